What follows belongs to an exercise in optimizing a design on an open flow for small area; a production flow would make more cautious choices.
Where RTL was checked, it was by simulation tests only, not by an equivalence proof against the original.
Runs are listed by start time; runs that overlapped did not see each other's results, and the first one shown may already differ from the original design.
The series may have gaps, and a smaller design here may also do less where the tests do not look.
The RTL of runs 2 to 5, 9 to 15 and 17 to 19 was laid out without a check of its function.
No driver is modelled on the clock port, so clocking that relies on it looks cheaper here than on a real chip.
Power is estimated from default activity; no workload was simulated.

`design.v`:
```
module Fifo #(
    parameter WIDTH      = 8,  
    parameter LOG2_DEPTH = 4   
)
(
    input clk,                        
    input rst,                        
    input write,                      
    input read,                       
    input [WIDTH-1:0] dataIn,         
    output wire [WIDTH-1:0] dataOut,  
    output reg dataPresent,           
    output wire halfFull,             
    output wire full                  
);
reg [WIDTH-1:0] memory[2**LOG2_DEPTH-1:0];
reg [LOG2_DEPTH-1:0] pointer;
wire zero;
integer i;
always @(posedge clk) begin
    if (write) begin
        memory[0] <= dataIn;
        for (i=1; i<(2**LOG2_DEPTH); i=i+1) begin
            memory[i] <= memory[i-1];
        end
    end
end
assign dataOut = memory[pointer];
always @(posedge clk) begin
    if (rst) begin
        pointer <= 'd0;
        dataPresent <= 1'b0;
    end
    else begin
        dataPresent <= write 
                     | (dataPresent & ~zero)
                     | (dataPresent &  zero & ~read);
        case ({read, write})
            2'b00 : pointer <= pointer;
            2'b01 : pointer <= (!full && dataPresent) ? pointer + 2'd1 : pointer;
            2'b10 : pointer <= (!zero)  ? pointer - 2'd1 : pointer;
            2'b11 : pointer <= pointer;
        endcase
    end
end
assign zero = ~|pointer;
assign halfFull = pointer[LOG2_DEPTH-1];  
assign full = &pointer;
endmodule
module Tx8b10b #(
    parameter FILL_WORD_RD0 = 10'b0011111010,  
    parameter FILL_WORD_RD1 = 10'b1100000101,  
    parameter FILL_WORD_FLIP = 1'b1,           
    parameter LOG2_DEPTH = 4                   
)
(
    input clk,           
    input rst,           
    input en,            
    input [7:0] dataIn,  
    input writeStrobe,   
    output dataPresent,  
    output halfFull,     
    output full,         
    output tx            
);
wire [7:0] dataToEncode;
reg [3:0] outCounter;
reg [1:9] shiftOut;
reg readStrobe;
reg runDisparity6b;  
reg runDisparity4b;  
reg useAlt;
reg dataPresentLatch;
reg busy;  
if (LOG2_DEPTH > 0) begin
    Fifo #(
        .WIDTH(8),               
        .LOG2_DEPTH(LOG2_DEPTH)  
    )
    txFifo
    (
        .clk(clk),                  
        .rst(rst),                  
        .write(writeStrobe),        
        .read(readStrobe),          
        .dataIn(dataIn),            
        .dataOut(dataToEncode),     
        .dataPresent(dataPresent),  
        .halfFull(halfFull),        
        .full(full)                 
    );
end
else begin
    assign dataToEncode = dataIn;
    always @(posedge clk) begin
        if (rst) begin
            busy <= 1'b0;
        end
        else begin
            busy <= busy ? (~readStrobe & busy) : writeStrobe;
        end
    end
end
assign tx = shiftOut[1];
always @(posedge clk) begin
    if (rst) begin
        readStrobe       <= 1'b0;
        runDisparity6b   <= 1'b0;
        runDisparity4b   <= 1'b0;
        outCounter       <= 'd0;
        shiftOut         <= 'd0;
        useAlt           <= 1'b0;
        dataPresentLatch <= 1'b0;
    end
    else if (en) begin
        if (outCounter == 'd0) begin
            readStrobe <= 1'b0;
            outCounter <= 'd9;
            shiftOut[7:9] <= {shiftOut[8:9], 1'b0};
            useAlt <= 1'b0;
            dataPresentLatch <= dataPresent;
            if (dataPresent) begin
                case ({dataToEncode[4:0], runDisparity6b})
                    6'b000000 : begin shiftOut[1:6] <= 6'b100111; runDisparity4b <= 1'b1; end
                    6'b000001 : begin shiftOut[1:6] <= 6'b011000; runDisparity4b <= 1'b0; end
                    6'b000010 : begin shiftOut[1:6] <= 6'b011101; runDisparity4b <= 1'b1; end
                    6'b000011 : begin shiftOut[1:6] <= 6'b100010; runDisparity4b <= 1'b0; end
                    6'b000100 : begin shiftOut[1:6] <= 6'b101101; runDisparity4b <= 1'b1; end
                    6'b000101 : begin shiftOut[1:6] <= 6'b010010; runDisparity4b <= 1'b0; end
                    6'b000110 : begin shiftOut[1:6] <= 6'b110001; runDisparity4b <= 1'b0; end
                    6'b000111 : begin shiftOut[1:6] <= 6'b110001; runDisparity4b <= 1'b1; end
                    6'b001000 : begin shiftOut[1:6] <= 6'b110101; runDisparity4b <= 1'b1; end
                    6'b001001 : begin shiftOut[1:6] <= 6'b001010; runDisparity4b <= 1'b0; end
                    6'b001010 : begin shiftOut[1:6] <= 6'b101001; runDisparity4b <= 1'b0; end
                    6'b001011 : begin shiftOut[1:6] <= 6'b101001; runDisparity4b <= 1'b1; end
                    6'b001100 : begin shiftOut[1:6] <= 6'b011001; runDisparity4b <= 1'b0; end
                    6'b001101 : begin shiftOut[1:6] <= 6'b011001; runDisparity4b <= 1'b1; end
                    6'b001110 : begin shiftOut[1:6] <= 6'b111000; runDisparity4b <= 1'b0; end
                    6'b001111 : begin shiftOut[1:6] <= 6'b000111; runDisparity4b <= 1'b1; end
                    6'b010000 : begin shiftOut[1:6] <= 6'b111001; runDisparity4b <= 1'b1; end
                    6'b010001 : begin shiftOut[1:6] <= 6'b000110; runDisparity4b <= 1'b0; end
                    6'b010010 : begin shiftOut[1:6] <= 6'b100101; runDisparity4b <= 1'b0; end
                    6'b010011 : begin shiftOut[1:6] <= 6'b100101; runDisparity4b <= 1'b1; end
                    6'b010100 : begin shiftOut[1:6] <= 6'b010101; runDisparity4b <= 1'b0; end
                    6'b010101 : begin shiftOut[1:6] <= 6'b010101; runDisparity4b <= 1'b1; end
                    6'b010110 : begin shiftOut[1:6] <= 6'b110100; runDisparity4b <= 1'b0; end
                    6'b010111 : begin shiftOut[1:6] <= 6'b110100; runDisparity4b <= 1'b1; useAlt <= 1'b1; end
                    6'b011000 : begin shiftOut[1:6] <= 6'b001101; runDisparity4b <= 1'b0; end
                    6'b011001 : begin shiftOut[1:6] <= 6'b001101; runDisparity4b <= 1'b1; end
                    6'b011010 : begin shiftOut[1:6] <= 6'b101100; runDisparity4b <= 1'b0; end
                    6'b011011 : begin shiftOut[1:6] <= 6'b101100; runDisparity4b <= 1'b1; useAlt <= 1'b1; end
                    6'b011100 : begin shiftOut[1:6] <= 6'b011100; runDisparity4b <= 1'b0; end
                    6'b011101 : begin shiftOut[1:6] <= 6'b011100; runDisparity4b <= 1'b1; useAlt <= 1'b1; end
                    6'b011110 : begin shiftOut[1:6] <= 6'b010111; runDisparity4b <= 1'b1; end
                    6'b011111 : begin shiftOut[1:6] <= 6'b101000; runDisparity4b <= 1'b0; end
                    6'b100000 : begin shiftOut[1:6] <= 6'b011011; runDisparity4b <= 1'b1; end
                    6'b100001 : begin shiftOut[1:6] <= 6'b100100; runDisparity4b <= 1'b0; end
                    6'b100010 : begin shiftOut[1:6] <= 6'b100011; runDisparity4b <= 1'b0; useAlt <= 1'b1; end
                    6'b100011 : begin shiftOut[1:6] <= 6'b100011; runDisparity4b <= 1'b1; end
                    6'b100100 : begin shiftOut[1:6] <= 6'b010011; runDisparity4b <= 1'b0; useAlt <= 1'b1; end
                    6'b100101 : begin shiftOut[1:6] <= 6'b010011; runDisparity4b <= 1'b1; end
                    6'b100110 : begin shiftOut[1:6] <= 6'b110010; runDisparity4b <= 1'b0; end
                    6'b100111 : begin shiftOut[1:6] <= 6'b110010; runDisparity4b <= 1'b1; end
                    6'b101000 : begin shiftOut[1:6] <= 6'b001011; runDisparity4b <= 1'b0; useAlt <= 1'b1; end
                    6'b101001 : begin shiftOut[1:6] <= 6'b001011; runDisparity4b <= 1'b1; end
                    6'b101010 : begin shiftOut[1:6] <= 6'b101010; runDisparity4b <= 1'b0; end
                    6'b101011 : begin shiftOut[1:6] <= 6'b101010; runDisparity4b <= 1'b1; end
                    6'b101100 : begin shiftOut[1:6] <= 6'b011010; runDisparity4b <= 1'b0; end
                    6'b101101 : begin shiftOut[1:6] <= 6'b011010; runDisparity4b <= 1'b1; end
                    6'b101110 : begin shiftOut[1:6] <= 6'b111010; runDisparity4b <= 1'b1; end
                    6'b101111 : begin shiftOut[1:6] <= 6'b000101; runDisparity4b <= 1'b0; end
                    6'b110000 : begin shiftOut[1:6] <= 6'b110011; runDisparity4b <= 1'b1; end
                    6'b110001 : begin shiftOut[1:6] <= 6'b001100; runDisparity4b <= 1'b0; end
                    6'b110010 : begin shiftOut[1:6] <= 6'b100110; runDisparity4b <= 1'b0; end
                    6'b110011 : begin shiftOut[1:6] <= 6'b100110; runDisparity4b <= 1'b1; end
                    6'b110100 : begin shiftOut[1:6] <= 6'b010110; runDisparity4b <= 1'b0; end
                    6'b110101 : begin shiftOut[1:6] <= 6'b010110; runDisparity4b <= 1'b1; end
                    6'b110110 : begin shiftOut[1:6] <= 6'b110110; runDisparity4b <= 1'b1; end
                    6'b110111 : begin shiftOut[1:6] <= 6'b001001; runDisparity4b <= 1'b0; end
                    6'b111000 : begin shiftOut[1:6] <= 6'b001110; runDisparity4b <= 1'b0; end
                    6'b111001 : begin shiftOut[1:6] <= 6'b001110; runDisparity4b <= 1'b1; end
                    6'b111010 : begin shiftOut[1:6] <= 6'b101110; runDisparity4b <= 1'b1; end
                    6'b111011 : begin shiftOut[1:6] <= 6'b010001; runDisparity4b <= 1'b0; end
                    6'b111100 : begin shiftOut[1:6] <= 6'b011110; runDisparity4b <= 1'b1; end
                    6'b111101 : begin shiftOut[1:6] <= 6'b100001; runDisparity4b <= 1'b0; end
                    6'b111110 : begin shiftOut[1:6] <= 6'b101011; runDisparity4b <= 1'b1; end
                    6'b111111 : begin shiftOut[1:6] <= 6'b010100; runDisparity4b <= 1'b0; end
                endcase
            end
            else begin
                shiftOut[1:6] <= (runDisparity4b) ? FILL_WORD_RD1[9:4] : FILL_WORD_RD0[9:4];
                runDisparity6b <= runDisparity4b;
            end
        end
        else if (outCounter == 'd9) begin
            outCounter <= outCounter - 2'd1;
            shiftOut[1:5] <= shiftOut[2:6];
            if (dataPresentLatch) begin
                readStrobe <= 1'b1;
                case ({dataToEncode[7:5], runDisparity4b})
                    4'b0000 : begin shiftOut[6:9] <= 4'b1011; runDisparity6b <= 1'b1; end
                    4'b0001 : begin shiftOut[6:9] <= 4'b0100; runDisparity6b <= 1'b0; end
                    4'b0010 : begin shiftOut[6:9] <= 4'b1001; runDisparity6b <= 1'b0; end
                    4'b0011 : begin shiftOut[6:9] <= 4'b1001; runDisparity6b <= 1'b1; end
                    4'b0100 : begin shiftOut[6:9] <= 4'b0101; runDisparity6b <= 1'b0; end
                    4'b0101 : begin shiftOut[6:9] <= 4'b0101; runDisparity6b <= 1'b1; end
                    4'b0110 : begin shiftOut[6:9] <= 4'b1100; runDisparity6b <= 1'b0; end
                    4'b0111 : begin shiftOut[6:9] <= 4'b0011; runDisparity6b <= 1'b1; end
                    4'b1000 : begin shiftOut[6:9] <= 4'b1101; runDisparity6b <= 1'b1; end
                    4'b1001 : begin shiftOut[6:9] <= 4'b0010; runDisparity6b <= 1'b0; end
                    4'b1010 : begin shiftOut[6:9] <= 4'b1010; runDisparity6b <= 1'b0; end
                    4'b1011 : begin shiftOut[6:9] <= 4'b1010; runDisparity6b <= 1'b1; end
                    4'b1100 : begin shiftOut[6:9] <= 4'b0110; runDisparity6b <= 1'b0; end
                    4'b1101 : begin shiftOut[6:9] <= 4'b0110; runDisparity6b <= 1'b1; end
                    4'b1110 : begin shiftOut[6:9] <= (useAlt) ? 4'b0111 : 4'b1110; runDisparity6b <= 1'b1; end
                    4'b1111 : begin shiftOut[6:9] <= (useAlt) ? 4'b1000 : 4'b0001; runDisparity6b <= 1'b0; end
                endcase
            end
            else begin
                readStrobe <= 1'b0;
                shiftOut[6:9] <= (runDisparity4b) ? FILL_WORD_RD1[3:0] : FILL_WORD_RD0[3:0];
                runDisparity4b <= FILL_WORD_FLIP ^ runDisparity6b;
            end
        end
        else begin
            readStrobe <= 1'b0;
            outCounter <= outCounter - 2'd1;
            shiftOut <= {shiftOut[2:9], 1'b0};
        end
    end
    else begin
        readStrobe <= 1'b0;
    end
end
endmodule
```
`run.sh`:
```
#!/bin/bash
# synth_recipe.tcl (not shown) runs the flow's synth.tcl, then flattens the netlist and writes it again
# the make line also repeats each setting of config.mk as NAME=value (left out here)
make -C /OpenROAD-flow-scripts/flow DESIGN_CONFIG=/design/flow/config.mk WORK_HOME=/design/flow/orfs CLKGATE_MAP_FILE= SYNTH_SCRIPT=/design/flow/synth_recipe.tcl finish
```
`config.mk`:
```
export PLATFORM = sky130hd
export DESIGN_NAME = Tx8b10b
export DESIGN_NICKNAME = Tx8b10b
export VERILOG_FILES = /design/flow/design.v
export SDC_FILE = /design/flow/constraint.sdc
export NUM_CORES = 4
export LEC_CHECK = 0
export CAP_MARGIN = 20
export CORE_MARGIN = 2
export CORE_UTILIZATION = 40
export SLEW_MARGIN = 20
```
`constraint.sdc`:
```
create_clock -name core_clock -period 5.0 [get_ports {clk}]
set_input_delay 1.0000 -clock core_clock [delete_from_list [all_inputs] [get_ports {clk}]]
set_output_delay 1.0000 -clock core_clock [all_outputs]
set_load 0.01 [all_outputs]
```
==> results.cfg, run 1 <==
[min_path]
hold_path.class = flop to flop
holdPathStages = 0

[critical_path]
cp_common_cell = nor2_1
crit_path_start_kind = flop
worstRegToRegCells = 10
required_ps = 5350
cp.arrival_ps = 4340
slowest_delay_ps = 780
rrSetupSlack_ps = 1020
path_max_fanout = 20
crit_slowest_cell = a2111o_1
critical_path_class = flop to flop
end_kind = flop
crit_chain = inv_1 -> ha_1 -> a2111o_1 -> nor2_1 -> a41o_1 -> nor2_1 -> a32o_1 -> a311o_1 -> o32a_1 -> a41oi_2

[drt]
drt-initial-drc-count = 493
drtPass1Iterations = 5
detail-route-antenna-nets = 0
drt_wl_total_um = 16900
wl_per_cell_um = 20.0
via_per_inst = 6.14
num_vias = 5184
drc_errors = 0

[logic_synthesis]
synthArstFlopShare_pct = 0
synth-main-ff-cell = edfxtp_1
synth_top_area_share_pct = 53.6
synth_top_family_by_area = compound AO/OA/AOI/OAI gates
netlist_instances = 603
synth_xor_area_share_pct = 0.976
synth-simple-area-share_pct = 10.2
ys_seq_area_share_pct = 60.0
synth_edf_count = 128
yosys.area_share.adder_pct = 1.36
synth_area_mm2 = 0.00718
synth.distinct_cells = 71
synth_compound_area_share_pct = 20.5
synthMuxAreaShare_pct = 3.02
synth_warnings = 3
syn_area_per_cell_um2 = 11.9
synth_top_cell_by_area = edfxtp_1
ys_top_cells_by_area = edfxtp_1 (54%), dfxtp_1 (6.4%), a21oi_1 (2.7%)
syn_nets = 622
ys_ff_latch = 151

[global_routing]
grt_pass1_vias = 5153
antenna_found_initial = 0
grt_util_all_layers_pct = 18.9
grt_max_degree = 69
grt_pass1_wl_um = 27400
overflow = 0

[sta]
rsz0062_at_grt = false
max-slew-margin-rel_pct = 43.2
fmax_mhz = 251
hold_violations = 0
worst_pin_slew_ps = 852
finalCriticalPeriod_ps = 3980
finalCritPeriodShare_pct = 79.7
fin_skew_ps = 7.26
slew_violations = 0
setup_viol = 0
finalSetupTns_ps = 0

[die]
io-pin-count = 16
initial_core_util_pct = 41.2
dieHeight_um = 138
coreArea_mm2 = 0.0174
dieArea_mm2 = 0.0190
die_w_um = 138
fp-row-count = 48

[placed_design]
port_buffers = 15
hpwlAfterDp_um = 10900
place.gp.congestion = 0.845

[layout]
synthToLayoutAreaGrowth_pct = 13.4
fin_util_pct = 46.7
n_antenna_cell = 0
fin_nets = 625
drive_gt1_share_pct = 11.8

[clock_tree]
hold_buffers = 0
cts_made_buffers = 17
insertion_delay_ps = 430
cts_buffer_depth = 2
cts_sinks = 151
h-tree-depth = 4
post_cts.repair.setup_buffers = 0
cts_tree = yes
cts_resized = 0
clk_pin_slew_ps = 70
cts_root_buffer = clkbuf_16

[flow_run]
maxCapViolCount = 0

[pwr]
power.density_mw_per_mm2 = 432
p_leak_uw = 0.00270
peakVddDrop_mv = 0.332

[outcome]
status = finished clean
## layout by cell type, fill, tap and decap left out, types with 8 or more instances in the layout
cell	synthesis	routed
buf_4	2	20
nand3_1	17	17
o21ai_0	25	25
nor3_1	9	9
nand2_1	47	47
a22o_1	8	8
a221oi_1	16	16
nor2_1	45	45
a31oi_1	12	12
a222oi_1	8	8
dfxtp_1	23	23
nor2b_1	9	9
inv_1	11	11
edfxtp_1	128	128
a21oi_1	39	39
clkdlybuf4s50_1	0	14
clkbuf_16	0	17
a22oi_1	25	25
## stage by stage
step                instance area, µm²  hold slack, ps  worst slack (ps)  cells  total power, µW
global placement                  7500             425              1100    812             2170
detailed placement                7500             431               989    812             2170
global route                      8130             454               727    844             3660
CTS                               8130             447               990    844             3530
finish                            8130             446              1020    844             3510
floorplan                         7180             418              1950    603             1990
## metal layers
layer	GRT usage, %	vias to the layer above	wire length, µm
met5	0	-	0
met4	8.45	0	425
met3	3.84	28	916
met2	29.3	181	7870
met1	25.7	2581	7640
li1	-	2394	-
## cell usage after synthesis, drive strengths merged (6+ instances only)
cell    count
clkbuf     15
a222oi      8
a221oi     16
nand2      47
a31oi      13
nor2b       9
buf        35
edfxtp    128
nor3        9
a21oi      39
inv        11
a22oi      25
o22ai       8
a22o        8
nor2       47
nand3      17
xnor2       6
mux2        7
ha          7
dfxtp      23
mux2i       7
o21ai      27
## registers in the layout (all words and copies together), names as in the netlist, 4 cells and up
signal,flops
shiftOut,9
genblk1.txFifo.pointer,4
outCounter,4
genblk1.txFifo.memory,128
## power by group
part	internal (µW)	total, µW	leakage [µW]	switching, µW
sequential	1450	1510	0.00144	57.6
clock	802	1350	0.000301	550
combinational	230	648	0.000956	419
total	2490	3510	0.00270	1030
## critical path, delay by kind of cell (launching register included)
| kind | cells | cell delay [ps] |
|---|---|---|
| AOI/OAI and AO/OA | 6 | 2410 |
| adders and majority gates | 1 | 460 |
| buffers and inverters | 1 | 130 |
| DFF | 1 | 440 |
| and+or+nand+nor | 2 | 460 |
## logic make-up (layout without fill, tap and decap cells)
logic type	after synthesis	count (layout)
AOI/OAI and AO/OA	202	202
xor gates and xnor gates	8	8
adders and majority gates	8	8
and+or+nand+nor	156	156
muxes	17	17
DFF	151	151
buffers and inverters	61	77
## final timing paths
check | to | start
hold / removal | genblk1.txFifo.memory[7][7] | genblk1.txFifo.memory[6][7]
hold reg to reg | genblk1.txFifo.memory[7][7] | genblk1.txFifo.memory[6][7]
setup reg to reg | shiftOut[6] | genblk1.txFifo.pointer[0]
setup / recovery | shiftOut[6] | genblk1.txFifo.pointer[0]
## layout make-up
type / count / area (µm²)
clock buffer: 18 / 429
clock inverter: 14 / 195
fill: 1602 / 9280
inverter: 11 / 41.3
multi-input combinational: 391 / 2590
sequential: 151 / 4300
tap: 225 / 282
timing repair buffer: 34 / 290
==> run 2, diff against run 1 <==
==> design.v (replaced) <==
module Fifo(input clk, input rst, input write, input read, input [7:0] dataIn,
 output [7:0] dataOut, output reg dataPresent, output halfFull, output full);
reg [7:0] memory[15:0];
reg [3:0] pointer;
wire zero = ~|pointer;
integer i;
always @(posedge clk) if (write) begin memory[0] <= dataIn; for (i=1;i<16;i=i+1) memory[i] <= memory[i-1]; end
always @(posedge clk) begin
  if (rst) begin pointer <= 0; dataPresent <= 0; end
  else begin
    dataPresent <= write | (dataPresent & ~(zero & read));
    case ({read, write})
      2'b01: if (!full && dataPresent) pointer <= pointer + 1'b1;
      2'b10: if (!zero) pointer <= pointer - 1'b1;
      default: ;
    endcase
  end
end
assign halfFull = pointer[3];
assign full = &pointer;
reg [7:0] rd; always @* begin rd=0; for (i=0;i<16;i=i+1) rd = rd | (memory[i] & {8{pointer==i}}); end
assign dataOut=rd;
endmodule
module Tx8b10b (
    input clk,
    input rst,
    input en,
    input [7:0] dataIn,
    input writeStrobe,
    output dataPresent,
    output halfFull,
    output full,
    output tx
);
wire [7:0] d;
reg readStrobe;
Fifo txFifo (
    .clk(clk), .rst(rst), .write(writeStrobe), .read(readStrobe), .dataIn(dataIn),
    .dataOut(d), .dataPresent(dataPresent), .halfFull(halfFull), .full(full)
);
reg [3:0] cnt;       
reg [1:9] s;         
reg rd6;             
reg rd4;             
wire c0 = (cnt == 4'd0);
wire c9 = (cnt == 4'd9);
reg [5:0] base6;    
always @* begin
    case (d[4:0])
        5'd0 : base6 = 6'b100111;  5'd1 : base6 = 6'b011101;
        5'd2 : base6 = 6'b101101;  5'd3 : base6 = 6'b110001;
        5'd4 : base6 = 6'b110101;  5'd5 : base6 = 6'b101001;
        5'd6 : base6 = 6'b011001;  5'd7 : base6 = 6'b111000;
        5'd8 : base6 = 6'b111001;  5'd9 : base6 = 6'b100101;
        5'd10: base6 = 6'b010101;  5'd11: base6 = 6'b110100;
        5'd12: base6 = 6'b001101;  5'd13: base6 = 6'b101100;
        5'd14: base6 = 6'b011100;  5'd15: base6 = 6'b010111;
        5'd16: base6 = 6'b011011;  5'd17: base6 = 6'b100011;
        5'd18: base6 = 6'b010011;  5'd19: base6 = 6'b110010;
        5'd20: base6 = 6'b001011;  5'd21: base6 = 6'b101010;
        5'd22: base6 = 6'b011010;  5'd23: base6 = 6'b111010;
        5'd24: base6 = 6'b110011;  5'd25: base6 = 6'b100110;
        5'd26: base6 = 6'b010110;  5'd27: base6 = 6'b110110;
        5'd28: base6 = 6'b001110;  5'd29: base6 = 6'b101110;
        5'd30: base6 = 6'b011110;  default: base6 = 6'b101011;
    endcase
end
wire [31:0] NN6 = 32'he9818117;    
wire [31:0] CP6 = 32'he9818197;    
wire nn6 = NN6[d[4:0]];
wire flip6 = rd6 & CP6[d[4:0]];
wire [5:0] code6 = base6 ^ {6{flip6}};
wire [5:0] fill6 = rd4 ? 6'b110000 : 6'b001111;
wire dpLatch = ~((s[3] == s[4]) & (s[4] == s[5]) & (s[5] == s[6]));
wire useAlt = (s[5] == s[6]) & (s[6] != rd4);
reg [3:0] base4;    
always @* begin
    case (d[7:5])
        3'd0: base4 = 4'b1011;  3'd1: base4 = 4'b1001;
        3'd2: base4 = 4'b0101;  3'd3: base4 = 4'b1100;
        3'd4: base4 = 4'b1101;  3'd5: base4 = 4'b1010;
        3'd6: base4 = 4'b0110;  default: base4 = useAlt ? 4'b0111 : 4'b1110;
    endcase
end
wire nn4 = (d[7:5] == 3'd0) | (d[7:5] == 3'd4) | (d[7:5] == 3'd7);
wire flip4 = rd4 & (nn4 | (d[7:5] == 3'd3));
wire [3:0] code4 = base4 ^ {4{flip4}};
wire [3:0] fill4 = rd4 ? 4'b0101 : 4'b1010;
reg [3:0] cntDec;
always @* begin
    case (cnt)
        4'd8: cntDec = 4'd7;  4'd7: cntDec = 4'd6;  4'd6: cntDec = 4'd5;
        4'd5: cntDec = 4'd4;  4'd4: cntDec = 4'd3;  4'd3: cntDec = 4'd2;
        4'd2: cntDec = 4'd1;  default: cntDec = 4'd0;
    endcase
end
assign tx = s[1];
always @(posedge clk) begin
    if (rst) begin
        readStrobe <= 1'b0;
        rd6 <= 1'b0;
        rd4 <= 1'b0;
        cnt <= 4'd0;
        s <= 9'd0;
    end
    else begin
        readStrobe <= en & c9 & dpLatch;
        if (en) begin
            if (c0) begin
                cnt <= 4'd9;
                s[1:6] <= dataPresent ? code6 : fill6;
                s[7:9] <= 3'b000;
                if (dataPresent) rd4 <= rd6 ^ nn6;
                else rd6 <= rd4;
            end
            else if (c9) begin
                cnt <= 4'd8;
                s[1:5] <= s[2:6];
                s[6:9] <= dpLatch ? code4 : fill4;
                if (dpLatch) rd6 <= rd4 ^ nn4;
                else rd4 <= ~rd4;
            end
            else begin
                cnt <= cntDec;
                s <= {s[2:9], 1'b0};
            end
        end
    end
end
endmodule
==> flow/run.sh (new file) <==
#!/bin/bash
# Own flow: the standard ORFS flow, with synthesis using an area-oriented ABC script
# (flow/abc.script) and no half-adder extraction, and a leaner clock tree.
set -euo pipefail
W=$PWD
export OWN_ABC_SCRIPT=$W/flow/abc.script
bash standard.sh synth SYNTH_SCRIPT=$W/flow/my_synth.tcl > $W/own_synth.log 2>&1
export CTS_ARGS="-sink_clustering_enable -repair_clock_nets -dont_use_dummy_load"
bash standard.sh > $W/own_flow.log 2>&1
==> flow/abc.script (new file) <==
&get -n
&st
&dch -f
&nf -R 1000
&put
==> flow/my_synth.tcl (new file) <==
proc synth {args} { yosys synth -nofsm -noshare {*}$args }
proc abc {args} {
  set i [lsearch -exact $args -script]
  if { $i >= 0 } { lset args [expr {$i + 1}] $::env(OWN_ABC_SCRIPT) }
  puts "own abc: [lindex $args [expr {$i + 1}]]"
  yosys abc {*}$args
}
proc extract_fa {args} { puts "extract_fa skipped" }
source $::env(SCRIPTS_DIR)/synth.tcl
# left out here: clear keep_hierarchy, flatten, clean up, hide names made inside functions, write 1_2_yosys.v
==> standard.sh (new file) <==
#!/bin/bash
# synth_recipe.tcl (not shown) runs the flow's synth.tcl, then flattens the netlist and writes it again
# the make line also repeats each setting of config.mk as NAME=value (left out here)
make -C /OpenROAD-flow-scripts/flow DESIGN_CONFIG=/design/flow/config.mk WORK_HOME=/design/flow/orfs CLKGATE_MAP_FILE= SYNTH_SCRIPT=/design/flow/synth_recipe.tcl "${@:-finish}"
removed: run.sh
==> results.cfg, run 2 <==
[logic_synthesis]
syn_area_per_cell_um2 = 13.3
synth-main-ff-cell = edfxtp_1
synth_top_area_share_pct = 64.3
syn_nets = 463
ys_seq_area_share_pct = 71.3
synth_top_cell_by_area = edfxtp_1
yosysMostFrequentCell = edfxtp_1
ys_top_cells_by_area = edfxtp_1 (64%), dfxtp_1 (7.0%), nand2_1 (3.1%)
netlist_instances = 451
synth_area_mm2 = 0.00598
ys_ff_latch = 149
synth_common_cells = edfxtp_1 (128), nand2_1 (50), nor2_1 (43)
synth_edf_count = 128
synth.distinct_cells = 33
synthArstFlopShare_pct = 0
synth_warnings = 3

[clock_tree]
hold_buffers = 0
post_cts.repair.setup_buffers = 0
cts_sinks = 149
h-tree-depth = 4
cts_buffer_depth = 2
cts_tree = yes
insertion_delay_ps = 420
cts_made_buffers = 17
clk_pin_slew_ps = 50
cts_root_buffer = clkbuf_16

[global_routing]
antenna_found_initial = 0
grt_max_degree = 81
grt_util_all_layers_pct = 15.3
grt_pass1_wl_um = 19300
overflow = 0
grt_pass1_vias = 3704

[min_path]
hold_path.class = flop to flop

[flow_run]
maxCapViolCount = 0

[critical_path]
crit_slowest_cell = or2_0
path_max_fanout = 10
cp_top_family = compound AO/OA/AOI/OAI gates
critical_path_class = flop to flop
crit_path_start_kind = flop
crit_chain = buf_4 -> nand2b_1 -> nor3_2 -> a222oi_1 -> nand3_1 -> a221o_1 -> a221o_1 -> a221o_1 -> a221oi_1 -> nand4_1 -> or2_0 -> clkinv_1 -> o21ai_0 -> and2_0 -> o21a_1 -> a21oi_1 -> buf_4 -> xnor2_1 -> nand2_1 -> nand2_1 -> nand2_1 -> a211oi_1
end_kind = flop
cp.arrival_ps = 4780
required_ps = 5310
crit_buf_inv = 3
slowest_delay_ps = 360

[die]
coreArea_mm2 = 0.0146
io-pin-count = 16
die_w_um = 126
dieHeight_um = 126
dieArea_mm2 = 0.0159
fp-row-count = 44
initial_core_util_pct = 41.0

[layout]
final_common_cell = edfxtp_1
top_regs = txFifo.memory x128, s x9
fillers = 1269
ff_latch_area_mm2 = 0.00427
synthToLayoutAreaGrowth_pct = 14.9
n_antenna_cell = 0
largest_reg_flops = 128
final_area_mm2 = 0.00687
fin_nets = 506
largest_register = txFifo.memory
final_cell_mix = edfxtp_1 (128), nand2_1 (50), nor2_1 (43)
drive_gt1_share_pct = 6.71
multi_input_area_mm2 = 0.00170

[sta]
final_critical_path_setup_slack_ps = 531
fmax_mhz = 224
worst_pin_slew_ps = 1050
rsz0062_at_grt = false
finalSetupTns_ps = 0
finalCritPeriodShare_pct = 89.4
setup_viol = 0
holdWs_ps = 445
hold_violations = 0
max-slew-margin-rel_pct = 29.5
finalCriticalPeriod_ps = 4470
slew_violations = 0
fin_skew_ps = 15.1

[pwr]
power.density_mw_per_mm2 = 398
p_leak_uw = 0.00228
peakVddDrop_mv = 0.260

[drt]
drt_wl_total_um = 11600
wl_per_cell_um = 17.2
drt-initial-drc-count = 459
via_per_inst = 5.68
detail-route-antenna-nets = 0
num_vias = 3843
drtPass1Iterations = 6
drc_errors = 0

[placed_design]
placed_cell_area_mm2 = 0.00643
pre_cts_slack_ps = 338
place.gp.congestion = 0.768
hpwlAfterDp_um = 7620
port_buffers = 15

[outcome]
status = finished clean
[run 2: cell types whose count changed after synthesis, sizes merged, moves of 10 or more]
cell / delta
nor3: +10
buf: -35
inv: -11
a22oi: -18
clkbuf: -15
a31oi: -10
[run 2: logic make-up (layout without fill, tap and decap cells)]
family / count (synthesis) / after routing / synth area share, %
AND/OR/NAND/NOR: 161 / 161 / 12.2
flip-flops: 149 / 149 / 71.3
AO/OA/AOI/OAI: 117 / 117 / 13.7
XOR/XNOR: 14 / 14 / 2.05
buffers and inverters: 9 / 50 / 0.565
multiplexers: 1 / 1 / 0.167
[run 2: worst paths after layout]
| check | to | slack, ps | depth (start not counted) | start |
|---|---|---|---|---|
| max | s[6] | 530 | 22 | txFifo.pointer[0] |
| min | txFifo.memory[14][2] | 450 | 0 | txFifo.memory[13][2] |
| max reg2reg | s[6] | 530 | 22 | txFifo.pointer[0] |
| min reg2reg | txFifo.memory[14][2] | 450 | 0 | txFifo.memory[13][2] |
[run 2: final cells by class]
class                           count  area share, %
Timing Repair Buffer               24           3.13
Tap cell                          184           3.35
Sequential cell                   149           62.1
Inverter                            9          0.492
Clock buffer                       17           6.19
Multi-Input combinational cell    293           24.7
[run 2: power by group]
group | internal (µW) | switching [µW]
registers | 1430 | 43.9
logic | 102 | 158
clock network | 587 | 412
total | 2120 | 614
[run 2: metrics by stage]
step	utilization, %	cells	power, µW
2_1_floorplan	-	451	1660
3_3_place_gp	44.1	659	1750
3_5_place_dp	44.1	659	1760
4_1_cts	47.0	676	2760
5_1_grt	47.1	676	2860
6_report	47.1	676	2740
[run 2: timing repair]
action,in CTS,in global routing
endpoints found under the setup margin,0,6
gates resized for setup,0,6
hold endpoints to repair,0,0
[run 2: layer usage]
metal / vias to the layer above / global-route usage, % / part of all wire [%]
li1: 1864 / - / -
met1: 1880 / 21.1 / 48
met2: 89 / 23.6 / 47
met3: 10 / 4.51 / 4.1
met4: 0 / 4.85 / 0.83
met5: - / 0 / 0
==> run 3, diff against run 2 <==
--- a/flow/run.sh
+++ b/flow/run.sh
@@ -7,3 +7,4 @@
 bash standard.sh synth SYNTH_SCRIPT=$W/flow/my_synth.tcl > $W/own_synth.log 2>&1
-export CTS_ARGS="-sink_clustering_enable -repair_clock_nets -dont_use_dummy_load"
+export CTS_ARGS="-sink_clustering_enable -repair_clock_nets -dont_use_dummy_load -buf_list sky130_fd_sc_hd__clkbuf_8"
+export BUFFER_PORTS_ARGS="-buffer_cell sky130_fd_sc_hd__buf_1"
 bash standard.sh > $W/own_flow.log 2>&1
==> results.cfg, run 3 <==
[layout]
n_antenna_cell = 0
fin_util_pct = 45.3
largest_register = txFifo.memory
top_regs = txFifo.memory x128, s x9
final_cell_mix = edfxtp_1 (128), nand2_1 (50), nor2_1 (43)
multi_input_area_mm2 = 0.00170
largest_reg_flops = 128
fin_nets = 509
final_area_mm2 = 0.00661
drive_gt1_share_pct = 7.07
fillers = 1286
synthToLayoutAreaGrowth_pct = 10.6
ff_latch_area_mm2 = 0.00427
final_common_cell = edfxtp_1

[die]
initial_core_util_pct = 41.0
dieArea_mm2 = 0.0159
coreArea_mm2 = 0.0146
dieHeight_um = 126
fp-row-count = 44
die_w_um = 126
io-pin-count = 16

[logic_synthesis]
ys_top_cells_by_area = edfxtp_1 (64%), dfxtp_1 (7.0%), nand2_1 (3.1%)
ys_seq_area_share_pct = 71.3
netlist_instances = 451
synth-main-ff-cell = edfxtp_1
ys_ff_latch = 149
synth_top_area_share_pct = 64.3
synth_edf_count = 128
yosysMostFrequentCell = edfxtp_1
synth.distinct_cells = 33
synth_area_mm2 = 0.00598
syn_nets = 463
synth_top_cell_by_area = edfxtp_1
synthArstFlopShare_pct = 0
synth_warnings = 3
syn_area_per_cell_um2 = 13.3
synth_common_cells = edfxtp_1 (128), nand2_1 (50), nor2_1 (43)

[min_path]
hold_path.class = flop to flop

[global_routing]
overflow = 0
grt_util_all_layers_pct = 15.2
grt_max_degree = 80
grt_pass1_wl_um = 19200
antenna_found_initial = 0
grt_pass1_vias = 3746

[clock_tree]
cts_made_buffers = 17
cts_sinks = 149
h-tree-depth = 4
clk_pin_slew_ps = 90
insertion_delay_ps = 440
cts_tree = yes
hold_buffers = 0
cts_root_buffer = clkbuf_8
cts_buffer_depth = 2

[sta]
fin_skew_ps = 31.0
setup_viol = 0
hold_violations = 0
holdWs_ps = 440
finalCritPeriodShare_pct = 92.4
max-slew-margin-rel_pct = 33.8
slew_violations = 0
finalCriticalPeriod_ps = 4620
fmax_mhz = 216
worst_pin_slew_ps = 985

[critical_path]
cp.arrival_ps = 4950
crit_path_start_kind = flop
critical_path_class = flop to flop
path_max_fanout = 11
required_ps = 5330
end_kind = flop

[pwr]
p_total_uw = 2410
power.density_mw_per_mm2 = 364
peakVddDrop_mv = 0.213
p_leak_uw = 0.00216

[placed_design]
placed_cell_area_mm2 = 0.00635
port_buffers = 15
hpwlAfterDp_um = 7710
place.gp.congestion = 0.785

[outcome]
status = finished clean

[drt]
drtPass1Iterations = 5
drc_errors = 0
via_per_inst = 5.74
num_vias = 3899
wl_per_cell_um = 17.2
drt_wl_total_um = 11700
detail-route-antenna-nets = 0
drt-initial-drc-count = 408

[flow_run]
maxCapViolCount = 0
[run 3: worst paths after layout]
kind	startpoint	end	cells past startpoint	slack, ps
max	txFifo.pointer[3]	s[6]	21	380
min	txFifo.memory[7][3]	txFifo.memory[8][3]	0	440
max reg2reg	txFifo.pointer[3]	s[6]	21	380
min reg2reg	txFifo.memory[7][3]	txFifo.memory[8][3]	0	440
[run 3: final cells by class]
cell class / instances / area share [%]
sequential: 149 / 64.5
inverter: 9 / 0.511
clock buffer: 17 / 3.54
tap: 184 / 3.48
timing repair buffer: 27 / 2.27
multi-input combinational: 293 / 25.7
[run 3: metrics by stage]
step / TNS (ps) / worst slack [ps] / instances
after global routing: -56.4 / -29.1 / 679
final: 0 / 378 / 679
after CTS: 0 / 281 / 677
after global placement: 0 / 568 / 660
after floorplan: 0 / 601 / 451
after detailed placement: 0 / 295 / 660
[run 3: power by group]
part | total (µW) | leakage, µW | internal, µW | switching, µW
combinational | 258 | 0.000618 | 99.8 | 158
clock | 673 | 0.000122 | 300 | 374
sequential | 1480 | 0.00142 | 1430 | 43.6
[run 3: timing repair]
action                     4_1_cts  5_1_grt
setup endpoints to repair        0        6
gates resized for setup          0        6
buffers inserted                 0        2
[run 3: logic make-up (layout without fill, tap and decap cells)]
logic type	count (synthesis)	in the layout	synth area share (%)
XOR/XNOR	14	14	2.05
AND/OR/NAND/NOR	161	161	12.2
AO/OA/AOI/OAI	117	117	13.7
multiplexers	1	1	0.167
flip-flops	149	149	71.3
buffers and inverters	9	53	0.565
[run 3: critical path: stages (launching register included)]
cell and delay, ps:
dfxtp_1 590, nor3_1 270, a222oi_1 400, nand3_1 130
a221o_1 270, a221o_1 260, a221o_1 260, a221oi_1 240
nand4_1 260, or2_4 340, clkinv_1 60, o21ai_0 100
nor3_1 230, a31oi_1 100, o21ai_1 230, a21oi_1 60
buf_4 170, xnor2_1 140, nand2_1 70, nand2_1 80
nand2_1 50, a211oi_1 210
[run 3: per-layer routing]
| layer | vias up | part of all wire, % | GRT usage, % |
|---|---|---|---|
| met5 | - | 0 | 0 |
| met4 | 0 | 1.2 | 5.30 |
| met3 | 11 | 4.1 | 4.13 |
| met2 | 85 | 49 | 24.3 |
| met1 | 1935 | 46 | 20.1 |
| li1 | 1868 | - | - |
==> run 4, diff against run 3 <==
--- a/design.v
+++ b/design.v
@@ -97,5 +97,6 @@
 assign tx = s[1];
+wire [1:6] L6 = dataPresent ? code6 : fill6;
+wire [6:9] L4 = dpLatch ? code4 : fill4;
 always @(posedge clk) begin
     if (rst) begin
-        readStrobe <= 1'b0;
         rd6 <= 1'b0;
@@ -103,25 +104,18 @@
         cnt <= 4'd0;
-        s <= 9'd0;
+        s[1] <= 1'b0;
     end
-    else begin
-        readStrobe <= en & c9 & dpLatch;
-        if (en) begin
-            if (c0) begin
-                cnt <= 4'd9;
-                s[1:6] <= dataPresent ? code6 : fill6;
-                s[7:9] <= 3'b000;
-                if (dataPresent) rd4 <= rd6 ^ nn6;
-                else rd6 <= rd4;
-            end
-            else if (c9) begin
-                cnt <= 4'd8;
-                s[1:5] <= s[2:6];
-                s[6:9] <= dpLatch ? code4 : fill4;
-                if (dpLatch) rd6 <= rd4 ^ nn4;
-                else rd4 <= ~rd4;
-            end
-            else begin
-                cnt <= cntDec;
-                s <= {s[2:9], 1'b0};
-            end
+    else if (en) begin
+        s[1] <= c0 ? L6[1] : s[2];
+        if (c0) begin
+            cnt <= 4'd9;
+            if (dataPresent) rd4 <= rd6 ^ nn6;
+            else rd6 <= rd4;
+        end
+        else if (c9) begin
+            cnt <= 4'd8;
+            if (dpLatch) rd6 <= rd4 ^ nn4;
+            else rd4 <= ~rd4;
+        end
+        else begin
+            cnt <= cntDec;
         end
@@ -129,2 +123,11 @@
 end
+always @(posedge clk) begin
+    readStrobe <= en & c9 & dpLatch;
+    if (en) begin
+        s[2:5] <= c0 ? L6[2:5] : s[3:6];
+        s[6]   <= c0 ? L6[6] : c9 ? L4[6] : s[7];
+        s[7:8] <= c9 ? L4[7:8] : s[8:9];
+        s[9]   <= L4[9];
+    end
+end
 endmodule
--- a/flow/run.sh
+++ b/flow/run.sh
@@ -7,3 +7,3 @@
 bash standard.sh synth SYNTH_SCRIPT=$W/flow/my_synth.tcl > $W/own_synth.log 2>&1
-export CTS_ARGS="-sink_clustering_enable -repair_clock_nets -dont_use_dummy_load -buf_list sky130_fd_sc_hd__clkbuf_8"
+export CTS_ARGS="-sink_clustering_enable -repair_clock_nets -dont_use_dummy_load -buf_list {sky130_fd_sc_hd__clkbuf_4 sky130_fd_sc_hd__clkbuf_8}"
 export BUFFER_PORTS_ARGS="-buffer_cell sky130_fd_sc_hd__buf_1"
==> results.cfg, run 4 <==
[outcome]
status = finished clean

[sta]
rsz0062_at_grt = false
finalSetupTns_ps = 0
finalCriticalPeriod_ps = 4640
fin_skew_ps = 33.8
finalCritPeriodShare_pct = 92.7
fmax_mhz = 216
worst_pin_slew_ps = 1110
max-slew-margin-rel_pct = 25.3
setup_viol = 0
slew_violations = 0
hold_violations = 0

[die]
die_w_um = 126
dieHeight_um = 126
coreArea_mm2 = 0.0145
fp-row-count = 44
dieArea_mm2 = 0.0159
initial_core_util_pct = 41.1
io-pin-count = 16

[logic_synthesis]
ys_ff_latch = 149
synth-main-ff-cell = edfxtp_1
ys_top_cells_by_area = edfxtp_1 (68%), dfxtp_1 (4.4%), nand2_1 (3.1%)
netlist_instances = 429
yosysMostFrequentCell = edfxtp_1
syn_area_per_cell_um2 = 13.9
ys_seq_area_share_pct = 72.8
synthArstFlopShare_pct = 0
syn_nets = 441
synth_area_mm2 = 0.00597
synth_common_cells = edfxtp_1 (136), nand2_1 (50), nor2_1 (45)
synth_top_area_share_pct = 68.4
synth_edf_count = 136
synth_top_cell_by_area = edfxtp_1
synth.distinct_cells = 36
synth_warnings = 3

[drt]
wl_per_cell_um = 17.9
via_per_inst = 5.78
num_vias = 3795
drtPass1Iterations = 6
detail-route-antenna-nets = 0
drc_errors = 0
drt-initial-drc-count = 449
drt_wl_total_um = 11800

[critical_path]
crit_path_start_kind = flop
critical_path_class = flop to flop
cp.arrival_ps = 4810
path_max_fanout = 12
required_ps = 5180
end_kind = flop
r2r-end = s[6]
r2r-start = txFifo.pointer[0]
worstRegToRegCells = 18
rrSetupSlack_ps = 360

[layout]
n_antenna_cell = 0
synthToLayoutAreaGrowth_pct = 10.6
largest_reg_flops = 128
layoutNonFillerInstCount = 657
largest_register = txFifo.memory
final_common_cell = edfxtp_1
top_regs = txFifo.memory x128, s x9
fin_nets = 487
fillers = 1321
drive_gt1_share_pct = 7.40
final_cell_mix = edfxtp_1 (136), nand2_1 (50), nor2_1 (45)

[min_path]
hold_end = txFifo.memory[6][1]
holdPathStages = 0
hp-start = txFifo.memory[5][1]
hold_path.class = flop to flop

[clock_tree]
cts_sinks = 149
clk_pin_slew_ps = 90
cts_buffer_depth = 2
h-tree-depth = 4
cts_root_buffer = clkbuf_8
hold_buffers = 0
insertion_delay_ps = 450
cts_made_buffers = 17
cts_tree = yes

[global_routing]
grt_pass1_vias = 3563
overflow = 0
grt_max_degree = 92
grt_util_all_layers_pct = 15.2
grt_pass1_wl_um = 18900
antenna_found_initial = 0

[flow_run]
maxCapViolCount = 0

[pwr]
p_leak_uw = 0.00220
peakVddDrop_mv = 0.205
p_total_uw = 2450
power.density_mw_per_mm2 = 371

[placed_design]
port_buffers = 15
place.gp.congestion = 0.801
hpwlAfterDp_um = 7710
placed_cells = 639
-- run 4: area by class of cell --
class	instances	area [µm²]	share of cell area (%)
Tap cell	184	230	3.49
Inverter	8	30.0	0.455
Clock buffer	17	234	3.54
Timing Repair Buffer	27	154	2.33
Multi-Input combinational cell	272	1610	24.4
Sequential cell	149	4350	65.8
-- run 4: worst max-delay path by stage --
stage	from	end	depth (start not counted)
after CTS	txFifo.pointer[0]	s[6]	18
after global routing	txFifo.pointer[0]	s[6]	18
after global placement	txFifo.pointer[1]	s[6]	18
final	txFifo.pointer[0]	s[6]	18
after floorplan	txFifo.pointer[1]	s[6]	16
after detailed placement	txFifo.pointer[0]	s[6]	18
-- run 4: metal layers --
| layer | vias to the layer above | track usage [%] | share of wire [%] |
|---|---|---|---|
| li1 | 1796 | - | - |
| met5 | - | 0 | 0 |
| met2 | 112 | 23.4 | 47 |
| met1 | 1876 | 20.9 | 47 |
| met4 | 0 | 4.46 | 0.90 |
| met3 | 11 | 4.63 | 5.4 |
-- run 4: worst max-delay path, cell delays in order (launching register included) --
cell      delay (ps)
dfxtp_2          450
nand2b_1         240
nor3_1           190
a222oi_1         360
nand3_1          120
a221o_1          260
a221o_1          260
a221o_1          260
a221oi_1         240
nand4_1          360
or2_0            380
nor2_1           210
nor2_1           120
o21ai_0          140
and3_2           290
xor2_1           160
nand2_1           60
a32oi_1          170
o21ai_0          100
-- run 4: through the flow --
step	util [%]	setup WS [ps]	hold slack, ps	instance area [µm²]
2_1_floorplan	-	601	425	5970
3_3_place_gp	43.7	401	431	6350
3_5_place_dp	43.7	211	435	6350
4_1_cts	45.3	192	439	6580
5_1_grt	45.4	9.22	453	6600
6_report	45.4	364	438	6600
-- run 4: what timing repair did --
action | 4_1_cts | 5_1_grt
endpoints found under the setup margin | 0 | 6
resized for setup | 0 | 4
setup buffers | 0 | 1
-- run 4: logic make-up after synthesis --
| kind of cell | share of synthesized area (%) |
|---|---|
| buffers and inverters | 0.503 |
| AND/OR/NAND/NOR | 11.3 |
| AO/OA/AOI/OAI | 12.9 |
| multiplexers | 0.671 |
| XOR/XNOR | 1.91 |
| flip-flops | 72.8 |
-- run 4: report_power, final --
group / total, µW / internal [µW] / switching, µW / leakage (µW)
clock: 681 / 300 / 381 / 0.000122
combinational: 262 / 104 / 158 / 0.000639
sequential: 1510 / 1460 / 51.0 / 0.00144
==> run 5, diff against run 4 <==
--- a/flow/run.sh
+++ b/flow/run.sh
@@ -7,3 +7,3 @@
 bash standard.sh synth SYNTH_SCRIPT=$W/flow/my_synth.tcl > $W/own_synth.log 2>&1
-export CTS_ARGS="-sink_clustering_enable -repair_clock_nets -dont_use_dummy_load -buf_list {sky130_fd_sc_hd__clkbuf_4 sky130_fd_sc_hd__clkbuf_8}"
+export CTS_ARGS="-sink_clustering_enable -repair_clock_nets -dont_use_dummy_load -buf_list sky130_fd_sc_hd__clkbuf_4 -root_buf sky130_fd_sc_hd__clkbuf_8"
 export BUFFER_PORTS_ARGS="-buffer_cell sky130_fd_sc_hd__buf_1"
--- a/config.mk
+++ b/config.mk
@@ -9,3 +9,3 @@
 export CORE_MARGIN = 2
-export CORE_UTILIZATION = 40
+export CORE_UTILIZATION = 60
 export SLEW_MARGIN = 20
==> results.cfg, run 5 <==
[die]
initial_core_util_pct = 61.4
dieArea_mm2 = 0.0108
io-pin-count = 16
fp-row-count = 36
die_w_um = 104
dieHeight_um = 104
coreArea_mm2 = 0.00973

[clock_tree]
cts_tree = yes
cts_buffer_depth = 2
insertion_delay_ps = 420
cts_root_buffer = clkbuf_8
h-tree-depth = 4
clk_pin_slew_ps = 120
cts_sinks = 149
cts_made_buffers = 17

[logic_synthesis]
synth_edf_count = 136
netlist_instances = 429
synth_warnings = 3
syn_nets = 441
ys_top_cells_by_area = edfxtp_1 (68%), dfxtp_1 (4.4%), nand2_1 (3.1%)
synth_top_area_share_pct = 68.4
synth_common_cells = edfxtp_1 (136), nand2_1 (50), nor2_1 (45)
ys_seq_area_share_pct = 72.8
yosysMostFrequentCell = edfxtp_1
synth_area_mm2 = 0.00597
synth_top_cell_by_area = edfxtp_1
synth-main-ff-cell = edfxtp_1
ys_ff_latch = 149
syn_area_per_cell_um2 = 13.9
synthArstFlopShare_pct = 0
synth.distinct_cells = 36

[sta]
worst_pin_slew_ps = 1030
holdWs_ps = 449
hold_violations = 0
max-slew-margin-rel_pct = 31.6
fin_skew_ps = 46.5
rsz0062_at_grt = false
finalCriticalPeriod_ps = 4470
finalSetupTns_ps = 0
slew_violations = 0
finalCritPeriodShare_pct = 89.5
fmax_mhz = 224
setup_viol = 0

[pwr]
power.density_mw_per_mm2 = 352
peakVddDrop_mv = 0.246
p_leak_uw = 0.00217

[layout]
final_common_cell = edfxtp_1
final_cell_mix = edfxtp_1 (136), nand2_1 (50), nor2_1 (45)
top_regs = txFifo.memory x128, s x9
fin_nets = 489
drive_gt1_share_pct = 8.00
largest_register = txFifo.memory
synthToLayoutAreaGrowth_pct = 8.15
layoutNonFillerInstCount = 608
largest_reg_flops = 128
fin_util_pct = 66.4
n_antenna_cell = 0

[drt]
drc_errors = 0
drt_wl_total_um = 11400
wl_per_cell_um = 18.7
detail-route-antenna-nets = 0
num_vias = 3819
via_per_inst = 6.28
drt-initial-drc-count = 314
drtPass1Iterations = 5

[critical_path]
required_ps = 5120
r2r-end = s[6]
rrSetupSlack_ps = 530
cp.arrival_ps = 4590
path_max_fanout = 12
cp_common_cell = a221o_1
crit_path_end = s[6]
slowest_delay_ps = 430
end_kind = flop
worstRegToRegCells = 18
crit_path_start_kind = flop
crit_chain = nand2b_1 -> nor3_1 -> a222oi_1 -> nand3_1 -> a221o_1 -> a221o_1 -> a221o_1 -> a221oi_1 -> nand4_1 -> or2_0 -> nor2_1 -> nor2_1 -> o21ai_0 -> and3_2 -> xor2_1 -> nand2_1 -> a32oi_1 -> o21ai_0
cp-startpoint = txFifo.pointer[0]
r2r-start = txFifo.pointer[0]
crit_slowest_cell = dfxtp_4
critical_path_class = flop to flop

[outcome]
status = finished clean

[placed_design]
placed_cells = 588
port_buffers = 15
place.gp.congestion = 0.871
hpwlAfterDp_um = 7650

[global_routing]
antenna_found_initial = 0
overflow = 0
grt_pass1_wl_um = 18300
grt_pass1_vias = 3589
grt_max_degree = 85
grt_util_all_layers_pct = 22.3

[min_path]
hold_path.class = flop to flop

[flow_run]
maxCapViolCount = 0
-- run 5: worst min path at each step --
stage | startpoint | end | slack (ps) | cells after the start
floorplan | txFifo.memory[10][2] | txFifo.memory[11][2] | 430 | 0
global route | txFifo.memory[13][0] | txFifo.memory[14][0] | 460 | 0
finish | txFifo.memory[14][5] | txFifo.memory[15][5] | 450 | 0
global placement | txFifo.memory[9][2] | txFifo.memory[10][2] | 430 | 0
detailed placement | txFifo.memory[3][4] | txFifo.memory[4][4] | 430 | 0
CTS | txFifo.memory[14][5] | txFifo.memory[15][5] | 450 | 0
-- run 5: area by class of cell --
| type | count | area, µm² |
|---|---|---|
| multi-input combinational | 272 | 1610 |
| inverter | 8 | 30.0 |
| tap | 133 | 166 |
| fill | 729 | 3270 |
| sequential | 149 | 4350 |
| timing repair buffer | 29 | 165 |
| clock buffer | 17 | 134 |
-- run 5: cell families after synthesis --
kind of cell | after synthesis | synth area share [%]
compound gates | 106 | 12.9
buf+inv | 8 | 0.503
flops | 149 | 72.8
simple gates | 149 | 11.3
xor+xnor | 13 | 1.91
mux | 4 | 0.671
-- run 5: repair_timing --
item,in CTS,in global routing
endpoints found under the setup margin,0,6
hold buffers,0,0
setup buffers,0,3
endpoints found under the hold margin,0,0
resized for setup,0,5
-- run 5: report_power, final --
| part | total (µW) | internal (µW) | switching (µW) |
|---|---|---|---|
| logic | 268 | 108 | 160 |
| clock network | 503 | 167 | 336 |
| registers | 1500 | 1450 | 49.6 |
-- run 5: routing by layer --
layer	global-route usage, %	vias up	share of wire [%]
met1	30.5	1872	46
met3	6.73	12	5.7
li1	-	1798	-
met4	7.24	0	1.1
met2	34.7	137	48
met5	0	-	0
-- run 5: stage by stage --
step	instance area, µm²	total power (µW)	setup WS (ps)
2_1_floorplan	5970	1700	601
3_3_place_gp	6290	1780	416
3_5_place_dp	6290	1790	169
4_1_cts	6420	2290	86.4
5_1_grt	6460	2380	24.7
6_report	6460	2280	526
-- run 5: critical path: cells and delay by family, from the launching register on --
kind	cells	cell delay, ps
AOI/OAI and AO/OA	8	1830
and+or+nand+nor	9	1730
DFF	1	430
xor gates and xnor gates	1	170
==> run 6, diff against run 5 <==
--- a/design.v
+++ b/design.v
@@ -40,8 +40,10 @@
 );
-reg [3:0] cnt;       
-reg [1:9] s;         
+reg line;
+reg [8:0] t;
+reg ph;              
+reg idle;            
 reg rd6;             
 reg rd4;             
-wire c0 = (cnt == 4'd0);
-wire c9 = (cnt == 4'd9);
+wire c9 = ph;
+wire c0 = idle | (~ph & ~|t[7:0]);
 reg [5:0] base6;    
@@ -73,4 +75,4 @@
 wire [5:0] fill6 = rd4 ? 6'b110000 : 6'b001111;
-wire dpLatch = ~((s[3] == s[4]) & (s[4] == s[5]) & (s[5] == s[6]));
-wire useAlt = (s[5] == s[6]) & (s[6] != rd4);
+wire dpLatch = ~((t[7] == t[6]) & (t[6] == t[5]) & (t[5] == t[4]));
+wire useAlt = (t[5] == t[4]) & (t[4] != rd4);
 reg [3:0] base4;    
@@ -88,13 +90,5 @@
 wire [3:0] fill4 = rd4 ? 4'b0101 : 4'b1010;
-reg [3:0] cntDec;
-always @* begin
-    case (cnt)
-        4'd8: cntDec = 4'd7;  4'd7: cntDec = 4'd6;  4'd6: cntDec = 4'd5;
-        4'd5: cntDec = 4'd4;  4'd4: cntDec = 4'd3;  4'd3: cntDec = 4'd2;
-        4'd2: cntDec = 4'd1;  default: cntDec = 4'd0;
-    endcase
-end
-assign tx = s[1];
-wire [1:6] L6 = dataPresent ? code6 : fill6;
-wire [6:9] L4 = dpLatch ? code4 : fill4;
+assign tx = line;
+wire [5:0] L6 = dataPresent ? code6 : fill6;    
+wire [3:0] L4 = dpLatch ? code4 : fill4;        
 always @(posedge clk) begin
@@ -103,9 +97,11 @@
         rd4 <= 1'b0;
-        cnt <= 4'd0;
-        s[1] <= 1'b0;
+        ph <= 1'b0;
+        idle <= 1'b1;
+        line <= 1'b0;
     end
     else if (en) begin
-        s[1] <= c0 ? L6[1] : s[2];
+        idle <= 1'b0;
+        ph <= c0;
+        line <= c0 ? L6[5] : t[8];
         if (c0) begin
-            cnt <= 4'd9;
             if (dataPresent) rd4 <= rd6 ^ nn6;
@@ -114,8 +110,4 @@
         else if (c9) begin
-            cnt <= 4'd8;
             if (dpLatch) rd6 <= rd4 ^ nn4;
             else rd4 <= ~rd4;
-        end
-        else begin
-            cnt <= cntDec;
         end
@@ -126,6 +118,6 @@
     if (en) begin
-        s[2:5] <= c0 ? L6[2:5] : s[3:6];
-        s[6]   <= c0 ? L6[6] : c9 ? L4[6] : s[7];
-        s[7:8] <= c9 ? L4[7:8] : s[8:9];
-        s[9]   <= L4[9];
+        t[8:5] <= c0 ? L6[4:1] : t[7:4];
+        t[4]   <= c0 ? L6[0] : c9 ? L4[3] : t[3];
+        t[3:1] <= c9 ? L4[2:0] : t[2:0];
+        t[0]   <= c9;
     end
==> results.cfg, run 6 <==
[outcome]
status = finished clean

[clock_tree]
post_cts.repair.setup_buffers = 0
cts_buffer_depth = 2
cts_sinks = 148
cts_made_buffers = 17
clk_pin_slew_ps = 120
h-tree-depth = 4
cts_root_buffer = clkbuf_8
insertion_delay_ps = 420
cts_tree = yes

[die]
dieHeight_um = 103
coreArea_mm2 = 0.00964
fp-row-count = 36
io-pin-count = 16
initial_core_util_pct = 61.2
dieArea_mm2 = 0.0106
die_w_um = 103

[sta]
hold_violations = 0
setup_viol = 0
rsz0062_at_grt = false
finalCritPeriodShare_pct = 90.7
fin_skew_ps = 35.1
fmax_mhz = 221
finalSetupTns_ps = 0
finalCriticalPeriod_ps = 4540
worst_pin_slew_ps = 1030
max-slew-margin-rel_pct = 30.8
slew_violations = 0

[layout]
n_antenna_cell = 0
fin_nets = 467
fillers = 733
top_regs = txFifo.memory x128, t x9, txFifo.pointer x4
final_common_cell = edfxtp_1
final_cell_mix = edfxtp_1 (137), nand2_1 (38), nor2_1 (34)
drive_gt1_share_pct = 7.51
fin_util_pct = 66.0
largest_reg_flops = 128
synthToLayoutAreaGrowth_pct = 7.83
largest_register = txFifo.memory

[critical_path]
cp.arrival_ps = 4700
crit_chain = nand2b_1 -> nor3_1 -> a222oi_1 -> nand3_1 -> a221o_1 -> a221o_1 -> a221o_1 -> a221oi_1 -> nand4_1 -> nor2_2 -> nor2_1 -> nor2_1 -> nor2_1 -> or4_1 -> nand3_1 -> xor2_1 -> nand2_1 -> a22o_1
critical_path_class = flop to flop
r2r-end = t[5]
worstRegToRegCells = 18
end_kind = flop
rrSetupSlack_ps = 460
crit_slowest_cell = or4_1
required_ps = 5170
crit_path_start_kind = flop
slowest_delay_ps = 490
r2r-start = txFifo.pointer[1]
path_max_fanout = 12

[min_path]
hold_path.class = flop to flop
hold_end = txFifo.memory[7][1]
holdPathStages = 0
hp-start = txFifo.memory[6][1]

[logic_synthesis]
synth_warnings = 3
yosysMostFrequentCell = edfxtp_1
synth_edf_count = 137
syn_area_per_cell_um2 = 14.4
ys_top_cells_by_area = edfxtp_1 (70%), dfxtp_1 (3.7%), a221o_1 (3.1%)
synth_top_area_share_pct = 69.7
netlist_instances = 409
synth-main-ff-cell = edfxtp_1
synthArstFlopShare_pct = 0
synth.distinct_cells = 34
ys_ff_latch = 148
syn_nets = 421
synth_top_cell_by_area = edfxtp_1
synth_common_cells = edfxtp_1 (137), nand2_1 (38), nor2_1 (35)
ys_seq_area_share_pct = 73.5
synth_area_mm2 = 0.00590

[placed_design]
hpwlAfterDp_um = 7650
port_buffers = 15
place.gp.congestion = 0.869

[global_routing]
grt_util_all_layers_pct = 22.7
grt_pass1_wl_um = 17600
overflow = 0
grt_max_degree = 75
grt_pass1_vias = 3415
antenna_found_initial = 0

[drt]
drtPass1Iterations = 6
num_vias = 3631
drc_errors = 0
via_per_inst = 6.20
detail-route-antenna-nets = 0
wl_per_cell_um = 19.1
drt-initial-drc-count = 329
drt_wl_total_um = 11200

[pwr]
p_sw_share_pct = 23.8
power.density_mw_per_mm2 = 354
pwr-share-seq_pct = 66.2
peakVddDrop_mv = 0.235
p_comb_share_pct = 11.7
p_switching_uw = 536
p_int_uw = 1720
p_leak_uw = 0.00209
p_clk_share_pct = 22.1

[flow_run]
maxCapViolCount = 0
==> run 6: cell types whose count changed in the layout (fill, tap and decap cells not counted), sizes merged, moves of 3 or more <==
cell and change:
a21oi +3, a221o +7, a222oi -3, a22oi +5, mux2i -3, nand2 -12, nor2 -10
==> run 6: power by group through the flow <==
stage / clock [µW] / combinational (µW) / sequential, µW
final: 498 / 265 / 1490
after global routing: 566 / 296 / 1500
after CTS: 517 / 264 / 1490
after detailed placement: 0 / 263 / 1520
after global placement: 0 / 255 / 1510
after floorplan: 0 / 185 / 1500
==> run 6: worst max-delay path by stage <==
stage	start	endpoint	slack, ps	depth (start not counted)
final	txFifo.pointer[1]	t[5]	460	18
after detailed placement	txFifo.pointer[1]	t[5]	350	18
after CTS	txFifo.pointer[1]	t[5]	310	18
after global placement	txFifo.pointer[0]	t[5]	470	18
after global routing	txFifo.pointer[2]	t[4]	100	17
after floorplan	txFifo.pointer[1]	t[5]	780	18
==> run 6: worst max-delay path, delay by kind of cell (launching register included) <==
family,cells,cell delay (ps)
xor gates and xnor gates,1,180
DFF,1,460
AOI/OAI and AO/OA,6,1520
and+or+nand+nor,11,2110
==> run 6: routing by layer <==
metal  GRT usage [%]  part of all wire, %  up-vias
li1                -                    -     1742
met1            31.8                   45     1746
met2            35.5                   48      132
met3            5.97                  5.7       11
met4            6.58                  1.1        0
met5               0                    0        -
==> run 6: metrics by stage <==
step | total power, µW | cell area [µm²] | setup WS, ps | hold slack, ps | instances
final | 2250 | 6360 | 465 | 415 | 586
after global routing | 2360 | 6360 | 96.3 | 420 | 586
after CTS | 2270 | 6350 | 308 | 411 | 586
after floorplan | 1680 | 5900 | 777 | 425 | 409
after detailed placement | 1780 | 6220 | 346 | 436 | 569
after global placement | 1770 | 6220 | 472 | 428 | 569
==> run 6: cell type report <==
type / instances / area, µm² / share of cell area [%]
tap: 133 / 166 / 2.62
clock buffer: 17 / 134 / 2.11
timing repair buffer: 27 / 150 / 2.36
inverter: 8 / 30.0 / 0.472
sequential: 148 / 4340 / 68.2
multi-input combinational: 253 / 1540 / 24.3
==> run 6: timing repair <==
action / in CTS / in global routing
hold buffers: 0 / 0
setup endpoints to repair: 0 / 5
gates resized for setup: 0 / 3
==> run 6: cells by family after synthesis <==
group / share of synthesized area, %
buffers and inverters: 0.509
AOI/OAI and AO/OA: 14.5
DFF: 73.5
xor gates and xnor gates: 1.63
muxes: 0.361
and+or+nand+nor: 9.53
==> run 7, diff against run 6 <==
==> flow/abc.script (replaced) <==
&get -n
&st
&dc2
&dc2
&dch -f
&nf -R 1000 -p -C 32 -F 8
&put
==> results.cfg, run 7 <==
[outcome]
status = finished clean

[clock_tree]
cts_root_buffer = clkbuf_8
insertion_delay_ps = 410
cts_resized = 0
hold_buffers = 0
cts_made_buffers = 17
cts_sinks = 148
h-tree-depth = 4
cts_tree = yes
clk_pin_slew_ps = 110
post_cts.repair.setup_buffers = 0
cts_buffer_depth = 2

[critical_path]
crit_chain = nand2_1 -> nor2_1 -> a222oi_1 -> nand3_1 -> nor2_1 -> nor3_1 -> clkinv_1 -> a21oi_1 -> or3b_1 -> nand2_1 -> a31oi_1 -> xor2_1 -> a21oi_1 -> a21o_1
crit_buf_inv = 1
slowest_delay_ps = 800
critical_path_class = flop to flop
required_ps = 5170
crit_slowest_cell = nor2_1
crit_path_start_kind = flop
cp_top_family = simple AND/OR/NAND/NOR gates
cp.arrival_ps = 4370
end_kind = flop
path_max_fanout = 11

[layout]
fin_nets = 447
final_cell_mix = edfxtp_1 (137), nor2_1 (36), a22oi_1 (31)
largest_register = txFifo.memory
synthToLayoutAreaGrowth_pct = 7.58
largest_reg_flops = 128
n_antenna_cell = 0
final_area_mm2 = 0.00627
drive_gt1_share_pct = 6.47
final_common_cell = edfxtp_1
top_regs = txFifo.memory x128, t x9, txFifo.pointer x4

[logic_synthesis]
synth_common_cells = edfxtp_1 (137), nor2_1 (36), a22oi_1 (31)
ys_seq_area_share_pct = 74.4
netlist_instances = 392
synth-main-ff-cell = edfxtp_1
syn_area_per_cell_um2 = 14.9
synth_top_cell_by_area = edfxtp_1
yosysMostFrequentCell = edfxtp_1
synth_warnings = 3
synth_area_mm2 = 0.00583
ys_ff_latch = 148
synth_top_area_share_pct = 70.6
syn_nets = 404
ys_top_cells_by_area = edfxtp_1 (71%), a22oi_1 (4.0%), dfxtp_1 (3.8%)
synth_edf_count = 137
synth.distinct_cells = 39
synthArstFlopShare_pct = 0

[placed_design]
hpwlAfterDp_um = 8250
placed_cell_area_mm2 = 0.00614
port_buffers = 15
place.gp.congestion = 0.813

[drt]
drt_wl_total_um = 12500
wl_per_cell_um = 22.3
num_vias = 3736
detail-route-antenna-nets = 0
top_layer = met4
drt-initial-drc-count = 588
via_per_inst = 6.65
wl_met2_um = 5880
drc_errors = 0
wl_met1_um = 5330
route.met3.wl_um = 1100
drtPass1Iterations = 9

[sta]
hold_violations = 0
finalSetupTns_ps = 0
fin_skew_ps = 35.4
setup_viol = 0
max-slew-margin-rel_pct = 33.9
slew_violations = 0
finalCritPeriodShare_pct = 84.1
finalCriticalPeriod_ps = 4210
worst_pin_slew_ps = 989
rsz0062_at_grt = false
fmax_mhz = 238

[global_routing]
grt_pass1_vias = 3569
overflow = 0
grt_max_degree = 105
grt_util_all_layers_pct = 25.5
antenna_found_initial = 0
grt_pass1_wl_um = 19100

[pwr]
p_leak_uw = 0.00207
peakVddDrop_mv = 0.235
power.density_mw_per_mm2 = 356

[die]
dieArea_mm2 = 0.0105
io-pin-count = 16
die_w_um = 103
coreArea_mm2 = 0.00933
dieHeight_um = 103
fp-row-count = 35
initial_core_util_pct = 62.5

[flow_run]
maxCapViolCount = 0

[min_path]
hold_path.class = flop to flop
## run 7: power breakdown
group	switching (µW)	internal (µW)	total, µW
logic	147	89.7	237
clock network	338	167	505
registers	50.9	1440	1490
## run 7: area by class of cell
cell class	count	area, µm²
sequential	148	4330
fill	679	3060
multi-input combinational	237	1480
tap	129	161
timing repair buffer	24	140
clock buffer	17	134
inverter	7	26.3
## run 7: per-stage QoR
step	setup WS (ps)	total power, µW	util, %	hold WS (ps)	cells
floorplan	1370	1660	-	425	392
global placement	1000	1750	65.8	431	545
detailed placement	870	1750	65.8	434	545
CTS	876	2250	67.2	443	562
global route	440	2340	67.2	455	562
finish	793	2230	67.2	438	562
## run 7: worst paths after layout
kind	start	end	slack (ps)	cells after the start
setup / recovery	txFifo.pointer[0]	t[8]	790	14
hold / removal	txFifo.memory[2][0]	txFifo.memory[3][0]	440	0
setup reg to reg	txFifo.pointer[0]	t[8]	790	14
hold reg to reg	txFifo.memory[2][0]	txFifo.memory[3][0]	440	0
## run 7: worst register-to-register path, delay by kind of cell (launching register included)
family / cells / cell delay (ps)
flops: 1 / 580
simple gates: 7 / 1820
buf+inv: 1 / 170
compound gates: 5 / 1200
xor+xnor: 1 / 210
## run 7: cell families (layout without fill, tap and decap cells)
logic type	Yosys count	after routing	synth area share, %
flip-flops	148	148	74.4
multiplexers	1	1	0.193
XOR/XNOR	12	12	1.80
AO/OA/AOI/OAI	117	117	14.8
AND/OR/NAND/NOR	107	107	8.41
buffers and inverters	7	48	0.451
## run 7: per-layer routing
metal | GRT usage [%] | up-vias
met5 | 0 | -
met4 | 11.6 | 0
met3 | 6.10 | 24
met2 | 39.0 | 198
met1 | 35.5 | 1812
li1 | - | 1702
==> run 8, diff against run 7 <==
--- a/config.mk
+++ b/config.mk
@@ -9,3 +9,3 @@
 export CORE_MARGIN = 2
-export CORE_UTILIZATION = 60
+export CORE_UTILIZATION = 75
 export SLEW_MARGIN = 20
==> results.cfg, run 8 <==
[logic_synthesis]
synthArstFlopShare_pct = 0
yosysMostFrequentCell = edfxtp_1
synth_warnings = 3
synth.distinct_cells = 39
synth_top_cell_by_area = edfxtp_1
ys_seq_area_share_pct = 74.4
synth_area_mm2 = 0.00583
ys_top_cells_by_area = edfxtp_1 (71%), a22oi_1 (4.0%), dfxtp_1 (3.8%)
synth-main-ff-cell = edfxtp_1
syn_area_per_cell_um2 = 14.9
syn_nets = 404
synth_top_area_share_pct = 70.6
synth_common_cells = edfxtp_1 (137), nor2_1 (36), a22oi_1 (31)
synth_edf_count = 137
ys_ff_latch = 148
netlist_instances = 392

[clock_tree]
hold_buffers = 0
cts_buffer_depth = 2
cts_sinks = 148
cts_made_buffers = 17
h-tree-depth = 4
cts_tree = yes
cts_root_buffer = clkbuf_8
post_cts.repair.setup_buffers = 0
insertion_delay_ps = 430
clk_pin_slew_ps = 110
cts_resized = 0

[global_routing]
grt_pass1_vias = 3631
antenna_found_initial = 0
grt_util_all_layers_pct = 31.4
grt_max_degree = 70
grt_pass1_wl_um = 19400
overflow = 0

[pwr]
peakVddDrop_mv = 0.326
p_leak_uw = 0.00206
power.density_mw_per_mm2 = 360

[critical_path]
end_kind = flop
path_max_fanout = 11
r2r-start = txFifo.pointer[0]
critical_path_class = flop to flop
cp-startpoint = txFifo.pointer[0]
cp.arrival_ps = 4360
required_ps = 5140
crit_path_start_kind = flop

[die]
dieHeight_um = 92.2
io-pin-count = 16
fp-row-count = 32
dieArea_mm2 = 0.00849
initial_core_util_pct = 76.2
coreArea_mm2 = 0.00765
die_w_um = 92.2

[sta]
finalCritPeriodShare_pct = 84.4
max-slew-margin-rel_pct = 34.2
rsz0062_at_grt = false
fin_skew_ps = 44.6
setup_viol = 0
hold_violations = 0
worst_pin_slew_ps = 983
slew_violations = 0
finalSetupTns_ps = 0
fmax_mhz = 237
finalCriticalPeriod_ps = 4220

[layout]
fin_nets = 446
largest_reg_flops = 128
top_regs = txFifo.memory x128, t x9, txFifo.pointer x4
fillers = 405
fin_util_pct = 81.3
final_common_cell = edfxtp_1
multi_input_area_mm2 = 0.00148
layoutNonFillerInstCount = 534
drive_gt1_share_pct = 6.25
synthToLayoutAreaGrowth_pct = 6.65
n_antenna_cell = 0
largest_register = txFifo.memory
final_cell_mix = edfxtp_1 (137), nor2_1 (36), a22oi_1 (31)
ff_latch_area_mm2 = 0.00433

[drt]
num_vias = 3879
detail-route-antenna-nets = 0
wl_per_cell_um = 23.4
drt_wl_total_um = 12500
via_per_inst = 7.26
drtPass1Iterations = 5
drt-initial-drc-count = 568
drc_errors = 0

[flow_run]
maxCapViolCount = 0

[placed_design]
place.gp.congestion = 0.828
hpwlAfterDp_um = 8190
port_buffers = 15
placed_cells = 517

[min_path]
hp-start = txFifo.memory[9][5]
hold_path.class = flop to flop

[outcome]
status = finished clean
==> run 8: cell counts after synthesis <==
No cell type changed its count.
==> run 8: critical path: stages, from the launching register on <==
cell      delay (ps)
dfxtp_1          560
nand2_1          200
nor2_1           720
a222oi_1         270
nand4_1          250
nor2_1           130
nor3_1           280
clkinv_1         180
a21oi_1          160
or3b_1           130
nand2_1           50
a31oi_1          540
xor2_1           200
nand2_1           80
a22o_1           210
==> run 8: path summary, 6_finish.rpt <==
check | end | slack [ps] | depth (start not counted)
worst min register to register | txFifo.memory[10][5] | 450 | 0
worst min-delay path | txFifo.memory[10][5] | 450 | 0
worst max-delay path | t[7] | 780 | 14
worst max register to register | t[7] | 780 | 14
==> run 8: where the power goes <==
part / switching [µW] / internal, µW / total (µW) / leakage, µW
Sequential: 52.1 / 1440 / 1490 / 0.00143
Combinational: 153 / 88.6 / 242 / 0.000547
Clock: 335 / 167 / 501 / 0.0000808
Total: 540 / 1700 / 2240 / 0.00206
==> run 8: logic make-up after synthesis <==
group	Yosys count	synth area share [%]
muxes	1	0.193
DFF	148	74.4
and+or+nand+nor	107	8.41
buffers and inverters	7	0.451
AOI/OAI and AO/OA	117	14.8
xor gates and xnor gates	12	1.80
==> run 8: cell type report <==
| type | instances | share of cell area [%] |
|---|---|---|
| sequential | 148 | 69.7 |
| multi-input combinational | 237 | 23.7 |
| clock buffer | 17 | 2.15 |
| tap | 102 | 2.05 |
| timing repair buffer | 23 | 1.93 |
| inverter | 7 | 0.423 |
==> run 8: stage by stage <==
step | hold WS [ps] | area [µm²] | setup WS, ps | power [µW]
after global routing | 461 | 6220 | 370 | 2320
after CTS | 451 | 6220 | 854 | 2230
after detailed placement | 436 | 6080 | 865 | 1760
after global placement | 430 | 6080 | 1050 | 1740
after floorplan | 425 | 5830 | 1370 | 1660
final | 446 | 6220 | 782 | 2240
==> run 8: per-layer routing <==
metal / share of wire (%) / GRT usage [%] / vias to the layer above / routed length [µm]
met3: 12 / 9.70 / 29 / 1470
met5: 0 / 0 / - / 0
li1: - / - / 1700 / -
met1: 39 / 44.4 / 1851 / 4940
met2: 46 / 47.4 / 299 / 5800
met4: 2.5 / 11.1 / 0 / 308
==> run 9, diff against run 8 <==
--- a/design.v
+++ b/design.v
@@ -77,5 +77,6 @@
 wire useAlt = (t[5] == t[4]) & (t[4] != rd4);
+wire [2:0] x4 = dpLatch ? d[7:5] : {~rd4, rd4, ~rd4};
 reg [3:0] base4;    
 always @* begin
-    case (d[7:5])
+    case (x4)
         3'd0: base4 = 4'b1011;  3'd1: base4 = 4'b1001;
@@ -86,4 +87,4 @@
 end
-wire nn4 = (d[7:5] == 3'd0) | (d[7:5] == 3'd4) | (d[7:5] == 3'd7);
-wire flip4 = rd4 & (nn4 | (d[7:5] == 3'd3));
+wire nn4 = (x4 == 3'd0) | (x4 == 3'd4) | (x4 == 3'd7);
+wire flip4 = rd4 & (nn4 | (x4 == 3'd3));
 wire [3:0] code4 = base4 ^ {4{flip4}};
@@ -91,4 +92,4 @@
 assign tx = line;
-wire [5:0] L6 = dataPresent ? code6 : fill6;    
-wire [3:0] L4 = dpLatch ? code4 : fill4;        
+wire [5:0] L6 = (dataPresent ? base6 : 6'b001111) ^ {6{dataPresent ? flip6 : rd4}};    
+wire [3:0] L4 = code4;        
 always @(posedge clk) begin
@@ -110,4 +111,4 @@
         else if (c9) begin
-            if (dpLatch) rd6 <= rd4 ^ nn4;
-            else rd4 <= ~rd4;
+            rd6 <= rd4 ^ nn4;
+            if (~dpLatch) rd4 <= ~rd4;
         end
--- a/flow/run.sh
+++ b/flow/run.sh
@@ -8,2 +8,4 @@
 export CTS_ARGS="-sink_clustering_enable -repair_clock_nets -dont_use_dummy_load -buf_list sky130_fd_sc_hd__clkbuf_4 -root_buf sky130_fd_sc_hd__clkbuf_8"
+export POST_CTS_TCL=$W/flow/post_cts.tcl
+export OWN_CLK_SLEW=0.112
 export BUFFER_PORTS_ARGS="-buffer_cell sky130_fd_sc_hd__buf_1"
==> flow/post_cts.tcl (new file) <==
estimate_parasitics -placement
proc own_load_slew { inst } {
  set worst 0
  set out [get_pins -of_objects $inst -filter "direction == output"]
  foreach pin [get_pins -of_objects [get_nets -of_objects $out]] {
    if { [get_property $pin direction] == "output" } { continue }
    set s [get_property $pin slew_max]
    if { $s > $worst } { set worst $s }
  }
  return $worst
}
set own_sizes {sky130_fd_sc_hd__clkbuf_4 sky130_fd_sc_hd__clkbuf_8 sky130_fd_sc_hd__clkbuf_16}
set n 0
foreach inst [get_cells clkbuf_*] {
  set leaf 1
  set out [get_pins -of_objects $inst -filter "direction == output"]
  foreach pin [get_pins -of_objects [get_nets -of_objects $out]] {
    if { [get_property $pin direction] == "output" } { continue }
    if { [string match "clkbuf_*" [get_full_name [get_cells -of_objects $pin]]] } { set leaf 0 }
  }
  if { !$leaf } { continue }
  set cur [lsearch -exact $own_sizes [get_property $inst ref_name]]
  if { $cur < 0 } { continue }
  while { [own_load_slew $inst] > $::env(OWN_CLK_SLEW) && $cur < [llength $own_sizes] - 1 } {
    incr cur
    replace_cell $inst [lindex $own_sizes $cur]
    incr n
  }
}
puts "post_cts: upsized clock buffers $n times"
if { $n > 0 } {
  detailed_placement
  estimate_parasitics -placement
}
--- a/config.mk
+++ b/config.mk
@@ -9,3 +9,3 @@
 export CORE_MARGIN = 2
-export CORE_UTILIZATION = 75
+export CORE_UTILIZATION = 70
 export SLEW_MARGIN = 20
==> results.cfg, run 9 <==
[outcome]
status = finished clean

[critical_path]
crit_path_start_kind = flop
cp.arrival_ps = 4310
required_ps = 5140
end_kind = flop
critical_path_class = flop to flop
path_max_fanout = 10
cp-startpoint = txFifo.pointer[3]
r2r-start = txFifo.pointer[3]

[logic_synthesis]
synth_area_mm2 = 0.00580
synth_warnings = 3
ys_top_cells_by_area = edfxtp_1 (71%), a222oi_1 (3.8%), dfxtp_1 (3.8%)
synth_top_area_share_pct = 70.9
ys_ff_latch = 148
ys_seq_area_share_pct = 74.7
syn_nets = 402
synth-main-ff-cell = edfxtp_1
yosysMostFrequentCell = edfxtp_1
synthArstFlopShare_pct = 0
synth.distinct_cells = 38
netlist_instances = 390
synth_top_cell_by_area = edfxtp_1
synth_edf_count = 137
syn_area_per_cell_um2 = 14.9
synth_common_cells = edfxtp_1 (137), nor2_1 (47), a22oi_1 (28)

[layout]
drive_gt1_share_pct = 7.78
fin_util_pct = 77.0
fillers = 478
final_common_cell = edfxtp_1
largest_reg_flops = 128
multi_input_area_mm2 = 0.00145
largest_register = txFifo.memory
final_cell_mix = edfxtp_1 (137), nor2_1 (47), a22oi_1 (28)
top_regs = txFifo.memory x128, t x9, txFifo.pointer x4
synthToLayoutAreaGrowth_pct = 7.98
ff_latch_area_mm2 = 0.00433
n_antenna_cell = 0
fin_nets = 451
layoutNonFillerInstCount = 542

[global_routing]
grt_pass1_wl_um = 19600
grt_max_degree = 88
grt_util_all_layers_pct = 30.6
grt_pass1_vias = 3633
overflow = 0
antenna_found_initial = 0

[sta]
fin_skew_ps = 32.0
fmax_mhz = 240
max-slew-margin-rel_pct = 31.4
final_critical_path_setup_slack_ps = 833
setup_viol = 0
finalCritPeriodShare_pct = 83.3
finalCriticalPeriod_ps = 4170
finalSetupTns_ps = 0
worst_pin_slew_ps = 1030
holdWs_ps = 452
rsz0062_at_grt = false
hold_violations = 0
slew_violations = 0

[min_path]
hp-start = txFifo.memory[7][7]
hold_path.class = flop to flop

[die]
io-pin-count = 16
die_w_um = 95.0
dieHeight_um = 95.0
coreArea_mm2 = 0.00813
initial_core_util_pct = 71.3
fp-row-count = 33
dieArea_mm2 = 0.00903

[placed_design]
port_buffers = 15
hpwlAfterDp_um = 8640
pre_cts_slack_ps = 960
place.gp.congestion = 0.978
placed_cells = 525

[clock_tree]
cts_sinks = 148
clk_pin_slew_ps = 100
cts_tree = yes
insertion_delay_ps = 410

[pwr]
p_leak_uw = 0.00207
peakVddDrop_mv = 0.265
power.density_mw_per_mm2 = 362

[drt]
drc_errors = 0
drtPass1Iterations = 6
wl_per_cell_um = 24.0
via_per_inst = 7.16
drt-initial-drc-count = 532
detail-route-antenna-nets = 0
drt_wl_total_um = 13000
num_vias = 3883

[flow_run]
maxCapViolCount = 0
run 9: changes by cell type after synthesis, sizes merged, moves of 3 or more:
cell,change
a22oi,-3
o21ai,-3
a21o,-4
a22o,-4
a21oi,+7
o22ai,-3
mux2i,+3
nor3,-5
nand2,-4
nor2,+11
run 9: logic make-up (layout without fill, tap and decap cells):
| logic type | Yosys count | count (layout) | synth area share, % |
|---|---|---|---|
| flops | 148 | 148 | 74.7 |
| simple gates | 116 | 116 | 9.30 |
| compound gates | 108 | 108 | 13.6 |
| xor+xnor | 10 | 10 | 1.51 |
| buf+inv | 5 | 52 | 0.324 |
| mux | 3 | 3 | 0.518 |
run 9: path summary, 6_finish.rpt:
check,to,slack (ps),cells after the start
setup / recovery,t[5],830,13
hold / removal,txFifo.memory[8][7],450,0
setup reg to reg,t[5],830,13
hold reg to reg,txFifo.memory[8][7],450,0
run 9: worst max-delay path: stages, from the launching register on:
cell and delay (ps):
dfxtp_1 520, nand2b_1 170, nor2_1 820, a22oi_1 250, nand4_1 170, nor2_1 120
nor2_1 220, nor2_1 100, nor3_1 250, o21ai_0 150, o2111ai_1 320, o21ai_0 390
xnor2_1 310, a21oi_1 100
run 9: area by class of cell:
| type | count | area share [%] |
|---|---|---|
| inverters | 5 | 0.300 |
| flip-flops and latches | 148 | 69.2 |
| multi-input cells | 237 | 23.2 |
| clock buffers | 17 | 2.44 |
| well taps | 105 | 2.10 |
| repair buffers | 30 | 2.76 |
run 9: stage by stage:
step | power (µW) | area, µm²
6_report | 2270 | 6260
5_1_grt | 2350 | 6260
3_5_place_dp | 1750 | 6110
3_3_place_gp | 1740 | 6110
2_1_floorplan | 1650 | 5800
run 9: report_power, final:
group          internal [µW]  switching, µW
clock                    192            343
combinational           80.6            152
sequential              1440           54.6
run 9: metal layers:
metal | share of wire (%) | track usage [%]
met1 | 37 | 41.0
met2 | 47 | 46.6
met3 | 12 | 9.33
met4 | 3.7 | 14.5
met5 | 0 | 0
==> run 10, diff against run 9 <==
--- a/config.mk
+++ b/config.mk
@@ -9,3 +9,3 @@
 export CORE_MARGIN = 2
-export CORE_UTILIZATION = 70
+export CORE_UTILIZATION = 75
 export SLEW_MARGIN = 20
==> results.cfg, run 10 <==
[layout]
n_antenna_cell = 0
final_area_mm2 = 0.00625
final_common_cell = edfxtp_1
largest_register = txFifo.memory
fin_nets = 450
synthToLayoutAreaGrowth_pct = 7.79
top_regs = txFifo.memory x128, t x9, txFifo.pointer x4
drive_gt1_share_pct = 7.57
fillers = 396
final_cell_mix = edfxtp_1 (137), nor2_1 (47), a22oi_1 (28)
largest_reg_flops = 128

[sta]
final_critical_path_setup_slack_ps = 899
setup_viol = 0
slew_violations = 0
fmax_mhz = 244
rsz0062_at_grt = false
max-slew-margin-rel_pct = 35.7
finalCriticalPeriod_ps = 4100
fin_skew_ps = 35.1
finalSetupTns_ps = 0
finalCritPeriodShare_pct = 82.0
hold_violations = 0
worst_pin_slew_ps = 965

[critical_path]
cp.arrival_ps = 4220
critical_path_class = flop to flop
crit_path_start_kind = flop
path_max_fanout = 10
end_kind = flop
required_ps = 5120

[die]
coreArea_mm2 = 0.00761
io-pin-count = 16
fp-row-count = 32
dieArea_mm2 = 0.00845
initial_core_util_pct = 76.2
dieHeight_um = 91.9
die_w_um = 91.9

[logic_synthesis]
synth-main-ff-cell = edfxtp_1
ys_top_cells_by_area = edfxtp_1 (71%), a222oi_1 (3.8%), dfxtp_1 (3.8%)
yosysMostFrequentCell = edfxtp_1
synth_warnings = 3
synth_edf_count = 137
syn_area_per_cell_um2 = 14.9
synth_common_cells = edfxtp_1 (137), nor2_1 (47), a22oi_1 (28)
synth_top_area_share_pct = 70.9
synth_area_mm2 = 0.00580
synthArstFlopShare_pct = 0
ys_ff_latch = 148
synth.distinct_cells = 38
ys_seq_area_share_pct = 74.7
syn_nets = 402
netlist_instances = 390
synth_top_cell_by_area = edfxtp_1

[flow_run]
maxCapViolCount = 0

[placed_design]
hpwlAfterDp_um = 8470
place.gp.congestion = 1.02
placed_cell_area_mm2 = 0.00610
port_buffers = 15
pre_cts_slack_ps = 1000

[pwr]
peakVddDrop_mv = 0.308
power.density_mw_per_mm2 = 361
p_leak_uw = 0.00206

[global_routing]
antenna_found_initial = 0
grt_pass1_wl_um = 19900
grt_pass1_vias = 3693
grt_util_all_layers_pct = 32.4
overflow = 0
grt_max_degree = 78

[clock_tree]
insertion_delay_ps = 420
clk_pin_slew_ps = 110
cts_sinks = 148
cts_tree = yes

[drt]
via_per_inst = 7.22
num_vias = 3884
drt-initial-drc-count = 630
detail-route-antenna-nets = 0
drtPass1Iterations = 6
drt_wl_total_um = 12800
drc_errors = 0
wl_per_cell_um = 23.8

[min_path]
hold_path.class = flop to flop

[outcome]
status = finished clean
-- run 10: cell counts after synthesis --
Identical to the previous run, type by type.
-- run 10: logic make-up (layout without fill, tap and decap cells) --
group | after synthesis | count (layout) | synth area share (%)
DFF | 148 | 148 | 74.7
xor gates and xnor gates | 10 | 10 | 1.51
and+or+nand+nor | 116 | 116 | 9.30
AOI/OAI and AO/OA | 108 | 108 | 13.6
buffers and inverters | 5 | 51 | 0.324
muxes | 3 | 3 | 0.518
-- run 10: final cells by class --
type | instances | area (µm²) | share of cell area [%]
sequential | 148 | 4330 | 69.3
multi-input combinational | 237 | 1450 | 23.2
timing repair buffer | 29 | 165 | 2.64
clock buffer | 17 | 153 | 2.44
tap | 102 | 128 | 2.04
inverter | 5 | 18.8 | 0.300
-- run 10: per-layer routing --
layer | wire length [µm] | track usage (%) | vias up
li1 | - | - | 1696
met1 | 4910 | 45.4 | 1841
met2 | 5890 | 49.0 | 286
met3 | 1570 | 9.61 | 61
met4 | 437 | 12.6 | 0
met5 | 0 | 0 | -
-- run 10: metrics by stage --
stage | utilization, % | instances | power [µW] | hold slack, ps
floorplan | - | 390 | 1650 | 425
global placement | 80.2 | 521 | 1740 | 429
detailed placement | 80.2 | 521 | 1750 | 434
global route | 82.2 | 538 | 2340 | 448
finish | 82.2 | 538 | 2260 | 440
-- run 10: final timing paths --
| path | start | end | slack (ps) | cells past startpoint |
|---|---|---|---|---|
| min | txFifo.memory[11][6] | txFifo.memory[12][6] | 440 | 0 |
| max reg2reg | txFifo.pointer[0] | t[6] | 900 | 12 |
| min reg2reg | txFifo.memory[11][6] | txFifo.memory[12][6] | 440 | 0 |
| max | txFifo.pointer[0] | t[6] | 900 | 12 |
-- run 10: power by group --
part / total (µW) / internal [µW] / switching (µW)
registers: 1500 / 1440 / 54.0
logic: 230 / 80.6 / 149
clock network: 530 / 192 / 338
-- run 10: critical path: stages (launching register included) --
cell and delay (ps):
dfxtp_1 540, nand2b_1 260, nor2_1 230, a222oi_1 410, nand3_1 190, nor2_1 500
nor3_1 180, nor2b_1 250, o21ai_0 150, o2111ai_1 320, o21ai_0 400, xnor2_1 290
a21oi_1 90
==> run 11, diff against run 10 <==
--- a/flow/run.sh
+++ b/flow/run.sh
@@ -10,2 +10,4 @@
 export OWN_CLK_SLEW=0.112
+# Timing-driven global placement keeps none of its trial buffering.
+export GPL_KEEP_OVERFLOW=0
 export BUFFER_PORTS_ARGS="-buffer_cell sky130_fd_sc_hd__buf_1"
==> results.cfg, run 11 <==
[global_routing]
antenna_found_initial = 0
grt_pass1_vias = 3639
grt_util_all_layers_pct = 33.5
overflow = 0
grt_pass1_wl_um = 20300
grt_max_degree = 37

[pwr]
p_clk_share_pct = 23.4
p_total_uw = 2270
p_switching_uw = 551
p_leak_uw = 0.00204
p_comb_share_pct = 10.4
peakVddDrop_mv = 0.279
p_int_uw = 1720
p_sw_share_pct = 24.3
pwr-share-seq_pct = 66.1
power.density_mw_per_mm2 = 363

[sta]
setup_viol = 0
fin_skew_ps = 32.4
fmax_mhz = 227
hold_violations = 0
finalCritPeriodShare_pct = 88.1
rsz0062_at_grt = false
finalCriticalPeriod_ps = 4400
max-slew-margin-rel_pct = 29.3
worst_pin_slew_ps = 1060
slew_violations = 0
holdWs_ps = 417

[min_path]
hold_path.class = flop to flop

[clock_tree]
insertion_delay_ps = 430
clk_pin_slew_ps = 110
cts_tree = yes
cts_sinks = 148

[layout]
fillers = 375
largest_register = txFifo.memory
n_antenna_cell = 0
final_area_mm2 = 0.00624
final_common_cell = edfxtp_1
largest_reg_flops = 128
fin_util_pct = 82.0
top_regs = txFifo.memory x128, t x9, txFifo.pointer x4
fin_nets = 440
final_cell_mix = edfxtp_1 (137), nor2_1 (47), a22oi_1 (28)
synthToLayoutAreaGrowth_pct = 7.57
drive_gt1_share_pct = 6.81
layoutNonFillerInstCount = 528

[critical_path]
slowest_delay_ps = 850
required_ps = 5340
end_kind = flop
crit_path_start_kind = flop
cp_common_cell = nor2_1
path_max_fanout = 10
crit_slowest_cell = nor2_1
critical_path_class = flop to flop
crit_chain = nand2_1 -> nor2_1 -> a22oi_1 -> nand4_1 -> nor2_1 -> nor2_1 -> nor2_1 -> nor3_1 -> o21ai_0 -> o2111ai_1 -> o21ai_0 -> o21ai_0 -> a21oi_1 -> nor2_1 -> a21oi_1 -> nor2_1
cp.arrival_ps = 4740

[logic_synthesis]
synth_area_mm2 = 0.00580
synth.distinct_cells = 38
ys_ff_latch = 148
ys_seq_area_share_pct = 74.7
synth_warnings = 3
yosysMostFrequentCell = edfxtp_1
synth-main-ff-cell = edfxtp_1
synthArstFlopShare_pct = 0
synth_edf_count = 137
ys_top_cells_by_area = edfxtp_1 (71%), a222oi_1 (3.8%), dfxtp_1 (3.8%)
synth_top_cell_by_area = edfxtp_1
syn_nets = 402
synth_top_area_share_pct = 70.9
netlist_instances = 390
synth_common_cells = edfxtp_1 (137), nor2_1 (47), a22oi_1 (28)
syn_area_per_cell_um2 = 14.9

[drt]
num_vias = 3870
drt_wl_total_um = 13300
drt-initial-drc-count = 624
detail-route-antenna-nets = 0
via_per_inst = 7.33
wl_per_cell_um = 25.1
drc_errors = 0
drtPass1Iterations = 7

[placed_design]
hpwlAfterDp_um = 8370
place.gp.congestion = 0.944
placed_cells = 511
placed_cell_area_mm2 = 0.00609
port_buffers = 15

[flow_run]
maxCapViolCount = 0

[die]
coreArea_mm2 = 0.00761
die_w_um = 91.9
initial_core_util_pct = 76.2
dieHeight_um = 91.9
io-pin-count = 16
fp-row-count = 32
dieArea_mm2 = 0.00845

[outcome]
status = finished clean
## run 11: changes by cell type in the layout (fill, tap and decap cells not counted), sizes merged
| cell | before | now |
|---|---|---|
| buf | 28 | 19 |
| clkbuf | 18 | 17 |
## run 11: layout make-up
| type | instances | area (µm²) | share of cell area [%] |
|---|---|---|---|
| flip-flops and latches | 148 | 4330 | 69.5 |
| clock buffers | 17 | 153 | 2.45 |
| well taps | 102 | 128 | 2.05 |
| multi-input cells | 237 | 1480 | 23.8 |
| inverters | 5 | 18.8 | 0.301 |
| repair buffers | 19 | 123 | 1.97 |
## run 11: cells by family after synthesis
group / share of synthesized area [%]
simple gates: 9.30
flops: 74.7
buf+inv: 0.324
mux: 0.518
xor+xnor: 1.51
compound gates: 13.6
## run 11: critical path: cells and delay by family, from the launching register on
family	cells	cell delay, ps
compound gates	7	1440
simple gates	9	2270
flops	1	600
## run 11: per-layer routing
metal	vias to the layer above	wire length (µm)	global-route usage, %
met4	0	362	13.2
met1	1825	4970	46.1
met3	36	1650	11.3
met2	325	6290	50.6
li1	1684	-	-
met5	-	0	0
## run 11: power groups by stage
stage	Sequential (µW)	Combinational (µW)	Clock (µW)
6_report	1500	237	531
5_1_grt	1510	256	580
3_5_place_dp	1520	228	0
3_3_place_gp	1530	211	0
2_1_floorplan	1500	151	0
## run 11: path summary, 6_finish.rpt
| path | end | slack [ps] | cells past startpoint | start |
|---|---|---|---|---|
| worst max-delay path | line | 600 | 16 | txFifo.pointer[0] |
| worst max register to register | line | 600 | 16 | txFifo.pointer[0] |
| worst min-delay path | txFifo.memory[7][4] | 420 | 0 | txFifo.memory[6][4] |
| worst min register to register | txFifo.memory[7][4] | 420 | 0 | txFifo.memory[6][4] |
## run 11: per-stage QoR
| step | worst slack (ps) | setup TNS, ps |
|---|---|---|
| global placement | -2330 | -144840 |
| floorplan | 1590 | 0 |
| global route | 296 | 0 |
| finish | 596 | 0 |
| detailed placement | 815 | 0 |
==> run 12, diff against run 11 <==
--- a/config.mk
+++ b/config.mk
@@ -9,3 +9,3 @@
 export CORE_MARGIN = 2
-export CORE_UTILIZATION = 75
+export CORE_UTILIZATION = 65
 export SLEW_MARGIN = 20
==> results.cfg, run 12 <==
[outcome]
status = finished clean

[logic_synthesis]
netlist_instances = 390
syn_nets = 402
ys_top_cells_by_area = edfxtp_1 (71%), a222oi_1 (3.8%), dfxtp_1 (3.8%)
synth_area_mm2 = 0.00580
synth_top_area_share_pct = 70.9
ys_seq_area_share_pct = 74.7
syn_area_per_cell_um2 = 14.9
synth.distinct_cells = 38
yosysMostFrequentCell = edfxtp_1
synthArstFlopShare_pct = 0
synth-main-ff-cell = edfxtp_1
ys_ff_latch = 148
synth_top_cell_by_area = edfxtp_1
synth_warnings = 3
synth_edf_count = 137
synth_common_cells = edfxtp_1 (137), nor2_1 (47), a22oi_1 (28)

[critical_path]
path_max_fanout = 10
rrSetupSlack_ps = 650
r2r-end = t[6]
cp.arrival_ps = 4480
crit_path_start_kind = flop
critical_path_class = flop to flop
r2r-start = txFifo.pointer[0]
required_ps = 5130
worstRegToRegCells = 13
cp-startpoint = txFifo.pointer[0]
end_kind = flop

[layout]
largest_reg_flops = 128
top_regs = txFifo.memory x128, t x9, txFifo.pointer x4
largest_register = txFifo.memory
synthToLayoutAreaGrowth_pct = 8.59
drive_gt1_share_pct = 7.24
n_antenna_cell = 0
fin_nets = 442
fillers = 574
fin_util_pct = 72.6
final_cell_mix = edfxtp_1 (137), nor2_1 (47), a22oi_1 (28)
final_common_cell = edfxtp_1

[global_routing]
grt_util_all_layers_pct = 27.6
grt_pass1_wl_um = 19900
grt_pass1_vias = 3651
overflow = 0
antenna_found_initial = 0
grt_max_degree = 38

[pwr]
p_switching_uw = 551
peakVddDrop_mv = 0.247
power.density_mw_per_mm2 = 362
pwr-share-seq_pct = 65.6
p_comb_share_pct = 10.3
p_leak_uw = 0.00207
p_total_uw = 2280
p_sw_share_pct = 24.2
p_int_uw = 1730
p_clk_share_pct = 24.0

[die]
dieArea_mm2 = 0.00969
die_w_um = 98.5
coreArea_mm2 = 0.00868
dieHeight_um = 98.5
io-pin-count = 16
initial_core_util_pct = 66.8
fp-row-count = 34

[sta]
fin_skew_ps = 41.7
hold_violations = 0
slew_violations = 0
rsz0062_at_grt = false
final_critical_path_setup_slack_ps = 650
setup_viol = 0
holdWs_ps = 441
worst_pin_slew_ps = 1080
finalCriticalPeriod_ps = 4350
fmax_mhz = 230
max-slew-margin-rel_pct = 27.7
finalSetupTns_ps = 0
finalCritPeriodShare_pct = 87.0

[placed_design]
place.gp.congestion = 0.838
hpwlAfterDp_um = 8450
port_buffers = 15
pre_cts_slack_ps = 829

[flow_run]
maxCapViolCount = 0

[drt]
drc_errors = 0
via_per_inst = 7.08
detail-route-antenna-nets = 0
num_vias = 3797
drt-initial-drc-count = 533
drtPass1Iterations = 6
drt_wl_total_um = 12700
wl_per_cell_um = 23.7

[clock_tree]
cts_sinks = 148
cts_tree = yes
insertion_delay_ps = 420
clk_pin_slew_ps = 100

[min_path]
hold_end = txFifo.memory[13][4]
hp-start = txFifo.memory[12][4]
holdPathStages = 0
hold_path.class = flop to flop
-- run 12: final cells by class --
class / count / area, µm² / area share [%]
Sequential cell: 148 / 4330 / 68.8
Multi-Input combinational cell: 237 / 1480 / 23.5
Timing Repair Buffer: 21 / 168 / 2.66
Clock buffer: 17 / 159 / 2.52
Tap cell: 108 / 135 / 2.15
Inverter: 5 / 18.8 / 0.298
-- run 12: per-layer routing --
| layer | wire, µm | vias up | GRT usage [%] |
|---|---|---|---|
| met5 | 0 | - | 0 |
| met4 | 218 | 0 | 10.1 |
| met3 | 1370 | 18 | 5.89 |
| met2 | 5970 | 240 | 41.8 |
| met1 | 5160 | 1855 | 40.7 |
| li1 | - | 1684 | - |
-- run 12: worst max-delay path by stage --
stage | end | slack [ps] | depth (start not counted)
global placement | txFifo.pointer[2] | -2410 | 6
floorplan | t[5] | 1590 | 12
global route | line | 190 | 16
finish | t[6] | 650 | 13
detailed placement | line | 830 | 16
-- run 12: worst max-delay path, cell delays in order (launching register included) --
cell and delay (ps):
dfxtp_1 600, nand2_1 200, nor2_1 870, a22oi_1 220, nand4_1 220, nor2_1 120, nor2_1 210, nor2_1 100
nor3_1 260, o21ai_0 160, o2111ai_1 320, o21ai_0 380, xnor2_1 310, a21oi_1 90
-- run 12: power by group through the flow --
| stage | combinational (µW) | sequential (µW) | clock (µW) |
|---|---|---|---|
| detailed placement | 230 | 1520 | 0 |
| global route | 262 | 1500 | 599 |
| global placement | 212 | 1530 | 0 |
| floorplan | 151 | 1500 | 0 |
| finish | 236 | 1500 | 547 |
-- run 12: logic make-up (layout without fill, tap and decap cells) --
group | Yosys count | after routing | synth area share, %
AO/OA/AOI/OAI | 108 | 108 | 13.6
flip-flops | 148 | 148 | 74.7
XOR/XNOR | 10 | 10 | 1.51
AND/OR/NAND/NOR | 116 | 116 | 9.30
multiplexers | 3 | 3 | 0.518
buffers and inverters | 5 | 43 | 0.324
-- run 12: through the flow --
| step | instances | instance area, µm² |
|---|---|---|
| finish | 536 | 6300 |
| global route | 536 | 6300 |
| detailed placement | 519 | 6140 |
| global placement | 513 | 5990 |
| floorplan | 390 | 5800 |
==> run 13, diff against run 12 <==
--- a/flow/run.sh
+++ b/flow/run.sh
@@ -10,4 +10,2 @@
 export OWN_CLK_SLEW=0.112
-# Timing-driven global placement keeps none of its trial buffering.
-export GPL_KEEP_OVERFLOW=0
 export BUFFER_PORTS_ARGS="-buffer_cell sky130_fd_sc_hd__buf_1"
--- a/config.mk
+++ b/config.mk
@@ -9,3 +9,3 @@
 export CORE_MARGIN = 2
-export CORE_UTILIZATION = 65
+export CORE_UTILIZATION = 80
 export SLEW_MARGIN = 20
==> results.cfg, run 13 <==
[layout]
synthToLayoutAreaGrowth_pct = 7.36
final_cell_mix = edfxtp_1 (137), nor2_1 (47), a22oi_1 (28)
largest_reg_flops = 128
largest_register = txFifo.memory
n_antenna_cell = 0
drive_gt1_share_pct = 7.14
final_common_cell = edfxtp_1
top_regs = txFifo.memory x128, t x9, txFifo.pointer x4
layoutNonFillerInstCount = 533
fin_nets = 448

[sta]
max-slew-margin-rel_pct = 35.2
worst_pin_slew_ps = 968
finalCriticalPeriod_ps = 4470
slew_violations = 0
setup_viol = 0
fin_skew_ps = 30.7
fmax_mhz = 224
rsz0062_at_grt = false
hold_violations = 0
finalCritPeriodShare_pct = 89.5
finalSetupTns_ps = 0

[die]
dieArea_mm2 = 0.00795
fp-row-count = 31
initial_core_util_pct = 81.3
die_w_um = 89.1
dieHeight_um = 89.1
coreArea_mm2 = 0.00714
io-pin-count = 16

[critical_path]
rrSetupSlack_ps = 530
cp.arrival_ps = 4830
crit_path_start_kind = flop
r2r-end = line
path_max_fanout = 10
slowest_delay_ps = 770
cp_common_cell = nor2_1
r2r-start = txFifo.pointer[3]
crit_chain = nand2b_1 -> nor2_1 -> a22oi_1 -> nand4_1 -> nor2_1 -> nor2_1 -> nor2_1 -> nor3_1 -> o21ai_0 -> o2111ai_1 -> o21ai_0 -> o21ai_0 -> a21oi_1 -> nor2_1 -> a21oi_1 -> nor2_1
worstRegToRegCells = 16
crit_slowest_cell = nor2_1
end_kind = flop
critical_path_class = flop to flop
required_ps = 5350

[logic_synthesis]
synth.distinct_cells = 38
ys_top_cells_by_area = edfxtp_1 (71%), a222oi_1 (3.8%), dfxtp_1 (3.8%)
ys_seq_area_share_pct = 74.7
synth_top_family_by_area = compound AO/OA/AOI/OAI gates
synth_xor_area_share_pct = 1.51
synthArstFlopShare_pct = 0
synth_compound_area_share_pct = 13.6
ys_ff_latch = 148
synthMuxAreaShare_pct = 0.518
synth_area_mm2 = 0.00580
synth_common_cells = edfxtp_1 (137), nor2_1 (47), a22oi_1 (28)
netlist_instances = 390
yosysMostFrequentCell = edfxtp_1
yosys.area_share.adder_pct = 0
synth_warnings = 3
syn_nets = 402
synth-main-ff-cell = edfxtp_1
synth_top_cell_by_area = edfxtp_1
synth-simple-area-share_pct = 9.30
synth_top_area_share_pct = 70.9
syn_area_per_cell_um2 = 14.9
synth_edf_count = 137

[clock_tree]
cts_sinks = 148
cts_tree = yes
insertion_delay_ps = 420
clk_pin_slew_ps = 110

[min_path]
hp-start = txFifo.memory[14][5]
holdPathStages = 0
hold_path.class = flop to flop
hold_end = txFifo.memory[15][5]

[global_routing]
grt_util_all_layers_pct = 36.1
grt_max_degree = 71
overflow = 0
antenna_found_initial = 0
grt_pass1_vias = 3776
grt_pass1_wl_um = 20200

[placed_design]
port_buffers = 15
hpwlAfterDp_um = 8830
placed_cells = 516
place.gp.congestion = 1.08

[drt]
via_per_inst = 7.66
drt_wl_total_um = 13500
drtPass1Iterations = 8
drt-initial-drc-count = 840
num_vias = 4083
wl_per_cell_um = 25.4
detail-route-antenna-nets = 0
drc_errors = 0

[pwr]
power.density_mw_per_mm2 = 364
peakVddDrop_mv = 0.296
p_total_uw = 2270
p_leak_uw = 0.00205

[outcome]
status = finished clean

[flow_run]
maxCapViolCount = 0
run 13: cell types whose count changed in the layout (fill, tap and decap cells not counted):
cell      delta
buf_16       -2
nor3_2       -6
buf_4       +10
buf_12       -2
clkbuf_4     +3
buf_2        -1
nor3_1       +6
clkbuf_8     -2
run 13: power breakdown:
part           switching, µW  leakage [µW]  internal [µW]
clock network            347     0.0000860            184
logic                    153      0.000532           80.7
registers               58.2       0.00143           1440
run 13: layout make-up:
cell class	instances	area [µm²]
Clock buffer	17	146
Fill cell	318	911
Tap cell	99	124
Sequential cell	148	4330
Multi-Input combinational cell	237	1450
Timing Repair Buffer	27	150
Inverter	5	18.8
run 13: worst max-delay path by stage:
stage,start,to,slack (ps),depth (start not counted)
after floorplan,txFifo.pointer[0],t[5],1590,12
after detailed placement,txFifo.pointer[0],line,850,16
after global routing,txFifo.pointer[3],line,360,16
after global placement,txFifo.pointer[0],line,1270,16
final,txFifo.pointer[3],line,530,16
run 13: cells by family after synthesis:
kind of cell,after synthesis
xor gates and xnor gates,10
DFF,148
AOI/OAI and AO/OA,108
and+or+nand+nor,116
buffers and inverters,5
muxes,3
run 13: critical path, delay by kind of cell, from the launching register on:
family	cells	cell delay, ps
flip-flops	1	580
AO/OA/AOI/OAI	7	1640
AND/OR/NAND/NOR	9	2190
run 13: metrics by stage:
stage                     hold slack [ps]  utilization (%)  setup slack [ps]  area [µm²]
after detailed placement              432             85.2               849        6080
after global routing                  440             87.2               355        6230
after floorplan                       425                -              1590        5800
after global placement                432             85.2              1270        6080
final                                 443             87.2               527        6230
run 13: metal layers:
| layer | up-vias | global-route usage, % | routed length (µm) |
|---|---|---|---|
| met5 | - | 0 | 0 |
| li1 | 1697 | - | - |
| met3 | 94 | 10.6 | 1890 |
| met1 | 1871 | 49.0 | 4610 |
| met2 | 421 | 53.5 | 6130 |
| met4 | 0 | 19.5 | 881 |
==> run 14, diff against run 13 <==
--- a/config.mk
+++ b/config.mk
@@ -9,3 +9,3 @@
 export CORE_MARGIN = 2
-export CORE_UTILIZATION = 80
+export CORE_UTILIZATION = 72
 export SLEW_MARGIN = 20
==> results.cfg, run 14 <==
[outcome]
status = finished clean

[layout]
fin_nets = 451
fillers = 427
top_regs = txFifo.memory x128, t x9, txFifo.pointer x4
largest_register = txFifo.memory
synthToLayoutAreaGrowth_pct = 8.20
drive_gt1_share_pct = 7.78
final_common_cell = edfxtp_1
n_antenna_cell = 0
fin_util_pct = 80.8
ff_latch_area_mm2 = 0.00433
largest_reg_flops = 128
multi_input_area_mm2 = 0.00145
final_cell_mix = edfxtp_1 (137), nor2_1 (47), a22oi_1 (28)

[clock_tree]
cts_sinks = 148
insertion_delay_ps = 430
clk_pin_slew_ps = 110
cts_tree = yes

[flow_run]
maxCapViolCount = 0

[critical_path]
crit_chain = nand2b_1 -> nor2_1 -> a222oi_1 -> nand4_1 -> nor2_1 -> nor3_1 -> nor2b_1 -> o21ai_0 -> o2111ai_1 -> o21ai_0 -> o21ai_0 -> a21oi_1 -> nor2_1 -> a21oi_1 -> nor2_1
cp.arrival_ps = 4560
required_ps = 5270
cp-startpoint = txFifo.pointer[0]
crit_path_start_kind = flop
critical_path_class = flop to flop
crit_slowest_cell = nor2_1
crit_buf_inv = 0
cp_top_family = simple AND/OR/NAND/NOR gates
path_max_fanout = 10
cp_common_cell = nor2_1
slowest_delay_ps = 730
r2r-start = txFifo.pointer[0]
end_kind = flop

[logic_synthesis]
synth_edf_count = 137
synth.distinct_cells = 38
netlist_instances = 390
synth_top_area_share_pct = 70.9
synth_common_cells = edfxtp_1 (137), nor2_1 (47), a22oi_1 (28)
synthArstFlopShare_pct = 0
ys_ff_latch = 148
synth-main-ff-cell = edfxtp_1
syn_nets = 402
ys_top_cells_by_area = edfxtp_1 (71%), a222oi_1 (3.8%), dfxtp_1 (3.8%)
synth_warnings = 3
syn_area_per_cell_um2 = 14.9
ys_seq_area_share_pct = 74.7
synth_top_cell_by_area = edfxtp_1
synth_area_mm2 = 0.00580
yosysMostFrequentCell = edfxtp_1

[min_path]
hp-start = txFifo.memory[12][6]
hold_path.class = flop to flop

[drt]
num_vias = 3974
drt_wl_total_um = 13100
drc_errors = 0
detail-route-antenna-nets = 0
wl_per_cell_um = 24.3
drtPass1Iterations = 6
drt-initial-drc-count = 593
via_per_inst = 7.37

[die]
die_w_um = 93.7
dieHeight_um = 93.7
initial_core_util_pct = 74.7
fp-row-count = 32
dieArea_mm2 = 0.00879
io-pin-count = 16
coreArea_mm2 = 0.00777

[global_routing]
grt_pass1_vias = 3774
grt_pass1_wl_um = 20300
overflow = 0
grt_util_all_layers_pct = 32.2
grt_max_degree = 97
antenna_found_initial = 0

[sta]
rsz0062_at_grt = false
finalCritPeriodShare_pct = 85.8
fmax_mhz = 233
fin_skew_ps = 36.6
finalSetupTns_ps = 0
slew_violations = 0
finalCriticalPeriod_ps = 4290
max-slew-margin-rel_pct = 36.2
hold_violations = 0
worst_pin_slew_ps = 953
setup_viol = 0

[pwr]
p_leak_uw = 0.00207
power.density_mw_per_mm2 = 365
peakVddDrop_mv = 0.245

[placed_design]
hpwlAfterDp_um = 8650
port_buffers = 15
place.gp.congestion = 0.932
==> run 14: cell counts after synthesis <==
No cell type changed its count.
==> run 14: logic make-up (layout without fill, tap and decap cells) <==
family          Yosys count  count (layout)  share of synthesized area (%)
xor+xnor                 10              10                           1.51
simple gates            116             116                           9.30
buf+inv                   5              52                          0.324
flops                   148             148                           74.7
mux                       3               3                          0.518
compound gates          108             108                           13.6
==> run 14: final timing paths <==
path	to	cells after the start	slack, ps
min reg2reg	txFifo.memory[13][6]	0	420
max	line	15	710
max reg2reg	line	15	710
min	txFifo.memory[13][6]	0	420
==> run 14: through the flow <==
step	instance area (µm²)	setup WS [ps]	power (µW)	hold WS, ps	std cells
global route	6270	303	2370	432	539
floorplan	5800	1590	1650	425	390
global placement	6110	1250	1730	430	522
detailed placement	6110	935	1750	433	522
finish	6270	710	2290	415	539
==> run 14: power by group <==
part | switching, µW | total, µW | internal [µW] | leakage [µW]
logic | 152 | 231 | 79.6 | 0.000550
clock network | 354 | 563 | 209 | 0.0000937
registers | 53.9 | 1500 | 1440 | 0.00143
==> run 14: layout make-up <==
type | instances | area share, %
well taps | 102 | 2.03
multi-input cells | 237 | 23.2
clock buffers | 17 | 2.63
inverters | 5 | 0.299
flip-flops and latches | 148 | 69.1
repair buffers | 30 | 2.81
==> run 14: layer usage <==
layer / track usage [%] / up-vias / share of wire (%)
li1: - / 1702 / -
met1: 45.2 / 1889 / 38
met2: 47.5 / 331 / 46
met3: 8.43 / 52 / 12
met4: 15.7 / 0 / 3.7
met5: 0 / - / 0
==> run 15, diff against run 14 <==
--- a/flow/run.sh
+++ b/flow/run.sh
@@ -10,2 +10,3 @@
 export OWN_CLK_SLEW=0.112
+export POST_GLOBAL_PLACE_TCL=$W/flow/post_gp.tcl
 export BUFFER_PORTS_ARGS="-buffer_cell sky130_fd_sc_hd__buf_1"
==> flow/post_gp.tcl (new file) <==
# Drop the buffers that timing-driven global placement put on internal nets
# (not those on the input ports' fan-out); repair_design in the resize step
# adds back whatever slew or capacitance still needs.
set own_bufs {}
foreach inst [get_cells place*] {
  if { ![string match "sky130_fd_sc_hd__buf_*" [get_property $inst ref_name]] } { continue }
  set in [get_pins -of_objects $inst -filter "direction == input"]
  set drv [get_pins -of_objects [get_nets -of_objects $in] -filter "direction == output"]
  if { [llength $drv] == 0 } { continue }
  if { [string match "input*" [get_full_name [get_cells -of_objects $drv]]] } { continue }
  lappend own_bufs $inst
}
puts "post_gp: removing [llength $own_bufs] buffers"
if { [llength $own_bufs] > 0 } {
  remove_buffers $own_bufs
  estimate_parasitics -placement
}
--- a/config.mk
+++ b/config.mk
@@ -9,3 +9,3 @@
 export CORE_MARGIN = 2
-export CORE_UTILIZATION = 72
+export CORE_UTILIZATION = 75
 export SLEW_MARGIN = 20
==> results.cfg, run 15 <==
[outcome]
status = finished clean

[sta]
finalSetupTns_ps = 0
hold_violations = 0
rsz0062_at_grt = false
worst_pin_slew_ps = 1110
finalCritPeriodShare_pct = 88.5
fmax_mhz = 226
max-slew-margin-rel_pct = 25.4
fin_skew_ps = 38.4
slew_violations = 0
finalCriticalPeriod_ps = 4420
setup_viol = 0
final_critical_path_setup_slack_ps = 577

[logic_synthesis]
ys_seq_area_share_pct = 74.7
synth_edf_count = 137
ys_top_cells_by_area = edfxtp_1 (71%), a222oi_1 (3.8%), dfxtp_1 (3.8%)
ys_ff_latch = 148
synth-main-ff-cell = edfxtp_1
yosysMostFrequentCell = edfxtp_1
synth_warnings = 3
synth_top_area_share_pct = 70.9
syn_area_per_cell_um2 = 14.9
synthArstFlopShare_pct = 0
syn_nets = 402
synth_top_cell_by_area = edfxtp_1
netlist_instances = 390
synth.distinct_cells = 38
synth_area_mm2 = 0.00580
synth_common_cells = edfxtp_1 (137), nor2_1 (47), a22oi_1 (28)

[critical_path]
required_ps = 5330
path_max_fanout = 10
rrSetupSlack_ps = 580
worstRegToRegCells = 16
critical_path_class = flop to flop
end_kind = flop
cp.arrival_ps = 4750
cp-startpoint = txFifo.pointer[1]
r2r-start = txFifo.pointer[1]
r2r-end = line
crit_path_start_kind = flop

[layout]
largest_register = txFifo.memory
fin_nets = 422
top_regs = txFifo.memory x128, t x9, txFifo.pointer x4
largest_reg_flops = 128
final_common_cell = edfxtp_1
final_cell_mix = edfxtp_1 (137), nor2_1 (47), a22oi_1 (28)
ff_latch_area_mm2 = 0.00433
synthToLayoutAreaGrowth_pct = 5.70
drive_gt1_share_pct = 6.13
n_antenna_cell = 0
final_area_mm2 = 0.00613
multi_input_area_mm2 = 0.00149
fillers = 398
layoutNonFillerInstCount = 510

[clock_tree]
clk_pin_slew_ps = 120
insertion_delay_ps = 420
cts_tree = yes
cts_sinks = 148

[die]
fp-row-count = 32
die_w_um = 91.9
coreArea_mm2 = 0.00761
io-pin-count = 16
initial_core_util_pct = 76.2
dieArea_mm2 = 0.00845
dieHeight_um = 91.9

[min_path]
hold_end = txFifo.memory[14][7]
hold_path.class = flop to flop
hp-start = txFifo.memory[13][7]
holdPathStages = 0

[drt]
wl_per_cell_um = 25.4
drtPass1Iterations = 6
detail-route-antenna-nets = 0
drt-initial-drc-count = 659
num_vias = 3801
drt_wl_total_um = 13000
drc_errors = 0
via_per_inst = 7.45

[global_routing]
overflow = 0
antenna_found_initial = 0
grt_pass1_wl_um = 20000
grt_max_degree = 132
grt_util_all_layers_pct = 32.5
grt_pass1_vias = 3607

[pwr]
p_sw_share_pct = 23.8
pwr-share-seq_pct = 67.2
p_switching_uw = 530
p_int_uw = 1700
p_clk_share_pct = 24.0
peakVddDrop_mv = 0.274
p_comb_share_pct = 8.9
p_leak_uw = 0.00200
p_total_uw = 2230
power.density_mw_per_mm2 = 364

[placed_design]
hpwlAfterDp_um = 8030
port_buffers = 15
placed_cell_area_mm2 = 0.00598
pre_cts_slack_ps = 799
placed_cells = 493

[flow_run]
maxCapViolCount = 0
==> run 15: how the worst max path moves through the flow <==
stage	end	slack (ps)	cells past startpoint
floorplan	t[5]	1590	12
global placement	line	1210	16
detailed placement	line	800	16
global route	line	290	16
finish	line	580	16
==> run 15: final cells by class <==
| cell class | count | area share [%] |
|---|---|---|
| sequential | 148 | 70.7 |
| multi-input combinational | 237 | 24.3 |
| clock buffer | 17 | 2.39 |
| tap | 102 | 2.08 |
| inverter | 5 | 0.306 |
| timing repair buffer | 1 | 0.184 |
==> run 15: metal layers <==
layer | GRT usage (%) | routed length [µm]
met2 | 48.0 | 5970
met1 | 46.4 | 4970
met5 | 0 | 0
met3 | 9.78 | 1610
met4 | 13.2 | 415
==> run 15: critical path, cell delays in order, from the launching register on <==
cell and delay [ps]:
dfxtp_1 600, nand2b_1 240, nor2_1 830, a22oi_1 230, nand4_1 240, nor2_1 130
nor2_1 200, nor2_1 100, nor3_1 280, o21ai_0 170, o2111ai_1 320, o21ai_0 380
o21ai_0 280, a21oi_1 70, nor2_1 140, a21oi_1 50, nor2_1 100
==> run 15: logic make-up after synthesis <==
group                     Yosys count  share of synthesized area (%)
buffers and inverters               5                          0.324
AOI/OAI and AO/OA                 108                           13.6
muxes                               3                          0.518
and+or+nand+nor                   116                           9.30
xor gates and xnor gates           10                           1.51
DFF                               148                           74.7
==> run 15: per-stage QoR <==
stage / utilization (%) / hold WS (ps)
2_1_floorplan: - / 425
3_3_place_gp: 80.2 / 429
3_5_place_dp: 78.7 / 435
5_1_grt: 80.6 / 432
6_report: 80.6 / 437
==> run 15: power groups by stage <==
stage                     Clock, µW  Combinational (µW)  Sequential [µW]
after floorplan                   0                 151             1500
after global placement            0                 217             1520
after detailed placement          0                 193             1520
after global routing            580                 219             1510
final                           535                 198             1500
==> run 16, diff against run 15 <==
--- a/design.v
+++ b/design.v
@@ -77,6 +77,5 @@
 wire useAlt = (t[5] == t[4]) & (t[4] != rd4);
-wire [2:0] x4 = dpLatch ? d[7:5] : {~rd4, rd4, ~rd4};
 reg [3:0] base4;    
 always @* begin
-    case (x4)
+    case (d[7:5])
         3'd0: base4 = 4'b1011;  3'd1: base4 = 4'b1001;
@@ -87,4 +86,4 @@
 end
-wire nn4 = (x4 == 3'd0) | (x4 == 3'd4) | (x4 == 3'd7);
-wire flip4 = rd4 & (nn4 | (x4 == 3'd3));
+wire nn4 = (d[7:5] == 3'd0) | (d[7:5] == 3'd4) | (d[7:5] == 3'd7);
+wire flip4 = rd4 & (nn4 | (d[7:5] == 3'd3));
 wire [3:0] code4 = base4 ^ {4{flip4}};
@@ -92,4 +91,4 @@
 assign tx = line;
-wire [5:0] L6 = (dataPresent ? base6 : 6'b001111) ^ {6{dataPresent ? flip6 : rd4}};    
-wire [3:0] L4 = code4;        
+wire [5:0] L6 = dataPresent ? code6 : fill6;    
+wire [3:0] L4 = dpLatch ? code4 : fill4;        
 always @(posedge clk) begin
@@ -111,4 +110,4 @@
         else if (c9) begin
-            rd6 <= rd4 ^ nn4;
-            if (~dpLatch) rd4 <= ~rd4;
+            if (dpLatch) rd6 <= rd4 ^ nn4;
+            else rd4 <= ~rd4;
         end
==> flow/post_gp.tcl (replaced) <==
# Drop the buffers that timing-driven global placement put on internal nets
# (not the port buffers, nor buffers on the input ports' fan-out); the resize
# step's repair_design adds back whatever slew or capacitance still needs.
set own_n 0
foreach inst [get_cells place*] {
  if { ![string match "sky130_fd_sc_hd__buf_*" [get_property $inst ref_name]] } { continue }
  set name [get_full_name $inst]
  set in_net [get_nets -of_objects [get_pins $name/A]]
  set out_net [get_nets -of_objects [get_pins $name/X]]
  set drv [get_pins -of_objects $in_net -filter "direction == output"]
  if { [llength $drv] != 1 } { continue }
  if { [string match "input*" [get_full_name [get_cells -of_objects $drv]]] } { continue }
  if { [llength [get_ports -quiet -of_objects $out_net]] > 0 } { continue }
  if { [llength [get_ports -quiet -of_objects $in_net]] > 0 } { continue }
  foreach pin [get_pins -of_objects $out_net -filter "direction == input"] {
    disconnect_pin $out_net $pin
    connect_pin $in_net $pin
  }
  disconnect_pin $in_net [get_pins $name/A]
  disconnect_pin $out_net [get_pins $name/X]
  delete_instance $inst
  delete_net $out_net
  incr own_n
}
puts "post_gp: removed $own_n buffers"
estimate_parasitics -placement
==> results.cfg, run 16 <==
[min_path]
holdPathStages = 0
hold_path.class = flop to flop
hold_end = txFifo.memory[8][7]
hp-start = txFifo.memory[7][7]

[layout]
synthToLayoutAreaGrowth_pct = 6.74
fin_util_pct = 81.4
final_common_cell = edfxtp_1
top_regs = txFifo.memory x128, t x9, txFifo.pointer x4
drive_gt1_share_pct = 6.12
largest_reg_flops = 128
final_cell_mix = edfxtp_1 (137), nor2_1 (36), a22oi_1 (31)
n_antenna_cell = 0
fin_nets = 439
largest_register = txFifo.memory
fillers = 411

[logic_synthesis]
ys_seq_area_share_pct = 74.4
syn_nets = 404
synthArstFlopShare_pct = 0
yosysMostFrequentCell = edfxtp_1
ys_top_cells_by_area = edfxtp_1 (71%), a22oi_1 (4.0%), dfxtp_1 (3.8%)
synth_common_cells = edfxtp_1 (137), nor2_1 (36), a22oi_1 (31)
synth_top_area_share_pct = 70.6
synth_area_mm2 = 0.00583
synth_edf_count = 137
synth_warnings = 3
syn_area_per_cell_um2 = 14.9
synth_top_cell_by_area = edfxtp_1
synth.distinct_cells = 39
ys_ff_latch = 148
synth-main-ff-cell = edfxtp_1
netlist_instances = 392

[sta]
worst_pin_slew_ps = 1000
final_critical_path_setup_slack_ps = 644
fmax_mhz = 230
max-slew-margin-rel_pct = 32.9
slew_violations = 0
rsz0062_at_grt = false
holdWs_ps = 442
hold_violations = 0
finalSetupTns_ps = 0
finalCritPeriodShare_pct = 87.1
fin_skew_ps = 37.1
finalCriticalPeriod_ps = 4360
setup_viol = 0

[drt]
detail-route-antenna-nets = 0
via_per_inst = 7.36
drt-initial-drc-count = 571
wl_per_cell_um = 24.3
drtPass1Iterations = 5
num_vias = 3881
drc_errors = 0
drt_wl_total_um = 12800

[critical_path]
end_kind = flop
r2r-start = txFifo.pointer[0]
r2r-end = t[7]
path_max_fanout = 11
crit_chain = nand2b_1 -> nor2_1 -> a222oi_1 -> nand3_1 -> nor2_1 -> nor3_1 -> clkinv_1 -> a21oi_1 -> or3b_1 -> nand2_1 -> a31oi_1 -> xor2_1 -> nand2_1 -> a22o_1
crit_slowest_cell = nor2_1
worstRegToRegCells = 14
cp.arrival_ps = 4520
rrSetupSlack_ps = 640
slowest_delay_ps = 730
critical_path_class = flop to flop
crit_path_start_kind = flop
required_ps = 5170

[clock_tree]
insertion_delay_ps = 420
clk_pin_slew_ps = 100
cts_tree = yes
cts_sinks = 148

[pwr]
p_clk_share_pct = 23.7
p_total_uw = 2280
peakVddDrop_mv = 0.269
p_sw_share_pct = 24.3
p_switching_uw = 554
p_int_uw = 1720
power.density_mw_per_mm2 = 366
p_leak_uw = 0.00206
p_comb_share_pct = 10.5
pwr-share-seq_pct = 65.8

[placed_design]
port_buffers = 15
pre_cts_slack_ps = 715
hpwlAfterDp_um = 8300

[die]
dieHeight_um = 92.2
die_w_um = 92.2
initial_core_util_pct = 76.2
dieArea_mm2 = 0.00849
fp-row-count = 32
coreArea_mm2 = 0.00765
io-pin-count = 16

[global_routing]
busiest_layer = met2
grt_max_degree = 70
grt_pass1_vias = 3731
antenna_found_initial = 0
overflow = 0
grt_pass1_wl_um = 19600
grt_util_all_layers_pct = 32.0
use_met1_pct = 43.9
met2_usage_pct = 49.0
grtUsageMet3_pct = 8.22

[flow_run]
maxCapViolCount = 0

[outcome]
status = finished clean
[run 16: layout make-up]
| type | instances | area [µm²] | area share, % |
|---|---|---|---|
| Sequential cell | 148 | 4330 | 69.7 |
| Multi-Input combinational cell | 237 | 1510 | 24.3 |
| Clock buffer | 17 | 153 | 2.45 |
| Tap cell | 102 | 128 | 2.05 |
| Timing Repair Buffer | 16 | 67.6 | 1.09 |
| Inverter | 7 | 26.3 | 0.422 |
[run 16: critical path: cells and delay by family, from the launching register on]
kind                      cells  cell delay, ps
DFF                           1             650
AOI/OAI and AO/OA             4            1180
and+or+nand+nor               8            1900
buffers and inverters         1             180
xor gates and xnor gates      1             200
[run 16: worst max path at each step]
stage,start,cells past startpoint,slack [ps],end
2_1_floorplan,txFifo.pointer[0],13,1370,t[5]
3_3_place_gp,txFifo.pointer[0],14,1050,t[7]
3_5_place_dp,txFifo.pointer[0],14,720,t[6]
5_1_grt,txFifo.pointer[0],14,280,t[7]
6_report,txFifo.pointer[0],14,640,t[7]
[run 16: routing by layer]
metal	vias to the layer above	share of wire, %
met5	-	0
met4	0	3.3
met2	288	48
li1	1685	-
met1	1857	36
met3	51	12
[run 16: kinds of logic (layout without fill, tap and decap cells)]
group           Yosys count  count (layout)  share of synthesized area, %
xor+xnor                 12              12                          1.80
simple gates            107             107                          8.41
buf+inv                   7              40                         0.451
mux                       1               1                         0.193
flops                   148             148                          74.4
compound gates          117             117                          14.8
[run 16: metrics by stage]
step	instances	instance area, µm²
2_1_floorplan	392	5830
3_3_place_gp	517	6080
3_5_place_dp	510	6070
5_1_grt	527	6220
6_report	527	6220
[run 16: power groups by stage]
stage	sequential, µW	clock, µW	combinational [µW]
floorplan	1500	0	163
global placement	1510	0	227
detailed placement	1520	0	235
global route	1500	575	264
finish	1500	540	238
==> run 17, diff against run 16 <==
--- a/design.v
+++ b/design.v
@@ -77,5 +77,6 @@
 wire useAlt = (t[5] == t[4]) & (t[4] != rd4);
+wire [2:0] x4 = dpLatch ? d[7:5] : {~rd4, rd4, ~rd4};
 reg [3:0] base4;    
 always @* begin
-    case (d[7:5])
+    case (x4)
         3'd0: base4 = 4'b1011;  3'd1: base4 = 4'b1001;
@@ -86,4 +87,4 @@
 end
-wire nn4 = (d[7:5] == 3'd0) | (d[7:5] == 3'd4) | (d[7:5] == 3'd7);
-wire flip4 = rd4 & (nn4 | (d[7:5] == 3'd3));
+wire nn4 = (x4 == 3'd0) | (x4 == 3'd4) | (x4 == 3'd7);
+wire flip4 = rd4 & (nn4 | (x4 == 3'd3));
 wire [3:0] code4 = base4 ^ {4{flip4}};
@@ -91,4 +92,4 @@
 assign tx = line;
-wire [5:0] L6 = dataPresent ? code6 : fill6;    
-wire [3:0] L4 = dpLatch ? code4 : fill4;        
+wire [5:0] L6 = (dataPresent ? base6 : 6'b001111) ^ {6{dataPresent ? flip6 : rd4}};    
+wire [3:0] L4 = code4;        
 always @(posedge clk) begin
@@ -110,4 +111,4 @@
         else if (c9) begin
-            if (dpLatch) rd6 <= rd4 ^ nn4;
-            else rd4 <= ~rd4;
+            rd6 <= rd4 ^ nn4;
+            if (~dpLatch) rd4 <= ~rd4;
         end
==> results.cfg, run 17 <==
[outcome]
status = finished clean

[logic_synthesis]
yosysMostFrequentCell = edfxtp_1
syn_nets = 402
synth_top_area_share_pct = 70.9
synth_area_mm2 = 0.00580
synth_edf_count = 137
ys_seq_area_share_pct = 74.7
netlist_instances = 390
synth_common_cells = edfxtp_1 (137), nor2_1 (47), a22oi_1 (28)
synth-main-ff-cell = edfxtp_1
synth_top_cell_by_area = edfxtp_1
synth_warnings = 3
ys_top_cells_by_area = edfxtp_1 (71%), a222oi_1 (3.8%), dfxtp_1 (3.8%)
synthArstFlopShare_pct = 0
ys_ff_latch = 148
synth.distinct_cells = 38
syn_area_per_cell_um2 = 14.9

[flow_run]
maxCapViolCount = 0

[drt]
drc_errors = 0
detail-route-antenna-nets = 0
drtPass1Iterations = 7
via_per_inst = 7.40
drt_wl_total_um = 13000
drt-initial-drc-count = 662
num_vias = 3884
wl_per_cell_um = 24.8

[critical_path]
required_ps = 5130
crit_buf_inv = 0
cp.arrival_ps = 4590
end_kind = flop
critical_path_class = flop to flop
crit_slowest_cell = nor2_1
cp_common_cell = nor2_1
path_max_fanout = 10
crit_chain = nand2_1 -> nor2_1 -> a22oi_1 -> nand4_1 -> nor2_1 -> nor2_1 -> nor2_1 -> nor3_1 -> o21ai_0 -> o2111ai_1 -> o21ai_0 -> xnor2_1 -> a21oi_1
slowest_delay_ps = 920
crit_path_start_kind = flop
worstRegToRegCells = 13
crit_cells = 13
cp_top_family = simple AND/OR/NAND/NOR gates

[layout]
multi_input_area_mm2 = 0.00149
fillers = 405
drive_gt1_share_pct = 6.15
ff_latch_area_mm2 = 0.00433
largest_register = txFifo.memory
fin_util_pct = 81.5
synthToLayoutAreaGrowth_pct = 6.88
final_common_cell = edfxtp_1
n_antenna_cell = 0
final_cell_mix = edfxtp_1 (137), nor2_1 (47), a22oi_1 (28)
top_regs = txFifo.memory x128, t x9, txFifo.pointer x4
fin_nets = 437
largest_reg_flops = 128

[min_path]
hold_path.class = flop to flop
holdPathStages = 0

[placed_design]
hpwlAfterDp_um = 8250
port_buffers = 15

[clock_tree]
cts_tree = yes
clk_pin_slew_ps = 110
insertion_delay_ps = 430
cts_sinks = 148

[sta]
fmax_mhz = 224
hold_violations = 0
setup_viol = 0
finalSetupTns_ps = 0
fin_skew_ps = 36.2
rsz0062_at_grt = false
slew_violations = 0
worst_pin_slew_ps = 1160
max-slew-margin-rel_pct = 22.7
finalCritPeriodShare_pct = 89.3
finalCriticalPeriod_ps = 4460

[pwr]
peakVddDrop_mv = 0.298
power.density_mw_per_mm2 = 367
p_leak_uw = 0.00203

[global_routing]
grt_max_degree = 78
use_met1_pct = 48.3
met2_usage_pct = 46.9
grt_pass1_vias = 3639
grt_util_all_layers_pct = 32.8
overflow = 0
busiest_layer = met1
antenna_found_initial = 0
grt_pass1_wl_um = 20100
grtUsageMet3_pct = 9.12

[die]
coreArea_mm2 = 0.00761
die_w_um = 91.9
dieArea_mm2 = 0.00845
dieHeight_um = 91.9
io-pin-count = 16
fp-row-count = 32
initial_core_util_pct = 76.2
run 17: cell types whose count changed after synthesis, moves of 4 or more:
cell     change
nor3_1       -5
nand2_1      -4
a21o_1       -4
nor2_1      +11
a21oi_1      +7
a22o_1       -4
run 17: layout make-up:
type	count	share of cell area, %
clock buffers	17	2.56
inverters	5	0.303
multi-input cells	237	24.1
flip-flops and latches	148	69.9
well taps	102	2.06
repair buffers	16	1.09
run 17: metal layers:
metal	up-vias	part of all wire [%]
met2	319	44
met5	-	0
met3	44	12
met4	0	3.4
li1	1674	-
met1	1847	40
run 17: final timing paths:
kind / slack [ps] / from / end
max: 540 / txFifo.pointer[1] / t[5]
min: 440 / txFifo.memory[11][6] / txFifo.memory[12][6]
max reg2reg: 540 / txFifo.pointer[1] / t[5]
min reg2reg: 440 / txFifo.memory[11][6] / txFifo.memory[12][6]
run 17: per-stage QoR:
step / worst slack, ps / power, µW / cells / hold slack (ps) / cell area [µm²]
after global placement: 1210 / 1740 / 521 / 429 / 6100
after floorplan: 1590 / 1650 / 390 / 425 / 5800
after detailed placement: 717 / 1740 / 508 / 437 / 6040
after global routing: 223 / 2350 / 525 / 445 / 6200
final: 536 / 2270 / 525 / 440 / 6200
run 17: cells by family after synthesis:
logic type	count (synthesis)	share of synthesized area [%]
buffers and inverters	5	0.324
multiplexers	3	0.518
XOR/XNOR	10	1.51
flip-flops	148	74.7
AND/OR/NAND/NOR	116	9.30
AO/OA/AOI/OAI	108	13.6
run 17: where the power goes:
group	leakage, µW	switching, µW	internal (µW)	total [µW]
sequential	0.00143	55.9	1440	1500
combinational	0.000506	149	77.7	227
clock	0.0000912	347	201	548
total	0.00203	552	1720	2270
==> run 18, diff against run 17 <==
--- a/config.mk
+++ b/config.mk
@@ -7,5 +7,5 @@
 export LEC_CHECK = 0
-export CAP_MARGIN = 20
+export CAP_MARGIN = 0
 export CORE_MARGIN = 2
 export CORE_UTILIZATION = 75
-export SLEW_MARGIN = 20
+export SLEW_MARGIN = 0
==> results.cfg, run 18 <==
[critical_path]
critical_path_class = flop to flop
cp_common_cell = nor2_1
crit_path_start_kind = flop
rrSetupSlack_ps = 300
crit_chain = nand2_1 -> nor3_1 -> a22oi_1 -> nand4_1 -> nor2_1 -> nor2_1 -> nor2_1 -> nor3_1 -> o21ai_0 -> o2111ai_1 -> o21ai_0 -> xnor2_1 -> a21oi_1
r2r-start = txFifo.pointer[3]
crit_slowest_cell = nor3_1
path_max_fanout = 10
end_kind = flop
required_ps = 5110
cp.arrival_ps = 4820
slowest_delay_ps = 1190
cp-startpoint = txFifo.pointer[3]
crit_path_end = t[5]
r2r-end = t[5]
worstRegToRegCells = 13

[clock_tree]
insertion_delay_ps = 410
cts_sinks = 148
clk_pin_slew_ps = 100
cts_tree = yes

[logic_synthesis]
synth_edf_count = 137
ys_seq_area_share_pct = 74.7
synth_common_cells = edfxtp_1 (137), nor2_1 (47), a22oi_1 (28)
synthArstFlopShare_pct = 0
ys_top_cells_by_area = edfxtp_1 (71%), a222oi_1 (3.8%), dfxtp_1 (3.8%)
ys_ff_latch = 148
yosysMostFrequentCell = edfxtp_1
netlist_instances = 390
synth-main-ff-cell = edfxtp_1
syn_area_per_cell_um2 = 14.9
synth_top_cell_by_area = edfxtp_1
synth_area_mm2 = 0.00580
synth.distinct_cells = 38
synth_top_area_share_pct = 70.9
synth_warnings = 3
syn_nets = 402

[layout]
drive_gt1_share_pct = 5.42
largest_register = txFifo.memory
fin_nets = 438
top_regs = txFifo.memory x128, t x9, txFifo.pointer x4
ff_latch_area_mm2 = 0.00433
final_common_cell = edfxtp_1
synthToLayoutAreaGrowth_pct = 6.41
n_antenna_cell = 0
largest_reg_flops = 128
layoutNonFillerInstCount = 526
multi_input_area_mm2 = 0.00146
fillers = 405
final_cell_mix = edfxtp_1 (137), nor2_1 (47), a22oi_1 (28)

[drt]
via_per_inst = 7.45
drtPass1Iterations = 7
num_vias = 3917
drt_wl_total_um = 12900
drt-initial-drc-count = 692
detail-route-antenna-nets = 0
wl_per_cell_um = 24.5
drc_errors = 0

[pwr]
p_leak_uw = 0.00200
power.density_mw_per_mm2 = 366
peakVddDrop_mv = 0.324

[outcome]
status = complete, but fails checks
so.violations = capacitance limit, slew limit

[die]
coreArea_mm2 = 0.00761
dieHeight_um = 91.9
fp-row-count = 32
io-pin-count = 16
initial_core_util_pct = 76.2
dieArea_mm2 = 0.00845
die_w_um = 91.9

[sta]
rsz0062_at_grt = false
setup_viol = 0
finalSetupTns_ps = 0
fin_skew_ps = 24.9
worst_pin_slew_ps = 1540
max-slew-margin-rel_pct = -3.34
hold_violations = 0
finalCriticalPeriod_ps = 4700
slew_violations = 9
fmax_mhz = 213
finalCritPeriodShare_pct = 94.1

[placed_design]
hpwlAfterDp_um = 8180
port_buffers = 15
placed_cells = 508

[global_routing]
grt_util_all_layers_pct = 31.7
grt_pass1_vias = 3610
antenna_found_initial = 0
grt_pass1_wl_um = 19300
overflow = 0
grt_max_degree = 78

[flow_run]
maxCapViolCount = 1

[min_path]
hp-start = txFifo.memory[10][5]
hold_path.class = flop to flop
## run 18: cell types whose count changed in the layout (fill, tap and decap cells not counted)
cell / before / now
clkbuf_4: 13 / 14
nor4_2: 0 / 1
nor3_1: 7 / 11
nor3_2: 6 / 2
clkbuf_8: 5 / 4
nor4_4: 1 / 0
buf_4: 1 / 2
## run 18: routing by layer
layer	wire length [µm]	vias to the layer above	global-route usage, %
met5	0	-	0
met4	361	0	12.6
met3	1560	47	8.30
met2	5970	331	47.9
met1	5000	1867	45.4
li1	-	1672	-
## run 18: worst min path at each step
stage / slack (ps) / endpoint / cells after the start
floorplan: 430 / txFifo.memory[10][3] / 0
global placement: 430 / txFifo.memory[14][3] / 0
detailed placement: 430 / txFifo.memory[1][6] / 0
global route: 460 / txFifo.memory[11][5] / 0
finish: 450 / txFifo.memory[11][5] / 0
## run 18: logic make-up after synthesis
family | count (synthesis) | share of synthesized area (%)
muxes | 3 | 0.518
buffers and inverters | 5 | 0.324
DFF | 148 | 74.7
and+or+nand+nor | 116 | 9.30
AOI/OAI and AO/OA | 108 | 13.6
xor gates and xnor gates | 10 | 1.51
## run 18: worst max-delay path: cells and delay by family (launching register included)
family	cells	cell delay, ps
simple gates	7	2340
flops	1	530
xor+xnor	1	330
compound gates	5	1240
## run 18: power by group
group	total (µW)	switching (µW)	internal (µW)	leakage (µW)
combinational	228	150	77.9	0.000487
clock	533	340	192	0.0000886
sequential	1500	54.9	1440	0.00143
total	2260	545	1710	0.00200
## run 18: stage by stage
| stage | power [µW] | cell area, µm² | hold WS [ps] | utilization (%) | setup WS, ps |
|---|---|---|---|---|---|
| after floorplan | 1650 | 5800 | 425 | - | 1590 |
| after detailed placement | 1740 | 6000 | 435 | 78.9 | 576 |
| after global placement | 1740 | 6100 | 429 | 80.2 | 1210 |
| after global routing | 2330 | 6170 | 458 | 81.1 | 71.3 |
| final | 2260 | 6170 | 452 | 81.1 | 296 |
## run 18: area by class of cell
| type | instances | area share (%) |
|---|---|---|
| Clock buffer | 17 | 2.47 |
| Inverter | 5 | 0.304 |
| Multi-Input combinational cell | 237 | 23.7 |
| Sequential cell | 148 | 70.2 |
| Tap cell | 102 | 2.07 |
| Timing Repair Buffer | 17 | 1.22 |
==> run 19, diff against run 18 <==
--- a/config.mk
+++ b/config.mk
@@ -7,5 +7,5 @@
 export LEC_CHECK = 0
-export CAP_MARGIN = 0
+export CAP_MARGIN = 5
 export CORE_MARGIN = 2
 export CORE_UTILIZATION = 75
-export SLEW_MARGIN = 0
+export SLEW_MARGIN = 5
==> results.cfg, run 19 <==
[global_routing]
overflow = 0
grt_pass1_wl_um = 19700
grt_pass1_vias = 3577
antenna_found_initial = 0
grt_util_all_layers_pct = 32.0
grt_max_degree = 78

[die]
coreArea_mm2 = 0.00761
initial_core_util_pct = 76.2
die_w_um = 91.9
dieArea_mm2 = 0.00845
dieHeight_um = 91.9
io-pin-count = 16
fp-row-count = 32

[sta]
rsz0062_at_grt = false
finalSetupTns_ps = 0
max-slew-margin-rel_pct = 31.3
final_critical_path_setup_slack_ps = 665
finalCritPeriodShare_pct = 86.7
finalCriticalPeriod_ps = 4340
setup_viol = 0
slew_violations = 0
fmax_mhz = 231
worst_pin_slew_ps = 1030
hold_violations = 0
fin_skew_ps = 26.6

[drt]
drt-initial-drc-count = 603
drtPass1Iterations = 7
drt_wl_total_um = 12900
via_per_inst = 7.39
num_vias = 3900
wl_per_cell_um = 24.4
detail-route-antenna-nets = 0
drc_errors = 0

[logic_synthesis]
synth_common_cells = edfxtp_1 (137), nor2_1 (47), a22oi_1 (28)
syn_nets = 402
synth_area_mm2 = 0.00580
ys_seq_area_share_pct = 74.7
synth_edf_count = 137
synth-main-ff-cell = edfxtp_1
syn_area_per_cell_um2 = 14.9
yosysMostFrequentCell = edfxtp_1
ys_ff_latch = 148
synth_top_cell_by_area = edfxtp_1
ys_top_cells_by_area = edfxtp_1 (71%), a222oi_1 (3.8%), dfxtp_1 (3.8%)
synthArstFlopShare_pct = 0
synth_warnings = 3
netlist_instances = 390
synth_top_area_share_pct = 70.9
synth.distinct_cells = 38

[clock_tree]
insertion_delay_ps = 420
cts_tree = yes
cts_sinks = 148
clk_pin_slew_ps = 110

[layout]
final_common_cell = edfxtp_1
largest_register = txFifo.memory
final_cell_mix = edfxtp_1 (137), nor2_1 (47), a22oi_1 (28)
top_regs = txFifo.memory x128, t x9, txFifo.pointer x4
drive_gt1_share_pct = 6.10
n_antenna_cell = 0
largest_reg_flops = 128
synthToLayoutAreaGrowth_pct = 6.80
fin_nets = 440

[critical_path]
r2r-end = t[5]
rrSetupSlack_ps = 660
cp_common_cell = nor2_1
crit_chain = nand2_1 -> nor2_1 -> a22oi_1 -> nand4_1 -> nor2_1 -> nor2_1 -> nor2_1 -> nor3_1 -> o21ai_0 -> o2111ai_1 -> o21ai_0 -> xnor2_1 -> a21oi_1
path_max_fanout = 10
critical_path_class = flop to flop
crit_path_start_kind = flop
required_ps = 5120
crit_path_end = t[5]
cp-startpoint = txFifo.pointer[0]
crit_slowest_cell = nor2_1
end_kind = flop
slowest_delay_ps = 830
cp.arrival_ps = 4460
worstRegToRegCells = 13
r2r-start = txFifo.pointer[0]

[pwr]
peakVddDrop_mv = 0.215
p_leak_uw = 0.00202
power.density_mw_per_mm2 = 364
p_total_uw = 2250

[placed_design]
port_buffers = 15
pre_cts_slack_ps = 568
hpwlAfterDp_um = 8320

[min_path]
hold_path.class = flop to flop

[outcome]
status = finished clean

[flow_run]
maxCapViolCount = 0
## run 19: cell counts after synthesis
Identical to the previous run, type by type.
## run 19: how the worst min path moves through the flow
stage	cells after the start	end	start
after floorplan	0	txFifo.memory[10][3]	txFifo.memory[9][3]
after global placement	0	txFifo.memory[14][3]	txFifo.memory[13][3]
after detailed placement	0	txFifo.memory[1][6]	txFifo.memory[0][6]
after global routing	0	txFifo.memory[12][6]	txFifo.memory[11][6]
final	0	txFifo.memory[12][6]	txFifo.memory[11][6]
## run 19: report_power, final
| part | switching, µW | internal, µW |
|---|---|---|
| Sequential | 55.4 | 1440 |
| Clock | 341 | 184 |
| Combinational | 149 | 78.5 |
| Total | 546 | 1710 |
## run 19: logic make-up after synthesis
kind of cell    count (synthesis)  share of synthesized area (%)
xor+xnor                       10                           1.51
compound gates                108                           13.6
mux                             3                          0.518
simple gates                  116                           9.30
buf+inv                         5                          0.324
flops                         148                           74.7
## run 19: worst max-delay path, delay by kind of cell (launching register included)
family | cells | cell delay [ps]
AND/OR/NAND/NOR | 7 | 1960
AO/OA/AOI/OAI | 5 | 1160
flip-flops | 1 | 620
XOR/XNOR | 1 | 310
## run 19: layout make-up
| cell class | instances | area (µm²) |
|---|---|---|
| sequential | 148 | 4330 |
| multi-input combinational | 237 | 1480 |
| timing repair buffer | 19 | 90.1 |
| clock buffer | 17 | 146 |
| fill | 403 | 1410 |
| tap | 102 | 128 |
| inverter | 5 | 18.8 |
## run 19: through the flow
stage | hold WS [ps] | area [µm²] | util (%) | cells
after floorplan | 425 | 5800 | - | 390
after global placement | 429 | 6100 | 80.2 | 521
after detailed placement | 435 | 6030 | 79.2 | 510
after global routing | 436 | 6190 | 81.4 | 528
final | 434 | 6190 | 81.4 | 528
## run 19: per-layer routing
layer | track usage (%) | vias up | wire [µm]
li1 | - | 1682 | -
met1 | 46.8 | 1861 | 4960
met2 | 49.3 | 319 | 6060
met3 | 7.31 | 38 | 1490
met4 | 10.2 | 0 | 381
met5 | 0 | - | 0
==> run 20, diff against run 19 <==
--- a/design.v
+++ b/design.v
@@ -1,4 +1,13 @@
-module Fifo(input clk, input rst, input write, input read, input [7:0] dataIn,
- output [7:0] dataOut, output reg dataPresent, output halfFull, output full);
-reg [7:0] memory[15:0];
+module Fifo (
+    input clk,
+    input rst,
+    input write,
+    input read,
+    input [7:0] dataIn,
+    output [7:0] dataOut,
+    output reg dataPresent,
+    output halfFull,
+    output full
+);
+reg [7:0] memory [15:0];
 reg [3:0] pointer;
@@ -6,13 +15,21 @@
 integer i;
-always @(posedge clk) if (write) begin memory[0] <= dataIn; for (i=1;i<16;i=i+1) memory[i] <= memory[i-1]; end
 always @(posedge clk) begin
-  if (rst) begin pointer <= 0; dataPresent <= 0; end
-  else begin
-    dataPresent <= write | (dataPresent & ~(zero & read));
-    case ({read, write})
-      2'b01: if (!full && dataPresent) pointer <= pointer + 1'b1;
-      2'b10: if (!zero) pointer <= pointer - 1'b1;
-      default: ;
-    endcase
-  end
+    if (write) begin
+        memory[0] <= dataIn;
+        for (i = 1; i < 16; i = i + 1) memory[i] <= memory[i-1];
+    end
+end
+always @(posedge clk) begin
+    if (rst) begin
+        pointer <= 0;
+        dataPresent <= 0;
+    end
+    else begin
+        dataPresent <= write | (dataPresent & ~(zero & read));
+        case ({read, write})
+            2'b01: if (!full && dataPresent) pointer <= pointer + 1'b1;
+            2'b10: if (!zero) pointer <= pointer - 1'b1;
+            default: ;
+        endcase
+    end
 end
@@ -20,4 +37,8 @@
 assign full = &pointer;
-reg [7:0] rd; always @* begin rd=0; for (i=0;i<16;i=i+1) rd = rd | (memory[i] & {8{pointer==i}}); end
-assign dataOut=rd;
+reg [7:0] rd;
+always @* begin
+    rd = 0;
+    for (i = 0; i < 16; i = i + 1) rd = rd | (memory[i] & {8{pointer == i}});
+end
+assign dataOut = rd;
 endmodule
@@ -73,4 +94,2 @@
 wire flip6 = rd6 & CP6[d[4:0]];
-wire [5:0] code6 = base6 ^ {6{flip6}};
-wire [5:0] fill6 = rd4 ? 6'b110000 : 6'b001111;
 wire dpLatch = ~((t[7] == t[6]) & (t[6] == t[5]) & (t[5] == t[4]));
@@ -90,3 +109,2 @@
 wire [3:0] code4 = base4 ^ {4{flip4}};
-wire [3:0] fill4 = rd4 ? 4'b0101 : 4'b1010;
 assign tx = line;
--- a/flow/run.sh
+++ b/flow/run.sh
@@ -1,4 +1,11 @@
 #!/bin/bash
-# Own flow: the standard ORFS flow, with synthesis using an area-oriented ABC script
-# (flow/abc.script) and no half-adder extraction, and a leaner clock tree.
+# Own flow: the standard ORFS flow (standard.sh) with these changes, all aimed
+# at cell area:
+#  - synthesis uses an area-oriented ABC script (flow/abc.script) and skips
+#    Yosys's half-adder extraction (flow/my_synth.tcl); registers are mapped as
+#    in the standard synthesis, before ABC, so they are the same;
+#  - port buffers are buf_1;
+#  - buffers that timing-driven global placement put on internal nets are taken
+#    out again (flow/post_gp.tcl); the resize step's repair_design keeps what
+#    slew and capacitance need, and later timing repair what timing needs;
 set -euo pipefail
--- a/flow/my_synth.tcl
+++ b/flow/my_synth.tcl
@@ -1 +1,4 @@
+# synth_recipe.tcl (the standard synthesis) with two changes: the final ABC mapping
+# uses the script in $OWN_ABC_SCRIPT, and extract_fa (half-adder extraction) is
+# skipped. Flip-flops are mapped before ABC as in the standard synthesis.
 proc synth {args} { yosys synth -nofsm -noshare {*}$args }
==> results.cfg, run 20 <==
[placed_design]
placed_cells = 510
port_buffers = 15
hpwlAfterDp_um = 8320
placed_cell_area_mm2 = 0.00603

[die]
dieArea_mm2 = 0.00845
io-pin-count = 16
coreArea_mm2 = 0.00761
die_w_um = 91.9
dieHeight_um = 91.9
initial_core_util_pct = 76.2
fp-row-count = 32

[drt]
drt-initial-drc-count = 603
via_per_inst = 7.39
wl_met2_um = 6060
drtPass1Iterations = 7
wl_per_cell_um = 24.4
drc_errors = 0
detail-route-antenna-nets = 0
top_layer = met4
route.met3.wl_um = 1490
num_vias = 3900
drt_wl_total_um = 12900
wl_met1_um = 4960

[pwr]
p_total_uw = 2250
peakVddDrop_mv = 0.215
power.density_mw_per_mm2 = 364
p_leak_uw = 0.00202

[logic_synthesis]
synth_top_cell_by_area = edfxtp_1
netlist_instances = 390
synth_top_family_by_area = compound AO/OA/AOI/OAI gates
synth_warnings = 3
synth_compound_area_share_pct = 13.6
synth_top_area_share_pct = 70.9
syn_area_per_cell_um2 = 14.9
synthArstFlopShare_pct = 0
synth_common_cells = edfxtp_1 (137), nor2_1 (47), a22oi_1 (28)
synth_xor_area_share_pct = 1.51
yosysMostFrequentCell = edfxtp_1
synth-main-ff-cell = edfxtp_1
synth.distinct_cells = 38
ys_ff_latch = 148
synth-simple-area-share_pct = 9.30
yosys.area_share.adder_pct = 0
ys_seq_area_share_pct = 74.7
ys_top_cells_by_area = edfxtp_1 (71%), a222oi_1 (3.8%), dfxtp_1 (3.8%)
syn_nets = 402
synth_edf_count = 137
synthMuxAreaShare_pct = 0.518
synth_area_mm2 = 0.00580

[layout]
layoutNonFillerInstCount = 528
final_common_cell = edfxtp_1
largest_register = txFifo.memory
synthToLayoutAreaGrowth_pct = 6.80
fin_nets = 440
largest_reg_flops = 128
drive_gt1_share_pct = 6.10
n_antenna_cell = 0
top_regs = txFifo.memory x128, t x9, txFifo.pointer x4
final_area_mm2 = 0.00619
final_cell_mix = edfxtp_1 (137), nor2_1 (47), a22oi_1 (28)

[critical_path]
crit_buf_inv = 0
crit_slowest_cell = nor2_1
path_max_fanout = 10
end_kind = flop
cp.arrival_ps = 4460
cp_common_cell = nor2_1
required_ps = 5120
crit_path_start_kind = flop
critical_path_class = flop to flop
slowest_delay_ps = 830
cp_top_family = simple AND/OR/NAND/NOR gates
crit_chain = nand2_1 -> nor2_1 -> a22oi_1 -> nand4_1 -> nor2_1 -> nor2_1 -> nor2_1 -> nor3_1 -> o21ai_0 -> o2111ai_1 -> o21ai_0 -> xnor2_1 -> a21oi_1

[global_routing]
antenna_found_initial = 0
grt_max_degree = 78
grt_util_all_layers_pct = 32.0
overflow = 0
grt_pass1_vias = 3577
grt_pass1_wl_um = 19700

[clock_tree]
clk_pin_slew_ps = 110
insertion_delay_ps = 420
cts_tree = yes
cts_sinks = 148

[sta]
setup_viol = 0
hold_violations = 0
max-slew-margin-rel_pct = 31.3
fmax_mhz = 231
finalSetupTns_ps = 0
holdWs_ps = 434
finalCritPeriodShare_pct = 86.7
slew_violations = 0
finalCriticalPeriod_ps = 4340
rsz0062_at_grt = false
fin_skew_ps = 26.6
worst_pin_slew_ps = 1030

[min_path]
hold_path.class = flop to flop

[outcome]
status = finished clean

[flow_run]
maxCapViolCount = 0
[run 20: cell counts after synthesis]
Identical to the previous run, type by type.
[run 20: cells by family after synthesis]
kind of cell | after synthesis
DFF | 148
muxes | 3
and+or+nand+nor | 116
buffers and inverters | 5
xor gates and xnor gates | 10
AOI/OAI and AO/OA | 108
[run 20: worst paths after layout]
path / to / depth (start not counted) / slack, ps / startpoint
max reg2reg: t[5] / 13 / 660 / txFifo.pointer[0]
max: t[5] / 13 / 660 / txFifo.pointer[0]
min: txFifo.memory[12][6] / 0 / 430 / txFifo.memory[11][6]
min reg2reg: txFifo.memory[12][6] / 0 / 430 / txFifo.memory[11][6]
[run 20: per-stage QoR]
| step | util [%] | worst slack (ps) |
|---|---|---|
| final | 81.4 | 665 |
| after detailed placement | 79.2 | 568 |
| after floorplan | - | 1590 |
| after global routing | 81.4 | 256 |
| after global placement | 80.2 | 1210 |
[run 20: report_power, final]
| group | total, µW | switching, µW | internal, µW |
|---|---|---|---|
| clock | 525 | 341 | 184 |
| combinational | 227 | 149 | 78.5 |
| sequential | 1500 | 55.4 | 1440 |
[run 20: worst register-to-register path: stages, from the launching register on]
cell	delay [ps]
dfxtp_1	620
nand2_1	210
nor2_1	830
a22oi_1	180
nand4_1	230
nor2_1	130
nor2_1	210
nor2_1	90
nor3_1	270
o21ai_0	170
o2111ai_1	330
o21ai_0	390
xnor2_1	310
a21oi_1	100
[run 20: area by class of cell]
type / instances / area, µm²
well taps: 102 / 128
fillers: 403 / 1410
multi-input cells: 237 / 1480
inverters: 5 / 18.8
clock buffers: 17 / 146
repair buffers: 19 / 90.1
flip-flops and latches: 148 / 4330
[run 20: metal layers]
layer / vias up / GRT usage, %
met2: 319 / 49.3
met3: 38 / 7.31
met4: 0 / 10.2
met1: 1861 / 46.8
met5: - / 0
li1: 1682 / -

static timing again, ports no longer ideal:
How much do the figures lean on ideal ports? The routed layouts below were timed once more, with nothing changed but the port constraints.
Step 1 (the two cells are an assumption about what drives the block):
set clk [get_ports {clk}]
set_driving_cell -lib_cell sky130_fd_sc_hd__clkbuf_16 $clk
set_driving_cell -lib_cell sky130_fd_sc_hd__buf_2 [delete_from_list [all_inputs] $clk]
Step 2, shift: input delay + t, output delay - t, t = (earliest + latest rising clock arrival at the registers) / 2. This alone moves slack from input paths to output paths.
Slacks: no drivers / after step 1 / after step 2; pairs: no drivers / after step 1.
run | shift t [ns] | slack for setup (ns) | worst register clock-pin slew, ns | worst data-port slew with drivers (ns) | slew violations | max-capacitance violations
run 1 | 0.463 | 1.015 / 1.015 / 1.015 | 0.07 / 0.07 | 0.04 | 0 / 0 | 0 / 0
run 2 | 0.448 | 0.531 / 0.531 / 0.531 | 0.06 / 0.06 | 0.03 | 0 / 0 | 0 / 0
run 3 | 0.463 | 0.378 / 0.378 / 0.378 | 0.09 / 0.09 | 0.03 | 0 / 0 | 0 / 0
run 4 | 0.466 | 0.364 / 0.364 / 0.364 | 0.09 / 0.09 | 0.03 | 0 / 0 | 0 / 0
run 5 | 0.427 | 0.526 / 0.526 / 0.526 | 0.12 / 0.12 | 0.03 | 0 / 0 | 0 / 0
run 6 | 0.431 | 0.465 / 0.465 / 0.465 | 0.12 / 0.12 | 0.04 | 0 / 0 | 0 / 0
run 7 | 0.435 | 0.793 / 0.793 / 0.793 | 0.12 / 0.12 | 0.03 | 0 / 0 | 0 / 0
run 8 | 0.440 | 0.782 / 0.782 / 0.782 | 0.12 / 0.12 | 0.03 | 0 / 0 | 0 / 0
run 9 | 0.429 | 0.833 / 0.833 / 0.833 | 0.11 / 0.11 | 0.03 | 0 / 0 | 0 / 0
run 10 | 0.431 | 0.899 / 0.899 / 0.899 | 0.12 / 0.12 | 0.04 | 0 / 0 | 0 / 0
run 11 | 0.441 | 0.596 / 0.596 / 0.596 | 0.11 / 0.11 | 0.03 | 0 / 0 | 0 / 0
run 12 | 0.436 | 0.650 / 0.650 / 0.650 | 0.11 / 0.11 | 0.03 | 0 / 0 | 0 / 0
run 13 | 0.442 | 0.527 / 0.527 / 0.527 | 0.11 / 0.11 | 0.04 | 0 / 0 | 0 / 0
run 14 | 0.446 | 0.710 / 0.710 / 0.710 | 0.11 / 0.11 | 0.03 | 0 / 0 | 0 / 0
run 15 | 0.430 | 0.577 / 0.577 / 0.577 | 0.12 / 0.12 | 2.74 | 0 / 132 | 0 / 1
run 16 | 0.441 | 0.644 / 0.644 / 0.644 | 0.10 / 0.10 | 0.03 | 0 / 0 | 0 / 0
run 17 | 0.442 | 0.536 / 0.536 / 0.536 | 0.11 / 0.11 | 0.04 | 0 / 0 | 0 / 0
run 18 | 0.428 | 0.296 / 0.296 / 0.296 | 0.10 / 0.10 | 0.04 | 9 / 9 | 1 / 1
run 19 | 0.440 | 0.665 / 0.665 / 0.665 | 0.11 / 0.11 | 0.04 | 0 / 0 | 0 / 0
run 20 | 0.440 | 0.665 / 0.665 / 0.665 | 0.11 / 0.11 | 0.04 | 0 / 0 | 0 / 0
With drivers on, slew violations rise in run 15. The drivers bring new capacitance violations in run 15.
